From an optimization exercise on the open Yosys and OpenROAD flow, aimed at small area; shortcuts taken in it are not production practice.
Where RTL was checked, it was by simulation tests only, not by an equivalence proof against the original.
Order is by start time. A run may have started before the one above it ended, and the first run may already hold edits.
Some runs may be left out. An edit can pass the tests and still lose a function that they never use.
Only the layout flow was run in runs 4 to 9; the RTL was not checked for function there.

### config.mk
export PLATFORM = sky130hd
export DESIGN_NAME = the_game
export DESIGN_NICKNAME = the_game
export VERILOG_FILES = /design/flow/design.v
export SDC_FILE = /design/flow/constraint.sdc
export NUM_CORES = 8
export LEC_CHECK = 0
export CAP_MARGIN = 40
export CORE_MARGIN = 2
export CORE_UTILIZATION = 25
export PLACE_DENSITY = 0.35
export SLEW_MARGIN = 40
### design.v
module func_1hz(	 
	input CLK,
	input rst,
	input pause,
	output reg time_1hz,
	output tick);
	reg [24:0] count;
	assign tick = (count > 25'd200) && !time_1hz;
	always @(posedge CLK) begin
		if (rst) begin
			count <= 25'b0;
			time_1hz <= 1'b0;
		end
		else if(count > 25'd200) begin
			count <= 25'b0;
			time_1hz <= ~time_1hz;
		end
		else if(~pause)
			count <= count + 1'b1;
	end
endmodule
module func_4hz(	 
	input CLK,
	input rst,
	input pause,
	output reg time_4hz,
	output tick);
	reg [24:0] count;
	assign tick = (count > 25'd50) && !time_4hz;
	always @(posedge CLK) begin
		if (rst) begin
			count <= 25'b0;
			time_4hz <= 1'b0;
		end
		else if(count > 25'd50) begin
			count <= 25'b0;
			time_4hz <= ~time_4hz;
		end
		else if(~pause)
			count <= count + 1'b1;
	end
endmodule
module func_1000hz(	 
	input CLK,
	input rst,
	output reg time_1000hz,
	output tick);
	reg [24:0] count;
	assign tick = (count > 25'd2) && !time_1000hz;
	always @(posedge CLK) begin
		if (rst) begin
			count <= 25'b0;
			time_1000hz <= 1'b0;
		end
		else if(count > 25'd2) begin
			count <= 25'b0;
			time_1000hz <= ~time_1000hz;
		end
		else
			count <= count + 1'b1;
	end
endmodule
module the_game(
	input CLK,
	input rst,	 
	input stage_plus,	 
	input shoot,	 
	input pause,	 
	input plate_move_r,plate_move_l,	 
	output [7:0] LightR,	 
	output [7:0] LightG,
	output [7:0] LightB,
	output reg [2:0] chooseCol,	 
	output enable	 
	);
	reg [63:0] LightR_reg, LightG_reg, LightB_reg;
	reg [2:0] stage;
	reg signed [3:0] ball_x, ball_y;
	reg [2:0] plate_xl, tmp_x, move_mode;
	reg shoot_confirm;
	wire time_1hz, time_4hz, time_1000hz;
	wire tick_1hz, tick_4hz, tick_1000hz;
	assign enable = 1'b1;
	assign LightR = LightR_reg[{chooseCol,3'b000} +: 8];
	assign LightG = LightG_reg[{chooseCol,3'b000} +: 8];
	assign LightB = LightB_reg[{chooseCol,3'b000} +: 8];
	func_1000hz f0(CLK,rst,time_1000hz,tick_1000hz);
	func_1hz f1(CLK,rst,pause,time_1hz,tick_1hz);
	func_4hz f2(CLK,rst,pause,time_4hz,tick_4hz);
	function rd;
		input [63:0] a;
		input signed [5:0] x, y;
		reg [63:0] sh;
		begin
			sh = a >> {x[2:0],y[2:0]};
			if (x >= 0 && x <= 7 && y >= 0 && y <= 7)
				rd = sh[0];
			else
				rd = 1'b1;
		end
	endfunction
	function [63:0] wr;
		input [63:0] a;
		input signed [5:0] x, y;
		input v;
		reg [63:0] m;
		begin
			if (x >= 0 && x <= 7 && y >= 0 && y <= 7)
				m = 64'd1 << {x[2:0],y[2:0]};
			else
				m = 64'd0;
			wr = v ? (a | m) : (a & ~m);
		end
	endfunction
	function [63:0] level;
		input [2:0] s;
		begin
			case (s)
			3'd0: level = {8'b11111111,8'b11001111,8'b10001111,8'b10011111,
			               8'b10011111,8'b10001111,8'b11001111,8'b11111111};
			3'd1: level = {8'b00001111,8'b00001111,8'b11001111,8'b01111111,
			               8'b01111111,8'b11001111,8'b00001111,8'b00001111};
			3'd2: level = {8'b00011111,8'b00011111,8'b00011111,8'b00011111,
			               8'b00011111,8'b00011111,8'b00011111,8'b00011111};
			3'd3: level = {8'b11101111,8'b11001111,8'b00101111,8'b10001111,
			               8'b00101111,8'b10001111,8'b00111111,8'b10111111};
			3'd4: level = {8'b00001111,8'b11011111,8'b00001111,8'b10111111,
			               8'b00001111,8'b01101111,8'b00001111,8'b11011111};
			3'd5: level = {8'b11111111,8'b11111111,8'b11101111,8'b11001111,
			               8'b10001111,8'b00001111,8'b00001111,8'b00001111};
			3'd6: level = {8'b00101111,8'b00001111,8'b10011111,8'b00001111,
			               8'b00001111,8'b10011111,8'b00001111,8'b01001111};
			default: level = {8'b10111111,8'b00011111,8'b10001111,8'b00011111,
			               8'b00011111,8'b10001111,8'b00011111,8'b10111111};
			endcase
		end
	endfunction
	reg [63:0] nR, nG, nB;
	reg [2:0] n_stage, n_mode;
	reg signed [3:0] bx, by;
	reg n_shot;
	wire signed [5:0] px = {3'b000, plate_xl};
	wire signed [5:0] tx = {3'b000, tmp_x};
	wire signed [5:0] X = {{2{ball_x[3]}}, ball_x};
	wire signed [5:0] Y = {{2{ball_y[3]}}, ball_y};
	task paddle;
		reg signed [5:0] cx;
		begin
			cx = {{2{bx[3]}}, bx};
			if (px+1 == cx) begin 	 
				by = by + 1;
				n_mode = 3'd0;
			end
			else if (px == cx) begin 	 
				bx = bx - 1;
				by = by + 1;
				n_mode = 3'd2;
			end
			else if (px+2 == cx) begin 	 
				bx = bx + 1;
				by = by + 1;
				n_mode = 3'd3;
			end
		end
	endtask
	task hit;
		input signed [5:0] x, y;
		begin
			nR = wr(nR, x, y, 1'b1);
			nG = wr(nG, x, y, 1'b1);
			nB = wr(nB, x, y, 1'b1);
		end
	endtask
	always @* begin
		nR = LightR_reg;
		nG = LightG_reg;
		nB = LightB_reg;
		n_stage = stage;
		n_mode = move_mode;
		n_shot = shoot_confirm;
		bx = ball_x;
		by = ball_y;
		nB = wr(nB, tx, 6'sd0, 1'b1);	 
		nB = wr(nB, tx+1, 6'sd0, 1'b1);
		nB = wr(nB, tx+2, 6'sd0, 1'b1);
		nG = wr(nG, X, Y, 1'b1);	 
		if (~pause) begin
			if (!shoot_confirm) begin
				if (stage_plus)
					n_stage = stage + 3'd1;
				nR = level(n_stage);
				nG = nR;
				nB = nR;
			end
		end
		if (~pause && shoot && !n_shot) begin 	 
			n_mode = 3'd0;
			n_shot = 1'b1;
		end
		if (~pause && n_shot) begin
			case (n_mode)
			3'd0:	 
			begin
				if (Y == 7) begin 	 
					by = by - 1;
					n_mode = 3'd1;
				end
				else if (rd(nR, X, Y+1) == 0) begin 	 
					hit(X, Y+1);
					by = by - 1;
					n_mode = 3'd1;
				end
				else begin
					by = by + 1;
				end
			end
			3'd1:	 
			begin
				if (Y == 1) begin
					paddle;
				end
				else if (rd(nR, X, Y-1) == 0) begin 	 
					hit(X, Y-1);
					by = by + 1;
					n_mode = 3'd0;
				end
				else begin
					by = by - 1;
				end
			end
			3'd2: 	 
			begin
				if (Y == 7) begin 	 
					if (X == 0) begin 	 
						bx = bx + 1;
						by = by - 1;
						n_mode = 3'd5;
					end
					else if (rd(nR, X-1, Y) == 0) begin 	 
						hit(X-1, Y);
						bx = bx + 1;
						by = by - 1;
						n_mode = 3'd5;
					end
					else if (rd(nR, X-1, Y-1) == 0) begin 	 
						hit(X-1, Y-1);
						bx = bx + 1;
						by = by - 1;
						n_mode = 3'd5;
					end
					else begin
						bx = bx - 1;
						by = by - 1;
						n_mode = 3'd4;
					end
				end
				else if (rd(nR, X, Y+1) == 0) begin 	 
					hit(X, Y+1);
					if (rd(nR, X-1, Y) == 0) begin 	 
						hit(X-1, Y);
						bx = bx + 1;
						by = by - 1;
						n_mode = 3'd5;
					end
					else if (rd(nR, X-1, Y-1) == 0) begin 	 
						hit(X-1, Y-1);
						bx = bx + 1;
						by = by - 1;
						n_mode = 3'd5;
					end
					else begin
						bx = bx - 1;
						by = by - 1;
						n_mode = 3'd4;
					end
				end
				else begin 	 
					if (rd(nR, X-1, Y) == 0) begin 	 
						hit(X-1, Y);
						if (rd(nR, X+1, Y+1) == 0) begin 	 
							hit(X+1, Y+1);
							bx = bx + 1;
							by = by - 1;
							n_mode = 3'd5;
						end
						else begin
							bx = bx + 1;
							by = by + 1;
							n_mode = 3'd3;
						end
					end
					else begin
						if (rd(nR, X-1, Y+1) == 0) begin 	 
							hit(X-1, Y+1);
							bx = bx + 1;
							by = by - 1;
							n_mode = 3'd5;
						end
						else begin
							bx = bx - 1;
							by = by + 1;
						end
					end
				end
			end
			3'd3:   
			begin
				if (Y == 7) begin 	 
					if (X == 7) begin 	 
						bx = bx - 1;
						by = by - 1;
						n_mode = 3'd4;
					end
					else if (rd(nR, X+1, Y) == 0) begin 	 
						hit(X+1, Y);
						bx = bx - 1;
						by = by - 1;
						n_mode = 3'd4;
					end
					else if (rd(nR, X+1, Y-1) == 0) begin 	 
						hit(X+1, Y-1);
						bx = bx - 1;
						by = by - 1;
						n_mode = 3'd4;
					end
					else begin
						bx = bx + 1;
						by = by - 1;
						n_mode = 3'd5;
					end
				end
				else if (rd(nR, X, Y+1) == 0) begin 	 
					hit(X, Y+1);
					if (rd(nR, X+1, Y) == 0) begin 	 
						hit(X+1, Y);
						bx = bx - 1;
						by = by - 1;
						n_mode = 3'd4;
					end
					else if (rd(nR, X+1, Y-1) == 0) begin 	 
						hit(X+1, Y-1);
						bx = bx - 1;
						by = by - 1;
						n_mode = 3'd4;
					end
					else begin
						bx = bx + 1;
						by = by - 1;
						n_mode = 3'd5;
					end
				end
				else begin 	 
					if (rd(nR, X+1, Y) == 0) begin 	 
						hit(X+1, Y);
						if (rd(nR, X-1, Y+1) == 0) begin 	 
							hit(X-1, Y+1);
							bx = bx - 1;
							by = by - 1;
							n_mode = 3'd4;
						end
						else begin
							bx = bx - 1;
							by = by + 1;
							n_mode = 3'd2;
						end
					end
					else begin
						if (rd(nR, X+1, Y+1) == 0) begin 	 
							hit(X+1, Y+1);
							bx = bx - 1;
							by = by - 1;
							n_mode = 3'd4;
						end
						else begin
							bx = bx + 1;
							by = by + 1;
						end
					end
				end
			end
			3'd4:   
			begin
				if (bx == 0) begin
					bx = bx + 1;
					by = by - 1;
					n_mode = 3'd4;
				end
				else begin
					bx = bx - 1;
					by = by - 1;
				end
				if (by == 1)
					paddle;
			end
			3'd5: 	 
			begin
				if (bx == 7) begin
					bx = bx + 1;
					by = by - 1;
					n_mode = 3'd4;
				end
				else begin
					bx = bx - 1;
					by = by - 1;
				end
				if (by == 1)
					paddle;
			end
			default: ;
			endcase
		end
		nB = wr(nB, px, 6'sd0, 1'b0);	 
		nB = wr(nB, px+1, 6'sd0, 1'b0);
		nB = wr(nB, px+2, 6'sd0, 1'b0);
		nG = wr(nG, {{2{bx[3]}}, bx}, {{2{by[3]}}, by}, 1'b0);	 
	end
	always @(posedge CLK) begin 	 
		if (rst) begin
			LightR_reg <= {64{1'b1}};
			LightG_reg <= {64{1'b1}};
			LightB_reg <= {64{1'b1}};
			stage <= 3'd0;
			ball_x <= 4'sd4;
			ball_y <= 4'sd1;
			move_mode <= 3'd0;
			shoot_confirm <= 1'b0;
			tmp_x <= 3'd3;
		end
		else if (tick_1hz) begin
			LightR_reg <= nR;
			LightG_reg <= nG;
			LightB_reg <= nB;
			stage <= n_stage;
			ball_x <= bx;
			ball_y <= by;
			move_mode <= n_mode;
			shoot_confirm <= n_shot;
			tmp_x <= plate_xl;
		end
	end
	always @(posedge CLK) begin 	 
		if (rst)
			plate_xl <= 3'd3;
		else if (tick_4hz) begin
			if (plate_move_l) begin
				if (plate_xl > 0)
					plate_xl <= plate_xl - 3'd1;
			end
			else if (plate_move_r) begin
				if (plate_xl < 5)
					plate_xl <= plate_xl + 3'd1;
			end
		end
	end
	always @(posedge CLK) begin 	 
		if (rst)
			chooseCol <= 3'd0;
		else if (tick_1000hz)
			chooseCol <= chooseCol + 3'd1;
	end
endmodule
### constraint.sdc
create_clock -name core_clock -period 12.0 [get_ports {CLK}]
set_input_delay 2.4000 -clock core_clock [delete_from_list [all_inputs] [get_ports {CLK}]]
set_output_delay 2.4000 -clock core_clock [all_outputs]
set_load 0.01 [all_outputs]
### run.sh
#!/bin/bash
# synth_recipe.tcl (not shown) runs the flow's synth.tcl, then flattens the netlist and writes it again
# the make line also repeats each setting of config.mk as NAME=value (left out here)
make -C /OpenROAD-flow-scripts/flow DESIGN_CONFIG=/design/flow/config.mk WORK_HOME=/design/flow/orfs CLKGATE_MAP_FILE= SYNTH_SCRIPT=/design/flow/synth_recipe.tcl finish
==> flow_summary_export.csv, run 1 <==
group,metric,value,unit
logic_synthesis,synth_async_sr_flop_share,0,
timing,finalCritPeriodShare,0.836,
floorplan,coreArea,149000,um^2
clock_tree,ctsHoldBuffers,0,
layout,drive_gt1_frac,0.149,
logic_synthesis,ys_ff_latch,294,
routing,drt_iter0_drc,10900,
clock_tree,cts_max_level,2,
logic_synthesis,ys_seq_area_frac,0.157,
routing,drt_wl_total,431,mm
clock_tree,cts_sinks,294,
floorplan,die_h,391,um
routing,dr.pass1.iters,7,
global_routing,grt_pass1_wl,549,mm
timing,rsz0062_at_grt,"false",
layout,finalNetCount,5691,
floorplan,start_util,0.251,
worst_setup_path,cp-end-kind,"flip-flop",
global_routing,antenna_found_initial,66,
routing,final_antenna_net_count,0,
worst_setup_path,critPathLaunchType,"input port",
clock_tree,cts-resized-gates,0,
run_status,status,"finished clean",
global_routing,grt_max_degree,73,
clock_tree,cts_setup_buffers,0,
worst_setup_path,cp_max_fo,13,
layout,syn2layout_area_growth,17.4,%
worst_setup_path,crit_arrival,10.59,ns
place,dp_hpwl,317,mm
floorplan,ios,35,
timing,setup_viol,0,
clock_tree,cts_buffer_depth,3,
clock_tree,cts_buffers,44,
layout,fill_cells,16800,
clock_tree,cts_tree,"built",
timing,tightest_slew,1.03,ns
routing,post_drt_wl_per_cell,56.1,um
hold_path,min_path_type,"reg2reg",
clock_tree,cts-root-buf,"clkbuf_16",
floorplan,dieArea,153000,um^2
worst_setup_path,worstSetupPathType,"in2reg",
timing,drv_slew,0,
timing,setup_tns,0,ns
logic_synthesis,synthTopCellsByArea,"dfxtp_1 (16%), o21ai_0 (8.4%), a21oi_1 (7.8%)",
place,place.port_buffers,33,
logic_synthesis,avgSynthCellArea,6.57,um^2
floorplan,num_rows,142,
timing,maxSlewHeadroom,0.316,
layout,multiInputGateArea,30100,um^2
logic_synthesis,synth.most_common_cell,"nor2_1",
logic_synthesis,synth_cells,5698,
clock_tree,clock_latency,0.71,ns
worst_setup_path,cp_data_required_time,12.56,ns
logic_synthesis,synth_common_cells,"nor2_1 (665), o21ai_0 (628), a21oi_1 (580), nand2_1 (569), clkbuf_1 (438)",
routing,vias_per_cell,7.70,
routing,drc_errors,0,
logic_synthesis,synth_ff_type,"dfxtp_1",
timing,fmax,99.7,MHz
global_routing,grt_pass1_vias,52000,
timing,worst_clock_skew,0.0256,ns
timing,hold_viol,0,
global_routing,globalRouteOverflowTotal,0,
routing,vias,59200,
global_routing,grt_usage,0.542,
job,cap_violations,0,
timing,fin_crit,10.03,ns
layout,regArea,5920,um^2
logic_synthesis,synth-edff-count,0,
logic_synthesis,ys_types,120,
logic_synthesis,ys_warn_count,4,
floorplan,fp.dieW,391,um
clock_tree,path_clk_slew,0.06,ns
logic_synthesis,synth_top_cell_area_share,0.157,
place,place_congestion,1.12,
logic_synthesis,yosys.area.top_type,"dfxtp_1",
logic_synthesis,syn_area,37400,um^2
[through the flow]
stage                util  area (um^2)  setup slack (ns)  cells  hold slack, ns
floorplan               -        37700              4.72   5755           0.405
global placement    0.278        41500              1.31   7519           0.427
detailed placement  0.281        42000              1.83   7530           0.432
CTS                 0.292        43600              2.53   7612           0.446
global route        0.293        43800              2.02   7620           0.450
finish              0.295        44000              1.97   7690           0.444
[cells in the final DEF (no fill, tap or decap), types with 33 or more instances in the layout]
master     Yosys  layout
nand4_1       40      40
o31ai_1       89      84
mux4_2        57      57
conb_1         2      59
nor2b_1       43      37
nand2_1      569     547
o221ai_1     102     100
a211oi_1     118     115
a311oi_1      37      35
nor2_1       665     615
inv_1         48      48
nand3_1      186     182
a211o_1       35      35
clkbuf_16      0      45
dfxtp_1      294     278
nor2_2         1      34
o21ai_0      628     612
a22oi_1       33      33
o211ai_1      97      97
mux2_2        35      35
a21oi_1      580     570
diode_2        0      74
nor4_1        45      42
mux2i_1       44      43
a221oi_1      66      66
buf_4          5     370
a31oi_1      136     134
nor3_1       203     193
ha_1          46      42
o22ai_1      113     112
or3_1         42      41
[area by class of cell]
| class | count | share of cell area |
|---|---|---|
| clock inverter | 28 | 0.0102 |
| tap | 1944 | 0.0553 |
| multi-input combinational | 4816 | 0.684 |
| clock buffer | 54 | 0.0268 |
| sequential | 294 | 0.135 |
| inverter | 57 | 0.00487 |
| antenna | 74 | 0.00421 |
| timing repair buffer | 423 | 0.0797 |
[layer usage]
metal / part of all wire / GRT usage
met2: 0.38 / 0.717
met5: 0.00044 / 0.00128
met3: 0.15 / 0.275
met1: 0.37 / 0.632
met4: 0.11 / 0.476
[kinds of logic (layout without fill, tap and decap cells)]
family          Yosys count  count (layout)  synth area share
xor+xnor                 50              50            0.0117
mux                     136             136            0.0566
compound gates         2500            2500             0.439
flops                   294             294             0.157
fa+ha+maj                48              48            0.0164
simple gates           2023            2023             0.251
buf+inv                 645             562            0.0684
other cells               2             133          0.000201
[worst paths after layout]
check        cells past startpoint                   startpoint  slack, ns                     endpoint
max reg2reg                     19       ball_x[0]$_SDFFE_PP0P_       2.98  LightG_reg[19]$_SDFFE_PP1P_
min                              1  LightB_reg[17]$_SDFFE_PP1P_       0.44  LightB_reg[17]$_SDFFE_PP1P_
min reg2reg                      1  LightB_reg[17]$_SDFFE_PP1P_       0.44  LightB_reg[17]$_SDFFE_PP1P_
max                             20                   stage_plus       1.97  LightG_reg[41]$_SDFFE_PP1P_
[worst max-delay path: stages]
cell and delay (ns):
clkdlybuf4s50_1 0.79, mux2i_1 0.56, inv_1 0.14, ha_1 0.40
or3_1 0.61, a21o_1 0.29, a211oi_1 0.74, o21ai_0 0.31
nand3_1 0.14, a21boi_0 0.77, and3_2 0.80, a31o_2 0.27
a31oi_1 0.04, or2_1 0.25, nor3_2 0.40, buf_4 0.29
buf_4 0.24, nand3_1 0.66, a21oi_1 0.33, a21boi_0 0.12
Power of run 1 is not shown: the default activity estimate is doubtful for this run.
==> inputs of run 2 (changes only) <==
==> design.v (replaced) <==
module the_game_step(
	input signed [3:0] X, Y,	 
	input [2:0] M,	 
	input [2:0] px,	 
	input go,	 
	input bV, bS, bDS, bUS, bUO,	 
	output side,	 
	output signed [4:0] XS, XO,	 
	output signed [4:0] YU, YD, YV,	 
	output reg signed [3:0] bx, by,	 
	output reg [2:0] nm,	 
	output reg hV, hS, hDS, hUS, hUO	 
	);
	wire signed [4:0] X5 = {X[3], X};
	wire signed [4:0] Y5 = {Y[3], Y};
	assign side = (M == 3'd3);
	assign XS = side ? X5 + 5'sd1 : X5 - 5'sd1;
	assign XO = side ? X5 - 5'sd1 : X5 + 5'sd1;
	assign YU = Y5 + 5'sd1;
	assign YD = Y5 - 5'sd1;
	assign YV = (M == 3'd1) ? YD : YU;
	wire isU = (M == 3'd0), isD = (M == 3'd1), isL = (M == 3'd4), isR = (M == 3'd5);
	wire isUD = (M == 3'd2) | (M == 3'd3);
	wire Y7 = (Y == 4'sd7), Y1 = (Y == 4'sd1), Y2 = (Y == 4'sd2);
	wire X0 = (X == 4'sd0), X7 = (X == 4'sd7);
	wire A = Y7 | bV;
	wire ye = Y7 & (side ? X7 : X0);
	wire back = A ? (ye | bS | bDS) : (bS | bUS);
	wire down = A | (bS ? bUO : bUS);
	wire ep = (isL & X0) | (isR & X7);
	wire signed [3:0] Xp = X + 4'sd1, Xm = X - 4'sd1;
	wire signed [3:0] c = isD ? X : (ep ? Xp : Xm);
	wire [3:0] k = {1'b0, c[2:0]} - {1'b0, px};
	wire onpad = !c[3] && !k[3] && k[2:0] <= 3'd2;
	wire bounce = onpad & ((isD & Y1) | ((isL | isR) & Y2));
	always @* begin
		bx = X;
		by = Y;
		nm = M;
		hV = 1'b0; hS = 1'b0; hDS = 1'b0; hUS = 1'b0; hUO = 1'b0;
		if (go) begin
			if (bounce) begin
				by = 4'sd2;
				bx = (k[1:0] == 2'd0) ? c - 4'sd1 : (k[1:0] == 2'd1) ? c : c + 4'sd1;
				nm = (k[1:0] == 2'd0) ? 3'd2 : (k[1:0] == 2'd1) ? 3'd0 : 3'd3;
			end
			else if (isU | isD) begin
				if (isD & Y1) ;
				else if (isU ? A : ~bV) begin
					by = Y - 4'sd1;
					nm = 3'd1;
				end
				else begin
					by = Y + 4'sd1;
					nm = 3'd0;
				end
				hV = bV & ~(isU ? Y7 : Y1);
			end
			else if (isUD) begin
				bx = (back ^ side) ? Xp : Xm;
				by = down ? Y - 4'sd1 : Y + 4'sd1;
				nm = {down, ~down, back ^ side};
				hV = ~Y7 & bV;
				hS = A ? (~ye & bS) : bS;
				hDS = A & ~ye & ~bS & bDS;
				hUS = ~A & ~bS & bUS;
				hUO = ~A & bS & bUO;
			end
			else if (isL | isR) begin
				bx = c;
				by = Y - 4'sd1;
				nm = (isL | X7) ? 3'd4 : 3'd5;
			end
		end
	end
endmodule
module the_game(
	input CLK,
	input rst,	 
	input stage_plus,	 
	input shoot,	 
	input pause,	 
	input plate_move_r,plate_move_l,	 
	output [7:0] LightR,	 
	output [7:0] LightG,
	output [7:0] LightB,
	output [2:0] chooseCol,	 
	output enable	 
	);
	assign enable = 1'b1;
	reg [5:0] u;
	always @(posedge CLK)
		if (rst) u <= 6'd4;
		else u <= u + 6'd1;
	assign chooseCol = u[5:3];
	wire scan = &u[2:0];	 
	reg [7:0] gc;
	reg gt;
	wire gwrap = (gc == 8'd201);
	wire tick = gwrap & ~gt;
	always @(posedge CLK)
		if (rst) begin
			gc <= 8'd0;
			gt <= 1'b0;
		end
		else if (gwrap) begin
			gc <= 8'd0;
			gt <= ~gt;
		end
		else if (~pause)
			gc <= gc + 8'd1;
	reg [5:0] pc;
	reg pt;
	wire pwrap = (pc == 6'd51);
	wire ptick = pwrap & ~pt;
	always @(posedge CLK)
		if (rst) begin
			pc <= 6'd0;
			pt <= 1'b0;
		end
		else if (pwrap) begin
			pc <= 6'd0;
			pt <= ~pt;
		end
		else if (~pause)
			pc <= pc + 6'd1;
	reg [2:0] plate_xl;
	always @(posedge CLK)
		if (rst)
			plate_xl <= 3'd3;
		else if (ptick) begin
			if (plate_move_l) begin
				if (plate_xl != 3'd0)
					plate_xl <= plate_xl - 3'd1;
			end
			else if (plate_move_r) begin
				if (plate_xl < 3'd5)
					plate_xl <= plate_xl + 3'd1;
			end
		end
	reg started, lp, shot;
	wire loaded = lp | shot;
	reg [2:0] ms;	 
	reg signed [3:0] ball_x, ball_y;
	reg [2:0] tmp_x;	 
	wire [2:0] M = (shot & ~lp) ? ms : 3'd0;
	wire go = ~pause & (shot | shoot);	 
	reg [3:0] R [0:7];	 
	reg [3:0] E [0:7];	 
	function [3:0] lvl;	 
		input [2:0] s, c;
		reg [63:0] l;
		begin
			case (s)
			3'd0: l = {8'b11111111,8'b11001111,8'b10001111,8'b10011111,
			           8'b10011111,8'b10001111,8'b11001111,8'b11111111};
			3'd1: l = {8'b00001111,8'b00001111,8'b11001111,8'b01111111,
			           8'b01111111,8'b11001111,8'b00001111,8'b00001111};
			3'd2: l = {8'b00011111,8'b00011111,8'b00011111,8'b00011111,
			           8'b00011111,8'b00011111,8'b00011111,8'b00011111};
			3'd3: l = {8'b11101111,8'b11001111,8'b00101111,8'b10001111,
			           8'b00101111,8'b10001111,8'b00111111,8'b10111111};
			3'd4: l = {8'b00001111,8'b11011111,8'b00001111,8'b10111111,
			           8'b00001111,8'b01101111,8'b00001111,8'b11011111};
			3'd5: l = {8'b11111111,8'b11111111,8'b11101111,8'b11001111,
			           8'b10001111,8'b00001111,8'b00001111,8'b00001111};
			3'd6: l = {8'b00101111,8'b00001111,8'b10011111,8'b00001111,
			           8'b00001111,8'b10011111,8'b00001111,8'b01001111};
			default: l = {8'b10111111,8'b00011111,8'b10001111,8'b00011111,
			           8'b00011111,8'b10001111,8'b00011111,8'b10111111};
			endcase
			lvl = l[{c,3'b100} +: 4];
		end
	endfunction
	reg h1v, h2v;
	reg [2:0] h1c, h2c;
	reg [1:0] h1r, h2r;
	wire [3:0] hitnow;
	genvar gi;
	generate for (gi = 0; gi < 4; gi = gi + 1) begin : g_hit
		assign hitnow[gi] = (h1v && h1c == chooseCol && h1r == gi) ||
		                    (h2v && h2c == chooseCol && h2r == gi);
	end endgenerate
	wire [3:0] Rv = lp ? lvl(ms, chooseCol) : (R[0] | hitnow);
	wire [3:0] Ev = lp ? 4'd0 : E[0];
	wire ballcol = started && !ball_x[3] && ball_x[2:0] == chooseCol;
	wire [7:0] ballrow;
	generate for (gi = 0; gi < 8; gi = gi + 1) begin : g_ball
		assign ballrow[gi] = ballcol && ball_y == gi;
	end endgenerate
	integer i;
	always @(posedge CLK)
		if (scan) begin
			for (i = 0; i < 7; i = i + 1) begin
				R[i] <= R[i+1];
				E[i] <= E[i+1];
			end
			R[7] <= Rv;
			E[7] <= Ev | ballrow[7:4];
		end
	wire [3:0] top = loaded ? Rv : 4'hf;
	wire paddle_here = started && chooseCol >= tmp_x && chooseCol <= tmp_x + 3'd2;
	assign LightR = {top, 4'hf};
	assign LightB = {top, 3'b111, ~paddle_here};
	assign LightG = {top | Ev, 4'hf} & ~ballrow;
	wire side;
	wire signed [4:0] XS, XO, YU, YD, YV;
	wire signed [3:0] bx, by;
	wire [2:0] nm;
	wire hV, hS, hDS, hUS, hUO;
	reg cV, cS, cDS, cUS, cUO;	 
	function brick;	 
		input [3:0] v;
		input signed [4:0] r;
		brick = (r >= 5'sd4) && (r <= 5'sd7) && !v[r[1:0]];
	endfunction
	function onb;	 
		input signed [4:0] x;
		onb = (x >= 5'sd0) && (x <= 5'sd7);
	endfunction
	the_game_step st(
		.X(ball_x), .Y(ball_y), .M(M), .px(plate_xl), .go(go),
		.bV(cV & onb({ball_x[3], ball_x})), .bS(cS & onb(XS)), .bDS(cDS & onb(XS)),
		.bUS(cUS & onb(XS)), .bUO(cUO & onb(XO)),
		.side(side), .XS(XS), .XO(XO), .YU(YU), .YD(YD), .YV(YV),
		.bx(bx), .by(by), .nm(nm),
		.hV(hV), .hS(hS), .hDS(hDS), .hUS(hUS), .hUO(hUO));
	always @(posedge CLK) begin
		if (chooseCol == ball_x[2:0])
			cV <= brick(Rv, YV);
		if (chooseCol == XS[2:0]) begin
			cS <= brick(Rv, {ball_y[3], ball_y});
			cDS <= brick(Rv, YD);
			cUS <= brick(Rv, YU);
		end
		if (chooseCol == XO[2:0])
			cUO <= brick(Rv, YU);
	end
	always @(posedge CLK)
		if (rst) begin
			started <= 1'b0;
			lp <= 1'b0;
			shot <= 1'b0;
			ms <= 3'd0;
			ball_x <= 4'sd4;
			ball_y <= 4'sd1;
		end
		else if (tick) begin
			started <= 1'b1;
			lp <= ~shot & (lp | ~pause);
			shot <= shot | (~pause & shoot);
			if (shot)
				ms <= nm;
			else if (~pause)
				ms <= ms + {2'b00, stage_plus};
			ball_x <= bx;
			ball_y <= by;
		end
	always @(posedge CLK)
		if (tick) begin
			tmp_x <= plate_xl;
			h1v <= hV | hUO;
			h1c <= hV ? ball_x[2:0] : XO[2:0];
			h1r <= hV ? YV[1:0] : YU[1:0];
			h2v <= hS | hDS | hUS;
			h2c <= XS[2:0];
			h2r <= hS ? ball_y[1:0] : hDS ? YD[1:0] : YU[1:0];
		end
endmodule
==> run 2 against run 1 <==
Net effect:
- still clean
- die area fell by 81%
- clock skew shrank 0.014 ns
- worst hold slack got worse by 0.027 ns
- design area decreased by 81%
- synthesized cell count fell by 88%
- count of clock-buffer cells in the layout is 37 lower
- largest cell class unchanged
==> flow_summary_export.csv, run 2 <==
group,metric,value,unit
timing,worst_clock_skew,0.0118,ns
global_routing,grt_max_degree,65,
place,dp_hpwl,14.0,mm
global_routing,grt_util_met3,0.0260,
worst_setup_path,worst-path-buf-inv,2,
logic_synthesis,ys_warn_count,4,
timing,setup_viol,0,
worst_setup_path,worstSetupPathType,"reg2out",
layout,layout_common_cells,"edfxtp_1 (84), nor2_1 (58), nand2_1 (55)",
place,place.port_buffers,26,
layout,final_common_cell,"edfxtp_1",
layout,syn2layout_area_growth,16.6,%
clock_tree,cts_max_level,4,
timing,setup_tns,0,ns
global_routing,antenna_found_initial,0,
routing,final_antenna_net_count,0,
layout,finalNetCount,753,
timing,hold_viol,0,
worst_setup_path,endpoint,"LightG[5]",
global_routing,gr-usage-met1,0.187,
logic_synthesis,synth.most_common_cell,"edfxtp_1",
logic_synthesis,synth_top_cell_area_share,0.361,
place,place_congestion,0.841,
clock_tree,clock_latency,0.43,ns
floorplan,dieArea,29300,um^2
logic_synthesis,ys_types,79,
worst_setup_path,r2r-end,"ms[1]$_SDFFE_PP0P_",
worst_setup_path,slowest_stage,"dfxtp_2",
clock_tree,cts-root-buf,"clkbuf_16",
worst_setup_path,path_depth,8,
hold_path,hold_path_depth,0,
logic_synthesis,synthTopCellsByArea,"edfxtp_1 (36%), dfxtp_1 (11%), ha_1 (5.0%)",
job,cap_violations,0,
worst_setup_path,path_common_cell,"o21ai_0",
global_routing,globalRouteOverflowTotal,0,
clock_tree,cts_sinks,123,
logic_synthesis,synth_common_cells,"edfxtp_1 (84), nor2_1 (58), nand2_1 (55), a21oi_1 (40), dfxtp_1 (39)",
layout,antenna_cells,0,
clock_tree,path_clk_slew,0.07,ns
clock_tree,cts_buffers,17,
timing,fmax,166,MHz
run_status,status,"finished clean",
routing,drt_iter0_drc,271,
routing,post_drt_wl_per_cell,17.7,um
worst_setup_path,r2r_start,"ms[0]$_SDFFE_PP0P_",
clock_tree,cts_setup_buffers,0,
hold_path,min_path_type,"reg2reg",
routing,vias_per_cell,4.82,
timing,tightest_slew,0.854,ns
logic_synthesis,syn_area,7000,um^2
timing,finalCritPeriodShare,0.502,
clock_tree,cts_tree,"built",
floorplan,start_util,0.253,
worst_setup_path,slowest_delay,0.63,ns
timing,drv_slew,0,
clock_tree,ctsHoldBuffers,0,
global_routing,grt_usage,0.139,
clock_tree,cts-resized-gates,0,
routing,dr.pass1.iters,4,
worst_setup_path,r2r_cells,15,
logic_synthesis,synth_ff_type,"edfxtp_1",
timing,rsz0062_at_grt,"false",
worst_setup_path,timing.critical_path.from,"ms[2]$_SDFFE_PP0P_",
worst_setup_path,cp_data_required_time,9.60,ns
clock_tree,cts_buffer_depth,2,
worst_setup_path,cp_max_fo,23,
worst_setup_path,path_cells,"clkinv_1 -> o32ai_1 -> a21oi_1 -> o21ai_0 -> mux2i_1 -> o21ai_0 -> a2bb2oi_1 -> clkdlybuf4s50_1",
worst_setup_path,crit_arrival,3.62,ns
worst_setup_path,cp-end-kind,"output pin",
timing,fin_crit,6.02,ns
floorplan,fp.dieW,171,um
layout,drive_gt1_frac,0.0797,
logic_synthesis,synth-edff-count,84,
floorplan,ios,35,
global_routing,grt_use_met2,0.224,
worst_setup_path,cp_top_family,"compound AO/OA/AOI/OAI gates",
logic_synthesis,ys_ff_latch,123,
worst_setup_path,r2r_slack,6.54,ns
logic_synthesis,synth_async_sr_flop_share,0,
layout,fill_cells,2972,
logic_synthesis,avgSynthCellArea,9.94,um^2
global_routing,grt_pass1_wl,30.9,mm
logic_synthesis,ys_seq_area_frac,0.472,
routing,vias,5330,
floorplan,num_rows,61,
worst_setup_path,critPathLaunchType,"flip-flop",
routing,drt_wl_total,19.6,mm
logic_synthesis,yosys.area.top_type,"edfxtp_1",
floorplan,die_h,171,um
routing,drc_errors,0,
logic_synthesis,synth_cells,704,
floorplan,coreArea,27600,um^2
global_routing,grt_pass1_vias,5321,
global_routing,busiest_layer,"met2",
timing,maxSlewHeadroom,0.429,
-- run 2: cell types whose count changed after synthesis, sizes merged, moves of 124 or more --
| cell | change |
|---|---|
| nor2 | -609 |
| dfxtp | -255 |
| a31oi | -125 |
| nand2 | -515 |
| o21ai | -609 |
| nand3 | -169 |
| nor3 | -194 |
| buf | -124 |
| a21oi | -544 |
| clkbuf | -416 |
-- run 2: layer usage --
metal,up-vias,part of all wire
li1,2603,-
met1,2629,0.48
met2,77,0.47
met3,21,0.029
met4,0,0.017
met5,-,0
-- run 2: metrics by stage --
stage          utilization  hold slack [ns]  area [um^2]  std cells  setup slack, ns
3_3_place_gp         0.274            0.401         7560       1074             5.90
6_report             0.295            0.416         8160       1106             5.98
4_1_cts              0.295            0.418         8140       1106             5.46
3_5_place_dp         0.274            0.405         7570       1074             5.94
5_1_grt              0.295            0.422         8160       1106             5.60
2_1_floorplan            -            0.400         7020        711             7.38
-- run 2: kinds of logic after synthesis --
kind of cell | after synthesis | synth area share
simple gates | 232 | 0.170
compound gates | 173 | 0.169
flops | 123 | 0.472
buf+inv | 89 | 0.0572
xor+xnor | 43 | 0.0538
fa+ha+maj | 31 | 0.0587
mux | 12 | 0.0179
other cells | 1 | 0.000536
-- run 2: worst min-delay path by stage --
stage	start	end	slack [ns]
after floorplan	E[1][0]$_DFFE_PP_	E[0][0]$_DFFE_PP_	0.40
after detailed placement	R[3][0]$_DFFE_PP_	R[2][0]$_DFFE_PP_	0.41
after CTS	R[6][2]$_DFFE_PP_	R[5][2]$_DFFE_PP_	0.42
after global placement	R[4][2]$_DFFE_PP_	R[3][2]$_DFFE_PP_	0.40
after global routing	R[6][2]$_DFFE_PP_	R[5][2]$_DFFE_PP_	0.42
final	E[4][2]$_DFFE_PP_	E[3][2]$_DFFE_PP_	0.42
-- run 2: final cells by class --
cell class | count | area, um^2 | area share
multi-input combinational | 499 | 3330 | 0.409
sequential | 123 | 3310 | 0.405
tap | 378 | 473 | 0.0580
clock buffer | 17 | 425 | 0.0521
timing repair buffer | 33 | 317 | 0.0388
inverter | 41 | 154 | 0.0189
clock inverter | 15 | 149 | 0.0182
Power of run 2 is not shown: the default activity estimate is doubtful for this run.
==> inputs of run 3 (changes only) <==
--- a/config.mk
+++ b/config.mk
@@ -5,6 +5,7 @@
 export SDC_FILE = /design/flow/constraint.sdc
 export NUM_CORES = 8
 export LEC_CHECK = 0
+export ABC_AREA = 1
 export CAP_MARGIN = 40
 export CORE_MARGIN = 2
 export CORE_UTILIZATION = 25
==> run 3 against run 2 <==
Net effect:
- sequential share of layout area about the same
- global-route usage down 0.68 points
- non-clock buffer count down 5
- design area down 0.14%
- still clean on timing, DRC and antenna
- cell count up 9.0%
- area after synthesis up 0.13%
- via count up 0.71%
==> flow_summary_export.csv, run 3 <==
group,metric,value,unit
layout,regArea,3300,um^2
logic_synthesis,synth_cells,797,
layout,finalNetCount,854,
logic_synthesis,syn_area,7000,um^2
floorplan,coreArea,27700,um^2
worst_setup_path,critPathLaunchType,"flip-flop",
worst_setup_path,cp-end-kind,"output pin",
routing,vias_per_cell,4.45,
global_routing,grt_usage,0.132,
worst_setup_path,crit_arrival,3.46,ns
logic_synthesis,synth.most_common_cell,"nand2_1",
job,cap_violations,0,
floorplan,num_rows,61,
logic_synthesis,synth_async_sr_flop_share,0,
timing,fmax,171,MHz
logic_synthesis,avgSynthCellArea,8.79,um^2
global_routing,grt_max_degree,65,
layout,fill_cells,2920,
global_routing,globalRouteOverflowTotal,0,
worst_setup_path,slowest_stage,"dfxtp_1",
clock_tree,cts_setup_buffers,0,
global_routing,busiest_layer,"met2",
worst_setup_path,worstSetupPathType,"reg2out",
clock_tree,cts_tree,"built",
routing,post_drt_wl_per_cell,15.3,um
logic_synthesis,synth_top_cell_area_share,0.360,
timing,hold_viol,0,
global_routing,grt_util_met3,0.0235,
worst_setup_path,cp_max_fo,13,
logic_synthesis,ys_types,55,
global_routing,antenna_found_initial,0,
logic_synthesis,ys_warn_count,4,
timing,maxSlewHeadroom,0.510,
worst_setup_path,path_cells,"fa_1 -> a31oi_1 -> o21ai_0 -> a31oi_1 -> o21ai_0 -> nand2_1 -> inv_1 -> nand3_1 -> nand2_1 -> inv_1 -> clkdlybuf4s50_1",
layout,final_common_cell,"nand2_1",
timing,fin_crit,5.86,ns
timing,finalCritPeriodShare,0.489,
place,place_congestion,0.851,
layout,syn2layout_area_growth,16.3,%
timing,rsz0062_at_grt,"false",
place,place.port_buffers,26,
timing,setup_tns,0,ns
logic_synthesis,ys_seq_area_frac,0.472,
floorplan,ios,35,
layout,multiInputGateArea,3060,um^2
place,placed_area,7560,um^2
worst_setup_path,cp_data_required_time,9.60,ns
logic_synthesis,synth_common_cells,"nand2_1 (156), inv_1 (100), edfxtp_1 (84), nor2_1 (61), o21ai_0 (53)",
global_routing,grt_use_met2,0.214,
worst_setup_path,slowest_delay,0.79,ns
clock_tree,cts_buffers,17,
logic_synthesis,yosys.area.top_type,"edfxtp_1",
layout,layout_common_cells,"nand2_1 (156), inv_1 (100), edfxtp_1 (84)",
routing,dr.pass1.iters,5,
timing,fin_hold_ws,0.412,ns
routing,final_antenna_net_count,0,
global_routing,gr-usage-met1,0.178,
layout,fin_util,0.294,
layout,antenna_cells,0,
floorplan,dieArea,29400,um^2
clock_tree,cts-root-buf,"clkbuf_16",
routing,drt_iter0_drc,352,
routing,vias,5368,
timing,setup_viol,0,
layout,final_area,8150,um^2
logic_synthesis,ys_ff_latch,123,
layout,drive_gt1_frac,0.107,
place,dp_hpwl,13.6,mm
clock_tree,cts-resized-gates,0,
global_routing,grt_pass1_vias,5245,
clock_tree,path_clk_slew,0.06,ns
floorplan,die_h,171,um
logic_synthesis,synth_ff_type,"edfxtp_1",
clock_tree,ctsHoldBuffers,0,
run_status,status,"finished clean",
floorplan,start_util,0.253,
hold_path,min_path_type,"reg2reg",
clock_tree,clock_latency,0.42,ns
clock_tree,cts_sinks,123,
routing,drt_wl_total,18.4,mm
timing,drv_slew,0,
floorplan,fp.dieW,171,um
routing,drc_errors,0,
timing,tightest_slew,0.734,ns
timing,worst_clock_skew,0.0143,ns
clock_tree,cts_buffer_depth,2,
logic_synthesis,synth-edff-count,84,
clock_tree,cts_max_level,4,
logic_synthesis,synthTopCellsByArea,"edfxtp_1 (36%), dfxtp_1 (11%), nand2_1 (8.4%)",
global_routing,grt_pass1_wl,29.3,mm
[run 3: cell types whose count changed after synthesis, moves of 7 or more]
cell and change:
nor2b_1 -15, nand2_2 +7, xnor2_1 -22, inv_1 +63
nand2b_1 -10, mux2i_1 -8, o21ai_0 +22, nor3_1 -7
clkbuf_1 -20, inv_2 +7, nand3_1 +32, nand2_1 +101
[run 3: kinds of logic after synthesis]
kind of cell,share of synthesized area
simple gates,0.233
compound gates,0.108
buf+inv,0.0970
flops,0.472
fa+ha+maj,0.0586
xor+xnor,0.0313
other cells,0.000535
[run 3: layout make-up]
class                      count  area share
clock buffer                  17      0.0522
clock inverter                14      0.0200
inverter                     114      0.0544
multi-input combinational    532       0.376
sequential                   123       0.405
tap                          378      0.0580
timing repair buffer          28      0.0342
[run 3: path summary, 6_finish.rpt]
check	startpoint	to	slack, ns	cells after the start
worst min-delay path	R[4][3]$_DFFE_PP_	R[3][3]$_DFFE_PP_	0.41	0
worst min register to register	R[4][3]$_DFFE_PP_	R[3][3]$_DFFE_PP_	0.41	0
worst max-delay path	ms[2]$_SDFFE_PP0P_	LightG[5]	6.14	11
worst max register to register	ball_x[0]$_SDFFE_PP0P_	ms[2]$_SDFFE_PP0P_	7.95	20
[run 3: metal layers]
| layer | vias up | wire length, um |
|---|---|---|
| met5 | - | 0 |
| met4 | 0 | 349 |
| met3 | 22 | 574 |
| met2 | 102 | 8570 |
| met1 | 2547 | 8950 |
| li1 | 2697 | - |
[run 3: critical path: cells and delay by family, from the launching register on]
kind	cells	cell delay [ns]
buf+inv	3	0.69
flops	1	0.79
simple gates	3	0.39
compound gates	4	0.63
fa+ha+maj	1	0.54
[run 3: per-stage QoR]
stage,setup WS (ns),std cells
3_5_place_dp,6.44,1175
6_report,6.14,1206
3_3_place_gp,6.54,1175
5_1_grt,5.91,1206
2_1_floorplan,7.85,804
4_1_cts,5.99,1206
Power of run 3 is not shown: the default activity estimate is doubtful for this run.
==> inputs of run 4 (changes only) <==
--- a/design.v
+++ b/design.v
@@ -189,15 +189,18 @@
 		assign ballrow[gi] = ballcol && ball_y == gi;
 	end endgenerate
 	integer i;
-	always @(posedge CLK)
+	always @(posedge CLK) begin
+		for (i = 1; i < 7; i = i + 1) begin
+			R[i] <= R[i+1];
+			E[i] <= E[i+1];
+		end
+		R[7] <= scan ? Rv : R[1];
+		E[7] <= scan ? (Ev | ballrow[7:4]) : E[1];
 		if (scan) begin
-			for (i = 0; i < 7; i = i + 1) begin
-				R[i] <= R[i+1];
-				E[i] <= E[i+1];
-			end
-			R[7] <= Rv;
-			E[7] <= Ev | ballrow[7:4];
-		end
+			R[0] <= R[1];
+			E[0] <= E[1];
+		end
+	end
 	wire [3:0] top = loaded ? Rv : 4'hf;
 	wire paddle_here = started && chooseCol >= tmp_x && chooseCol <= tmp_x + 3'd2;
 	assign LightR = {top, 4'hf};
--- a/config.mk
+++ b/config.mk
@@ -6,6 +6,7 @@
 export NUM_CORES = 8
 export LEC_CHECK = 0
 export ABC_AREA = 1
+export ABC_CLOCK_PERIOD_IN_PS = 12000
 export CAP_MARGIN = 40
 export CORE_MARGIN = 2
 export CORE_UTILIZATION = 25
==> run 4 against run 3 <==
Net effect:
- design area is 5.7% lower
- via count is 0.89% higher
- synthesized cell count is 1.3% higher
- worst hold slack worse by 0.090 ns
- still clean on timing, DRC and antenna
- sequential cell count unchanged
- setup slack got worse by 0.043 ns
- wire length decreased by 2.4%
==> flow_summary_export.csv, run 4 <==
group,metric,value,unit
logic_synthesis,synthTopCellsByArea,"dfxtp_1 (29%), edfxtp_1 (13%), nand2_1 (8.6%)",
routing,vias_per_cell,4.62,
timing,drv_slew,0,
floorplan,coreArea,26000,um^2
clock_tree,path_clk_slew,0.07,ns
timing,fin_hold_ws,0.322,ns
timing,maxSlewHeadroom,0.426,
clock_tree,cts_tree,"built",
clock_tree,cts_max_level,4,
timing,setup_tns,0,ns
floorplan,die_h,167,um
logic_synthesis,synth_async_sr_flop_share,0,
floorplan,start_util,0.254,
hold_path,hold_start,"E[3][3]$_DFF_P_",
run_status,status,"finished clean",
logic_synthesis,synth.most_common_cell,"nand2_1",
logic_synthesis,ys_ff_latch,123,
timing,setup_viol,0,
place,place.port_buffers,26,
worst_setup_path,slowest_delay,0.69,ns
logic_synthesis,ys_types,55,
timing,rsz0062_at_grt,"false",
worst_setup_path,cp_max_fo,15,
global_routing,grt_max_degree,20,
global_routing,globalRouteOverflowTotal,0,
layout,antenna_cells,0,
global_routing,antenna_found_initial,0,
global_routing,grt_usage,0.136,
layout,fill_cells,2726,
floorplan,dieArea,27700,um^2
job,cap_violations,0,
clock_tree,cts_setup_buffers,0,
logic_synthesis,synth-edff-count,28,
global_routing,grt_pass1_wl,29.4,mm
layout,final_cells,1173,
clock_tree,cts-resized-gates,0,
global_routing,grt_pass1_vias,5331,
worst_setup_path,cp_top_family,"compound AO/OA/AOI/OAI gates",
timing,hold_viol,0,
place,place_inst,1141,
timing,fmax,169,MHz
worst_setup_path,worst-path-buf-inv,3,
worst_setup_path,r2r_start,"ball_x[0]$_SDFFE_PP0P_",
clock_tree,cts-root-buf,"clkbuf_16",
layout,final_area,7690,um^2
routing,final_antenna_net_count,0,
logic_synthesis,synth_ff_type,"dfxtp_1",
logic_synthesis,yosys.area.top_type,"dfxtp_1",
logic_synthesis,ys_warn_count,4,
worst_setup_path,path_cells,"inv_1 -> o211ai_1 -> o221ai_1 -> o21ai_0 -> nand3_1 -> nand2_1 -> inv_1 -> clkdlybuf4s50_1",
clock_tree,cts_sinks,123,
floorplan,ios,35,
routing,dr.pass1.iters,5,
worst_setup_path,worstSetupPathType,"reg2out",
routing,drt_wl_total,18.0,mm
clock_tree,cts_buffer_depth,2,
logic_synthesis,synth_cells,807,
logic_synthesis,ys_seq_area_frac,0.415,
timing,fin_crit,5.91,ns
timing,tightest_slew,0.853,ns
timing,finalCritPeriodShare,0.492,
worst_setup_path,slowest_stage,"dfxtp_1",
logic_synthesis,avgSynthCellArea,8.19,um^2
layout,drive_gt1_frac,0.121,
floorplan,fp.dieW,167,um
floorplan,num_rows,59,
place,placed_area,7090,um^2
worst_setup_path,critPathLaunchType,"flip-flop",
layout,layout_common_cells,"nand2_1 (151), dfxtp_1 (95), inv_1 (91)",
worst_setup_path,timing.critical_path.from,"u[3]$_SDFF_PP0_",
routing,drt_iter0_drc,305,
logic_synthesis,syn_area,6610,um^2
layout,finalNetCount,862,
logic_synthesis,synth_top_cell_area_share,0.288,
worst_setup_path,cp_data_required_time,9.60,ns
routing,post_drt_wl_per_cell,15.4,um
clock_tree,clock_latency,0.42,ns
clock_tree,cts_buffers,17,
timing,worst_clock_skew,0.0152,ns
routing,drc_errors,0,
worst_setup_path,crit_arrival,3.51,ns
layout,final_common_cell,"nand2_1",
hold_path,min_path_type,"reg2reg",
place,dp_hpwl,13.6,mm
layout,syn2layout_area_growth,16.3,%
worst_setup_path,cp-end-kind,"output pin",
worst_setup_path,path_common_cell,"inv_1",
place,place_congestion,0.829,
routing,vias,5416,
logic_synthesis,synth_common_cells,"nand2_1 (151), dfxtp_1 (95), inv_1 (91), nor2_1 (67), nand3_1 (57)",
clock_tree,ctsHoldBuffers,0,
run 4: cell types whose count changed after synthesis, sizes merged, moves of 3 or more:
cell	previous run	this run
inv	112	104
o22ai	7	4
o21a	1	5
dfxtp	39	95
nand2	169	165
nor3	10	13
nor2	72	78
nand3b	3	0
o21ai	59	50
a21oi	39	43
nand3	55	66
o211ai	12	17
edfxtp	84	28
run 4: cell families (layout without fill, tap and decap cells):
group	Yosys count	count (layout)	share of synthesized area
buffers and inverters	141	165	0.101
AO/OA/AOI/OAI	139	139	0.127
XOR/XNOR	25	25	0.0331
adder cells (fa/ha/maj)	30	30	0.0602
other	1	8	0.000568
flip-flops	123	123	0.415
AND/OR/NAND/NOR	348	348	0.263
run 4: cell type report:
| cell class | count | area (um^2) | share of cell area |
|---|---|---|---|
| repair buffers | 27 | 268 | 0.0348 |
| inverters | 106 | 424 | 0.0552 |
| multi-input cells | 550 | 3240 | 0.421 |
| clock buffers | 18 | 450 | 0.0586 |
| clock inverters | 14 | 145 | 0.0189 |
| flip-flops and latches | 123 | 2740 | 0.357 |
| well taps | 335 | 419 | 0.0545 |
run 4: path summary, 6_finish.rpt:
path | endpoint | slack (ns) | cells after the start
max reg2reg | ball_x[0]$_SDFFE_PP0P_ | 8.11 | 21
max | LightG[7] | 6.09 | 8
min | E[2][3]$_DFF_P_ | 0.32 | 0
min reg2reg | E[2][3]$_DFF_P_ | 0.32 | 0
run 4: metal layers:
metal,vias up,track usage,part of all wire
met1,2552,0.182,0.49
met4,0,0.0506,0.023
met3,23,0.0280,0.034
met5,-,0,0
met2,137,0.215,0.46
li1,2704,-,-
run 4: through the flow:
stage / setup slack (ns) / utilization
2_1_floorplan: 7.80 / -
3_3_place_gp: 6.67 / 0.272
3_5_place_dp: 6.56 / 0.273
4_1_cts: 6.09 / 0.296
5_1_grt: 5.78 / 0.296
6_report: 6.09 / 0.296
Power of run 4 is not shown: the default activity estimate is doubtful for this run.
==> inputs of run 5 (changes only) <==
--- a/config.mk
+++ b/config.mk
@@ -5,7 +5,6 @@
 export SDC_FILE = /design/flow/constraint.sdc
 export NUM_CORES = 8
 export LEC_CHECK = 0
-export ABC_AREA = 1
 export ABC_CLOCK_PERIOD_IN_PS = 12000
 export CAP_MARGIN = 40
 export CORE_MARGIN = 2
==> run 5 against run 4 <==
Net effect:
- cell count is 9.1% lower
- core utilization is 0.090 points lower
- largest cell class unchanged
- sequential cell count stayed put
- count of clock-buffer cells in the layout is 1 lower
- critical endpoint is now LightG[4]
- synthesized cell count is 12% lower
- critical path type unchanged
- worst hold slack better by 0.0024 ns
- clock skew is 0.0043 ns higher
- via count is 4.2% lower
- register-to-register slack worse by 1.3 ns
- first-iteration DRC count is 1.6% higher
- sequential share of layout area is 0.29 points higher
==> flow_summary_export.csv, run 5 <==
group,metric,value,unit
run_status,status,"finished clean",
logic_synthesis,synth_async_sr_flop_share,0,
clock_tree,cts_buffers,17,
hold_path,min_path_type,"reg2reg",
global_routing,globalRouteOverflowTotal,0,
floorplan,die_h,166,um
logic_synthesis,synth_ff_type,"dfxtp_1",
global_routing,grt_usage,0.138,
logic_synthesis,ys_seq_area_frac,0.419,
global_routing,antenna_found_initial,1,
logic_synthesis,synth_compound_area_frac,0.181,
floorplan,num_rows,59,
logic_synthesis,ys_warn_count,4,
routing,drc_errors,0,
worst_setup_path,r2r_slack,6.81,ns
timing,fmax,175,MHz
global_routing,grt_max_degree,31,
timing,tightest_slew,0.824,ns
layout,syn2layout_area_growth,16.7,%
timing,finalCritPeriodShare,0.475,
logic_synthesis,synth_fa_ha_area_frac,0.0608,
routing,post_drt_wl_per_cell,17.6,um
floorplan,ios,35,
timing,maxSlewHeadroom,0.449,
routing,drt_wl_total,18.8,mm
timing,worst_clock_skew,0.0195,ns
hold_path,whs_endpoint,"R[3][3]$_DFF_P_",
timing,fin_crit,5.71,ns
global_routing,grt_pass1_vias,5024,
worst_setup_path,cp_data_required_time,9.60,ns
timing,rsz0062_at_grt,"false",
layout,layout_common_cells,"dfxtp_1 (90), nor2_1 (70), nand2_1 (52)",
global_routing,grt_use_met2,0.222,
worst_setup_path,cp_max_fo,30,
clock_tree,cts_tree,"built",
global_routing,busiest_layer,"met2",
clock_tree,cts_setup_buffers,0,
clock_tree,cts_max_level,4,
clock_tree,cts-root-buf,"clkbuf_16",
global_routing,gr-usage-met1,0.183,
logic_synthesis,avgSynthCellArea,9.23,um^2
clock_tree,ctsHoldBuffers,0,
floorplan,start_util,0.253,
place,place_congestion,0.828,
routing,drt_iter0_drc,310,
clock_tree,path_clk_slew,0.06,ns
place,dp_hpwl,13.4,mm
logic_synthesis,synthSimpleGateAreaFrac,0.191,
floorplan,coreArea,25900,um^2
logic_synthesis,synth.most_common_cell,"dfxtp_1",
layout,finalNetCount,754,
logic_synthesis,synth_top_family_by_area,"simple AND/OR/NAND/NOR gates",
logic_synthesis,muxShareOfSynthArea,0.0292,
job,cap_violations,0,
logic_synthesis,ys_ff_latch,123,
logic_synthesis,synth-edff-count,28,
floorplan,dieArea,27500,um^2
global_routing,grt_pass1_wl,29.7,mm
worst_setup_path,cp-end-kind,"output pin",
hold_path,hold_path_depth,0,
place,place.port_buffers,26,
routing,dr.pass1.iters,5,
worst_setup_path,worstSetupPathType,"reg2out",
logic_synthesis,synth_top_cell_area_share,0.290,
global_routing,grt_util_met3,0.0307,
layout,drive_gt1_frac,0.0863,
worst_setup_path,crit_arrival,3.31,ns
clock_tree,cts_buffer_depth,2,
routing,final_antenna_net_count,0,
worst_setup_path,r2r_cells,14,
worst_setup_path,critPathLaunchType,"flip-flop",
hold_path,hold_start,"R[4][3]$_DFF_P_",
worst_setup_path,r2r_start,"ball_x[0]$_SDFFE_PP0P_",
clock_tree,cts_sinks,123,
logic_synthesis,yosys.area.top_type,"dfxtp_1",
clock_tree,clock_latency,0.42,ns
logic_synthesis,ys_types,89,
timing,hold_viol,0,
worst_setup_path,r2r-end,"ball_x[2]$_SDFFE_PP1P_",
logic_synthesis,synth_common_cells,"dfxtp_1 (95), nor2_1 (70), nand2_1 (52), inv_1 (38), a21oi_1 (36)",
timing,setup_tns,0,ns
logic_synthesis,syn_area,6550,um^2
timing,drv_slew,0,
clock_tree,cts-resized-gates,0,
timing,setup_viol,0,
floorplan,fp.dieW,166,um
logic_synthesis,synthXorXnorAreaFrac,0.0589,
layout,final_common_cell,"dfxtp_1",
logic_synthesis,synthTopCellsByArea,"dfxtp_1 (29%), edfxtp_1 (13%), ha_1 (5.2%)",
logic_synthesis,synth_cells,709,
routing,vias,5191,
routing,vias_per_cell,4.87,
run 5: cell types whose count changed in the layout (fill, tap and decap cells not counted), sizes merged, moves of 7 or more:
| cell | before | now |
|---|---|---|
| nand3 | 66 | 23 |
| nand2b | 0 | 7 |
| nand3b | 0 | 8 |
| or3 | 1 | 8 |
| nor2 | 78 | 70 |
| a211oi | 2 | 9 |
| mux2 | 0 | 7 |
| nor2b | 0 | 16 |
| nand2 | 165 | 53 |
| o211ai | 17 | 7 |
| mux2i | 0 | 9 |
| o21ai | 50 | 29 |
| xnor2 | 10 | 34 |
| inv | 113 | 48 |
run 5: area by class of cell:
cell class / instances / area (um^2)
Multi-Input combinational cell: 507 / 3440
Clock buffer: 17 / 425
Clock inverter: 15 / 175
Timing Repair Buffer: 28 / 275
Antenna cell: 1 / 2.50
Tap cell: 335 / 419
Sequential cell: 123 / 2750
Inverter: 40 / 150
Fill cell: 2723 / 18300
run 5: worst max path at each step:
stage                     slack [ns]        end               start
after floorplan                 7.55  LightR[7]     u[3]$_SDFF_PP0_
after global placement          6.26  LightG[4]  ms[0]$_SDFFE_PP0P_
after detailed placement        6.51  LightG[7]  ms[2]$_SDFFE_PP0P_
after CTS                       6.05  LightG[7]  ms[2]$_SDFFE_PP0P_
after global routing            6.08  LightG[4]  ms[0]$_SDFFE_PP0P_
final                           6.29  LightG[4]  ms[0]$_SDFFE_PP0P_
run 5: kinds of logic (layout without fill, tap and decap cells):
group / Yosys count / count (layout)
buffers and inverters: 86 / 100
muxes: 17 / 17
AOI/OAI and AO/OA: 164 / 164
other: 1 / 9
xor gates and xnor gates: 44 / 44
and+or+nand+nor: 244 / 244
adders and majority gates: 30 / 30
DFF: 123 / 123
run 5: worst max-delay path: stages (launching register included):
cell,delay [ns]
dfxtp_2,0.69
clkinv_1,0.38
ha_1,0.38
nand2_1,0.05
o211ai_1,0.11
a21oi_1,0.10
or3_1,0.44
a22oi_1,0.19
clkdlybuf4s50_1,0.57
run 5: per-stage QoR:
| step | instance area [um^2] | instances | util | hold WS, ns | worst slack [ns] |
|---|---|---|---|---|---|
| after CTS | 7630 | 1065 | 0.295 | 0.324 | 6.05 |
| final | 7640 | 1066 | 0.295 | 0.324 | 6.29 |
| after detailed placement | 7030 | 1033 | 0.271 | 0.312 | 6.51 |
| after global placement | 7030 | 1033 | 0.271 | 0.310 | 6.26 |
| after global routing | 7640 | 1065 | 0.295 | 0.326 | 6.08 |
| after floorplan | 6570 | 716 | - | 0.310 | 7.55 |
run 5: layer usage:
metal,vias up,routed length (um)
li1,2558,-
met1,2500,9140
met2,114,8670
met3,19,697
met4,0,294
met5,-,0
Power of run 5 is not shown: the default activity estimate is doubtful for this run.
==> inputs of run 6 (changes only) <==
==> design.v (replaced) <==
module the_game(CLK, rst, stage_plus, shoot, pause, plate_move_r, plate_move_l, LightR, LightG, LightB, chooseCol, enable);
  input CLK;
  wire CLK;
  input rst;
  wire rst;
  input stage_plus;
  wire stage_plus;
  input shoot;
  wire shoot;
  input pause;
  wire pause;
  input plate_move_r;
  wire plate_move_r;
  input plate_move_l;
  wire plate_move_l;
  output [7:0] LightR;
  wire [7:0] LightR;
  output [7:0] LightG;
  wire [7:0] LightG;
  output [7:0] LightB;
  wire [7:0] LightB;
  output [2:0] chooseCol;
  reg [2:0] chooseCol;
  output enable;
  wire enable;
  wire [3:0] _000_;
  wire [3:0] _001_;
  wire _002_;
  wire _003_;
  wire _004_;
  wire _005_;
  wire _006_;
  wire _007_;
  wire _008_;
  wire _009_;
  wire _010_;
  wire _011_;
  wire _012_;
  wire _013_;
  wire _014_;
  wire _015_;
  wire _016_;
  wire _017_;
  wire _018_;
  wire _019_;
  wire _020_;
  wire _021_;
  wire _022_;
  wire _023_;
  wire _024_;
  wire _025_;
  wire _026_;
  wire _027_;
  wire _028_;
  wire _029_;
  wire _030_;
  wire _031_;
  wire _032_;
  wire _033_;
  wire _034_;
  wire _035_;
  wire _036_;
  wire _037_;
  wire _038_;
  wire _039_;
  wire _040_;
  wire _041_;
  wire _042_;
  wire _043_;
  wire _044_;
  wire _045_;
  wire _046_;
  wire _047_;
  wire _048_;
  wire _049_;
  wire _050_;
  wire _051_;
  wire _052_;
  wire _053_;
  wire _054_;
  wire _055_;
  wire _056_;
  wire _057_;
  wire _058_;
  wire _059_;
  wire _060_;
  wire _061_;
  wire _062_;
  wire _063_;
  wire _064_;
  wire _065_;
  wire _066_;
  wire _067_;
  wire _068_;
  wire _069_;
  wire _070_;
  wire _071_;
  wire _072_;
  wire _073_;
  wire _074_;
  wire _075_;
  wire _076_;
  wire _077_;
  wire _078_;
  wire _079_;
  wire _080_;
  wire _081_;
  wire _082_;
  wire _083_;
  wire _084_;
  wire _085_;
  wire _086_;
  wire _087_;
  wire _088_;
  wire _089_;
  wire _090_;
  wire _091_;
  wire _092_;
  wire _093_;
  wire _094_;
  wire _095_;
  wire _096_;
  wire _097_;
  wire _098_;
  wire _099_;
  wire _100_;
  wire _101_;
  wire _102_;
  wire _103_;
  wire _104_;
  wire _105_;
  wire _106_;
  wire _107_;
  wire _108_;
  wire _109_;
  wire _110_;
  wire _111_;
  wire _112_;
  wire _113_;
  wire _114_;
  wire _115_;
  wire _116_;
  wire _117_;
  wire _118_;
  wire _119_;
  wire _120_;
  wire _121_;
  wire _122_;
  wire _123_;
  wire _124_;
  wire _125_;
  wire _126_;
  wire _127_;
  wire _128_;
  wire _129_;
  wire _130_;
  wire _131_;
  wire _132_;
  wire _133_;
  wire _134_;
  wire _135_;
  wire _136_;
  wire _137_;
  wire _138_;
  wire _139_;
  wire _140_;
  wire _141_;
  wire _142_;
  wire _143_;
  wire _144_;
  wire _145_;
  wire _146_;
  wire _147_;
  wire _148_;
  wire _149_;
  wire _150_;
  wire _151_;
  wire _152_;
  wire _153_;
  wire _154_;
  wire _155_;
  wire _156_;
  wire _157_;
  wire _158_;
  wire _159_;
  wire _160_;
  wire _161_;
  wire _162_;
  wire _163_;
  wire _164_;
  wire _165_;
  wire _166_;
  wire _167_;
  wire _168_;
  wire _169_;
  wire _170_;
  wire _171_;
  wire _172_;
  wire _173_;
  wire _174_;
  wire _175_;
  wire _176_;
  wire _177_;
  wire _178_;
  wire _179_;
  wire _180_;
  wire _181_;
  wire _182_;
  wire _183_;
  wire _184_;
  wire _185_;
  wire _186_;
  wire _187_;
  wire _188_;
  wire _189_;
  wire _190_;
  wire _191_;
  wire _192_;
  wire _193_;
  wire _194_;
  wire _195_;
  wire _196_;
  wire _197_;
  wire _198_;
  wire _199_;
  wire _200_;
  wire _201_;
  wire _202_;
  wire _203_;
  wire _204_;
  wire _205_;
  wire _206_;
  wire _207_;
  wire _208_;
  wire _209_;
  wire _210_;
  wire _211_;
  wire _212_;
  wire _213_;
  wire _214_;
  wire _215_;
  wire _216_;
  wire _217_;
  wire _218_;
  wire _219_;
  wire _220_;
  wire _221_;
  wire _222_;
  wire _223_;
  wire _224_;
  wire _225_;
  wire _226_;
  wire _227_;
  wire _228_;
  wire _229_;
  wire _230_;
  wire _231_;
  wire _232_;
  wire _233_;
  wire _234_;
  wire _235_;
  wire _236_;
  wire _237_;
  wire _238_;
  wire _239_;
  wire _240_;
  wire _241_;
  wire _242_;
  wire _243_;
  wire _244_;
  wire _245_;
  wire _246_;
  wire _247_;
  wire _248_;
  wire _249_;
  wire _250_;
  wire _251_;
  wire _252_;
  wire _253_;
  wire _254_;
  wire _255_;
  wire _256_;
  wire _257_;
  wire _258_;
  wire _259_;
  wire _260_;
  wire _261_;
  wire _262_;
  wire _263_;
  wire _264_;
  wire _265_;
  wire _266_;
  wire _267_;
  wire _268_;
  wire _269_;
  wire _270_;
  wire _271_;
  wire _272_;
  wire _273_;
  wire _274_;
  wire _275_;
  wire _276_;
  wire _277_;
  wire _278_;
  wire _279_;
  wire _280_;
  wire _281_;
  wire _282_;
  wire _283_;
  wire _284_;
  wire _285_;
  wire _286_;
  wire _287_;
  wire _288_;
  wire _289_;
  wire _290_;
  wire _291_;
  wire _292_;
  wire _293_;
  wire _294_;
  wire _295_;
  wire _296_;
  wire _297_;
  wire _298_;
  wire _299_;
  wire _300_;
  wire _301_;
  wire _302_;
  wire _303_;
  wire _304_;
  wire _305_;
  wire _306_;
  wire _307_;
  wire _308_;
  wire _309_;
  wire _310_;
  wire _311_;
  wire _312_;
  wire _313_;
  wire _314_;
  wire _315_;
  wire _316_;
  wire _317_;
  wire _318_;
  wire _319_;
  wire _320_;
  wire _321_;
  wire _322_;
  wire _323_;
  wire _324_;
  wire _325_;
  wire _326_;
  wire _327_;
  wire _328_;
  wire _329_;
  wire _330_;
  wire _331_;
  wire _332_;
  wire _333_;
  wire _334_;
  wire _335_;
  wire _336_;
  wire _337_;
  wire _338_;
  wire _339_;
  wire _340_;
  wire _341_;
  wire _342_;
  wire _343_;
  wire _344_;
  wire _345_;
  wire _346_;
  wire _347_;
  wire _348_;
  wire _349_;
  wire _350_;
  wire _351_;
  wire _352_;
  wire _353_;
  wire _354_;
  wire _355_;
  wire _356_;
  wire _357_;
  wire _358_;
  wire _359_;
  wire _360_;
  wire _361_;
  wire _362_;
  wire _363_;
  wire _364_;
  wire _365_;
  wire _366_;
  wire _367_;
  wire _368_;
  wire _369_;
  wire _370_;
  wire _371_;
  wire _372_;
  wire _373_;
  wire _374_;
  wire _375_;
  wire _376_;
  wire _377_;
  wire _378_;
  wire _379_;
  wire _380_;
  wire _381_;
  wire _382_;
  wire _383_;
  wire _384_;
  wire _385_;
  wire _386_;
  wire _387_;
  wire _388_;
  wire _389_;
  wire _390_;
  wire _391_;
  wire _392_;
  wire _393_;
  wire _394_;
  wire _395_;
  wire _396_;
  wire _397_;
  wire _398_;
  wire _399_;
  wire _400_;
  wire _401_;
  wire _402_;
  wire _403_;
  wire _404_;
  wire _405_;
  wire _406_;
  wire _407_;
  wire _408_;
  reg [3:0] \E[0] ;
  reg [3:0] \E[1] ;
  reg [3:0] \E[2] ;
  reg [3:0] \E[3] ;
  reg [3:0] \E[4] ;
  reg [3:0] \E[5] ;
  reg [3:0] \E[6] ;
  reg [3:0] \E[7] ;
  reg [3:0] \R[0] ;
  reg [3:0] \R[1] ;
  reg [3:0] \R[2] ;
  reg [3:0] \R[3] ;
  reg [3:0] \R[4] ;
  reg [3:0] \R[5] ;
  reg [3:0] \R[6] ;
  reg [3:0] \R[7] ;
  wire [4:0] XO;
  wire [4:0] XS;
  reg [3:0] ball_x;
  reg [3:0] ball_y;
  reg cDS;
  reg cS;
  reg cUO;
  reg cUS;
  reg cV;
  reg [7:0] gc;
  reg gt;
  reg [2:0] h1c;
  reg [1:0] h1r;
  reg h1v;
  reg [2:0] h2c;
  reg [1:0] h2r;
  reg h2v;
  reg lp;
  reg [2:0] ms;
  reg [5:0] pc;
  reg [2:0] plate_xl;
  reg pt;
  wire scan;
  reg shot;
  reg started;
  wire tick;
  reg [2:0] tmp_x;
  wire [5:0] u;
  assign _064_ = ~ball_x[2];
  assign _065_ = ~ms[0];
  assign _066_ = shot & ~(lp);
  assign _067_ = _066_ & ~(_065_);
  assign _068_ = ~(ms[2] | ms[1]);
  assign _069_ = _068_ & _067_;
  assign _070_ = ball_x[0] | ball_x[1];
  assign _071_ = ~(_070_ | _069_);
  assign _072_ = _071_ ^ _064_;
  assign _073_ = _064_ & ~(_070_);
  assign _074_ = ~(ball_x[2] & ball_x[1]);
  assign _075_ = ball_x[0] & ~(_074_);
  assign _076_ = _065_ ? _073_ : _075_;
  assign _077_ = _076_ & ~(ball_x[3]);
  assign _078_ = ms[2] & ~(ms[1]);
  assign _079_ = _078_ & _066_;
  assign _080_ = _079_ & _077_;
  assign _081_ = ~(_080_ | _072_);
  assign _082_ = _069_ | ball_x[0];
  assign _083_ = _082_ ^ ball_x[1];
  assign _084_ = ~(_083_ | _080_);
  assign _085_ = ~_084_;
  assign _086_ = ~(_075_ & ms[0]);
  assign _087_ = ~((_086_ & ball_x[3]) | _077_);
  assign _088_ = ball_y[2] & ~(ball_y[3]);
  assign _089_ = ball_y[0] & ball_y[1];
  assign _090_ = _089_ & _088_;
  assign _091_ = cV & ~(ball_x[3]);
  assign _092_ = ~_091_;
  assign _093_ = _092_ & ~(_090_);
  assign _094_ = cDS & ~(_093_);
  assign _095_ = ~((_093_ & cUS) | cS);
  assign _096_ = _094_ | ~(_095_);
  assign _097_ = ~((_096_ & _087_) | (_090_ & _077_));
  assign _098_ = ~_066_;
  assign _099_ = ms[0] & ms[1];
  assign _100_ = _099_ & ~(ms[2]);
  assign _101_ = _100_ & ~(_098_);
  assign _102_ = ~_101_;
  assign _103_ = ~ms[1];
  assign _104_ = _066_ & ~(_103_);
  assign _105_ = ~(ms[2] | ms[0]);
  assign _106_ = ~(_105_ & _104_);
  assign _107_ = _097_ ? _102_ : _106_;
  assign _108_ = ball_y[0] & ~(ball_y[1]);
  assign _109_ = ~(ball_y[2] | ball_y[3]);
  assign _110_ = ~(_109_ & _108_);
  assign _111_ = _069_ & ~(_110_);
  assign _112_ = ~_111_;
  assign _113_ = ball_y[1] & ~(ball_y[0]);
  assign _114_ = ~(_113_ & _109_);
  assign _115_ = _114_ | ~(_079_);
  assign _116_ = _073_ & ~(_069_);
  assign _117_ = _080_ | ball_x[3];
  assign _118_ = _117_ ^ _116_;
  assign _119_ = ~((_115_ & _112_) | _118_);
  assign _120_ = plate_xl[1] & ~(_084_);
  assign _121_ = _081_ ^ plate_xl[2];
  assign _122_ = _121_ ^ _120_;
  assign _123_ = _119_ & ~(_122_);
  assign _124_ = _069_ ^ ball_x[0];
  assign _125_ = ~(_124_ & plate_xl[0]);
  assign _126_ = _084_ & ~(plate_xl[1]);
  assign _127_ = ~(_126_ | _120_);
  assign _128_ = _127_ ^ _125_;
  assign _129_ = _123_ & ~(_128_);
  assign _034_ = ~plate_xl[0];
  assign _130_ = _124_ ^ _034_;
  assign _131_ = _123_ & ~(_130_);
  assign _132_ = ~(_131_ | _129_);
  assign _133_ = ~_124_;
  assign _134_ = _124_ & ~(plate_xl[1]);
  assign _135_ = ~((_134_ & _085_) | (_126_ & _133_));
  assign _136_ = ~((_135_ | _132_) & (_107_ | _085_));
  assign _019_ = _136_ ^ _081_;
  assign _137_ = _107_ ^ _085_;
  assign _138_ = _124_ ^ plate_xl[1];
  assign _018_ = _132_ ? _137_ : _138_;
  assign _017_ = _123_ ? _034_ : _133_;
  assign _139_ = ~_104_;
  assign _140_ = ~_093_;
  assign _141_ = cS | ~(cUS);
  assign _142_ = ~(cUO & cS);
  assign _143_ = _142_ | _075_;
  assign _144_ = _143_ | _073_;
  assign _145_ = ~(_144_ & _141_);
  assign _146_ = ~((_145_ & _087_) | _140_);
  assign _147_ = _146_ | _139_;
  assign _148_ = ~ms[2];
  assign _149_ = _066_ & ~(_148_);
  assign _150_ = ~_067_;
  assign _151_ = ~((_092_ | _065_) & _068_);
  assign _152_ = ~((_151_ & _066_) | (_093_ & _150_));
  assign _153_ = ~(_152_ | _149_);
  assign _154_ = _153_ & _147_;
  assign _155_ = ~(ball_y[0] | ball_y[1]);
  assign _156_ = _154_ ? _089_ : _155_;
  assign _023_ = _156_ ^ ball_y[2];
  assign _157_ = ~(_155_ | _089_);
  assign _158_ = _157_ ^ _154_;
  assign _022_ = ~(_158_ & _132_);
  assign _021_ = _132_ & ~(ball_y[0]);
  assign _159_ = plate_move_l | ~(plate_xl[1]);
  assign _160_ = plate_xl[1] | ~(plate_move_l);
  assign _161_ = _160_ & _159_;
  assign _035_ = _161_ ^ _034_;
  assign _162_ = pause | ~(_131_);
  assign _163_ = ~shot;
  assign _164_ = ms[2] | pause;
  assign _165_ = _164_ | _146_;
  assign _166_ = ~(ms[0] | ms[1]);
  assign _167_ = ~(_166_ | _099_);
  assign _168_ = ~((_167_ & _163_) | (_165_ & _104_));
  assign _038_ = ~(_168_ & _162_);
  assign _169_ = lp | ~(ms[0]);
  assign _170_ = _169_ | _148_;
  assign _171_ = ~(_152_ | _111_);
  assign _172_ = ~((_170_ | _080_) & _171_);
  assign _173_ = _107_ & ~(_172_);
  assign _174_ = _173_ & ~(_131_);
  assign _175_ = pause | ~(shot);
  assign _176_ = _175_ | _129_;
  assign _177_ = ~((_067_ & pause) | (_065_ & _163_));
  assign _037_ = ~((_176_ | _174_) & _177_);
  assign _178_ = ball_x[0] ^ ball_x[1];
  assign _179_ = ~_178_;
  assign _180_ = _101_ ^ ball_x[1];
  assign _181_ = _179_ & ~(_180_);
  assign XS[2] = _181_ ^ ball_x[2];
  assign _043_ = ~ball_y[0];
  assign _182_ = _164_ | ~(_104_);
  assign _183_ = _087_ & ~(_182_);
  assign _184_ = _183_ & cS;
  assign _045_ = _184_ ^ _043_;
  assign _185_ = shoot & ~(pause);
  assign _186_ = _175_ & ~(_185_);
  assign _187_ = _186_ | _092_;
  assign _188_ = ~(_187_ | _111_);
  assign _189_ = ~(_090_ | _149_);
  assign _190_ = ~((_189_ | _069_) & _188_);
  assign _191_ = _178_ ^ _101_;
  assign _041_ = _190_ ? _191_ : ball_x[1];
  assign XO[0] = ~ball_x[0];
  assign _040_ = _190_ ^ ball_x[0];
  assign _192_ = ~(chooseCol[2] ^ ball_x[2]);
  assign _193_ = chooseCol[1] & chooseCol[0];
  assign _194_ = ~(chooseCol[1] | chooseCol[0]);
  assign _195_ = ~(_194_ | _193_);
  assign _196_ = ~(chooseCol[0] ^ ball_x[0]);
  assign _197_ = ~_196_;
  assign _198_ = ~(_197_ & _195_);
  assign _199_ = _192_ & ~(_198_);
  assign _200_ = ~((_192_ & _179_) | _196_);
  assign _201_ = ~_195_;
  assign _202_ = ~((_192_ | _179_) & _201_);
  assign _203_ = _200_ & ~(_202_);
  assign _204_ = ~_199_;
  assign _205_ = ~_203_;
  assign _015_ = _180_ ? _204_ : _205_;
  assign _016_ = ~((_203_ | _199_) & _015_);
  assign XS[1] = ~_191_;
  assign _206_ = chooseCol[1] ^ ball_x[1];
  assign _207_ = ~(_196_ & _192_);
  assign _014_ = _207_ | _206_;
  assign _208_ = ~(_109_ & _089_);
  assign _209_ = ball_x[3] | ~(started);
  assign _210_ = _209_ | _014_;
  assign LightG[3] = _210_ | _208_;
  assign LightG[2] = _210_ | _114_;
  assign LightG[1] = _210_ | _110_;
  assign _211_ = ~(_155_ & _109_);
  assign LightG[0] = _211_ | _210_;
  assign _212_ = ~(lp | shot);
  assign _213_ = ~_212_;
  assign _214_ = h1c[1] & ~(chooseCol[1]);
  assign _215_ = h1c[0] ^ chooseCol[0];
  assign _216_ = _215_ | _214_;
  assign _217_ = ~chooseCol[2];
  assign _218_ = ~((h1c[2] | _217_) & h1v);
  assign _219_ = ~chooseCol[1];
  assign _220_ = ~h1c[2];
  assign _221_ = ~((_220_ | chooseCol[2]) & (h1c[1] | _219_));
  assign _222_ = _221_ | _218_;
  assign _223_ = _222_ | _216_;
  assign _224_ = _223_ | h1r[0];
  assign _225_ = h1r[1] & ~(_224_);
  assign _226_ = ~_225_;
  assign _227_ = ~chooseCol[0];
  assign _228_ = ~((h2c[1] & _219_) | (h2c[0] & _227_));
  assign _229_ = ~((h2c[0] | _227_) & _228_);
  assign _230_ = ~((h2c[2] | _217_) & h2v);
  assign _231_ = ~h2c[2];
  assign _232_ = ~((_231_ | chooseCol[2]) & (h2c[1] | _219_));
  assign _233_ = _232_ | _230_;
  assign _234_ = _233_ | _229_;
  assign _235_ = _234_ | h2r[0];
  assign _236_ = h2r[1] & ~(_235_);
  assign _237_ = \R[0] [2] | lp;
  assign _238_ = ~(_237_ | _236_);
  assign _239_ = ~(chooseCol[2] & chooseCol[1]);
  assign _240_ = _100_ & ~(_239_);
  assign _241_ = ~_240_;
  assign _242_ = ~(ms[2] & ms[1]);
  assign _243_ = _068_ | ~(_242_);
  assign _244_ = chooseCol[2] | chooseCol[1];
  assign _245_ = _244_ & _239_;
  assign _246_ = ~(_245_ & _195_);
  assign _247_ = _243_ & ~(_246_);
  assign _248_ = ms[2] & ~(_247_);
  assign _249_ = ~((ms[2] & chooseCol[2]) | chooseCol[0]);
  assign _250_ = _249_ & ~(ms[0]);
  assign _251_ = ~(_250_ & _248_);
  assign _252_ = _245_ ^ ms[0];
  assign _253_ = _068_ & ~(_252_);
  assign _254_ = ~((chooseCol[1] & _227_) | ms[0]);
  assign _255_ = ~(_078_ & chooseCol[2]);
  assign _256_ = ~((_255_ | _254_) & lp);
  assign _257_ = _256_ | _253_;
  assign _258_ = _251_ & ~(_257_);
  assign _259_ = ~((_258_ & _241_) | (_238_ & _226_));
  assign _260_ = _213_ & ~(_259_);
  assign LightB[6] = ~_260_;
  assign _261_ = _234_ | ~(h2r[0]);
  assign _262_ = _261_ | h2r[1];
  assign _263_ = _251_ | _219_;
  assign _264_ = ~lp;
  assign _265_ = chooseCol[2] & ms[0];
  assign _266_ = _078_ & ~(_194_);
  assign _267_ = ~((_266_ & _265_) | _264_);
  assign _268_ = _255_ & ~(_099_);
  assign _269_ = _265_ | ~(_194_);
  assign _270_ = _239_ | _242_;
  assign _271_ = _270_ & ~(_100_);
  assign _272_ = ~((_271_ | _227_) & (_269_ | _268_));
  assign _273_ = _272_ | ~(_267_);
  assign _274_ = ~((_253_ & _201_) | _273_);
  assign _275_ = ~h1r[1];
  assign _276_ = h1r[0] & ~(_223_);
  assign _277_ = \R[0] [1] | lp;
  assign _278_ = ~((_276_ & _275_) | _277_);
  assign _279_ = ~((_278_ & _262_) | (_274_ & _263_));
  assign _280_ = _213_ & ~(_279_);
  assign LightB[5] = ~_280_;
  assign _281_ = _193_ | ms[1];
  assign _282_ = _281_ & ~(_248_);
  assign _283_ = ~((_193_ & chooseCol[2]) | _249_);
  assign _284_ = _099_ & ~(_283_);
  assign _285_ = _194_ & _166_;
  assign _286_ = _285_ | _256_;
  assign _287_ = ~(_286_ | _284_);
  assign _288_ = ~_287_;
  assign _289_ = ms[2] & ~(_239_);
  assign _290_ = ~(lp & ms[0]);
  assign _291_ = ~((_290_ | _289_) & (_288_ | _282_));
  assign _292_ = _248_ | ~(_244_);
  assign _293_ = ~((_292_ & _099_) | (_253_ & _201_));
  assign _294_ = _235_ | h2r[1];
  assign _295_ = _224_ | h1r[1];
  assign _296_ = \R[0] [0] | lp;
  assign _297_ = _295_ & ~(_296_);
  assign _298_ = ~((_297_ & _294_) | (_293_ & _291_));
  assign _299_ = _213_ & ~(_298_);
  assign LightB[4] = ~_299_;
  assign _300_ = u[0] & u[1];
  assign scan = _300_ & u[2];
  assign _301_ = ~scan;
  assign _302_ = ~_088_;
  assign _303_ = _210_ | _302_;
  assign _304_ = _113_ & ~(_303_);
  assign _305_ = \E[0] [2] & ~(lp);
  assign _306_ = _305_ | _304_;
  assign _000_[2] = _301_ ? \E[1] [2] : _306_;
  assign _307_ = _108_ & ~(_303_);
  assign _308_ = \E[0] [1] & ~(lp);
  assign _309_ = _308_ | _307_;
  assign _000_[1] = _301_ ? \E[1] [1] : _309_;
  assign _310_ = \E[0] [0] & ~(lp);
  assign _311_ = ~_155_;
  assign _312_ = ~(_303_ | _311_);
  assign _313_ = _312_ | _310_;
  assign _000_[0] = _301_ ? \E[1] [0] : _313_;
  assign _001_[2] = _301_ ? \R[1] [2] : _259_;
  assign _001_[1] = _301_ ? \R[1] [1] : _279_;
  assign _001_[0] = _301_ ? \R[1] [0] : _298_;
  assign _011_ = ~pc[0];
  assign _314_ = pc[1] & pc[0];
  assign _315_ = ~(pc[4] & pc[5]);
  assign _316_ = pc[2] | pc[3];
  assign _317_ = _316_ | _315_;
  assign _318_ = _314_ & ~(_317_);
  assign _013_ = ~_318_;
  assign _010_ = ~gc[0];
  assign _319_ = gc[1] & gc[0];
  assign _320_ = _319_ | gc[2];
  assign _321_ = ~(gc[3] & gc[0]);
  assign _322_ = ~(gc[6] & gc[7]);
  assign _323_ = gc[4] | gc[5];
  assign _324_ = _323_ | _322_;
  assign _325_ = _324_ | _321_;
  assign _012_ = _325_ | _320_;
  assign _029_ = ~gt;
  assign tick = _029_ & ~(_012_);
  assign _326_ = ~_305_;
  assign LightG[6] = ~((_326_ & _260_) | _304_);
  assign _327_ = ~_308_;
  assign LightG[5] = ~((_327_ & _280_) | _307_);
  assign _328_ = _310_ | ~(_299_);
  assign LightG[4] = _328_ & ~(_312_);
  assign _007_ = rst | ~(_012_);
  assign _008_ = _318_ | rst;
  assign _329_ = ~((_132_ | pause) & _149_);
  assign _330_ = _099_ ^ _148_;
  assign _331_ = ~((_330_ | shot) & (_147_ | pause));
  assign _039_ = _331_ | ~(_329_);
  assign _332_ = ~plate_xl[2];
  assign _333_ = ~(plate_xl[1] | plate_xl[0]);
  assign _334_ = ~((_333_ | _332_) & plate_move_r);
  assign _335_ = _334_ & ~(plate_move_l);
  assign _336_ = ~(_333_ & plate_move_l);
  assign _337_ = _318_ & ~(pt);
  assign _338_ = ~((_336_ | plate_xl[2]) & _337_);
  assign _003_ = ~(_338_ | _335_);
  assign _339_ = ~((_139_ | _148_) & _112_);
  assign _340_ = _186_ | ~(tick);
  assign _004_ = ~((_339_ & _132_) | _340_);
  assign _341_ = _066_ & ~(pause);
  assign _342_ = ~(_341_ & tick);
  assign _005_ = ~((_243_ & _132_) | _342_);
  assign _343_ = stage_plus & ~(pause);
  assign _344_ = _163_ & ~(_343_);
  assign _006_ = tick & ~(_344_);
  assign _345_ = plate_xl[0] ? _159_ : _160_;
  assign _036_ = _345_ ^ _332_;
  assign _346_ = ~_094_;
  assign _347_ = _094_ & ~(_157_);
  assign _348_ = ~((_347_ & _183_) | (_108_ & _346_));
  assign _349_ = _043_ & ~(_094_);
  assign _350_ = _349_ | ~(_183_);
  assign _351_ = ~((_350_ & _157_) | (_184_ & ball_y[1]));
  assign _046_ = ~((_348_ | cS) & _351_);
  assign _033_ = _183_ & _096_;
  assign _352_ = ~_069_;
  assign _353_ = _188_ & ~(_352_);
  assign _044_ = _353_ ^ _157_;
  assign _354_ = ~(_180_ & _179_);
  assign _355_ = _190_ & ~(_354_);
  assign _042_ = _355_ ^ ball_x[2];
  assign _356_ = _144_ | _090_;
  assign _357_ = _356_ | ~(_183_);
  assign _032_ = ~(_357_ & _190_);
  assign _031_ = _185_ | shot;
  assign _002_ = ~((_264_ & pause) | shot);
  assign _358_ = ~((_155_ & _088_) | (_109_ & _089_));
  assign _359_ = _043_ ? _279_ : _298_;
  assign _360_ = ~_259_;
  assign _361_ = h2r[1] & ~(_261_);
  assign _362_ = ~_361_;
  assign _363_ = \R[0] [3] | lp;
  assign _364_ = ~((_276_ & h1r[1]) | _363_);
  assign _365_ = _193_ & _078_;
  assign _366_ = _065_ ? _068_ : _365_;
  assign _367_ = ~(_366_ | _247_);
  assign _368_ = ~((_367_ & _287_) | (_364_ & _362_));
  assign _369_ = ~_368_;
  assign _370_ = ~((_369_ & _113_) | (_360_ & _108_));
  assign _028_ = ~((_370_ | _302_) & (_359_ | _358_));
  assign _371_ = ~(_154_ & _089_);
  assign _372_ = _311_ | _154_;
  assign _373_ = ball_y[2] ? _371_ : _372_;
  assign _024_ = ~(_373_ ^ ball_y[3]);
  assign _374_ = ~_090_;
  assign _375_ = ~(_157_ & _088_);
  assign _027_ = ~((_375_ | _359_) & (_259_ | _374_));
  assign _376_ = _298_ | _311_;
  assign _377_ = _108_ & ~(_279_);
  assign _378_ = _113_ & ~(_259_);
  assign _379_ = ~((_369_ & _089_) | _378_);
  assign _380_ = _379_ & ~(_377_);
  assign _026_ = ~((_380_ & _376_) | _302_);
  assign _025_ = _352_ ? _028_ : _027_;
  assign _381_ = ball_x[2] ^ ball_x[1];
  assign _382_ = _136_ & ~(_381_);
  assign _020_ = _382_ ^ _118_;
  assign LightB[7] = _368_ | _212_;
  assign _383_ = \E[0] [3] & ~(lp);
  assign _384_ = _383_ | LightB[7];
  assign _385_ = _089_ & ~(_303_);
  assign LightG[7] = _384_ & ~(_385_);
  assign _386_ = chooseCol[0] & ~(tmp_x[0]);
  assign _387_ = ~_386_;
  assign _388_ = tmp_x[1] & ~(chooseCol[1]);
  assign _389_ = chooseCol[1] & ~(tmp_x[1]);
  assign _390_ = chooseCol[0] | ~(tmp_x[0]);
  assign _391_ = _390_ | _389_;
  assign _392_ = ~(tmp_x[2] ^ chooseCol[2]);
  assign _393_ = ~((_392_ & _391_) | (_388_ & _387_));
  assign _394_ = chooseCol[2] & ~(tmp_x[2]);
  assign _395_ = _388_ & ~(_394_);
  assign _396_ = ~(_389_ & _386_);
  assign _397_ = ~(_396_ & started);
  assign _398_ = _397_ | _395_;
  assign LightB[0] = _398_ | _393_;
  assign _399_ = _385_ | _383_;
  assign _000_[3] = _301_ ? \E[1] [3] : _399_;
  assign _001_[3] = _301_ ? \R[1] [3] : _368_;
  assign _400_ = _314_ & pc[2];
  assign _401_ = _400_ & pc[3];
  assign _402_ = _401_ & pc[4];
  assign _063_ = _402_ ^ pc[5];
  assign _062_ = _401_ ^ pc[4];
  assign _061_ = _400_ ^ pc[3];
  assign _060_ = _314_ ^ pc[2];
  assign _059_ = pc[1] ^ pc[0];
  assign _030_ = ~pt;
  assign _403_ = _319_ & gc[2];
  assign _404_ = _403_ & gc[3];
  assign _405_ = _404_ & gc[4];
  assign _406_ = _405_ & gc[5];
  assign _407_ = _406_ & gc[6];
  assign _058_ = _407_ ^ gc[7];
  assign _057_ = _406_ ^ gc[6];
  assign _056_ = _405_ ^ gc[5];
  assign _055_ = _404_ ^ gc[4];
  assign _054_ = _403_ ^ gc[3];
  assign _053_ = _320_ & ~(_403_);
  assign _052_ = gc[1] ^ gc[0];
  assign _408_ = ~(scan & chooseCol[0]);
  assign _051_ = _408_ ? chooseCol[2] : _245_;
  assign _050_ = ~((_408_ & _219_) | (scan & _193_));
  assign _049_ = scan ^ chooseCol[0];
  assign _048_ = _300_ ^ u[2];
  assign _047_ = u[0] ^ u[1];
  assign _009_ = ~u[0];
  always @(posedge CLK)
    if (tick) tmp_x[0] <= plate_xl[0];
  always @(posedge CLK)
    if (tick) tmp_x[1] <= plate_xl[1];
  always @(posedge CLK)
    if (tick) tmp_x[2] <= plate_xl[2];
  always @(posedge CLK)
    if (tick) h1v <= _032_;
  always @(posedge CLK)
    if (tick) h2v <= _033_;
  always @(posedge CLK)
    if (tick) h1c[0] <= _040_;
  always @(posedge CLK)
    if (tick) h1c[1] <= _041_;
  always @(posedge CLK)
    if (tick) h1c[2] <= _042_;
  always @(posedge CLK)
    if (tick) h2c[0] <= XO[0];
  always @(posedge CLK)
    if (tick) h2c[1] <= XS[1];
  always @(posedge CLK)
    if (tick) h2c[2] <= XS[2];
  always @(posedge CLK)
    if (tick) h1r[0] <= _043_;
  always @(posedge CLK)
    if (tick) h1r[1] <= _044_;
  always @(posedge CLK)
    if (tick) h2r[0] <= _045_;
  always @(posedge CLK)
    if (tick) h2r[1] <= _046_;
  always @(posedge CLK)
    if (rst) started <= 1'h0;
    else if (tick) started <= 1'h1;
  always @(posedge CLK)
    if (rst) lp <= 1'h0;
    else if (tick) lp <= _002_;
  always @(posedge CLK)
    if (rst) shot <= 1'h0;
    else if (tick) shot <= _031_;
  always @(posedge CLK)
    if (rst) ms[0] <= 1'h0;
    else if (_006_) ms[0] <= _037_;
  always @(posedge CLK)
    if (rst) ms[1] <= 1'h0;
    else if (_006_) ms[1] <= _038_;
  always @(posedge CLK)
    if (rst) ms[2] <= 1'h0;
    else if (_006_) ms[2] <= _039_;
  always @(posedge CLK)
    if (rst) ball_x[0] <= 1'h0;
    else if (_005_) ball_x[0] <= _017_;
  always @(posedge CLK)
    if (rst) ball_x[1] <= 1'h0;
    else if (_005_) ball_x[1] <= _018_;
  always @(posedge CLK)
    if (rst) ball_x[2] <= 1'h1;
    else if (_005_) ball_x[2] <= _019_;
  always @(posedge CLK)
    if (rst) ball_x[3] <= 1'h0;
    else if (_005_) ball_x[3] <= _020_;
  always @(posedge CLK)
    if (rst) ball_y[0] <= 1'h1;
    else if (_004_) ball_y[0] <= _021_;
  always @(posedge CLK)
    if (rst) ball_y[1] <= 1'h0;
    else if (_004_) ball_y[1] <= _022_;
  always @(posedge CLK)
    if (rst) ball_y[2] <= 1'h0;
    else if (_004_) ball_y[2] <= _023_;
  always @(posedge CLK)
    if (rst) ball_y[3] <= 1'h0;
    else if (_004_) ball_y[3] <= _024_;
  always @(posedge CLK)
    if (!_014_) cV <= _025_;
  always @(posedge CLK)
    if (!_015_) cS <= _026_;
  always @(posedge CLK)
    if (!_015_) cDS <= _027_;
  always @(posedge CLK)
    if (!_015_) cUS <= _028_;
  always @(posedge CLK)
    if (!_016_) cUO <= _028_;
  always @(posedge CLK)
    if (scan) \R[0] [0] <= \R[1] [0];
  always @(posedge CLK)
    if (scan) \R[0] [1] <= \R[1] [1];
  always @(posedge CLK)
    if (scan) \R[0] [2] <= \R[1] [2];
  always @(posedge CLK)
    if (scan) \R[0] [3] <= \R[1] [3];
  always @(posedge CLK)
    if (scan) \E[0] [0] <= \E[1] [0];
  always @(posedge CLK)
    if (scan) \E[0] [1] <= \E[1] [1];
  always @(posedge CLK)
    if (scan) \E[0] [2] <= \E[1] [2];
  always @(posedge CLK)
    if (scan) \E[0] [3] <= \E[1] [3];
  always @(posedge CLK)
    if (rst) plate_xl[0] <= 1'h1;
    else if (_003_) plate_xl[0] <= _034_;
  always @(posedge CLK)
    if (rst) plate_xl[1] <= 1'h1;
    else if (_003_) plate_xl[1] <= _035_;
  always @(posedge CLK)
    if (rst) plate_xl[2] <= 1'h0;
    else if (_003_) plate_xl[2] <= _036_;
  always @(posedge CLK)
    if (_008_) pc[0] <= 1'h0;
    else if (!pause) pc[0] <= _011_;
  always @(posedge CLK)
    if (_008_) pc[1] <= 1'h0;
    else if (!pause) pc[1] <= _059_;
  always @(posedge CLK)
    if (_008_) pc[2] <= 1'h0;
    else if (!pause) pc[2] <= _060_;
  always @(posedge CLK)
    if (_008_) pc[3] <= 1'h0;
    else if (!pause) pc[3] <= _061_;
  always @(posedge CLK)
    if (_008_) pc[4] <= 1'h0;
    else if (!pause) pc[4] <= _062_;
  always @(posedge CLK)
    if (_008_) pc[5] <= 1'h0;
    else if (!pause) pc[5] <= _063_;
  always @(posedge CLK)
    if (rst) pt <= 1'h0;
    else if (!_013_) pt <= _030_;
  always @(posedge CLK)
    if (_007_) gc[0] <= 1'h0;
    else if (!pause) gc[0] <= _010_;
  always @(posedge CLK)
    if (_007_) gc[1] <= 1'h0;
    else if (!pause) gc[1] <= _052_;
  always @(posedge CLK)
    if (_007_) gc[2] <= 1'h0;
    else if (!pause) gc[2] <= _053_;
  always @(posedge CLK)
    if (_007_) gc[3] <= 1'h0;
    else if (!pause) gc[3] <= _054_;
  always @(posedge CLK)
    if (_007_) gc[4] <= 1'h0;
    else if (!pause) gc[4] <= _055_;
  always @(posedge CLK)
    if (_007_) gc[5] <= 1'h0;
    else if (!pause) gc[5] <= _056_;
  always @(posedge CLK)
    if (_007_) gc[6] <= 1'h0;
    else if (!pause) gc[6] <= _057_;
  always @(posedge CLK)
    if (_007_) gc[7] <= 1'h0;
    else if (!pause) gc[7] <= _058_;
  always @(posedge CLK)
    if (rst) gt <= 1'h0;
    else if (!_012_) gt <= _029_;
  reg \u_reg[0] ;
  always @(posedge CLK)
    if (rst) \u_reg[0]  <= 1'h0;
    else \u_reg[0]  <= _009_;
  assign u[0] = \u_reg[0] ;
  reg \u_reg[1] ;
  always @(posedge CLK)
    if (rst) \u_reg[1]  <= 1'h0;
    else \u_reg[1]  <= _047_;
  assign u[1] = \u_reg[1] ;
  reg \u_reg[2] ;
  always @(posedge CLK)
    if (rst) \u_reg[2]  <= 1'h1;
    else \u_reg[2]  <= _048_;
  assign u[2] = \u_reg[2] ;
  always @(posedge CLK)
    if (rst) chooseCol[0] <= 1'h0;
    else chooseCol[0] <= _049_;
  always @(posedge CLK)
    if (rst) chooseCol[1] <= 1'h0;
    else chooseCol[1] <= _050_;
  always @(posedge CLK)
    if (rst) chooseCol[2] <= 1'h0;
    else chooseCol[2] <= _051_;
  always @(posedge CLK)
    \R[1] [0] <= \R[2] [0];
  always @(posedge CLK)
    \R[1] [1] <= \R[2] [1];
  always @(posedge CLK)
    \R[1] [2] <= \R[2] [2];
  always @(posedge CLK)
    \R[1] [3] <= \R[2] [3];
  always @(posedge CLK)
    \R[2] [0] <= \R[3] [0];
  always @(posedge CLK)
    \R[2] [1] <= \R[3] [1];
  always @(posedge CLK)
    \R[2] [2] <= \R[3] [2];
  always @(posedge CLK)
    \R[2] [3] <= \R[3] [3];
  always @(posedge CLK)
    \R[3] [0] <= \R[4] [0];
  always @(posedge CLK)
    \R[3] [1] <= \R[4] [1];
  always @(posedge CLK)
    \R[3] [2] <= \R[4] [2];
  always @(posedge CLK)
    \R[3] [3] <= \R[4] [3];
  always @(posedge CLK)
    \R[4] [0] <= \R[5] [0];
  always @(posedge CLK)
    \R[4] [1] <= \R[5] [1];
  always @(posedge CLK)
    \R[4] [2] <= \R[5] [2];
  always @(posedge CLK)
    \R[4] [3] <= \R[5] [3];
  always @(posedge CLK)
    \R[5] [0] <= \R[6] [0];
  always @(posedge CLK)
    \R[5] [1] <= \R[6] [1];
  always @(posedge CLK)
    \R[5] [2] <= \R[6] [2];
  always @(posedge CLK)
    \R[5] [3] <= \R[6] [3];
  always @(posedge CLK)
    \R[6] [0] <= \R[7] [0];
  always @(posedge CLK)
    \R[6] [1] <= \R[7] [1];
  always @(posedge CLK)
    \R[6] [2] <= \R[7] [2];
  always @(posedge CLK)
    \R[6] [3] <= \R[7] [3];
  always @(posedge CLK)
    \R[7] [0] <= _001_[0];
  always @(posedge CLK)
    \R[7] [1] <= _001_[1];
  always @(posedge CLK)
    \R[7] [2] <= _001_[2];
  always @(posedge CLK)
    \R[7] [3] <= _001_[3];
  always @(posedge CLK)
    \E[1] [0] <= \E[2] [0];
  always @(posedge CLK)
    \E[1] [1] <= \E[2] [1];
  always @(posedge CLK)
    \E[1] [2] <= \E[2] [2];
  always @(posedge CLK)
    \E[1] [3] <= \E[2] [3];
  always @(posedge CLK)
    \E[2] [0] <= \E[3] [0];
  always @(posedge CLK)
    \E[2] [1] <= \E[3] [1];
  always @(posedge CLK)
    \E[2] [2] <= \E[3] [2];
  always @(posedge CLK)
    \E[2] [3] <= \E[3] [3];
  always @(posedge CLK)
    \E[3] [0] <= \E[4] [0];
  always @(posedge CLK)
    \E[3] [1] <= \E[4] [1];
  always @(posedge CLK)
    \E[3] [2] <= \E[4] [2];
  always @(posedge CLK)
    \E[3] [3] <= \E[4] [3];
  always @(posedge CLK)
    \E[4] [0] <= \E[5] [0];
  always @(posedge CLK)
    \E[4] [1] <= \E[5] [1];
  always @(posedge CLK)
    \E[4] [2] <= \E[5] [2];
  always @(posedge CLK)
    \E[4] [3] <= \E[5] [3];
  always @(posedge CLK)
    \E[5] [0] <= \E[6] [0];
  always @(posedge CLK)
    \E[5] [1] <= \E[6] [1];
  always @(posedge CLK)
    \E[5] [2] <= \E[6] [2];
  always @(posedge CLK)
    \E[5] [3] <= \E[6] [3];
  always @(posedge CLK)
    \E[6] [0] <= \E[7] [0];
  always @(posedge CLK)
    \E[6] [1] <= \E[7] [1];
  always @(posedge CLK)
    \E[6] [2] <= \E[7] [2];
  always @(posedge CLK)
    \E[6] [3] <= \E[7] [3];
  always @(posedge CLK)
    \E[7] [0] <= _000_[0];
  always @(posedge CLK)
    \E[7] [1] <= _000_[1];
  always @(posedge CLK)
    \E[7] [2] <= _000_[2];
  always @(posedge CLK)
    \E[7] [3] <= _000_[3];
  assign XS[0] = XO[0];
  assign u[5:3] = chooseCol;
  assign enable = 1'h1;
  assign LightB[3:1] = 3'h7;
  assign LightR = { LightB[7:4], 4'hf };
endmodule
--- a/config.mk
+++ b/config.mk
@@ -5,6 +5,7 @@
 export SDC_FILE = /design/flow/constraint.sdc
 export NUM_CORES = 8
 export LEC_CHECK = 0
+export ABC_AREA = 1
 export ABC_CLOCK_PERIOD_IN_PS = 12000
 export CAP_MARGIN = 40
 export CORE_MARGIN = 2
==> run 6 against run 5 <==
Net effect:
- area after synthesis shrank 12%
- critical endpoint is now LightG[5]
- core utilization grew 0.69 points
- worst hold slack lost 0.0048 ns
- largest cell class is now registers
- setup slack gained 0.058 ns
- critical path type unchanged
- critical path depth grew 4
- count of clock-buffer cells in the layout grew 1
==> flow_summary_export.csv, run 6 <==
group,metric,value,unit
timing,worst_clock_skew,0.00817,ns
timing,fin_crit,5.65,ns
logic_synthesis,synth_common_cells,"nand2_1 (161), dfxtp_1 (95), inv_1 (77), a21oi_1 (44), nor2_1 (43)",
layout,layout_common_cells,"nand2_1 (161), dfxtp_1 (95), inv_1 (77)",
place,dp_hpwl,10.8,mm
worst_setup_path,path_cells,"clkinv_1 -> ha_1 -> nand3_1 -> nand2_1 -> nor3_1 -> nand2_1 -> o2111ai_1 -> nand2_1 -> nand3_1 -> nand2_1 -> inv_1 -> clkdlybuf4s50_1",
worst_setup_path,slowest_delay,0.52,ns
timing,tightest_slew,0.749,ns
logic_synthesis,synth-edff-count,28,
global_routing,grt_max_degree,22,
floorplan,fp.dieW,156,um
logic_synthesis,synthTopCellsByArea,"dfxtp_1 (33%), edfxtp_1 (15%), nand2_1 (11%)",
layout,fill_cells,2394,
global_routing,globalRouteOverflowTotal,0,
layout,drive_gt1_frac,0.0898,
clock_tree,path_clk_slew,0.06,ns
job,cap_violations,0,
routing,drc_errors,0,
routing,vias_per_cell,4.38,
worst_setup_path,cp_data_required_time,9.60,ns
logic_synthesis,ys_ff_latch,123,
hold_path,min_path_type,"reg2reg",
layout,final_cells,1009,
floorplan,die_h,156,um
global_routing,antenna_found_initial,0,
logic_synthesis,syn_area,5740,um^2
logic_synthesis,yosys.area.top_type,"dfxtp_1",
clock_tree,cts_buffers,17,
place,place_inst,977,
floorplan,coreArea,22600,um^2
place,place.port_buffers,26,
logic_synthesis,synth_top_cell_area_share,0.331,
floorplan,num_rows,55,
timing,setup_viol,0,
floorplan,start_util,0.254,
logic_synthesis,synth.most_common_cell,"nand2_1",
global_routing,grt_usage,0.129,
worst_setup_path,critPathLaunchType,"flip-flop",
timing,finalCritPeriodShare,0.471,
worst_setup_path,worstSetupPathType,"reg2out",
worst_setup_path,worst-path-buf-inv,3,
clock_tree,cts-root-buf,"clkbuf_16",
run_status,status,"finished clean",
logic_synthesis,synth_ff_type,"dfxtp_1",
floorplan,ios,35,
worst_setup_path,crit_arrival,3.25,ns
routing,vias,4416,
timing,rsz0062_at_grt,"false",
clock_tree,cts_buffer_depth,2,
worst_setup_path,path_common_cell,"nand2_1",
timing,fmax,177,MHz
worst_setup_path,slowest_stage,"clkdlybuf4s50_1",
global_routing,grt_pass1_wl,23.6,mm
floorplan,dieArea,24200,um^2
timing,hold_viol,0,
clock_tree,cts-resized-gates,0,
logic_synthesis,avgSynthCellArea,8.47,um^2
clock_tree,cts_setup_buffers,0,
timing,drv_slew,0,
layout,syn2layout_area_growth,18.7,%
clock_tree,cts_max_level,4,
worst_setup_path,cp-end-kind,"output pin",
logic_synthesis,ys_types,44,
worst_setup_path,cp_top_family,"buffers and inverters",
routing,drt_wl_total,14.7,mm
layout,antenna_cells,0,
clock_tree,clock_latency,0.41,ns
layout,final_common_cell,"nand2_1",
timing,maxSlewHeadroom,0.499,
place,place_congestion,0.879,
logic_synthesis,ys_seq_area_frac,0.478,
worst_setup_path,cp_max_fo,9,
logic_synthesis,ys_warn_count,1,
timing,setup_tns,0,ns
routing,final_antenna_net_count,0,
routing,post_drt_wl_per_cell,14.5,um
clock_tree,cts_sinks,123,
global_routing,grt_pass1_vias,4373,
clock_tree,ctsHoldBuffers,0,
logic_synthesis,synth_cells,678,
logic_synthesis,synth_async_sr_flop_share,0,
layout,finalNetCount,758,
routing,dr.pass1.iters,5,
routing,drt_iter0_drc,232,
clock_tree,cts_tree,"built",
## run 6: cell types whose count changed after synthesis, moves of 7 or more
cell / change
ha_1: +13
or3_1: -8
mux2i_1: -9
inv_1: +39
a211oi_1: -8
nand2_1: +109
clkbuf_1: -11
nor2b_1: -16
nand3_1: +17
nand3b_1: -7
xnor2_1: -30
a21oi_1: +8
nor2_1: -27
nand2b_1: -7
## run 6: final timing paths
check,slack [ns],cells after the start,from,to
worst max-delay path,6.35,12,chooseCol[1]$_SDFF_PP0_,LightG[5]
worst min-delay path,0.32,0,E[7][3]$_DFF_P_,E[6][3]$_DFF_P_
worst max register to register,8.78,15,ms[2]$_SDFFE_PP0P_,ball_x[1]$_SDFFE_PP0N_
worst min register to register,0.32,0,E[7][3]$_DFF_P_,E[6][3]$_DFF_P_
## run 6: logic make-up (layout without fill, tap and decap cells)
group	after synthesis	in the layout	synth area share
mux	1	1	0.00196
other cells	1	8	0.000653
xor+xnor	19	19	0.0290
simple gates	286	286	0.224
fa+ha+maj	40	40	0.0872
compound gates	101	101	0.0992
buf+inv	107	146	0.0804
flops	123	123	0.478
## run 6: per-layer routing
layer  wire length (um)  track usage  up-vias
met4                334       0.0572        0
met1               7180        0.169     2029
met3                465       0.0258       14
met5                  0            0        -
met2               6680        0.204       98
li1                   -            -     2275
## run 6: layout make-up
cell class,instances,area [um^2],share of cell area
Clock buffer,18,439,0.0645
Clock inverter,14,106,0.0156
Inverter,85,322,0.0472
Multi-Input combinational cell,455,2560,0.376
Sequential cell,123,2740,0.403
Tap cell,285,357,0.0523
Timing Repair Buffer,29,283,0.0415
## run 6: per-stage QoR
| step | area [um^2] | setup slack (ns) | utilization | hold WS (ns) |
|---|---|---|---|---|
| after floorplan | 5770 | 7.60 | - | 0.310 |
| after global placement | 6270 | 6.83 | 0.278 | 0.310 |
| after detailed placement | 6270 | 6.74 | 0.278 | 0.312 |
| after CTS | 6810 | 6.33 | 0.302 | 0.320 |
| after global routing | 6810 | 6.08 | 0.302 | 0.323 |
| final | 6810 | 6.35 | 0.302 | 0.319 |
## run 6: worst reg2reg max path, delay by kind of cell (launching register included)
kind                       cells  cell delay (ns)
xor gates and xnor gates       2             0.35
DFF                            1             0.42
AOI/OAI and AO/OA              2             0.40
and+or+nand+nor                5             0.61
adders and majority gates      3             0.90
buffers and inverters          3             0.44
Power of run 6 is not shown: the default activity estimate is doubtful for this run.
==> inputs of run 7 (changes only) <==
==> flow/run.sh (new file) <==
#!/bin/bash
# Standard layout, with the port buffers made of buf_1 and a clock tree of
# clkbuf_8 without dummy loads.
export BUFFER_PORTS_ARGS="-buffer_cell sky130_fd_sc_hd__buf_1"
export CTS_ARGS="-sink_clustering_enable -repair_clock_nets -dont_use_dummy_load -buf_list sky130_fd_sc_hd__clkbuf_8 -root_buf sky130_fd_sc_hd__clkbuf_8"
bash standard.sh > standard.log 2>&1
==> standard.sh (new file) <==
#!/bin/bash
# synth_recipe.tcl (not shown) runs the flow's synth.tcl, then flattens the netlist and writes it again
# the make line also repeats each setting of config.mk as NAME=value (left out here)
make -C /OpenROAD-flow-scripts/flow DESIGN_CONFIG=/design/flow/config.mk WORK_HOME=/design/flow/orfs CLKGATE_MAP_FILE= SYNTH_SCRIPT=/design/flow/synth_recipe.tcl "${@:-finish}"
--- a/config.mk
+++ b/config.mk
@@ -7,8 +7,8 @@
 export LEC_CHECK = 0
 export ABC_AREA = 1
 export ABC_CLOCK_PERIOD_IN_PS = 12000
-export CAP_MARGIN = 40
+export CAP_MARGIN = 20
 export CORE_MARGIN = 2
-export CORE_UTILIZATION = 25
-export PLACE_DENSITY = 0.35
-export SLEW_MARGIN = 40
+export CORE_UTILIZATION = 60
+export PLACE_DENSITY = 0.7
+export SLEW_MARGIN = 20
removed: run.sh
==> run 7 against run 6 <==
Net effect:
- global-route usage increased by 13 points
- still clean
- area after synthesis stayed put
- sequential share of layout area increased by 4.5 points
- worst hold slack worse by 0.0070 ns
- critical path depth unchanged
- count of clock-buffer cells in the layout decreased by 1
- cell count is 17% lower
- core utilization rose by 36 points
- synthesized cell count did not move
- setup slack better by 0.43 ns
==> flow_summary_export.csv, run 7 <==
group,metric,value,unit
routing,vias_per_cell,5.30,
clock_tree,clock_latency,0.43,ns
logic_synthesis,ys_ff_latch,123,
place,place_inst,819,
logic_synthesis,synth.most_common_cell,"nand2_1",
global_routing,grt_pass1_wl,20.6,mm
logic_synthesis,avgSynthCellArea,8.47,um^2
floorplan,dieArea,10400,um^2
logic_synthesis,yosys.area.top_type,"dfxtp_1",
routing,drt_wl_total,12.7,mm
worst_setup_path,critPathLaunchType,"flip-flop",
place,dp_hpwl,9.45,mm
logic_synthesis,synth_ff_type,"dfxtp_1",
layout,final_common_cell,"nand2_1",
logic_synthesis,ys_warn_count,1,
timing,setup_tns,0,ns
floorplan,fp.dieW,102,um
clock_tree,cts_tree,"built",
floorplan,ios,35,
floorplan,start_util,0.618,
global_routing,grt_max_degree,22,
timing,drv_slew,0,
clock_tree,cts_sinks,123,
timing,tightest_slew,1.06,ns
logic_synthesis,synth-edff-count,28,
clock_tree,cts-root-buf,"clkbuf_8",
clock_tree,path_clk_slew,0.08,ns
logic_synthesis,syn_area,5740,um^2
clock_tree,cts_max_level,4,
logic_synthesis,ys_seq_area_frac,0.478,
worst_setup_path,cp_max_fo,9,
place,place_congestion,0.956,
layout,antenna_cells,0,
global_routing,grt_usage,0.262,
clock_tree,ctsHoldBuffers,0,
global_routing,globalRouteOverflowTotal,0,
logic_synthesis,synth_common_cells,"nand2_1 (161), dfxtp_1 (95), inv_1 (77), a21oi_1 (44), nor2_1 (43)",
timing,hold_viol,0,
routing,drc_errors,0,
floorplan,coreArea,9280,um^2
layout,finalNetCount,756,
worst_setup_path,cp-end-kind,"output pin",
timing,rsz0062_at_grt,"false",
clock_tree,cts_buffer_depth,2,
timing,fin_crit,5.21,ns
routing,post_drt_wl_per_cell,15.2,um
global_routing,grt_pass1_vias,4320,
floorplan,num_rows,35,
timing,setup_viol,0,
place,place.port_buffers,26,
timing,maxSlewHeadroom,0.294,
layout,layout_common_cells,"nand2_1 (161), dfxtp_1 (95), inv_1 (77)",
logic_synthesis,synth_cells,678,
routing,drt_iter0_drc,308,
logic_synthesis,synthTopCellsByArea,"dfxtp_1 (33%), edfxtp_1 (15%), nand2_1 (11%)",
routing,vias,4430,
job,cap_violations,0,
routing,dr.pass1.iters,6,
layout,final_cells,836,
timing,fin_hold_ws,0.312,ns
floorplan,die_h,102,um
clock_tree,cts-resized-gates,0,
hold_path,min_path_type,"reg2reg",
layout,drive_gt1_frac,0.0679,
worst_setup_path,cp_data_required_time,9.60,ns
global_routing,antenna_found_initial,0,
timing,finalCritPeriodShare,0.435,
logic_synthesis,synth_async_sr_flop_share,0,
logic_synthesis,synth_top_cell_area_share,0.331,
routing,final_antenna_net_count,0,
timing,fmax,192,MHz
run_status,status,"finished clean",
clock_tree,cts_setup_buffers,0,
logic_synthesis,ys_types,44,
timing,worst_clock_skew,0.0247,ns
clock_tree,cts_buffers,17,
worst_setup_path,crit_arrival,2.81,ns
worst_setup_path,worstSetupPathType,"reg2out",
layout,syn2layout_area_growth,6.73,%
## run 7: cell counts after synthesis
No cell type changed its count.
## run 7: final cells by class
cell class / count / area, um^2
sequential: 123 / 2740
timing repair buffer: 27 / 105
fill: 792 / 3160
clock buffer: 17 / 234
multi-input combinational: 455 / 2560
tap: 129 / 161
inverter: 85 / 322
## run 7: metrics by stage
stage / cell area, um^2 / util / setup WS, ns
finish: 6130 / 0.660 / 6.79
global route: 6130 / 0.660 / 6.48
CTS: 6130 / 0.660 / 6.76
detailed placement: 5890 / 0.635 / 7.16
global placement: 5890 / 0.635 / 7.25
floorplan: 5770 / - / 7.60
## run 7: worst max-delay path, stage by stage (launching register included)
cell and delay, ns:
dfxtp_1 0.49, clkinv_1 0.32, ha_1 0.42, nand3_1 0.13, nand2_1 0.07, nor3_1 0.25, nand2_1 0.09, o2111ai_1 0.12
nand2_1 0.16, nand3_1 0.09, nand2_1 0.05, inv_1 0.05, buf_1 0.14
## run 7: logic make-up (layout without fill, tap and decap cells)
logic type | after synthesis | in the layout | share of synthesized area
adder cells (fa/ha/maj) | 40 | 40 | 0.0872
AND/OR/NAND/NOR | 286 | 286 | 0.224
XOR/XNOR | 19 | 19 | 0.0290
multiplexers | 1 | 1 | 0.00196
AO/OA/AOI/OAI | 101 | 101 | 0.0992
flip-flops | 123 | 123 | 0.478
other | 1 | 8 | 0.000653
buffers and inverters | 107 | 129 | 0.0804
## run 7: path summary, 6_finish.rpt
path         slack [ns]               startpoint  cells after the start                endpoint
min reg2reg        0.31          E[5][0]$_DFF_P_                      0         E[4][0]$_DFF_P_
max                6.79  chooseCol[1]$_SDFF_PP0_                     12               LightG[5]
min                0.31          E[5][0]$_DFF_P_                      0         E[4][0]$_DFF_P_
max reg2reg        8.81       ms[2]$_SDFFE_PP0P_                     15  ball_x[1]$_SDFFE_PP0N_
## run 7: per-layer routing
metal	vias up	GRT usage	share of wire
met5	-	0	0
met4	0	0.0913	0.018
met3	18	0.0670	0.054
met2	131	0.425	0.47
met1	2031	0.342	0.46
li1	2250	-	-
Power of run 7 is not shown: the default activity estimate is doubtful for this run.
==> inputs of run 8 (changes only) <==
==> flow/run.sh (replaced) <==
#!/bin/bash
# Standard layout, with the port buffers made of buf_1 and a clock tree of
# clkbuf_4 without dummy loads.
export BUFFER_PORTS_ARGS="-buffer_cell sky130_fd_sc_hd__buf_1"
export CTS_ARGS="-sink_clustering_enable -repair_clock_nets -dont_use_dummy_load -buf_list sky130_fd_sc_hd__clkbuf_4 -sink_clustering_size 20 -sink_clustering_max_diameter 60"
bash standard.sh > standard.log 2>&1
==> run 8 against run 7 <==
Net effect:
- still clean
- first-iteration DRC count is 11% lower
- die area unchanged
- cell count unchanged
- largest cell class unchanged
- wire length about the same
- sequential share of layout area rose by 0.79 points
==> flow_summary_export.csv, run 8 <==
group,metric,value,unit
worst_setup_path,r2r_start,"ms[2]$_SDFFE_PP0P_",
timing,setup_viol,0,
floorplan,fp.dieW,102,um
worst_setup_path,timing.critical_path.from,"chooseCol[1]$_SDFF_PP0_",
hold_path,min_path_type,"reg2reg",
worst_setup_path,cp_max_fo,9,
logic_synthesis,synth_top_cell_area_share,0.331,
global_routing,grt_pass1_wl,20.5,mm
clock_tree,cts_buffers,17,
routing,drt_iter0_drc,273,
worst_setup_path,r2r_slack,8.81,ns
routing,final_antenna_net_count,0,
place,place.port_buffers,26,
floorplan,coreArea,9280,um^2
clock_tree,cts_tree,"built",
job,cap_violations,0,
logic_synthesis,synth.most_common_cell,"nand2_1",
logic_synthesis,synth-edff-count,28,
clock_tree,ctsHoldBuffers,0,
timing,fin_crit,5.29,ns
logic_synthesis,ys_seq_area_frac,0.478,
logic_synthesis,ys_warn_count,1,
logic_synthesis,ys_types,44,
timing,tightest_slew,1.06,ns
global_routing,grt_pass1_vias,4328,
timing,maxSlewHeadroom,0.291,
routing,dr.pass1.iters,5,
clock_tree,cts-root-buf,"clkbuf_4",
global_routing,grt_max_degree,22,
global_routing,globalRouteOverflowTotal,0,
layout,finalNetCount,756,
timing,drv_slew,0,
logic_synthesis,avgSynthCellArea,8.47,um^2
worst_setup_path,r2r_cells,14,
layout,syn2layout_area_growth,4.88,%
layout,layout_common_cells,"nand2_1 (161), dfxtp_1 (95), inv_1 (77)",
layout,drive_gt1_frac,0.0679,
floorplan,die_h,102,um
routing,vias_per_cell,5.36,
worst_setup_path,endpoint,"LightG[5]",
clock_tree,cts_sinks,123,
timing,fmax,189,MHz
routing,vias,4478,
logic_synthesis,yosys.area.top_type,"dfxtp_1",
clock_tree,cts_setup_buffers,0,
layout,antenna_cells,0,
clock_tree,clock_latency,0.51,ns
worst_setup_path,crit_arrival,2.89,ns
logic_synthesis,synth_async_sr_flop_share,0,
timing,finalCritPeriodShare,0.441,
logic_synthesis,synthTopCellsByArea,"dfxtp_1 (33%), edfxtp_1 (15%), nand2_1 (11%)",
clock_tree,path_clk_slew,0.11,ns
place,place_congestion,0.956,
floorplan,ios,35,
routing,drc_errors,0,
worst_setup_path,cp-end-kind,"output pin",
clock_tree,cts_buffer_depth,2,
clock_tree,cts_max_level,4,
layout,final_common_cell,"nand2_1",
timing,rsz0062_at_grt,"false",
timing,setup_tns,0,ns
worst_setup_path,cp_data_required_time,9.60,ns
place,dp_hpwl,9.45,mm
run_status,status,"finished clean",
routing,post_drt_wl_per_cell,15.2,um
floorplan,num_rows,35,
logic_synthesis,synth_cells,678,
worst_setup_path,worstSetupPathType,"reg2out",
logic_synthesis,synth_common_cells,"nand2_1 (161), dfxtp_1 (95), inv_1 (77), a21oi_1 (44), nor2_1 (43)",
routing,drt_wl_total,12.7,mm
logic_synthesis,syn_area,5740,um^2
floorplan,dieArea,10400,um^2
logic_synthesis,synth_ff_type,"dfxtp_1",
floorplan,start_util,0.618,
global_routing,antenna_found_initial,0,
worst_setup_path,r2r-end,"ball_y[1]$_SDFFE_PP0N_",
timing,worst_clock_skew,0.0350,ns
worst_setup_path,critPathLaunchType,"flip-flop",
logic_synthesis,ys_ff_latch,123,
global_routing,grt_usage,0.261,
clock_tree,cts-resized-gates,0,
timing,hold_viol,0,
layout,fin_util,0.649,
[run 8: cell counts after synthesis]
Identical to the previous run, type by type.
[run 8: area by class of cell]
cell class	instances	area [um^2]
Clock buffer	17	128
Inverter	85	322
Timing Repair Buffer	27	105
Tap cell	129	161
Multi-Input combinational cell	455	2560
Sequential cell	123	2740
Fill cell	809	3260
[run 8: worst max-delay path, cell delays in order (launching register included)]
cell and delay, ns:
dfxtp_1 0.51, clkinv_1 0.32, ha_1 0.43, nand3_1 0.13
nand2_1 0.08, nor3_1 0.25, nand2_1 0.09, o2111ai_1 0.11
nand2_1 0.16, nand3_1 0.09, nand2_1 0.05, inv_1 0.04
buf_1 0.14
[run 8: layer usage]
metal  global-route usage  vias up  wire (um)
li1                     -     2248          -
met1                0.339     2086       5940
met2                0.423      129       5940
met3               0.0616       15        593
met4                0.102        0        218
met5                    0        -          0
[run 8: kinds of logic after synthesis]
group / synth area share
AO/OA/AOI/OAI: 0.0992
XOR/XNOR: 0.0290
adder cells (fa/ha/maj): 0.0872
buffers and inverters: 0.0804
flip-flops: 0.478
multiplexers: 0.00196
other: 0.000653
AND/OR/NAND/NOR: 0.224
[run 8: metrics by stage]
stage	instance area, um^2	hold slack (ns)	setup WS, ns	instances
after global placement	5890	0.310	7.25	819
final	6020	0.310	6.71	836
after floorplan	5770	0.310	7.60	685
after global routing	6020	0.330	6.38	836
after detailed placement	5890	0.312	7.16	819
after CTS	6020	0.314	6.67	836
[run 8: how the worst min path moves through the flow]
stage	from	depth (start not counted)	to	slack [ns]
final	E[5][0]$_DFF_P_	0	E[4][0]$_DFF_P_	0.31
after global routing	E[5][0]$_DFF_P_	0	E[4][0]$_DFF_P_	0.33
after CTS	E[5][0]$_DFF_P_	0	E[4][0]$_DFF_P_	0.31
after detailed placement	E[5][0]$_DFF_P_	0	E[4][0]$_DFF_P_	0.31
after global placement	E[3][1]$_DFF_P_	0	E[2][1]$_DFF_P_	0.31
after floorplan	E[2][0]$_DFF_P_	0	E[1][0]$_DFF_P_	0.31
Power of run 8 is not shown: the default activity estimate is doubtful for this run.
==> inputs of run 9 (changes only) <==
==> flow/run.sh (replaced) <==
#!/bin/bash
# Own layout flow: the standard synthesis, its combinational logic re-mapped
# for area (flip-flops untouched), then the standard layout with port buffers
# of buf_1 and a clock tree of clkbuf_4 without dummy loads.
set -u
R=orfs/results/sky130hd/the_game/base
LIB=$FLOW_HOME/platforms/sky130hd/lib/sky130_fd_sc_hd__tt_025C_1v80.lib
bash standard.sh synth > standard_synth.log 2>&1 || exit 1
cp $LIB lib.lib
python3 flow/prep.py lib.lib $R/1_2_yosys.v prep.v > prep.log 2>&1
if yosys -s flow/resynth.ys > resynth.log 2>&1 &&
   python3 flow/prep.py lib.lib resynth.v resynth_assigns.v > prep2.log 2>&1 &&
   yosys -s flow/equiv.ys > equiv.log 2>&1; then
	cp $R/1_2_yosys.v standard_1_2_yosys.v
	cp resynth.v $R/1_2_yosys.v
	rm -f $R/1_synth.odb
	echo "re-mapped netlist used" > resynth_used.txt
else
	echo "re-mapping failed; standard netlist kept" > resynth_used.txt
fi
rm -f lib.lib
export BUFFER_PORTS_ARGS="-buffer_cell sky130_fd_sc_hd__buf_1"
export CTS_ARGS="-sink_clustering_enable -repair_clock_nets -dont_use_dummy_load -buf_list sky130_fd_sc_hd__clkbuf_8 -sink_clustering_size 20 -sink_clustering_max_diameter 60"
bash standard.sh > standard.log 2>&1
==> flow/equiv.ys (new file) <==
# The re-mapped netlist against the standard one, both with their cells
# written as assigns and the flip-flops modelled in ffmodels.v.
read_verilog flow/ffmodels.v
read_verilog prep.v
rename the_game gold
read_verilog resynth_assigns.v
rename the_game gate
proc
flatten gold gate
rename -hide gold/w:_*_ gate/w:_*_
opt_clean
equiv_make gold gate equiv
hierarchy -top equiv
equiv_simple
equiv_induct
equiv_status -assert
==> flow/ffmodels.v (new file) <==
module sky130_fd_sc_hd__dfxtp_1(input CLK, input D, output reg Q); always @(posedge CLK) Q <= D; endmodule
module sky130_fd_sc_hd__edfxtp_1(input CLK, input D, input DE, output reg Q); always @(posedge CLK) if (DE) Q <= D; endmodule
==> flow/prep.py (new file) <==
#!/usr/bin/env python3
"""Read a yosys netlist mapped to sky130_fd_sc_hd cells. Write it back with every
combinational cell replaced by an assign of its liberty function; flip-flops
(and anything without a plain function) stay as they are."""
import re, sys
lib_path, src_path, out_path = sys.argv[1:4]
lib = open(lib_path).read()

def block(text, start):
    i = start; depth = 1
    while depth:
        c = text[i]
        if c == '{': depth += 1
        elif c == '}': depth -= 1
        i += 1
    return text[start:i]

funcs = {}   # cell -> {outpin: verilog expr over pin names} for combinational cells
for m in re.finditer(r'\bcell\s*\(\s*"?(sky130_fd_sc_hd__\w+)"?\s*\)\s*\{', lib):
    body = block(lib, m.end())
    if re.search(r'\b(ff|latch|statetable)\s*\(', body):
        continue
    outs = {}
    ok = True
    for pm in re.finditer(r'(?<![\w])pin\s*\(\s*"?(\w+)"?\s*\)\s*\{', body):
        pb = block(body, pm.end())
        d = re.search(r'direction\s*:\s*"?(\w+)', pb)
        if d and d.group(1) == 'output':
            f = re.search(r'function\s*:\s*"([^"]+)"', pb)
            if not f: ok = False; break
            e = f.group(1).replace('!', '~').replace('*', '&').replace('+', '|')
            e = re.sub(r'(\w|\))\s+(?=[\w(~])', r'\1 & ', e)
            outs[pm.group(1)] = e
    if ok and outs:
        funcs[m.group(1)] = outs

src = open(src_path).read()
inst_re = re.compile(r'^\s*(sky130_fd_sc_hd__\w+)\s+(\S+)\s*\((.*?)\);', re.S | re.M)
out = []
pos = 0
n_conv = 0
for m in inst_re.finditer(src):
    cell, name, conns = m.group(1), m.group(2), m.group(3)
    if cell not in funcs:
        continue
    pins = dict(re.findall(r'\.(\w+)\s*\(\s*(.*?)\s*\)\s*(?:,|$)', conns.strip(), re.S))
    text = ''
    for o, e in funcs[cell].items():
        if o not in pins or pins[o] == '':
            continue
        expr = re.sub(r'\b([A-Z]\w*)\b', lambda mm: '(' + pins[mm.group(1)] + ' )' if mm.group(1) in pins else mm.group(0), e)
        text += '  assign %s = %s;\n' % (pins[o] + ' ', expr)
    out.append(src[pos:m.start()])
    out.append(text)
    pos = m.end()
    n_conv += 1
out.append(src[pos:])
open(out_path, 'w').write(''.join(out))
print('converted', n_conv, 'cells', file=sys.stderr)
==> flow/resynth.ys (new file) <==
# Re-map the combinational logic of the standard synthesis netlist (prep.v:
# its combinational cells written as assigns, its flip-flops kept as they are)
# with an area-oriented ABC script.
read_liberty -lib lib.lib
read_verilog prep.v
hierarchy -top the_game
proc
opt_clean
techmap
opt -fast
abc -liberty lib.lib -dont_use sky130_fd_sc_hd__probe_p_8 -dont_use sky130_fd_sc_hd__probec_p_8 -dont_use sky130_fd_sc_hd__lpflow_* -dont_use sky130_fd_sc_hd__ha_* -dont_use sky130_fd_sc_hd__fa_* -script +strash;dch,-f;amap;topo
opt_clean -purge
hilomap -singleton -hicell sky130_fd_sc_hd__conb_1 HI -locell sky130_fd_sc_hd__conb_1 LO
insbuf -buf sky130_fd_sc_hd__buf_4 A X
opt_clean -purge
stat -liberty lib.lib
check -assert -mapped
write_verilog -noattr -nohex -nodec resynth.v
==> run 9 against run 8 <==
Net effect:
- count of clock-buffer cells in the layout unchanged
- design area decreased by 9.2%
- die area shrank 11%
- maximum frequency down 8.8%
- setup slack got worse by 0.51 ns
==> flow_summary_export.csv, run 9 <==
group,metric,value,unit
place,dp_hpwl,8.75,mm
worst_setup_path,endpoint,"LightG[4]",
timing,maxSlewHeadroom,0.396,
global_routing,globalRouteOverflowTotal,0,
floorplan,fp.dieW,95.9,um
routing,drt_wl_total,11.9,mm
worst_setup_path,slowest_stage,"o21ai_0",
layout,drive_gt1_frac,0.0309,
floorplan,dieArea,9190,um^2
clock_tree,cts_buffers,17,
clock_tree,cts_tree,"built",
place,place_congestion,1.09,
worst_setup_path,r2r_slack,6.93,ns
worst_setup_path,cp-end-kind,"output pin",
run_status,status,"finished clean",
worst_setup_path,r2r_start,"shot$_SDFFE_PP0P_",
clock_tree,cts_setup_buffers,0,
timing,setup_tns,0,ns
routing,drc_errors,0,
timing,finalCritPeriodShare,0.484,
routing,dr.pass1.iters,5,
layout,syn2layout_area_growth,8.03,%
timing,drv_slew,0,
layout,final_cells,720,
worst_setup_path,path_cells,"clkinv_1 -> o21ai_0 -> clkinv_1 -> nor3_1 -> nor2_1 -> o21ai_0 -> nand3_1 -> o41ai_1 -> o21ai_0 -> nor2_1 -> nor2_1 -> buf_1",
routing,post_drt_wl_per_cell,16.5,um
logic_synthesis,syn_area,5060,um^2
global_routing,grt_util_met3,0.0705,
timing,rsz0062_at_grt,"false",
global_routing,grt_pass1_wl,18.6,mm
clock_tree,clock_latency,0.43,ns
timing,tightest_slew,0.900,ns
logic_synthesis,synth_cells,576,
clock_tree,ctsHoldBuffers,0,
routing,final_antenna_net_count,0,
layout,final_area,5470,um^2
floorplan,start_util,0.616,
logic_synthesis,avgSynthCellArea,8.79,um^2
timing,setup_viol,0,
global_routing,grt_pass1_vias,3783,
place,placed_area,5240,um^2
hold_path,min_path_type,"reg2reg",
global_routing,grt_max_degree,24,
worst_setup_path,r2r_cells,14,
timing,fmax,172,MHz
logic_synthesis,ys_warn_count,1,
layout,finalNetCount,624,
clock_tree,cts-root-buf,"clkbuf_8",
worst_setup_path,critPathLaunchType,"flip-flop",
layout,final_common_cell,"nor2_1",
place,place_inst,703,
clock_tree,cts_max_level,4,
worst_setup_path,cp_data_required_time,9.60,ns
clock_tree,cts-resized-gates,0,
worst_setup_path,worstSetupPathType,"reg2out",
floorplan,num_rows,33,
global_routing,grt_usage,0.274,
clock_tree,cts_sinks,123,
global_routing,grt_use_met2,0.407,
clock_tree,cts_buffer_depth,2,
timing,hold_viol,0,
layout,antenna_cells,0,
clock_tree,path_clk_slew,0.08,ns
global_routing,busiest_layer,"met2",
timing,worst_clock_skew,0.0391,ns
floorplan,die_h,95.9,um
timing,fin_crit,5.81,ns
floorplan,ios,35,
routing,vias_per_cell,5.99,
worst_setup_path,crit_arrival,3.41,ns
worst_setup_path,r2r-end,"ball_y[3]$_SDFFE_PP0N_",
routing,drt_iter0_drc,320,
global_routing,gr-usage-met1,0.383,
worst_setup_path,cp_max_fo,15,
worst_setup_path,timing.critical_path.from,"chooseCol[0]$_SDFF_PP0_",
layout,layout_common_cells,"nor2_1 (110), dfxtp_1 (95), clkinv_1 (61)",
job,cap_violations,0,
global_routing,antenna_found_initial,0,
place,place.port_buffers,26,
worst_setup_path,slowest_delay,0.53,ns
floorplan,coreArea,8220,um^2
routing,vias,4316,
## run 9: worst min path at each step
stage,from,endpoint,depth (start not counted)
6_report,R[6][2]$_DFF_P_,R[5][2]$_DFF_P_,0
5_1_grt,R[6][2]$_DFF_P_,R[5][2]$_DFF_P_,0
4_1_cts,E[4][2]$_DFF_P_,E[3][2]$_DFF_P_,0
3_5_place_dp,R[5][2]$_DFF_P_,R[4][2]$_DFF_P_,0
3_3_place_gp,R[3][3]$_DFF_P_,R[2][3]$_DFF_P_,0
2_1_floorplan,E[2][0]$_DFF_P_,E[1][0]$_DFF_P_,0
## run 9: layout make-up
| cell class | count | area, um^2 |
|---|---|---|
| fill | 682 | 2750 |
| sequential | 123 | 2740 |
| multi-input combinational | 386 | 2020 |
| clock buffer | 17 | 234 |
| inverter | 61 | 229 |
| tap | 105 | 131 |
| timing repair buffer | 28 | 113 |
## run 9: stage by stage
stage               setup slack (ns)  hold WS, ns  utilization
floorplan                       7.32        0.310            -
global placement                6.75        0.309        0.637
detailed placement              6.70        0.312        0.637
CTS                             6.27        0.313        0.666
global route                    5.84        0.315        0.666
finish                          6.19        0.311        0.666
## run 9: worst max-delay path: cells and delay by family (launching register included)
family	cells	cell delay (ns)
AO/OA/AOI/OAI	4	1.22
buffers and inverters	3	0.69
flip-flops	1	0.39
AND/OR/NAND/NOR	5	0.70
## run 9: per-layer routing
metal | up-vias | share of wire
met5 | - | 0
met4 | 0 | 0.023
met3 | 28 | 0.075
met2 | 182 | 0.44
met1 | 1990 | 0.46
li1 | 2116 | -
Power of run 9 is not shown: the default activity estimate is doubtful for this run.
==> inputs of run 10 (changes only) <==
==> design.v (replaced) <==
module the_game(CLK, rst, stage_plus, shoot, pause, plate_move_r, plate_move_l, LightR, LightG, LightB, chooseCol, enable);
  input CLK;
  wire CLK;
  input rst;
  wire rst;
  input stage_plus;
  wire stage_plus;
  input shoot;
  wire shoot;
  input pause;
  wire pause;
  input plate_move_r;
  wire plate_move_r;
  input plate_move_l;
  wire plate_move_l;
  output [7:0] LightR;
  wire [7:0] LightR;
  output [7:0] LightG;
  wire [7:0] LightG;
  output [7:0] LightB;
  wire [7:0] LightB;
  output [2:0] chooseCol;
  reg [2:0] chooseCol;
  output enable;
  wire enable;
  wire [3:0] _000_;
  wire [3:0] _001_;
  wire _002_;
  wire _003_;
  wire _004_;
  wire _005_;
  wire _006_;
  wire _007_;
  wire _008_;
  wire _009_;
  wire _010_;
  wire _011_;
  wire _012_;
  wire _013_;
  wire _014_;
  wire _015_;
  wire _016_;
  wire _017_;
  wire _018_;
  wire _019_;
  wire _020_;
  wire _021_;
  wire _022_;
  wire _023_;
  wire _024_;
  wire _025_;
  wire _026_;
  wire _027_;
  wire _028_;
  wire _029_;
  wire _030_;
  wire _031_;
  wire _032_;
  wire _033_;
  wire _034_;
  wire _035_;
  wire _036_;
  wire _037_;
  wire _038_;
  wire _039_;
  wire _040_;
  wire _041_;
  wire _042_;
  wire _043_;
  wire _044_;
  wire _045_;
  wire _046_;
  wire _047_;
  wire _048_;
  wire _049_;
  wire _050_;
  wire _051_;
  wire _052_;
  wire _053_;
  wire _054_;
  wire _055_;
  wire _056_;
  wire _057_;
  wire _058_;
  wire _059_;
  wire _060_;
  wire _061_;
  wire _062_;
  wire _063_;
  wire _064_;
  wire _065_;
  wire _066_;
  wire _067_;
  wire _068_;
  wire _069_;
  wire _070_;
  wire _071_;
  wire _072_;
  wire _073_;
  wire _074_;
  wire _075_;
  wire _076_;
  wire _077_;
  wire _078_;
  wire _079_;
  wire _080_;
  wire _081_;
  wire _082_;
  wire _083_;
  wire _084_;
  wire _085_;
  wire _086_;
  wire _087_;
  wire _088_;
  wire _089_;
  wire _090_;
  wire _091_;
  wire _092_;
  wire _093_;
  wire _094_;
  wire _095_;
  wire _096_;
  wire _097_;
  wire _098_;
  wire _099_;
  wire _100_;
  wire _101_;
  wire _102_;
  wire _103_;
  wire _104_;
  wire _105_;
  wire _106_;
  wire _107_;
  wire _108_;
  wire _109_;
  wire _110_;
  wire _111_;
  wire _112_;
  wire _113_;
  wire _114_;
  wire _115_;
  wire _116_;
  wire _117_;
  wire _118_;
  wire _119_;
  wire _120_;
  wire _121_;
  wire _122_;
  wire _123_;
  wire _124_;
  wire _125_;
  wire _126_;
  wire _127_;
  wire _128_;
  wire _129_;
  wire _130_;
  wire _131_;
  wire _132_;
  wire _133_;
  wire _134_;
  wire _135_;
  wire _136_;
  wire _137_;
  wire _138_;
  wire _139_;
  wire _140_;
  wire _141_;
  wire _142_;
  wire _143_;
  wire _144_;
  wire _145_;
  wire _146_;
  wire _147_;
  wire _148_;
  wire _149_;
  wire _150_;
  wire _151_;
  wire _152_;
  wire _153_;
  wire _154_;
  wire _155_;
  wire _156_;
  wire _157_;
  wire _158_;
  wire _159_;
  wire _160_;
  wire _161_;
  wire _162_;
  wire _163_;
  wire _164_;
  wire _165_;
  wire _166_;
  wire _167_;
  wire _168_;
  wire _169_;
  wire _170_;
  wire _171_;
  wire _172_;
  wire _173_;
  wire _174_;
  wire _175_;
  wire _176_;
  wire _177_;
  wire _178_;
  wire _179_;
  wire _180_;
  wire _181_;
  wire _182_;
  wire _183_;
  wire _184_;
  wire _185_;
  wire _186_;
  wire _187_;
  wire _188_;
  wire _189_;
  wire _190_;
  wire _191_;
  wire _192_;
  wire _193_;
  wire _194_;
  wire _195_;
  wire _196_;
  wire _197_;
  wire _198_;
  wire _199_;
  wire _200_;
  wire _201_;
  wire _202_;
  wire _203_;
  wire _204_;
  wire _205_;
  wire _206_;
  wire _207_;
  wire _208_;
  wire _209_;
  wire _210_;
  wire _211_;
  wire _212_;
  wire _213_;
  wire _214_;
  wire _215_;
  wire _216_;
  wire _217_;
  wire _218_;
  wire _219_;
  wire _220_;
  wire _221_;
  wire _222_;
  wire _223_;
  wire _224_;
  wire _225_;
  wire _226_;
  wire _227_;
  wire _228_;
  wire _229_;
  wire _230_;
  wire _231_;
  wire _232_;
  wire _233_;
  wire _234_;
  wire _235_;
  wire _236_;
  wire _237_;
  wire _238_;
  wire _239_;
  wire _240_;
  wire _241_;
  wire _242_;
  wire _243_;
  wire _244_;
  wire _245_;
  wire _246_;
  wire _247_;
  wire _248_;
  wire _249_;
  wire _250_;
  wire _251_;
  wire _252_;
  wire _253_;
  wire _254_;
  wire _255_;
  wire _256_;
  wire _257_;
  wire _258_;
  wire _259_;
  wire _260_;
  wire _261_;
  wire _262_;
  wire _263_;
  wire _264_;
  wire _265_;
  wire _266_;
  wire _267_;
  wire _268_;
  wire _269_;
  wire _270_;
  wire _271_;
  wire _272_;
  wire _273_;
  wire _274_;
  wire _275_;
  wire _276_;
  wire _277_;
  wire _278_;
  wire _279_;
  wire _280_;
  wire _281_;
  wire _282_;
  wire _283_;
  wire _284_;
  wire _285_;
  wire _286_;
  wire _287_;
  wire _288_;
  wire _289_;
  wire _290_;
  wire _291_;
  wire _292_;
  wire _293_;
  wire _294_;
  wire _295_;
  wire _296_;
  wire _297_;
  wire _298_;
  wire _299_;
  wire _300_;
  wire _301_;
  wire _302_;
  wire _303_;
  wire _304_;
  wire _305_;
  wire _306_;
  wire _307_;
  wire _308_;
  wire _309_;
  wire _310_;
  wire _311_;
  wire _312_;
  wire _313_;
  wire _314_;
  wire _315_;
  wire _316_;
  wire _317_;
  wire _318_;
  wire _319_;
  wire _320_;
  wire _321_;
  wire _322_;
  wire _323_;
  wire _324_;
  wire _325_;
  wire _326_;
  wire _327_;
  wire _328_;
  wire _329_;
  wire _330_;
  wire _331_;
  wire _332_;
  wire _333_;
  wire _334_;
  wire _335_;
  wire _336_;
  wire _337_;
  wire _338_;
  wire _339_;
  wire _340_;
  wire _341_;
  wire _342_;
  wire _343_;
  wire _344_;
  wire _345_;
  wire _346_;
  wire _347_;
  wire _348_;
  wire _349_;
  wire _350_;
  wire _351_;
  wire _352_;
  wire _353_;
  wire _354_;
  wire _355_;
  wire _356_;
  wire _357_;
  wire _358_;
  wire _359_;
  wire _360_;
  wire _361_;
  wire _362_;
  wire _363_;
  wire _364_;
  wire _365_;
  wire _366_;
  wire _367_;
  wire _368_;
  wire _369_;
  wire _370_;
  wire _371_;
  wire _372_;
  wire _373_;
  wire _374_;
  wire _375_;
  wire _376_;
  wire _377_;
  wire _378_;
  wire _379_;
  wire _380_;
  wire _381_;
  wire _382_;
  wire _383_;
  reg [3:0] \E[0] ;
  reg [3:0] \E[1] ;
  reg [3:0] \E[2] ;
  reg [3:0] \E[3] ;
  reg [3:0] \E[4] ;
  reg [3:0] \E[5] ;
  reg [3:0] \E[6] ;
  reg [3:0] \E[7] ;
  reg [3:0] \R[0] ;
  reg [3:0] \R[1] ;
  reg [3:0] \R[2] ;
  reg [3:0] \R[3] ;
  reg [3:0] \R[4] ;
  reg [3:0] \R[5] ;
  reg [3:0] \R[6] ;
  reg [3:0] \R[7] ;
  reg [3:0] ball_x;
  reg [3:0] ball_y;
  reg cDS;
  reg cS;
  reg cU;
  reg cUO;
  reg cUS;
  reg [7:0] gc;
  reg gt;
  reg [1:0] h1r;
  reg h1v;
  reg [1:0] h2c;
  reg h2v;
  reg hs;
  reg lp;
  reg [2:0] ms;
  reg [5:0] pc;
  reg [2:0] plate_xl;
  reg pt;
  wire scan;
  reg shot;
  wire side;
  reg started;
  wire tick;
  reg [2:0] tmp_x;
  wire [5:0] u;
  assign _061_ = lp | ~(shot);
  assign side = ms[0] & ~(_061_);
  assign _062_ = ball_x[1] & ball_x[2];
  assign _063_ = ~(_062_ & ball_x[0]);
  assign _064_ = ~(ball_x[1] | ball_x[2]);
  assign _065_ = _064_ & ~(ball_x[0]);
  assign _066_ = ~_065_;
  assign _067_ = side ? _063_ : _066_;
  assign _068_ = ~(_067_ | ball_x[3]);
  assign _069_ = ms[1] & ~(_061_);
  assign _070_ = _069_ & ~(ms[2]);
  assign _071_ = _068_ & ~(_070_);
  assign _072_ = ~ball_x[2];
  assign _073_ = _065_ & ~(_070_);
  assign _074_ = ~(_073_ | _062_);
  assign _075_ = ~(_070_ | ball_x[0]);
  assign _076_ = ~((_075_ | _072_) & (_074_ | _068_));
  assign _077_ = _071_ | ~(_076_);
  assign _078_ = _077_ ^ plate_xl[2];
  assign _079_ = ~(_075_ ^ ball_x[1]);
  assign _080_ = ~(_079_ | _071_);
  assign _081_ = plate_xl[1] & ~(_080_);
  assign _082_ = ~plate_xl[1];
  assign _083_ = ~(_080_ & _082_);
  assign _034_ = ~plate_xl[0];
  assign _084_ = _070_ ^ ball_x[0];
  assign _085_ = _084_ & ~(_034_);
  assign _086_ = ~((_085_ | _081_) & _083_);
  assign _087_ = _078_ & ~(_086_);
  assign _088_ = _083_ & ~(_081_);
  assign _089_ = _034_ & ~(_084_);
  assign _090_ = _088_ | ~(_089_);
  assign _091_ = ~ms[2];
  assign _092_ = _068_ & ~(_091_);
  assign _093_ = _092_ | ball_x[3];
  assign _094_ = _065_ & ~(_091_);
  assign _095_ = _094_ ^ _093_;
  assign _096_ = _090_ & ~(_095_);
  assign _097_ = ~((_081_ | _078_) & _096_);
  assign _098_ = ~(_097_ | _087_);
  assign _099_ = ball_y[2] | ball_y[1];
  assign _100_ = ball_y[0] & ~(ball_y[3]);
  assign _101_ = _099_ | ~(_100_);
  assign _102_ = _070_ & ~(_101_);
  assign _103_ = ball_y[3] | ball_y[0];
  assign _104_ = ball_y[1] & ~(ball_y[2]);
  assign _105_ = _103_ | ~(_104_);
  assign _106_ = ~(_069_ & ms[2]);
  assign _107_ = ~(_106_ | _105_);
  assign _108_ = _107_ | _102_;
  assign _109_ = _108_ & _098_;
  assign _110_ = ms[2] & ~(_061_);
  assign _111_ = _110_ & ~(ms[1]);
  assign _112_ = ball_y[2] & ball_y[1];
  assign _113_ = _112_ & _100_;
  assign _114_ = side & ~(_063_);
  assign _115_ = ball_x[3] ? _114_ : _067_;
  assign _116_ = cU & ~(ball_x[3]);
  assign _117_ = ~_116_;
  assign _118_ = _117_ & ~(_113_);
  assign _119_ = ~_118_;
  assign _120_ = ~((_119_ & cDS) | cS);
  assign _121_ = ~(_118_ & cUS);
  assign _122_ = ~(_121_ & _120_);
  assign _123_ = ~((_122_ & _115_) | (_113_ & _068_));
  assign _124_ = _123_ ^ ms[0];
  assign _125_ = _111_ & ~(_124_);
  assign _126_ = _118_ & ~(ms[2]);
  assign _127_ = _126_ | ms[1];
  assign _128_ = side & ~(_092_);
  assign _129_ = ~((_128_ & _127_) | _125_);
  assign _130_ = _088_ | _085_;
  assign _131_ = _109_ ? _130_ : _129_;
  assign _132_ = ~((_111_ & _068_) | _080_);
  assign _133_ = _132_ ^ _125_;
  assign _134_ = _084_ ^ _082_;
  assign _135_ = _109_ ? _134_ : _133_;
  assign _136_ = ~(_135_ | _080_);
  assign _137_ = _135_ & _080_;
  assign _138_ = _131_ ? _136_ : _137_;
  assign _020_ = ~(_138_ ^ _077_);
  assign _019_ = ~_135_;
  assign _139_ = ~_084_;
  assign _018_ = _109_ ? _034_ : _139_;
  assign _140_ = ball_y[2] & ~(ball_y[1]);
  assign _141_ = ~(_140_ | _104_);
  assign _142_ = ball_y[1] & ~(ball_y[0]);
  assign _143_ = ball_y[1] | ~(ball_y[0]);
  assign _144_ = ~_110_;
  assign _145_ = cS & ~(ball_x[3]);
  assign _146_ = ~(_145_ & cUO);
  assign _147_ = ball_x[0] ? _062_ : _064_;
  assign _148_ = ~(_147_ | _146_);
  assign _149_ = cUS & ~(cS);
  assign _150_ = ~((_149_ & _115_) | _148_);
  assign _151_ = _118_ & ~(_069_);
  assign _152_ = ~((_150_ | _144_) & _151_);
  assign _153_ = ~((_152_ & _143_) | _142_);
  assign _024_ = _153_ ^ _141_;
  assign _154_ = _143_ & ~(_142_);
  assign _155_ = _109_ | ~(_152_);
  assign _023_ = _154_ ? _152_ : _155_;
  assign _156_ = ~ball_y[0];
  assign _022_ = _156_ & ~(_109_);
  assign _157_ = plate_move_l | ~(plate_xl[1]);
  assign _158_ = plate_xl[1] | ~(plate_move_l);
  assign _159_ = _158_ & _157_;
  assign _035_ = _159_ ^ _034_;
  assign _160_ = pause | ~(shot);
  assign _161_ = ~shot;
  assign _162_ = ~(ms[0] | ms[1]);
  assign _163_ = ms[0] & ms[1];
  assign _164_ = ~(_163_ | _162_);
  assign _165_ = ~((_164_ & _161_) | (_069_ & pause));
  assign _038_ = ~((_160_ | _155_) & _165_);
  assign _166_ = ~ms[0];
  assign _167_ = ~((side & pause) | (_161_ & _166_));
  assign _037_ = ~((_131_ | pause) & _167_);
  assign _168_ = ~cS;
  assign _169_ = ~pause;
  assign _170_ = ~(_111_ & _169_);
  assign _171_ = _170_ | ~(_115_);
  assign _040_ = _171_ | _168_;
  assign _172_ = ~(chooseCol[0] ^ ball_x[0]);
  assign _173_ = ~(_172_ | side);
  assign _174_ = chooseCol[0] | ~(ball_x[0]);
  assign _175_ = chooseCol[2] ^ ball_x[2];
  assign _176_ = chooseCol[1] & ~(ball_x[1]);
  assign _177_ = ball_x[1] & ~(chooseCol[1]);
  assign _178_ = _177_ | _176_;
  assign _179_ = ~(_178_ | _175_);
  assign _180_ = _175_ ? _176_ : _177_;
  assign _181_ = _178_ & ~(_180_);
  assign _182_ = _174_ ? _179_ : _181_;
  assign _183_ = side & ~(_172_);
  assign _184_ = ~chooseCol[0];
  assign _185_ = ~_179_;
  assign _186_ = ~_180_;
  assign _187_ = _184_ ? _185_ : _186_;
  assign _188_ = ~_187_;
  assign _017_ = ~((_188_ & _183_) | (_182_ & _173_));
  assign _016_ = ~((_188_ & _173_) | (_183_ & _182_));
  assign _013_ = ~(_179_ & _172_);
  assign _189_ = ~_100_;
  assign _190_ = ball_x[3] | ~(started);
  assign _191_ = _190_ | _013_;
  assign _192_ = _191_ | _189_;
  assign LightG[3] = _192_ | ~(_104_);
  assign LightG[2] = _191_ | _105_;
  assign LightG[1] = _192_ | _099_;
  assign _193_ = _191_ | _103_;
  assign LightG[0] = _193_ | _099_;
  assign _194_ = ~(lp | shot);
  assign _195_ = ~hs;
  assign _196_ = h2c[1] & hs;
  assign _197_ = h2c[0] ? _195_ : _196_;
  assign _198_ = ~_197_;
  assign _199_ = _198_ & ~(_182_);
  assign _200_ = ~(h2c[1] | h2c[0]);
  assign _201_ = ~(_200_ ^ _172_);
  assign _202_ = _201_ & h2v;
  assign _203_ = _199_ | ~(_202_);
  assign _204_ = ~((_197_ & _187_) | _203_);
  assign _205_ = ~(_172_ & h1v);
  assign _206_ = ~((_186_ & _195_) | _205_);
  assign _207_ = ~((_181_ | _195_) & _206_);
  assign _208_ = h1r[0] & ~(_207_);
  assign _209_ = ~(h1r[1] ^ ball_y[1]);
  assign _210_ = ball_y[2] & ~(_209_);
  assign _211_ = ~((_210_ & _208_) | (_204_ & _140_));
  assign _212_ = ~(lp | ball_y[0]);
  assign _213_ = ~(_207_ | h1r[0]);
  assign _214_ = _213_ & _210_;
  assign _215_ = ~_214_;
  assign _216_ = ball_y[0] & ~(lp);
  assign _217_ = ~((_216_ & _215_) | (_212_ & _211_));
  assign _218_ = ~(ms[1] | ms[2]);
  assign _219_ = ~(ms[1] & ms[2]);
  assign _220_ = _218_ | ~(_219_);
  assign _221_ = chooseCol[2] ^ chooseCol[1];
  assign _222_ = ~(chooseCol[1] ^ chooseCol[0]);
  assign _223_ = _222_ | ~(_221_);
  assign _224_ = _220_ & ~(_223_);
  assign _225_ = ms[2] & ~(chooseCol[0]);
  assign _226_ = ~(chooseCol[2] | ms[0]);
  assign _227_ = ~(_226_ & _225_);
  assign _228_ = ~(_227_ | _224_);
  assign _229_ = chooseCol[2] & chooseCol[1];
  assign _230_ = ~(_163_ & _091_);
  assign _231_ = _229_ & ~(_230_);
  assign _232_ = ~lp;
  assign _233_ = chooseCol[2] & ms[2];
  assign _234_ = _233_ & ~(_166_);
  assign _235_ = _234_ & ~(ms[1]);
  assign _236_ = _235_ | _232_;
  assign _237_ = ~(_236_ | _231_);
  assign _238_ = ~(_221_ & _162_);
  assign _239_ = chooseCol[0] & ms[2];
  assign _240_ = _162_ & ~(_239_);
  assign _241_ = _221_ & _218_;
  assign _242_ = ~((_241_ | _240_) & _238_);
  assign _243_ = _242_ & _237_;
  assign _244_ = ~_243_;
  assign _245_ = ~((_244_ | _228_) & (_217_ | \R[0] [2]));
  assign _246_ = _245_ & ~(_194_);
  assign LightB[6] = ~_246_;
  assign _247_ = _209_ & ~(_141_);
  assign _248_ = ~((_247_ & _208_) | (_204_ & _104_));
  assign _249_ = ~((_248_ & _216_) | (_215_ & _212_));
  assign _250_ = _225_ & ~(_238_);
  assign _251_ = ~_233_;
  assign _252_ = ms[1] & ~(chooseCol[0]);
  assign _253_ = ms[1] & ~(chooseCol[2]);
  assign _254_ = ~_253_;
  assign _255_ = ~chooseCol[1];
  assign _256_ = _239_ & ~(_255_);
  assign _257_ = ~((_256_ & _254_) | (_252_ & _251_));
  assign _258_ = ~((_257_ | _166_) & _237_);
  assign _259_ = _091_ & ~(_242_);
  assign _260_ = _259_ | _258_;
  assign _261_ = _240_ & _223_;
  assign _262_ = ~((_223_ & ms[2]) | ms[0]);
  assign _263_ = ~((_262_ | _241_) & (_222_ | ms[1]));
  assign _264_ = ~((_239_ | _255_) & _253_);
  assign _265_ = _252_ | chooseCol[1];
  assign _266_ = ~((_265_ & _234_) | _232_);
  assign _267_ = ~((_264_ | _166_) & _266_);
  assign _268_ = _267_ | ~(_263_);
  assign _269_ = ~((_261_ & ms[2]) | _268_);
  assign _270_ = ~_269_;
  assign _271_ = _219_ | ~(_229_);
  assign _272_ = _230_ & ~(_235_);
  assign _273_ = ~(_272_ & _271_);
  assign _274_ = ~((_273_ & chooseCol[0]) | (_270_ & _260_));
  assign _275_ = ~_274_;
  assign _276_ = ~((_275_ | _250_) & (_249_ | \R[0] [1]));
  assign _277_ = _276_ & ~(_194_);
  assign LightB[5] = ~_277_;
  assign _278_ = _247_ & _213_;
  assign _279_ = ~_278_;
  assign _280_ = ~((_279_ & _216_) | (_248_ & _212_));
  assign _281_ = ~((_280_ | \R[0] [0]) & _270_);
  assign _282_ = _281_ & ~(_194_);
  assign LightB[4] = ~_282_;
  assign _283_ = u[0] & u[1];
  assign scan = _283_ & u[2];
  assign _284_ = ~scan;
  assign _285_ = _103_ | ~(_112_);
  assign _286_ = ~(_285_ | _191_);
  assign _287_ = lp | ~(\E[0] [2]);
  assign _288_ = _286_ | ~(_287_);
  assign _000_[2] = _284_ ? \E[1] [2] : _288_;
  assign _289_ = _140_ & ~(_192_);
  assign _290_ = \E[0] [1] & ~(lp);
  assign _291_ = _290_ | _289_;
  assign _000_[1] = _284_ ? \E[1] [1] : _291_;
  assign _292_ = _140_ & ~(_193_);
  assign _293_ = \E[0] [0] & ~(lp);
  assign _294_ = _293_ | _292_;
  assign _000_[0] = _284_ ? \E[1] [0] : _294_;
  assign _295_ = ~_245_;
  assign _001_[2] = _284_ ? \R[1] [2] : _295_;
  assign _296_ = ~_276_;
  assign _001_[1] = _284_ ? \R[1] [1] : _296_;
  assign _297_ = ~_281_;
  assign _001_[0] = _284_ ? \R[1] [0] : _297_;
  assign _012_ = ~pc[0];
  assign _298_ = pc[1] & pc[0];
  assign _299_ = ~(pc[4] & pc[5]);
  assign _300_ = pc[2] | pc[3];
  assign _301_ = _300_ | _299_;
  assign _302_ = _298_ & ~(_301_);
  assign _015_ = ~_302_;
  assign _011_ = ~gc[0];
  assign _303_ = gc[1] & gc[0];
  assign _304_ = _303_ | gc[2];
  assign _305_ = ~(gc[3] & gc[0]);
  assign _306_ = ~(gc[6] & gc[7]);
  assign _307_ = gc[4] | gc[5];
  assign _308_ = _307_ | _306_;
  assign _309_ = _308_ | _305_;
  assign _014_ = _309_ | _304_;
  assign _029_ = ~gt;
  assign tick = _029_ & ~(_014_);
  assign LightG[6] = ~((_287_ & _246_) | _286_);
  assign _310_ = ~_290_;
  assign LightG[5] = ~((_310_ & _277_) | _289_);
  assign _311_ = ~_293_;
  assign LightG[4] = ~((_311_ & _282_) | _292_);
  assign _007_ = rst | ~(_014_);
  assign _008_ = _302_ | rst;
  assign _312_ = _163_ ^ _091_;
  assign _313_ = ~(_109_ & _169_);
  assign _314_ = _089_ | _085_;
  assign _315_ = _313_ ? _144_ : _314_;
  assign _039_ = ~((_312_ | shot) & _315_);
  assign _316_ = ~plate_xl[2];
  assign _317_ = ~(plate_xl[1] | plate_xl[0]);
  assign _318_ = ~((_317_ | _316_) & plate_move_r);
  assign _319_ = _318_ & ~(plate_move_l);
  assign _320_ = _158_ | plate_xl[0];
  assign _321_ = _302_ & ~(pt);
  assign _322_ = ~((_320_ | plate_xl[2]) & _321_);
  assign _003_ = ~(_322_ | _319_);
  assign _323_ = _098_ | ~(_102_);
  assign _324_ = shoot & ~(pause);
  assign _325_ = _160_ & ~(_324_);
  assign _326_ = _325_ | ~(tick);
  assign _004_ = _323_ & ~(_326_);
  assign _327_ = _110_ | _109_;
  assign _328_ = ~(tick & _169_);
  assign _005_ = _327_ & ~(_328_);
  assign _329_ = ~((stage_plus & _169_) | shot);
  assign _006_ = tick & ~(_329_);
  assign _330_ = ~_148_;
  assign _331_ = _171_ | _330_;
  assign _009_ = ~((_331_ | _119_) & _110_);
  assign _332_ = _131_ ^ side;
  assign _042_ = _169_ & ~(_332_);
  assign _043_ = ~_042_;
  assign _333_ = _117_ | _069_;
  assign _334_ = _333_ | _325_;
  assign _033_ = ~((_334_ & _331_) | _113_);
  assign _335_ = ~((_118_ | _168_) & _330_);
  assign _336_ = _335_ | _120_;
  assign _041_ = _336_ | _171_;
  assign _032_ = _122_ & ~(_171_);
  assign _031_ = _324_ | shot;
  assign _002_ = ~((_232_ & pause) | shot);
  assign _337_ = _223_ ? _240_ : _220_;
  assign _338_ = _337_ | _258_;
  assign _339_ = ball_y[0] & ~(_211_);
  assign _340_ = ~(_209_ & _156_);
  assign _341_ = _141_ & ~(_340_);
  assign _342_ = ~(\R[0] [3] | lp);
  assign _343_ = ~_342_;
  assign _344_ = ~((_341_ & _213_) | _343_);
  assign _345_ = _344_ & ~(_339_);
  assign _346_ = _338_ & ~(_345_);
  assign _347_ = ~_346_;
  assign _348_ = ~((_347_ & _112_) | (_276_ & _140_));
  assign _349_ = ~((_281_ & _104_) | (_245_ & _140_));
  assign _026_ = ~((_349_ | _189_) & (_348_ | _103_));
  assign _350_ = plate_xl[0] ? _157_ : _158_;
  assign _036_ = _350_ ^ _316_;
  assign _351_ = ~((_281_ & _140_) | (_245_ & _112_));
  assign _028_ = ~((_351_ | _189_) & (_285_ | _296_));
  assign _027_ = ~((_351_ | _103_) & (_348_ | _189_));
  assign _352_ = ~(_346_ | _194_);
  assign LightB[7] = ~_352_;
  assign _353_ = \E[0] [3] & ~(lp);
  assign _354_ = ~_353_;
  assign _355_ = _113_ & ~(_191_);
  assign LightG[7] = ~((_354_ & _352_) | _355_);
  assign _356_ = chooseCol[2] & ~(tmp_x[2]);
  assign _357_ = tmp_x[1] & ~(chooseCol[1]);
  assign _358_ = chooseCol[2] | ~(tmp_x[2]);
  assign _359_ = _358_ & ~(_357_);
  assign _360_ = _359_ & ~(_356_);
  assign _361_ = tmp_x[0] | ~(chooseCol[0]);
  assign _362_ = chooseCol[1] & ~(tmp_x[1]);
  assign _363_ = chooseCol[0] | ~(tmp_x[0]);
  assign _364_ = _362_ ? _361_ : _363_;
  assign _365_ = _357_ & _356_;
  assign _366_ = ~((_365_ & _361_) | (_364_ & _360_));
  assign LightB[0] = _366_ | ~(started);
  assign _367_ = _355_ | _353_;
  assign _000_[3] = _284_ ? \E[1] [3] : _367_;
  assign _001_[3] = _284_ ? \R[1] [3] : _346_;
  assign _368_ = ~(_112_ & ball_y[0]);
  assign _369_ = _152_ | _368_;
  assign _370_ = _099_ | ball_y[0];
  assign _371_ = _370_ | ~(_152_);
  assign _372_ = _371_ ^ ball_y[3];
  assign _025_ = _369_ & ~(_372_);
  assign _373_ = _020_ ? _064_ : _062_;
  assign _021_ = _373_ ^ ball_x[3];
  assign _374_ = _298_ & pc[2];
  assign _375_ = _374_ & pc[3];
  assign _376_ = _375_ & pc[4];
  assign _060_ = _376_ ^ pc[5];
  assign _059_ = _375_ ^ pc[4];
  assign _058_ = _374_ ^ pc[3];
  assign _057_ = _298_ ^ pc[2];
  assign _056_ = pc[1] ^ pc[0];
  assign _030_ = ~pt;
  assign _377_ = _303_ & gc[2];
  assign _378_ = _377_ & gc[3];
  assign _379_ = _378_ & gc[4];
  assign _380_ = _379_ & gc[5];
  assign _381_ = _380_ & gc[6];
  assign _055_ = _381_ ^ gc[7];
  assign _054_ = _380_ ^ gc[6];
  assign _053_ = _379_ ^ gc[5];
  assign _052_ = _378_ ^ gc[4];
  assign _051_ = _377_ ^ gc[3];
  assign _050_ = _304_ & ~(_377_);
  assign _049_ = gc[1] ^ gc[0];
  assign _382_ = ~(scan & chooseCol[0]);
  assign _048_ = _382_ ? chooseCol[2] : _221_;
  assign _383_ = ~_222_;
  assign _047_ = scan ? _383_ : chooseCol[1];
  assign _046_ = scan ^ chooseCol[0];
  assign _045_ = _283_ ^ u[2];
  assign _044_ = u[0] ^ u[1];
  assign _010_ = ~u[0];
  always @(posedge CLK)
    if (tick) tmp_x[0] <= plate_xl[0];
  always @(posedge CLK)
    if (tick) tmp_x[1] <= plate_xl[1];
  always @(posedge CLK)
    if (tick) tmp_x[2] <= plate_xl[2];
  always @(posedge CLK)
    if (tick) hs <= side;
  always @(posedge CLK)
    if (tick) h1v <= _032_;
  always @(posedge CLK)
    if (tick) h2v <= _033_;
  always @(posedge CLK)
    if (tick) h1r[0] <= _040_;
  always @(posedge CLK)
    if (tick) h1r[1] <= _041_;
  always @(posedge CLK)
    if (tick)
      if (_009_) h2c[0] <= 1'h0;
      else h2c[0] <= _042_;
  always @(posedge CLK)
    if (tick)
      if (_009_) h2c[1] <= 1'h0;
      else h2c[1] <= _043_;
  always @(posedge CLK)
    if (rst) started <= 1'h0;
    else if (tick) started <= 1'h1;
  always @(posedge CLK)
    if (rst) lp <= 1'h0;
    else if (tick) lp <= _002_;
  always @(posedge CLK)
    if (rst) shot <= 1'h0;
    else if (tick) shot <= _031_;
  always @(posedge CLK)
    if (rst) ms[0] <= 1'h0;
    else if (_006_) ms[0] <= _037_;
  always @(posedge CLK)
    if (rst) ms[1] <= 1'h0;
    else if (_006_) ms[1] <= _038_;
  always @(posedge CLK)
    if (rst) ms[2] <= 1'h0;
    else if (_006_) ms[2] <= _039_;
  always @(posedge CLK)
    if (rst) ball_x[0] <= 1'h0;
    else if (_005_) ball_x[0] <= _018_;
  always @(posedge CLK)
    if (rst) ball_x[1] <= 1'h0;
    else if (_005_) ball_x[1] <= _019_;
  always @(posedge CLK)
    if (rst) ball_x[2] <= 1'h1;
    else if (_005_) ball_x[2] <= _020_;
  always @(posedge CLK)
    if (rst) ball_x[3] <= 1'h0;
    else if (_005_) ball_x[3] <= _021_;
  always @(posedge CLK)
    if (rst) ball_y[0] <= 1'h1;
    else if (_004_) ball_y[0] <= _022_;
  always @(posedge CLK)
    if (rst) ball_y[1] <= 1'h0;
    else if (_004_) ball_y[1] <= _023_;
  always @(posedge CLK)
    if (rst) ball_y[2] <= 1'h0;
    else if (_004_) ball_y[2] <= _024_;
  always @(posedge CLK)
    if (rst) ball_y[3] <= 1'h0;
    else if (_004_) ball_y[3] <= _025_;
  always @(posedge CLK)
    if (!_013_) cU <= _026_;
  always @(posedge CLK)
    if (!_016_) cS <= _027_;
  always @(posedge CLK)
    if (!_016_) cDS <= _028_;
  always @(posedge CLK)
    if (!_016_) cUS <= _026_;
  always @(posedge CLK)
    if (!_017_) cUO <= _026_;
  always @(posedge CLK)
    if (scan) \R[0] [0] <= \R[1] [0];
  always @(posedge CLK)
    if (scan) \R[0] [1] <= \R[1] [1];
  always @(posedge CLK)
    if (scan) \R[0] [2] <= \R[1] [2];
  always @(posedge CLK)
    if (scan) \R[0] [3] <= \R[1] [3];
  always @(posedge CLK)
    if (scan) \E[0] [0] <= \E[1] [0];
  always @(posedge CLK)
    if (scan) \E[0] [1] <= \E[1] [1];
  always @(posedge CLK)
    if (scan) \E[0] [2] <= \E[1] [2];
  always @(posedge CLK)
    if (scan) \E[0] [3] <= \E[1] [3];
  always @(posedge CLK)
    if (rst) plate_xl[0] <= 1'h1;
    else if (_003_) plate_xl[0] <= _034_;
  always @(posedge CLK)
    if (rst) plate_xl[1] <= 1'h1;
    else if (_003_) plate_xl[1] <= _035_;
  always @(posedge CLK)
    if (rst) plate_xl[2] <= 1'h0;
    else if (_003_) plate_xl[2] <= _036_;
  always @(posedge CLK)
    if (_008_) pc[0] <= 1'h0;
    else if (!pause) pc[0] <= _012_;
  always @(posedge CLK)
    if (_008_) pc[1] <= 1'h0;
    else if (!pause) pc[1] <= _056_;
  always @(posedge CLK)
    if (_008_) pc[2] <= 1'h0;
    else if (!pause) pc[2] <= _057_;
  always @(posedge CLK)
    if (_008_) pc[3] <= 1'h0;
    else if (!pause) pc[3] <= _058_;
  always @(posedge CLK)
    if (_008_) pc[4] <= 1'h0;
    else if (!pause) pc[4] <= _059_;
  always @(posedge CLK)
    if (_008_) pc[5] <= 1'h0;
    else if (!pause) pc[5] <= _060_;
  always @(posedge CLK)
    if (rst) pt <= 1'h0;
    else if (!_015_) pt <= _030_;
  always @(posedge CLK)
    if (_007_) gc[0] <= 1'h0;
    else if (!pause) gc[0] <= _011_;
  always @(posedge CLK)
    if (_007_) gc[1] <= 1'h0;
    else if (!pause) gc[1] <= _049_;
  always @(posedge CLK)
    if (_007_) gc[2] <= 1'h0;
    else if (!pause) gc[2] <= _050_;
  always @(posedge CLK)
    if (_007_) gc[3] <= 1'h0;
    else if (!pause) gc[3] <= _051_;
  always @(posedge CLK)
    if (_007_) gc[4] <= 1'h0;
    else if (!pause) gc[4] <= _052_;
  always @(posedge CLK)
    if (_007_) gc[5] <= 1'h0;
    else if (!pause) gc[5] <= _053_;
  always @(posedge CLK)
    if (_007_) gc[6] <= 1'h0;
    else if (!pause) gc[6] <= _054_;
  always @(posedge CLK)
    if (_007_) gc[7] <= 1'h0;
    else if (!pause) gc[7] <= _055_;
  always @(posedge CLK)
    if (rst) gt <= 1'h0;
    else if (!_014_) gt <= _029_;
  reg \u_reg[0] ;
  always @(posedge CLK)
    if (rst) \u_reg[0]  <= 1'h0;
    else \u_reg[0]  <= _010_;
  assign u[0] = \u_reg[0] ;
  reg \u_reg[1] ;
  always @(posedge CLK)
    if (rst) \u_reg[1]  <= 1'h0;
    else \u_reg[1]  <= _044_;
  assign u[1] = \u_reg[1] ;
  reg \u_reg[2] ;
  always @(posedge CLK)
    if (rst) \u_reg[2]  <= 1'h1;
    else \u_reg[2]  <= _045_;
  assign u[2] = \u_reg[2] ;
  always @(posedge CLK)
    if (rst) chooseCol[0] <= 1'h0;
    else chooseCol[0] <= _046_;
  always @(posedge CLK)
    if (rst) chooseCol[1] <= 1'h0;
    else chooseCol[1] <= _047_;
  always @(posedge CLK)
    if (rst) chooseCol[2] <= 1'h0;
    else chooseCol[2] <= _048_;
  always @(posedge CLK)
    \R[1] [0] <= \R[2] [0];
  always @(posedge CLK)
    \R[1] [1] <= \R[2] [1];
  always @(posedge CLK)
    \R[1] [2] <= \R[2] [2];
  always @(posedge CLK)
    \R[1] [3] <= \R[2] [3];
  always @(posedge CLK)
    \R[2] [0] <= \R[3] [0];
  always @(posedge CLK)
    \R[2] [1] <= \R[3] [1];
  always @(posedge CLK)
    \R[2] [2] <= \R[3] [2];
  always @(posedge CLK)
    \R[2] [3] <= \R[3] [3];
  always @(posedge CLK)
    \R[3] [0] <= \R[4] [0];
  always @(posedge CLK)
    \R[3] [1] <= \R[4] [1];
  always @(posedge CLK)
    \R[3] [2] <= \R[4] [2];
  always @(posedge CLK)
    \R[3] [3] <= \R[4] [3];
  always @(posedge CLK)
    \R[4] [0] <= \R[5] [0];
  always @(posedge CLK)
    \R[4] [1] <= \R[5] [1];
  always @(posedge CLK)
    \R[4] [2] <= \R[5] [2];
  always @(posedge CLK)
    \R[4] [3] <= \R[5] [3];
  always @(posedge CLK)
    \R[5] [0] <= \R[6] [0];
  always @(posedge CLK)
    \R[5] [1] <= \R[6] [1];
  always @(posedge CLK)
    \R[5] [2] <= \R[6] [2];
  always @(posedge CLK)
    \R[5] [3] <= \R[6] [3];
  always @(posedge CLK)
    \R[6] [0] <= \R[7] [0];
  always @(posedge CLK)
    \R[6] [1] <= \R[7] [1];
  always @(posedge CLK)
    \R[6] [2] <= \R[7] [2];
  always @(posedge CLK)
    \R[6] [3] <= \R[7] [3];
  always @(posedge CLK)
    \R[7] [0] <= _001_[0];
  always @(posedge CLK)
    \R[7] [1] <= _001_[1];
  always @(posedge CLK)
    \R[7] [2] <= _001_[2];
  always @(posedge CLK)
    \R[7] [3] <= _001_[3];
  always @(posedge CLK)
    \E[1] [0] <= \E[2] [0];
  always @(posedge CLK)
    \E[1] [1] <= \E[2] [1];
  always @(posedge CLK)
    \E[1] [2] <= \E[2] [2];
  always @(posedge CLK)
    \E[1] [3] <= \E[2] [3];
  always @(posedge CLK)
    \E[2] [0] <= \E[3] [0];
  always @(posedge CLK)
    \E[2] [1] <= \E[3] [1];
  always @(posedge CLK)
    \E[2] [2] <= \E[3] [2];
  always @(posedge CLK)
    \E[2] [3] <= \E[3] [3];
  always @(posedge CLK)
    \E[3] [0] <= \E[4] [0];
  always @(posedge CLK)
    \E[3] [1] <= \E[4] [1];
  always @(posedge CLK)
    \E[3] [2] <= \E[4] [2];
  always @(posedge CLK)
    \E[3] [3] <= \E[4] [3];
  always @(posedge CLK)
    \E[4] [0] <= \E[5] [0];
  always @(posedge CLK)
    \E[4] [1] <= \E[5] [1];
  always @(posedge CLK)
    \E[4] [2] <= \E[5] [2];
  always @(posedge CLK)
    \E[4] [3] <= \E[5] [3];
  always @(posedge CLK)
    \E[5] [0] <= \E[6] [0];
  always @(posedge CLK)
    \E[5] [1] <= \E[6] [1];
  always @(posedge CLK)
    \E[5] [2] <= \E[6] [2];
  always @(posedge CLK)
    \E[5] [3] <= \E[6] [3];
  always @(posedge CLK)
    \E[6] [0] <= \E[7] [0];
  always @(posedge CLK)
    \E[6] [1] <= \E[7] [1];
  always @(posedge CLK)
    \E[6] [2] <= \E[7] [2];
  always @(posedge CLK)
    \E[6] [3] <= \E[7] [3];
  always @(posedge CLK)
    \E[7] [0] <= _000_[0];
  always @(posedge CLK)
    \E[7] [1] <= _000_[1];
  always @(posedge CLK)
    \E[7] [2] <= _000_[2];
  always @(posedge CLK)
    \E[7] [3] <= _000_[3];
  assign u[5:3] = chooseCol;
  assign enable = 1'h1;
  assign LightB[3:1] = 3'h7;
  assign LightR = { LightB[7:4], 4'hf };
endmodule
--- a/flow/run.sh
+++ b/flow/run.sh
@@ -20,5 +20,5 @@
 fi
 rm -f lib.lib
 export BUFFER_PORTS_ARGS="-buffer_cell sky130_fd_sc_hd__buf_1"
-export CTS_ARGS="-sink_clustering_enable -repair_clock_nets -dont_use_dummy_load -buf_list sky130_fd_sc_hd__clkbuf_8 -sink_clustering_size 20 -sink_clustering_max_diameter 60"
+export CTS_ARGS="-sink_clustering_enable -repair_clock_nets -dont_use_dummy_load -buf_list sky130_fd_sc_hd__clkbuf_4 -sink_buffer_max_cap_derate 0.5"
 bash standard.sh > standard.log 2>&1
--- a/flow/resynth.ys
+++ b/flow/resynth.ys
@@ -8,7 +8,7 @@
 opt_clean
 techmap
 opt -fast
-abc -liberty lib.lib -dont_use sky130_fd_sc_hd__probe_p_8 -dont_use sky130_fd_sc_hd__probec_p_8 -dont_use sky130_fd_sc_hd__lpflow_* -dont_use sky130_fd_sc_hd__ha_* -dont_use sky130_fd_sc_hd__fa_* -script +strash;dch,-f;amap;topo
+abc -liberty lib.lib -dont_use sky130_fd_sc_hd__probe_p_8 -dont_use sky130_fd_sc_hd__probec_p_8 -dont_use sky130_fd_sc_hd__lpflow_* -dont_use sky130_fd_sc_hd__ha_* -dont_use sky130_fd_sc_hd__fa_* -script +strash;dc2;dch,-f;amap;strash;dc2;dch,-f;amap;topo
 opt_clean -purge
 hilomap -singleton -hicell sky130_fd_sc_hd__conb_1 HI -locell sky130_fd_sc_hd__conb_1 LO
 insbuf -buf sky130_fd_sc_hd__buf_4 A X
==> run 10 against run 9 <==
Net effect:
- largest cell class unchanged
- still clean on timing, DRC and antenna
- non-clock buffer count decreased by 1
- sequential share of layout area grew 0.89 points
- wire length fell by 1.7%
- maximum frequency shrank 11%
- worst hold slack worse by 0.0080 ns
- global-route usage rose by 1.2 points
==> flow_summary_export.csv, run 10 <==
group,metric,value,unit
global_routing,grt_max_degree,19,
timing,fmax,153,MHz
place,place_congestion,0.943,
clock_tree,cts-resized-gates,0,
timing,tightest_slew,0.811,ns
clock_tree,cts-root-buf,"clkbuf_4",
floorplan,ios,35,
timing,drv_slew,0,
routing,final_antenna_net_count,0,
floorplan,start_util,0.619,
global_routing,globalRouteOverflowTotal,0,
layout,syn2layout_area_growth,6.25,%
clock_tree,ctsHoldBuffers,0,
clock_tree,cts_buffers,17,
routing,vias_per_cell,6.09,
timing,maxSlewHeadroom,0.459,
routing,drt_iter0_drc,551,
clock_tree,clock_latency,0.52,ns
layout,drive_gt1_frac,0.0325,
global_routing,grt_usage,0.287,
worst_setup_path,crit_arrival,4.15,ns
timing,hold_viol,0,
routing,drt_wl_total,11.7,mm
timing,setup_tns,0,ns
clock_tree,path_clk_slew,0.11,ns
floorplan,dieArea,8700,um^2
clock_tree,cts_tree,"built",
routing,vias,4187,
hold_path,min_path_type,"reg2reg",
clock_tree,cts_buffer_depth,2,
worst_setup_path,worstSetupPathType,"reg2out",
worst_setup_path,slowest_stage,"dfxtp_1",
layout,antenna_cells,0,
logic_synthesis,avgSynthCellArea,8.76,um^2
worst_setup_path,cp_max_fo,10,
timing,worst_clock_skew,0.0568,ns
worst_setup_path,path_common_cell,"o22ai_1",
place,dp_hpwl,8.59,mm
logic_synthesis,syn_area,4780,um^2
place,place.port_buffers,26,
logic_synthesis,ys_warn_count,1,
floorplan,coreArea,7730,um^2
timing,finalCritPeriodShare,0.546,
clock_tree,cts_sinks,118,
clock_tree,cts_setup_buffers,0,
job,cap_violations,0,
worst_setup_path,critPathLaunchType,"flip-flop",
routing,drc_errors,0,
floorplan,fp.dieW,93.3,um
timing,setup_viol,0,
global_routing,antenna_found_initial,0,
routing,post_drt_wl_per_cell,17.0,um
routing,dr.pass1.iters,6,
global_routing,grt_pass1_wl,19.1,mm
layout,finalNetCount,594,
worst_setup_path,cp-end-kind,"output pin",
global_routing,grt_pass1_vias,3930,
logic_synthesis,synth_cells,546,
worst_setup_path,slowest_delay,0.57,ns
run_status,status,"finished clean",
clock_tree,cts_max_level,4,
worst_setup_path,path_cells,"clkinv_1 -> o22ai_1 -> clkinv_1 -> o22ai_1 -> nor2b_1 -> o21ai_0 -> a221oi_1 -> o21ai_0 -> o22ai_1 -> a2111oi_0 -> a31oi_1 -> o21bai_1 -> nor2_1 -> nor2_1 -> buf_1",
layout,layout_common_cells,"nor2_1 (112), dfxtp_1 (95), clkinv_1 (54)",
layout,final_common_cell,"nor2_1",
floorplan,num_rows,32,
floorplan,die_h,93.3,um
timing,fin_crit,6.55,ns
timing,rsz0062_at_grt,"false",
worst_setup_path,cp_data_required_time,9.60,ns
worst_setup_path,r2r_slack,6.41,ns
==> run 10: cell types whose count changed in the layout (fill, tap and decap cells not counted), sizes merged, moves of 4 or more <==
cell,before,now
edfxtp,28,23
a211oi,15,10
a21oi,30,26
a22oi,3,7
o22a,8,4
clkinv,61,54
nor3,22,17
==> run 10: through the flow <==
stage,instances,cell area [um^2],hold slack [ns],util,setup slack [ns]
final,687,5080,0.303,0.657,5.45
after global routing,687,5080,0.311,0.657,5.12
after CTS,687,5080,0.309,0.657,5.52
after detailed placement,670,4950,0.312,0.641,6.09
after global placement,670,4950,0.310,0.641,6.15
after floorplan,553,4810,0.310,-,6.84
==> run 10: worst max-delay path: cells and delay by family (launching register included) <==
kind	cells	cell delay, ns
flops	1	0.57
compound gates	9	2.17
buf+inv	3	0.55
simple gates	3	0.36
==> run 10: path summary, 6_finish.rpt <==
path / startpoint / end / cells past startpoint
max: chooseCol[2]$_SDFFE_PP0P_ / LightG[7] / 15
min: R[2][0]$_DFF_P_ / R[1][0]$_DFF_P_ / 0
max reg2reg: ms[0]$_SDFFE_PP0P_ / ball_x[3]$_SDFFE_PP0P_ / 24
min reg2reg: R[2][0]$_DFF_P_ / R[1][0]$_DFF_P_ / 0
==> run 10: metal layers <==
metal  GRT usage  wire [um]
met1       0.378       4990
met2       0.460       5440
met3      0.0685        926
met4       0.108        329
met5           0          0
==> run 10: area by class of cell <==
class	instances	area, um^2
multi-input combinational	369	1920
fill	664	2650
tap	102	128
clock buffer	17	128
inverter	54	203
sequential	118	2590
timing repair buffer	27	105
Power of run 10 is not shown: the default activity estimate is doubtful for this run.
==> inputs of run 11 (changes only) <==
--- a/flow/run.sh
+++ b/flow/run.sh
@@ -20,5 +20,5 @@
 fi
 rm -f lib.lib
 export BUFFER_PORTS_ARGS="-buffer_cell sky130_fd_sc_hd__buf_1"
-export CTS_ARGS="-sink_clustering_enable -repair_clock_nets -dont_use_dummy_load -buf_list sky130_fd_sc_hd__clkbuf_4 -sink_buffer_max_cap_derate 0.5"
+export CTS_ARGS="-sink_clustering_enable -repair_clock_nets -dont_use_dummy_load -buf_list sky130_fd_sc_hd__clkbuf_8"
 bash standard.sh > standard.log 2>&1
==> run 11 against run 10 <==
Net effect:
- die area unchanged
- clock skew decreased by 0.022 ns
- first-iteration DRC count increased by 5.3%
- register-to-register slack better by 0.11 ns
- via count increased by 0.45%
- setup slack improved by 0.073 ns
==> flow_summary_export.csv, run 11 <==
group,metric,value,unit
hold_path,min_path_type,"reg2reg",
routing,drt_iter0_drc,580,
run_status,status,"finished clean",
worst_setup_path,critPathLaunchType,"flip-flop",
timing,fmax,154,MHz
floorplan,die_h,93.3,um
clock_tree,cts_buffers,17,
worst_setup_path,worstSetupPathType,"reg2out",
worst_setup_path,cp-end-kind,"output pin",
timing,finalCritPeriodShare,0.540,
clock_tree,cts_setup_buffers,0,
worst_setup_path,r2r_start,"ms[0]$_SDFFE_PP0P_",
routing,vias,4206,
clock_tree,cts_sinks,118,
routing,dr.pass1.iters,6,
timing,tightest_slew,0.826,ns
hold_path,hold_start,"E[5][1]$_DFF_P_",
timing,worst_clock_skew,0.0350,ns
layout,final_common_cell,"nor2_1",
layout,syn2layout_area_growth,8.48,%
floorplan,fp.dieW,93.3,um
worst_setup_path,cp_data_required_time,9.60,ns
worst_setup_path,cp_max_fo,10,
floorplan,coreArea,7730,um^2
floorplan,dieArea,8700,um^2
global_routing,grt_pass1_wl,19.2,mm
timing,hold_viol,0,
hold_path,hold_path_depth,0,
clock_tree,cts_max_level,4,
hold_path,whs_endpoint,"E[4][1]$_DFF_P_",
routing,wl_met3,1.03,mm
global_routing,antenna_found_initial,0,
timing,setup_tns,0,ns
clock_tree,cts_buffer_depth,2,
floorplan,num_rows,32,
worst_setup_path,r2r_slack,6.52,ns
timing,rsz0062_at_grt,"false",
clock_tree,clock_latency,0.43,ns
worst_setup_path,r2r-end,"ball_x[3]$_SDFFE_PP0P_",
routing,met2WireLength,5.44,mm
routing,final_antenna_net_count,0,
clock_tree,cts-root-buf,"clkbuf_8",
logic_synthesis,ys_warn_count,1,
global_routing,grt_max_degree,19,
routing,vias_per_cell,6.12,
place,place.port_buffers,26,
logic_synthesis,synth_cells,546,
timing,setup_viol,0,
clock_tree,cts_tree,"built",
clock_tree,path_clk_slew,0.07,ns
job,cap_violations,0,
global_routing,grt_pass1_vias,3991,
layout,antenna_cells,0,
place,place_congestion,0.943,
routing,drt_wl_total,11.8,mm
layout,finalNetCount,594,
global_routing,globalRouteOverflowTotal,0,
layout,layout_common_cells,"nor2_1 (112), dfxtp_1 (95), clkinv_1 (54)",
worst_setup_path,r2r_cells,24,
logic_synthesis,syn_area,4780,um^2
logic_synthesis,avgSynthCellArea,8.76,um^2
routing,drc_errors,0,
routing,met1_length,4.94,mm
global_routing,grt_usage,0.289,
floorplan,start_util,0.619,
floorplan,ios,35,
timing,maxSlewHeadroom,0.449,
place,dp_hpwl,8.59,mm
routing,post_drt_wl_per_cell,17.2,um
layout,drive_gt1_frac,0.0325,
timing,drv_slew,0,
worst_setup_path,crit_arrival,4.08,ns
clock_tree,cts-resized-gates,0,
routing,top_layer,"met4",
clock_tree,ctsHoldBuffers,0,
timing,fin_crit,6.48,ns
==> run 11: worst max path at each step <==
stage,cells after the start,to,start,slack (ns)
after floorplan,14,LightG[7],chooseCol[2]$_SDFFE_PP0P_,6.84
after global placement,13,LightG[5],chooseCol[1]$_SDFFE_PP0P_,6.15
after detailed placement,15,LightG[7],chooseCol[2]$_SDFFE_PP0P_,6.09
after CTS,15,LightG[7],chooseCol[2]$_SDFFE_PP0P_,5.61
after global routing,15,LightG[7],chooseCol[2]$_SDFFE_PP0P_,5.23
final,15,LightG[7],chooseCol[2]$_SDFFE_PP0P_,5.52
==> run 11: metal layers <==
layer | up-vias | GRT usage
met3 | 47 | 0.0717
met2 | 234 | 0.459
met4 | 0 | 0.136
met5 | - | 0
li1 | 2002 | -
met1 | 1923 | 0.372
==> run 11: worst max-delay path, stage by stage (launching register included) <==
cell	delay, ns
dfxtp_1	0.55
clkinv_1	0.26
o22ai_1	0.34
clkinv_1	0.13
o22ai_1	0.15
nor2b_1	0.20
o21ai_0	0.19
a221oi_1	0.33
o21ai_0	0.25
o22ai_1	0.27
a2111oi_0	0.15
a31oi_1	0.31
o21bai_1	0.21
nor2_1	0.07
nor2_1	0.09
buf_1	0.15
==> run 11: final cells by class <==
cell class,instances,area (um^2)
Sequential cell,118,2590
Fill cell,653,2540
Multi-Input combinational cell,369,1920
Clock buffer,17,234
Inverter,54,203
Tap cell,102,128
Timing Repair Buffer,27,105
==> run 11: through the flow <==
stage / setup slack [ns] / util / hold WS, ns / area [um^2] / instances
after floorplan: 6.84 / - / 0.310 / 4810 / 553
after global placement: 6.15 / 0.641 / 0.310 / 4950 / 670
after detailed placement: 6.09 / 0.641 / 0.312 / 4950 / 670
after CTS: 5.61 / 0.671 / 0.314 / 5190 / 687
after global routing: 5.23 / 0.671 / 0.317 / 5190 / 687
final: 5.52 / 0.671 / 0.313 / 5190 / 687
Power of run 11 is not shown: the default activity estimate is doubtful for this run.

[separate check: timing with driven ports]
Ports are ideal in the flow. The routed layouts listed here were re-timed in OpenROAD.
Step 1 sets driving cells, clkbuf_16 on the clock port and buf_2 on the other inputs (assumed; they add their load-dependent delay and slew).
Step 2 adds t to the input delays and takes it off the output delays; t is the mean of the earliest and latest rising clock arrival at the registers after step 1. Input paths then give back, and output paths get back, about the clock's delay inside the block.
Three values: ideal ports, drivers, drivers and shift; two values: the first two.
| run | t, ns | setup WS [ns] | worst slew at a driven data input, ns |
|---|---|---|---|
| run 1 | 0.784 | 1.966 / 2.027 / 1.243 | 0.09 |
| run 2 | 0.468 | 5.976 / 5.933 / 6.401 | 0.05 |
| run 3 | 0.466 | 6.137 / 6.087 / 6.553 | 0.03 |
| run 4 | 0.461 | 6.095 / 6.050 / 6.511 | 0.04 |
| run 5 | 0.459 | 6.295 / 6.250 / 6.702 | 0.04 |
| run 6 | 0.455 | 6.353 / 6.307 / 6.717 | 0.03 |
| run 7 | 0.454 | 6.786 / 6.753 / 7.136 | 0.03 |
| run 8 | 0.527 | 6.706 / 6.673 / 7.148 | 0.03 |
| run 9 | 0.440 | 6.192 / 6.158 / 6.598 | 0.03 |
| run 10 | 0.518 | 5.450 / 5.418 / 5.937 | 0.04 |
| run 11 | 0.444 | 5.523 / 5.489 / 5.933 | 0.04 |
After both steps setup and hold are still met in every run listed. For run 1, which loses most, drivers alone change the setup slack by +0.061 ns; drivers and shift together by -0.723 ns.
